This is an optimization exercise on Yosys and OpenROAD, whose aim is small area, not a production implementation.
Where RTL was checked, it was by simulation tests only, not by an equivalence proof against the original.
The runs stand in the order in which they began. Some may have run side by side, so a run need not build on the results above it, and the first need not be the original design.
Not every run is shown, and edits may drop behaviour that the tests do not exercise.
Function not checked in runs 5, 6, 10, 13, 15 and 17: the RTL went through the layout flow alone.
Power is estimated from default activity; no workload was simulated.

--- design/flow/design.v ---
module alu #(
   parameter N_BITS = 32,
   parameter N_OPCODE = 6
)
(  input [N_BITS-1:0]   i_datoA,
   input [N_BITS-1:0]   i_datoB,
   input [N_OPCODE-1:0] i_opcode,
   output reg  [N_BITS-1:0] o_aluResult,
   output                   o_cero
);
   always @(*) begin
      case(i_opcode)
         6'b000000:  o_aluResult = i_datoA & i_datoB;
         6'b000001:   o_aluResult = i_datoA | i_datoB;
         6'b000010:  o_aluResult = i_datoA + i_datoB;
         6'b000011: o_aluResult = $unsigned(i_datoA) + $unsigned(i_datoB);
         6'b000100:  o_aluResult = ~(i_datoA | i_datoB);
         6'b000101:  begin
                o_aluResult = i_datoA ^ i_datoB; 
                end
         6'b000110:  o_aluResult = i_datoA << i_datoB;
         6'b000111:  o_aluResult = i_datoA >> i_datoB;
         6'b001000:  o_aluResult = i_datoA >>> i_datoB;
         6'b001001: o_aluResult = i_datoB << i_datoA;
         6'b001010: o_aluResult = i_datoB >> i_datoA;
         6'b001011: o_aluResult = i_datoB >>> i_datoA;
         6'b001100: o_aluResult = $unsigned(i_datoA) - $unsigned(i_datoB);
         6'b001101:  o_aluResult = i_datoA - i_datoB;
         6'b001110:  o_aluResult = i_datoA < i_datoB;
         6'b001111:  o_aluResult = i_datoB << 16;
         6'b010000:   o_aluResult = (i_datoA + i_datoB) & 32'h000000ff;
         6'b010001:   o_aluResult = (i_datoA + i_datoB) & 32'h0000ffff;
         6'b010010:  o_aluResult = ($unsigned(i_datoA) + $unsigned(i_datoB)) & 32'h000000ff;
         6'b010011:  o_aluResult = ($unsigned(i_datoA) + $unsigned(i_datoB)) & 32'h0000ffff;
         default: o_aluResult = {N_BITS{1'b0}}; 
      endcase
   end 
   assign o_cero = (o_aluResult == 0);
endmodule
`timescale 1ns / 1ps
module aluControl#(
      parameter N_OPCODE  = 6,
      parameter N_ALUOP = 2
)
(  input  [N_OPCODE-1:0]  i_funct,  
   input  [N_OPCODE-1:0]  i_op,     
   input  [N_ALUOP-1:0] i_aluOp,  
   output reg [N_OPCODE-1:0] o_opcodeAlu
);
   always@(*) begin
      case(i_aluOp)
      2'b00:  
      begin
         case(i_op)  
            6'b100000: o_opcodeAlu = 6'b010000;  
            6'b100001: o_opcodeAlu = 6'b010001;  
            6'b100011: o_opcodeAlu = 6'b010001;  
            6'b100100: o_opcodeAlu = 6'b010010;  
            6'b100101: o_opcodeAlu = 6'b010011;  
            6'b100111: o_opcodeAlu = 6'b000011;  
            6'b101000: o_opcodeAlu = 6'b0;  
            6'b101001: o_opcodeAlu = 6'b0;  
            6'b101011: o_opcodeAlu = 6'b0;  
            default: o_opcodeAlu = {N_OPCODE{1'b1}};   
         endcase
      end
      2'b01:  
      begin
         case(i_op)
            6'b000100,
            6'b000101: o_opcodeAlu = {N_OPCODE{1'b1}};  
            default: o_opcodeAlu = {N_OPCODE{1'b1}};
         endcase
      end
      2'b10:  
      begin
         case(i_funct)  
            6'b100100: o_opcodeAlu = 6'b000000;  
            6'b100101: o_opcodeAlu = 6'b000001;  
            6'b100001: o_opcodeAlu = 6'b000011;  
            6'b100111: o_opcodeAlu = 6'b000100;  
            6'b100110: o_opcodeAlu = 6'b000101;  
            6'b000000: o_opcodeAlu = 6'b000010;  
            6'b000011: o_opcodeAlu = 6'b001000;  
            6'b000100: o_opcodeAlu = 6'b001001;  
            6'b000110: o_opcodeAlu = 6'b001010;  
            6'b000111: o_opcodeAlu = 6'b001010;  
            6'b100011: o_opcodeAlu = 6'b001100;  
            6'b100010: o_opcodeAlu = 6'b001101;  
            6'b101010: o_opcodeAlu = 6'b001110;  
            6'b001000: o_opcodeAlu = {N_OPCODE{1'b1}};  
            6'b001001: o_opcodeAlu = {N_OPCODE{1'b1}};  
            default: o_opcodeAlu = {N_OPCODE{1'b1}};  
         endcase
      end
      2'b11:  
      begin
         case(i_op)  
            6'b001111: o_opcodeAlu = 6'b001111;  
            6'b001000: o_opcodeAlu = 6'b000010;  
            6'b001100: o_opcodeAlu = 6'b000000;  
            6'b001101: o_opcodeAlu = 6'b000001;  
            6'b001110: o_opcodeAlu = 6'b000101;  
            6'b001010: o_opcodeAlu = 6'b001110;  
            default: o_opcodeAlu = {N_OPCODE{1'b1}};  
         endcase
      end
      default: o_opcodeAlu = {N_OPCODE{1'b1}};  
      endcase
   end  
endmodule
`timescale 1ns / 1ps
module fowarding_unit #(
   parameter N_BITS_REG = 6
)
(   
   input  [N_BITS_REG-1:0] i_rt_id,
   input  [N_BITS_REG-1:0] i_rs_id,
   input  [N_BITS_REG-1:0] i_rd_EX_MEM,
   input  i_regWrite_EX_MEM,
   input  [N_BITS_REG-1:0] i_rd_MEM_WB, 
   input  i_regWrite_MEM_WB,
   output reg [1:0] o_forwardA,
   output reg [1:0] o_forwardB
);
   reg [2:0] temp1_EX;   
   reg [2:0] temp2_EX;   
   reg [3:0] temp1_MEM;  
   reg [3:0] temp2_MEM;  
   always @(*) begin 
      o_forwardA = 2'b00;
      o_forwardB = 2'b00;
      temp1_EX = {i_regWrite_EX_MEM, 
                     (i_rd_EX_MEM != 0), 
                     (i_rd_EX_MEM == i_rs_id)};
      temp2_EX = {i_regWrite_EX_MEM, 
                     (i_rd_EX_MEM != 0), 
                     (i_rd_EX_MEM == i_rt_id)};
      if(temp1_EX == 3'b111)
         o_forwardA = 2'b10;  
      if(temp2_EX == 3'b111)
         o_forwardB = 2'b10;  
      temp1_MEM = {i_regWrite_MEM_WB, 
                     (i_rd_MEM_WB != 0),
                  ~(i_regWrite_EX_MEM && (i_rd_EX_MEM != 0) && (i_rd_EX_MEM == i_rs_id)), 
                     (i_rd_MEM_WB == i_rs_id)};
      temp2_MEM = {i_regWrite_MEM_WB, 
                     (i_rd_MEM_WB != 0),
                  ~(i_regWrite_EX_MEM && (i_rd_EX_MEM != 0) && (i_rd_EX_MEM == i_rt_id)), 
                     (i_rd_MEM_WB == i_rt_id)};
      if(temp1_MEM == 4'b1111)
         o_forwardA = 2'b01;  
      if(temp2_MEM == 4'b1111)
         o_forwardB = 2'b01;  
   end 
endmodule
`timescale 1ns / 1ps
module IExecute #(
   parameter N_BITS = 32,
   parameter N_BITS_REG = 5,
   parameter N_OPCODE = 6
)
(  input i_clk, i_reset,
   input  i_exec_mode,
   input  i_step,
   input [1:0] i_aluOP,  
   input i_aluSrc,
   input [N_BITS-1:0] i_datoLeido1,  
   input [N_BITS-1:0] i_datoLeido2,
   input [N_BITS-1:0] i_datoExtSigno,
   input [N_BITS-1:0] i_instruccion,  
   input [N_BITS_REG-1:0] i_rt_id,  
   input [N_BITS_REG-1:0] i_rd_id,  
   input [N_BITS_REG-1:0] i_rt_OR_rd,  
   input [N_BITS_REG-1:0] i_rd_EX_MEM,  
   input [N_BITS_REG-1:0] i_rd_MEM_WB,  
   input [N_BITS_REG-1:0] i_rs_id,      
   input [N_BITS-1:0] i_wbData,
   input [N_BITS-1:0] i_memData,
   input i_memToReg,
   input i_regWrite_EX_MEM,
   input i_regWrite_MEM_WB,
   input [1:0] i_branch,
   input i_memWrite,
   input [1:0]i_memRead,
   input i_regWrite,
   input i_halt,
   output reg [N_BITS-1:0] o_instruccion,
   output reg  o_ceroSignal,
   output reg  [N_BITS-1:0] o_aluResult,
   output reg [N_BITS-1:0] o_datoLeido2,
   output reg [N_BITS_REG-1:0] o_rd_data,  
   output reg [N_BITS_REG-1:0] o_rt_OR_rd,
   output reg o_memToReg,
   output reg [1:0] o_branch,
   output reg o_memWrite,
   output reg o_memRead,
   output reg o_regWrite,
   output reg o_halt
);
   wire  [N_BITS-1:0] w_aluResult;
   wire  w_ceroSignal;
   wire [1:0] w_forwardA;
   wire [1:0] w_forwardB;
   reg [N_BITS-1:0] dato1ALU;  
   reg [N_BITS-1:0] dato2ALU;  
   reg [N_BITS-1:0] dato2_preALU;  
   wire [N_OPCODE-1:0] aluOpcode;  
   reg memToReg;
   reg regWrite_EX_MEM;
   reg regWrite_MEM_WB;
   reg branch;
   reg memWrite;
   reg memRead;
   always @(*)begin  
      case(w_forwardA)
         2'b00: dato1ALU = i_datoLeido1; 
         2'b01: dato1ALU = i_wbData;
         2'b10: dato1ALU = i_memData;
         default: dato1ALU = 32'h00000000;
      endcase
   end 
   always @(*)begin  
      case(w_forwardB)
         2'b00: dato2_preALU = i_datoLeido2; 
         2'b01: dato2_preALU = i_wbData;
         2'b10: dato2_preALU = i_memData;
         default: dato2_preALU = 32'h00000000;
      endcase
   end 
   always @(*)begin  
      case(i_aluSrc)
         1'b0: dato2ALU = dato2_preALU;
         1'b1: dato2ALU = i_datoExtSigno;
         default: dato2ALU = 32'h00000000;
      endcase
   end 
   always@(posedge i_clk) begin: EX_MEM
      if(i_reset) begin
         o_memToReg <= 1'b0;
         o_branch   <= 1'b0;
         o_memWrite <= 1'b0;
         o_memRead  <= 1'b0;
         o_aluResult <= 32'h00000000;
         o_ceroSignal <= 1'b0;
         o_datoLeido2 <= 32'h00000000;
         o_rd_data <= 6'b000000;
         o_rt_OR_rd <= 6'b000000;
         o_regWrite  <= 1'b0;
      end 
      else begin
         if((i_exec_mode == 1'b0 || (i_exec_mode && i_step)))
         begin
            o_instruccion <= i_instruccion;
            o_memToReg <= i_memToReg;
            o_branch   <= i_branch;
            o_memWrite <= i_memWrite;
            o_memRead  <= i_memRead;
            o_aluResult <= w_aluResult;
            o_ceroSignal <= w_ceroSignal;
            o_datoLeido2 <= dato2_preALU; 
            o_rd_data <= i_rd_id; 
            o_rt_OR_rd <= i_rt_OR_rd; 
            o_regWrite  <= i_regWrite;
            o_halt      <= i_halt;
         end
      end 
   end 
   aluControl
   u_aluBlock (
      .i_aluOp(i_aluOP),   
      .i_funct(i_instruccion[5:0]),  
      .i_op(i_instruccion[31:26]),  
      .o_opcodeAlu(aluOpcode)  
   );
   alu
   u_alu_1(
      .i_datoA(dato1ALU),
      .i_datoB(dato2ALU),
      .i_opcode(aluOpcode),
      .o_aluResult(w_aluResult),
      .o_cero(w_ceroSignal)
   );
   fowarding_unit
   u_corto (
      .i_rt_id(i_rt_id),
      .i_rs_id(i_rs_id),
      .i_rd_EX_MEM(i_rd_EX_MEM),
      .i_regWrite_EX_MEM(i_regWrite_EX_MEM),
      .i_rd_MEM_WB(i_rd_MEM_WB),
      .i_regWrite_MEM_WB(i_regWrite_MEM_WB),
      .o_forwardA(w_forwardA),
      .o_forwardB(w_forwardB)
   );
endmodule
--- design/flow/run.sh ---
#!/bin/bash
# synth_recipe.tcl (not shown) runs the flow's synth.tcl, then flattens the netlist and writes it again
# the make line also repeats each setting of config.mk as NAME=value (left out here)
make -C /OpenROAD-flow-scripts/flow DESIGN_CONFIG=/design/flow/config.mk WORK_HOME=/design/flow/orfs CLKGATE_MAP_FILE= SYNTH_SCRIPT=/design/flow/synth_recipe.tcl finish
--- design/flow/config.mk ---
export PLATFORM = sky130hd
export DESIGN_NAME = IExecute
export DESIGN_NICKNAME = IExecute
export VERILOG_FILES = /design/flow/design.v
export SDC_FILE = /design/flow/constraint.sdc
export NUM_CORES = 4
export LEC_CHECK = 0
export CAP_MARGIN = 20
export CORE_MARGIN = 2
export CORE_UTILIZATION = 40
export SLEW_MARGIN = 20
--- design/flow/constraint.sdc ---
create_clock -name core_clock -period 12.0 [get_ports {i_clk}]
set_input_delay 2.4000 -clock core_clock [delete_from_list [all_inputs] [get_ports {i_clk}]]
set_output_delay 2.4000 -clock core_clock [all_outputs]
set_load 0.01 [all_outputs]
==> results_dict.tcl, run 1 <==
set metrics [dict create \
    rsz0062_at_grt "false" \
    multi_input_area_um2 14300 \
    yosysTopAreaCellShare 0.0894 \
    slew_viol_final 0 \
    ys_ff_latch 114 \
    clock_path_buffers 2 \
    globalplace.congestion 1.15 \
    cts.sinks 114 \
    hold-path-endpoint "o_rt_OR_rd[1]$_SDFFE_PP0N_" \
    ios 353 \
    skew_ns 0 \
    insertion_delay_ns 0.45 \
    arrival_ns 10.46 \
    maxCapViolCount 0 \
    placedInstanceArea_um2 22300 \
    hpwlAfterDp_mm 86.9 \
    cts-buffers-inserted 17 \
    final_layout_size_suffix_gt1_frac 0.0781 \
    grt_pass1_vias 23010 \
    finalSetupViolCount 0 \
    synth_top_family_by_area "compound AO/OA/AOI/OAI gates" \
    drcViolationCount 0 \
    synth_area_leader_cell "dfxtp_1" \
    drt_iter0_drc 3967 \
    wire_per_inst_um 31.3 \
    synth.mux.area_fraction 0.0694 \
    cts_setup_buffers 0 \
    crit_fanout 17 \
    cp-end-kind "flop" \
    avgSynthCellArea_um2 6.96 \
    num_vias 24594 \
    die_w_um 217 \
    hold-path-cell-count 2 \
    yosysSeqAreaShare 0.144 \
    dr.pass1.iters 9 \
    ctsResizeCount 0 \
    grt_pass1_wl_mm 155 \
    p_leak_nw 8.37 \
    reg2regPathDepth 2 \
    antenna_left 0 \
    grt_max_degree 80 \
    synth_edf_count 33 \
    synthCells 2608 \
    cts_tree "done" \
    async_reset_ff_frac 0 \
    grt_util_all_layers 0.446 \
    synth_xor_area_frac 0.0130 \
    power.density_nw_per_um2 92.6 \
    r2r-start "o_aluResult[0]$_SDFFE_PP0N_" \
    r2r_end "o_aluResult[0]$_SDFFE_PP0N_" \
    syn_area_um2 18100 \
    synth-main-ff-cell "dfxtp_1" \
    path_clk_slew_ns 0.06 \
    initial_utilization 0.402 \
    core.rowCount 78 \
    synth_compound_area_frac 0.372 \
    final_cell_mix "349 x clkdlybuf4s50_1, 228 x nor2_1, 222 x nand2_1" \
    hold_start "o_rt_OR_rd[1]$_SDFFE_PP0N_" \
    vdd_ir_drop_max_mv 0.104 \
    synthSimpleGateAreaFrac 0.252 \
    nFillCells 4457 \
    max_freq_mhz 99.0 \
    status "timing/DRC/antenna clean" \
    via_per_inst 7.06 \
    hold_path.class "reg2reg" \
    antenna_found_initial 7 \
    path_class "in2reg" \
    root_buffer "clkbuf_16" \
    register_area_um2 2610 \
    nNetsFinal 3220 \
    hold_buffers 0 \
    h-tree-depth 4 \
    area_growth_pct 26.3 \
    die_area_um2 47100 \
    slew_headroom 0.138 \
    yosys_warnings 8 \
    die_h_um 217 \
    finalSetupTns_ns 0 \
    hold_viol_final 0 \
    grt-ovfl-total 0 \
    final_design_area_no_fill_um2 22900 \
    synth_cell_types 100 \
    wl_mm 109 \
    synthAdderAreaFrac 0.0781 \
    setup.worst_path.start_class "input port" \
    layout_min_cycle_time_ns 10.10 \
    crit_required_ns 12.36 \
    period_share 0.841 \
    core_um2 45100 \
    final_common_cell "clkdlybuf4s50_1" \
    rrSetupSlack_ns 11.28 \
    port_buffers 351 \
    worst_slew_pin_slew_ns 1.29 \
    synth_area_leaders "dfxtp_1 8.9%, ha_1 7.6%, mux2i_1 5.7%" \
]
## metal layers
layer	global-route usage	routed length (µm)	up-vias
li1	-	-	10604
met5	0	38	-
met3	0.125	14000	459
met4	0.334	9750	6
met1	0.540	39500	11449
met2	0.669	45800	2076
## kinds of logic (layout without fill, tap and decap cells)
group,after synthesis,after routing
AO/OA/AOI/OAI,977,977
buffers and inverters,313,587
other,0,3
flip-flops,114,114
XOR/XNOR,27,27
AND/OR/NAND/NOR,945,945
adder cells (fa/ha/maj),112,112
multiplexers,120,120
## final cells by class
| type | instances | share of cell area |
|---|---|---|
| Multi-Input combinational cell | 2181 | 0.625 |
| Antenna cell | 3 | 0.000328 |
| Clock inverter | 14 | 0.00524 |
| Sequential cell | 114 | 0.114 |
| Timing Repair Buffer | 451 | 0.186 |
| Inverter | 104 | 0.0170 |
| Tap cell | 600 | 0.0328 |
| Clock buffer | 18 | 0.0197 |
## worst max-delay path, stage by stage
cell	delay [ns]
clkdlybuf4s50_1	0.50
xor2_1	0.23
or4b_1	0.83
nor2_2	0.86
buf_4	0.32
mux2i_1	0.09
o21ai_0	0.68
ha_1	0.33
o21a_1	0.17
o21ai_0	0.10
or3_1	0.43
or3_1	0.47
a2111oi_0	0.63
buf_4	0.23
a31oi_1	0.17
o221ai_1	0.42
a41oi_1	0.24
nor4_1	0.58
nand4_1	0.17
nor4_1	0.24
nand3_1	0.13
o31ai_2	0.24
## how the worst max path moves through the flow
stage / from / endpoint / depth (start not counted)
2_1_floorplan: i_rd_MEM_WB[1] / o_ceroSignal$_SDFFE_PP0N_ / 24
3_3_place_gp: i_rd_MEM_WB[4] / o_ceroSignal$_SDFFE_PP0N_ / 22
3_5_place_dp: i_rd_MEM_WB[4] / o_ceroSignal$_SDFFE_PP0N_ / 22
4_1_cts: i_rd_MEM_WB[4] / o_ceroSignal$_SDFFE_PP0N_ / 22
5_1_grt: i_rd_MEM_WB[1] / o_ceroSignal$_SDFFE_PP0N_ / 21
6_report: i_rd_MEM_WB[4] / o_ceroSignal$_SDFFE_PP0N_ / 22
## power by group
part | switching [mW] | leakage [nW] | internal, mW | total, mW
sequential | 0.0151 | 0.987 | 0.430 | 0.445
clock | 0.211 | 0.273 | 0.281 | 0.492
combinational | 0.771 | 7.11 | 0.414 | 1.19
total | 0.997 | 8.37 | 1.12 | 2.12
## metrics by stage
step	std cells	hold WS (ns)	setup WS, ns	total power, mW	util
after global placement	3450	0.439	1.87	1.56	0.495
after CTS	3482	0.455	2.12	2.07	0.508
after floorplan	2608	0.476	3.69	1.08	-
final	3485	0.453	1.90	2.12	0.508
after global routing	3483	0.470	1.41	2.19	0.508
after detailed placement	3450	0.446	1.67	1.57	0.495
## synthesized netlist by cell type, types with 41 or more instances
cell      instances
buf_2            43
clkbuf_1        131
o21ai_0         162
o22ai_1          42
mux2i_1         103
nor3_1          176
dfxtp_1          81
a31oi_1          41
ha_1            110
a21oi_1         202
nand2_1         222
a211oi_1        131
a311oi_1         58
nand4_1          52
nor2_1          235
nand3_1          77
inv_1            98
## state kept, by name (all words and copies together) (netlist names)
name           flops
o_aluResult       32
o_datoLeido2      32
o_instruccion     32
o_rd_data          5
o_rt_OR_rd         5
o_branch           2
o_ceroSignal       1
o_halt             1
o_memRead          1
o_memToReg         1
o_memWrite         1
o_regWrite         1
==> run 2: changes to the inputs <==
==> design/flow/flow/run.sh (new file) <==
#!/bin/bash
cp standard.sh standard_sh_copy.log
export BUFFER_PORTS_ARGS="-buffer_cell sky130_fd_sc_hd__buf_1"
bash standard.sh > standard.log 2>&1
==> design/flow/standard.sh (new file) <==
#!/bin/bash
# synth_recipe.tcl (not shown) runs the flow's synth.tcl, then flattens the netlist and writes it again
# the make line also repeats each setting of config.mk as NAME=value (left out here)
make -C /OpenROAD-flow-scripts/flow DESIGN_CONFIG=/design/flow/config.mk WORK_HOME=/design/flow/orfs CLKGATE_MAP_FILE= SYNTH_SCRIPT=/design/flow/synth_recipe.tcl "${@:-finish}"
removed: design/flow/run.sh
==> run 2 against run 1 <==
Compared with the run above:
- register-to-register slack worse by 0.05 ns
- sequential cell count stayed put
- sequential share of layout area is 1.2 points higher
- maximum frequency is 3.6% higher
- largest cell class unchanged
- combinational power is 7% lower
==> results_dict.tcl, run 2 <==
set metrics [dict create \
    status "timing/DRC/antenna clean" \
    drcViolationCount 0 \
    layout_min_cycle_time_ns 9.74 \
    critPathSlowestCell "a311oi_1" \
    slew_headroom 0.142 \
    wire_per_inst_um 32.2 \
    swShare 0.488 \
    h-tree-depth 4 \
    clock_path_buffers 2 \
    cp_num_cells 22 \
    area_growth_pct 14.3 \
    num_vias 24965 \
    slew_viol_final 0 \
    path_class "in2reg" \
    die_h_um 217 \
    dp_cells 3451 \
    hpwlAfterDp_mm 90.0 \
    power.density_nw_per_um2 99.3 \
    switchingPower_mw 1.00 \
    synth_cell_types 100 \
    final_layout_size_suffix_gt1_frac 0.0780 \
    slowest_delay_ns 0.80 \
    antenna_found_initial 6 \
    maxCapViolCount 0 \
    hold_viol_final 0 \
    final_common_cell "buf_1" \
    r2r-start "o_aluResult[12]$_SDFFE_PP0N_" \
    reg_top3 "o_aluResult (32), o_datoLeido2 (32), o_instruccion (32)" \
    register_area_um2 2610 \
    yosys_warnings 8 \
    synth_area_leader_cell "dfxtp_1" \
    synth_area_leaders "dfxtp_1 8.9%, ha_1 7.6%, mux2i_1 5.7%" \
    die_area_um2 47100 \
    vdd_ir_drop_max_mv 0.104 \
    setup.worst_path.start_class "input port" \
    setup_slack_ns 2.26 \
    reg2regPathDepth 2 \
    core_um2 45100 \
    yosys-top-cells-count "235 x nor2_1, 222 x nand2_1, 202 x a21oi_1, 176 x nor3_1, 162 x o21ai_0" \
    finalSetupViolCount 0 \
    fin_cells 3487 \
    p_int_mw 1.05 \
    endpoint "o_ceroSignal$_SDFFE_PP0N_" \
    synthCells 2608 \
    cts-buffers-inserted 17 \
    globalplace.congestion 1.11 \
    hold_start "o_rd_data[1]$_SDFFE_PP0N_" \
    async_reset_ff_frac 0 \
    port_buffers 351 \
    yosysTopAreaCellShare 0.0894 \
    antenna_left 0 \
    worst-path-buf-inv 3 \
    nNetsFinal 3221 \
    via_per_inst 7.16 \
    multi_input_area_um2 14300 \
    yosysSeqAreaShare 0.144 \
    grt_pass1_vias 22615 \
    avgSynthCellArea_um2 6.96 \
    drt_iter0_drc 3792 \
    grt-ovfl-total 0 \
    nFillCells 4715 \
    wl_mm 112 \
    ctsResizeCount 0 \
    p_leak_nw 7.45 \
    period_share 0.812 \
    ys_ff_latch 114 \
    crit_fanout 28 \
    hold_buffers 0 \
    grt_util_all_layers 0.456 \
    cp-end-kind "flop" \
    crit_required_ns 12.37 \
    synth_most_common_cell "nor2_1" \
    path_cells "buf_1 > or4_4 > o211ai_4 > buf_4 > nor3_1 > a311oi_1 > nor2_1 > ha_1 > o21a_1 > o21ai_0 > or3_1 > or3_1 > a2111oi_0 > buf_4 > a31oi_1 > o221ai_1 > a41oi_1 > nor4_1 > nand4_1 > nor4_1 > nand3_1 > o31ai_2" \
    cts_tree "done" \
    finalSetupTns_ns 0 \
    syn_area_um2 18100 \
    path_clk_slew_ns 0.06 \
    grt_pass1_wl_mm 157 \
    skew_ns 0 \
    insertion_delay_ns 0.46 \
    rsz0062_at_grt "false" \
    worst_slew_pin_slew_ns 1.28 \
    final_cell_mix "349 x buf_1, 229 x nor2_1, 222 x nand2_1" \
    pwr-share-clk 0.245 \
    post-place-ws_ns 2.03 \
    initial_utilization 0.402 \
    p_comb_frac 0.539 \
    crit_path_start "i_rd_EX_MEM[4]" \
    r2r_end "o_aluResult[12]$_SDFFE_PP0N_" \
    synth_edf_count 33 \
    grt_max_degree 80 \
    cts_setup_buffers 0 \
    cts.sinks 114 \
    critPathTopFamily "simple AND/OR/NAND/NOR gates" \
    rrSetupSlack_ns 11.23 \
    arrival_ns 10.12 \
    root_buffer "clkbuf_16" \
    max_freq_mhz 103 \
    p_seq_frac 0.216 \
    ios 353 \
    die_w_um 217 \
    hold_path.class "reg2reg" \
    dr.pass1.iters 7 \
    core.rowCount 78 \
    synth-main-ff-cell "dfxtp_1" \
]
-- run 2: cell counts after synthesis --
No cell type changed its count.
-- run 2: cell families after synthesis --
kind of cell,count (synthesis),share of synthesized area
buffers and inverters,313,0.0711
multiplexers,120,0.0694
AO/OA/AOI/OAI,977,0.372
flip-flops,114,0.144
AND/OR/NAND/NOR,945,0.252
XOR/XNOR,27,0.0130
adder cells (fa/ha/maj),112,0.0781
-- run 2: layout make-up --
class                           instances  share of cell area
Timing Repair Buffer                  452               0.100
Tap cell                              600              0.0362
Clock buffer                           19              0.0219
Clock inverter                         13             0.00579
Inverter                              104              0.0188
Sequential cell                       114               0.126
Antenna cell                            4            0.000483
Multi-Input combinational cell       2181               0.691
-- run 2: worst register-to-register path: stages, from the launching register on --
cell and delay (ns):
dfxtp_1 0.34, nor2_1 0.05, a211oi_1 0.27
-- run 2: worst min path at each step --
stage,end,depth (start not counted)
5_1_grt,o_rd_data[4]$_SDFFE_PP0N_,2
2_1_floorplan,o_branch[0]$_SDFFE_PP0N_,2
3_3_place_gp,o_rd_data[3]$_SDFFE_PP0N_,2
6_report,o_rd_data[1]$_SDFFE_PP0N_,2
4_1_cts,o_rt_OR_rd[3]$_SDFFE_PP0N_,2
3_5_place_dp,o_rt_OR_rd[3]$_SDFFE_PP0N_,2
-- run 2: power groups by stage --
stage / Clock [mW] / Combinational (mW) / Sequential (mW)
6_report: 0.505 / 1.11 / 0.444
5_1_grt: 0.526 / 1.15 / 0.447
4_1_cts: 0.512 / 1.05 / 0.444
3_5_place_dp: 0 / 1.05 / 0.452
3_3_place_gp: 0 / 1.03 / 0.451
2_1_floorplan: 0 / 0.616 / 0.467
-- run 2: per-stage QoR --
stage	hold slack, ns	power [mW]	instance area (µm²)	utilization
after floorplan	0.476	1.08	18100	-
after global placement	0.437	1.48	20100	0.447
after detailed placement	0.445	1.50	20100	0.447
after CTS	0.452	2.01	20700	0.459
after global routing	0.467	2.12	20700	0.460
final	0.447	2.06	20700	0.460
-- run 2: metal layers --
metal | share of wire | global-route usage
met1 | 0.37 | 0.549
met3 | 0.12 | 0.123
met5 | 0.00025 | 0
met2 | 0.42 | 0.688
met4 | 0.091 | 0.351
==> run 3: changes to the inputs <==
==> design/flow/design.v (replaced) <==
`timescale 1ns / 1ps
module ex_aoi222 (input a1, a2, b1, b2, c1, c2, output y);
   assign y = ~((a1 & a2) | (b1 & b2) | (c1 & c2));
endmodule
module ex_aoi21 (input a1, a2, b1, output y);
   assign y = ~((a1 & a2) | b1);
endmodule
module ex_xor2 (input a, b, output y);
   assign y = a ^ b;
endmodule
module ex_xnor2 (input a, b, output y);
   assign y = ~(a ^ b);
endmodule
module ex_nor2 (input a, b, output y);
   assign y = ~(a | b);
endmodule
module ex_or2 (input a, b, output y);
   assign y = a | b;
endmodule
module ex_nand2 (input a, b, output y);
   assign y = ~(a & b);
endmodule
module ex_nand3 (input a, b, c, output y);
   assign y = ~(a & b & c);
endmodule
module ex_bsel (input nfb, ext, src, output nb);
   assign nb = ~(src ? ext : ~nfb);
endmodule
module ex_ldh (input d, ld, q, hold, output y);
   assign y = (d & ld) | (q & hold);
endmodule
module ex_nldh (input nd, q, hold, output y);
   assign y = ~(nd & ~(q & hold));
endmodule
module ex_shr (input [31:0] x, input [4:0] amt, output [31:0] y);
   assign y = x >> amt;
endmodule
module IExecute #(
   parameter N_BITS = 32,
   parameter N_BITS_REG = 5,
   parameter N_OPCODE = 6
)
(  input i_clk, i_reset,
   input  i_exec_mode,
   input  i_step,
   input [1:0] i_aluOP,
   input i_aluSrc,
   input [N_BITS-1:0] i_datoLeido1,
   input [N_BITS-1:0] i_datoLeido2,
   input [N_BITS-1:0] i_datoExtSigno,
   input [N_BITS-1:0] i_instruccion,
   input [N_BITS_REG-1:0] i_rt_id,
   input [N_BITS_REG-1:0] i_rd_id,
   input [N_BITS_REG-1:0] i_rt_OR_rd,
   input [N_BITS_REG-1:0] i_rd_EX_MEM,
   input [N_BITS_REG-1:0] i_rd_MEM_WB,
   input [N_BITS_REG-1:0] i_rs_id,
   input [N_BITS-1:0] i_wbData,
   input [N_BITS-1:0] i_memData,
   input i_memToReg,
   input i_regWrite_EX_MEM,
   input i_regWrite_MEM_WB,
   input [1:0] i_branch,
   input i_memWrite,
   input [1:0]i_memRead,
   input i_regWrite,
   input i_halt,
   output reg [N_BITS-1:0] o_instruccion,
   output reg  o_ceroSignal,
   output reg  [N_BITS-1:0] o_aluResult,
   output reg [N_BITS-1:0] o_datoLeido2,
   output reg [N_BITS_REG-1:0] o_rd_data,
   output reg [N_BITS_REG-1:0] o_rt_OR_rd,
   output reg o_memToReg,
   output reg [1:0] o_branch,
   output reg o_memWrite,
   output reg o_memRead,
   output reg o_regWrite,
   output reg o_halt
);
   genvar i;
   wire en   = ~i_exec_mode | i_step;
   wire ld   = en & ~i_reset;
   wire hold = ~en & ~i_reset;
   wire nld  = ~ld;
   wire exA = i_regWrite_EX_MEM & (|i_rd_EX_MEM) & (i_rd_EX_MEM == i_rs_id);
   wire wbA = i_regWrite_MEM_WB & (|i_rd_MEM_WB) & (i_rd_MEM_WB == i_rs_id) & ~exA;
   wire exB = i_regWrite_EX_MEM & (|i_rd_EX_MEM) & (i_rd_EX_MEM == i_rt_id);
   wire wbB = i_regWrite_MEM_WB & (|i_rd_MEM_WB) & (i_rd_MEM_WB == i_rt_id) & ~exB;
   wire rfA = ~exA & ~wbA;
   wire exBg = exB & ld;
   wire wbBg = wbB & ld;
   wire rfBg = ~exB & ~wbB & ld;
   wire [5:0] op = i_instruccion[31:26];
   wire [5:0] fn = i_instruccion[5:0];
   wire o00 = (i_aluOP == 2'b00);
   wire o10 = (i_aluOP == 2'b10);
   wire o11 = (i_aluOP == 2'b11);
   wire d_add8  = o00 & (op == 6'b100000 | op == 6'b100100);
   wire d_add16 = o00 & (op == 6'b100001 | op == 6'b100011 | op == 6'b100101);
   wire d_add   = (o00 & op == 6'b100111) | (o10 & (fn == 6'b100001 | fn == 6'b000000)) |
                  (o11 & op == 6'b001000);
   wire d_and   = (o00 & (op == 6'b101000 | op == 6'b101001 | op == 6'b101011)) |
                  (o10 & fn == 6'b100100) | (o11 & op == 6'b001100);
   wire d_or    = (o10 & fn == 6'b100101) | (o11 & op == 6'b001101);
   wire d_nor   = (o10 & fn == 6'b100111);
   wire d_xor   = (o10 & fn == 6'b100110) | (o11 & op == 6'b001110);
   wire d_srA   = (o10 & fn == 6'b000011);                         
   wire d_sl    = (o10 & fn == 6'b000100);                         
   wire d_srB   = (o10 & (fn == 6'b000110 | fn == 6'b000111));     
   wire d_sub   = (o10 & (fn == 6'b100011 | fn == 6'b100010));
   wire d_slt   = (o10 & fn == 6'b101010) | (o11 & op == 6'b001010);
   wire d_lui   = (o11 & op == 6'b001111);                         
   wire inv = d_sub | d_slt;
   wire [31:0] nA, nFB, nB, nBx;
   generate for (i = 0; i < 32; i = i + 1) begin : g_opnd
      ex_aoi222 u_a (.a1(exA), .a2(i_memData[i]), .b1(wbA), .b2(i_wbData[i]),
                     .c1(rfA), .c2(i_datoLeido1[i]), .y(nA[i]));
      ex_aoi222 u_b (.a1(exBg), .a2(i_memData[i]), .b1(wbBg), .b2(i_wbData[i]),
                     .c1(rfBg), .c2(i_datoLeido2[i]), .y(nFB[i]));
      ex_bsel   u_s (.nfb(nFB[i]), .ext(i_datoExtSigno[i]), .src(i_aluSrc), .nb(nB[i]));
      ex_xor2   u_x (.a(nB[i]), .b(inv), .y(nBx[i]));
   end endgenerate
   wire [32:0] cc;
   wire [31:0] s, p, g, nt;
   assign cc[0] = inv;
   generate for (i = 0; i < 32; i = i + 1) begin : g_add
      ex_xor2 u_p (.a(nA[i]), .b(nBx[i]), .y(p[i]));
      ex_nor2 u_g (.a(nA[i]), .b(nBx[i]), .y(g[i]));
      ex_nor2 u_t (.a(p[i]), .b(g[i]), .y(nt[i]));
      if (i % 2 == 0) begin : g_e
         ex_aoi21 u_c (.a1(p[i]), .a2(cc[i]), .b1(g[i]), .y(cc[i+1]));
         ex_xor2  u_s (.a(p[i]), .b(cc[i]), .y(s[i]));
      end else begin : g_o
         wire ng;
         ex_or2   u_n (.a(nA[i]), .b(nBx[i]), .y(ng));
         ex_aoi21 u_c (.a1(ng), .a2(cc[i]), .b1(nt[i]), .y(cc[i+1]));
         ex_xnor2 u_s (.a(p[i]), .b(cc[i]), .y(s[i]));
      end
   end endgenerate
   wire lt = ~cc[32];    
   wire [31:0] X, Y;
   wire selA = d_srA;
   wire selB = ~d_srA & d_srB;
   wire selR = ~d_srA & ~d_srB;
   generate for (i = 0; i < 32; i = i + 1) begin : g_shin
      ex_aoi222 u_x (.a1(selA), .a2(nA[i]), .b1(selB), .b2(nB[i]),
                     .c1(selR), .c2(nB[31-i]), .y(X[i]));
   end endgenerate
   wire [31:0] Av = ~nA;
   wire [31:0] Bv = ~nB;
   wire [4:0]  amt = d_srA ? Bv[4:0] : (d_lui ? 5'd16 : Av[4:0]);
   wire        big = d_srA ? (|Bv[31:5]) : (~d_lui & (|Av[31:5]));
   ex_shr u_shr (.x(X), .amt(amt), .y(Y));
   wire g_s8  = ld & (d_add8 | d_add16 | d_add | d_sub);
   wire g_s16 = ld & (d_add16 | d_add | d_sub);
   wire g_s32 = ld & (d_add | d_sub);
   wire g_t11 = ld & (d_and | d_or);
   wire g_t01 = ld & (d_or | d_xor);
   wire g_t00 = ld & d_nor;
   wire g_sr  = ld & (d_srA | d_srB) & ~big;
   wire g_sl  = ld & (d_sl & ~big | d_lui);
   wire g_lt  = ld & d_slt & lt;
   wire [31:0] rn;
   generate for (i = 0; i < 32; i = i + 1) begin : g_res
      wire ms = (i < 8) ? g_s8 : (i < 16) ? g_s16 : g_s32;
      wire m1, m2, hq;
      ex_aoi222 u_m1 (.a1(s[i]), .a2(ms), .b1(g[i]), .b2(g_t11), .c1(p[i]), .c2(g_t01), .y(m1));
      ex_aoi222 u_m2 (.a1(nt[i]), .a2(g_t00), .b1(Y[i]), .b2(g_sr), .c1(Y[31-i]), .c2(g_sl), .y(m2));
      if (i == 0) begin : g_b0
         wire hl;
         assign hl = ~((o_aluResult[0] & hold) | g_lt);
         ex_nand3 u_r (.a(m1), .b(m2), .c(hl), .y(rn[i]));
      end else begin : g_bn
         ex_nand2 u_h (.a(o_aluResult[i]), .b(hold), .y(hq));
         ex_nand3 u_r (.a(m1), .b(m2), .c(hq), .y(rn[i]));
      end
   end endgenerate
   wire [31:0] d2n, insn;
   wire [4:0] rdn, rtrdn;
   wire [1:0] brn;
   wire m2rn, mwn, mrn, rwn, hn;
   generate for (i = 0; i < 32; i = i + 1) begin : g_reg32
      ex_nldh u_d2 (.nd(nFB[i]), .q(o_datoLeido2[i]), .hold(hold), .y(d2n[i]));
      ex_ldh  u_in (.d(i_instruccion[i]), .ld(ld), .q(o_instruccion[i]), .hold(nld), .y(insn[i]));
   end endgenerate
   generate for (i = 0; i < 5; i = i + 1) begin : g_reg5
      ex_ldh u_rd (.d(i_rd_id[i]), .ld(ld), .q(o_rd_data[i]), .hold(hold), .y(rdn[i]));
      ex_ldh u_rr (.d(i_rt_OR_rd[i]), .ld(ld), .q(o_rt_OR_rd[i]), .hold(hold), .y(rtrdn[i]));
   end endgenerate
   generate for (i = 0; i < 2; i = i + 1) begin : g_reg2
      ex_ldh u_br (.d(i_branch[i]), .ld(ld), .q(o_branch[i]), .hold(hold), .y(brn[i]));
   end endgenerate
   ex_ldh u_m2r (.d(i_memToReg),  .ld(ld), .q(o_memToReg), .hold(hold), .y(m2rn));
   ex_ldh u_mw  (.d(i_memWrite),  .ld(ld), .q(o_memWrite), .hold(hold), .y(mwn));
   ex_ldh u_mr  (.d(i_memRead[0]), .ld(ld), .q(o_memRead), .hold(hold), .y(mrn));
   ex_ldh u_rw  (.d(i_regWrite),  .ld(ld), .q(o_regWrite), .hold(hold), .y(rwn));
   ex_ldh u_hl  (.d(i_halt),      .ld(ld), .q(o_halt),     .hold(nld),  .y(hn));
   wire zn = (ld & ~(|rn)) | (hold & o_ceroSignal);
   always @(posedge i_clk) begin
      o_aluResult   <= rn;
      o_ceroSignal  <= zn;
      o_datoLeido2  <= d2n;
      o_rd_data     <= rdn;
      o_rt_OR_rd    <= rtrdn;
      o_branch      <= brn;
      o_memToReg    <= m2rn;
      o_memWrite    <= mwn;
      o_memRead     <= mrn;
      o_regWrite    <= rwn;
      o_instruccion <= insn;
      o_halt        <= hn;
   end
endmodule
==> design/flow/flow/run.sh (replaced) <==
#!/bin/bash
# Layout flow: the standard flow (standard.sh) with two changes:
#  - synthesis is the standard flow's own script (synth_recipe.tcl), except that Yosys's
#    abc call uses an area-oriented mapping script (flow/abc_area.script);
#  - buffer_ports inserts buf_1 cells as the port buffers.
# Each tool's output is in the ORFS logs; make's output is in standard.log.
set -euo pipefail
HERE=$(pwd)
cat > "$HERE/my_synth.tcl" <<EOF
proc abc {args} {
  set i [lsearch -exact \$args -script]
  if {\$i >= 0} { lset args [expr {\$i+1}] $HERE/flow/abc_area.script }
  puts "abc with area script: \$args"
  yosys abc {*}\$args
}
source $HERE/synth_recipe.tcl
EOF
export BUFFER_PORTS_ARGS="-buffer_cell sky130_fd_sc_hd__buf_1"
bash standard.sh SYNTH_SCRIPT="$HERE/my_synth.tcl" finish > standard.log 2>&1
==> design/flow/flow/abc_area.script (new file) <==
strash; &get -n; &st; &dch; &nf -a; &put
--- a/design/flow/config.mk
+++ b/design/flow/config.mk
@@ -9,3 +9,5 @@
 export CORE_MARGIN = 2
 export CORE_UTILIZATION = 40
 export SLEW_MARGIN = 20
+export SYNTH_HIERARCHICAL = 1
+export SYNTH_MINIMUM_KEEP_SIZE = 0
==> run 3 against run 2 <==
Compared with the run above:
- still clean
- register-to-register slack got worse by 1.1 ns
- core utilization increased by 7.7 points
- sequential share of layout area increased by 6.8 points
- synthesized cell count decreased by 63%
- sequential cell count unchanged
- sequential power decreased by 5.0%
- worst setup slack got worse by 1.4 ns
- clock power increased by 4%
- critical endpoint is now o_ceroSignal$_DFF_P_
==> results_dict.tcl, run 3 <==
set metrics [dict create \
    status "timing/DRC/antenna clean" \
    root_buffer "clkbuf_16" \
    register_area_um2 2280 \
    finalSetupTns_ns 0 \
    nFillCells 2177 \
    synth_most_common_cell "a222oi_1" \
    maxCapViolCount 0 \
    reg_top3 "o_aluResult (32), o_datoLeido2 (32), o_instruccion (32)" \
    final_common_cell "buf_1" \
    max_freq_mhz 89.9 \
    via_per_inst 6.45 \
    insertion_delay_ns 0.43 \
    die_h_um 153 \
    ys_ff_latch 114 \
    drt_iter0_drc 1568 \
    hold_viol_final 0 \
    final_cell_mix "350 x buf_1, 160 x a222oi_1, 121 x nor2_1" \
    synth_cell_types 44 \
    antenna_left 0 \
    p_leak_nw 4.41 \
    post-place-ws_ns 0.0624 \
    synth_top_family_by_area "compound AO/OA/AOI/OAI gates" \
    num_vias 10876 \
    synthSimpleGateAreaFrac 0.162 \
    path_class "in2reg" \
    hold_start "o_ceroSignal$_DFF_P_" \
    yosys-top-cells-count "160 x a222oi_1, 125 x nor2_1, 114 x dfxtp_1, 86 x xor2_1, 76 x a21oi_1" \
    hold-path-cell-count 1 \
    grt_util_all_layers 0.310 \
    h-tree-depth 4 \
    setup.worst_path.start_class "input port" \
    nNetsFinal 1630 \
    yosysSeqAreaShare 0.255 \
    hpwlAfterDp_mm 29.4 \
    hold-path-endpoint "o_ceroSignal$_DFF_P_" \
    slowest_delay_ns 0.57 \
    synth_area_leaders "dfxtp_1 26%, a222oi_1 18%, mux4_2 8.6%" \
    utilization 0.536 \
    placedInstanceArea_um2 11100 \
    cts-buffers-inserted 17 \
    antenna_found_initial 2 \
    grt-ovfl-total 0 \
    worst_slew_pin_slew_ns 1.20 \
    clock_path_buffers 2 \
    core_um2 21900 \
    layout_min_cycle_time_ns 11.13 \
    hold_path.class "reg2reg" \
    rrSetupSlack_ns 10.18 \
    grt_pass1_wl_mm 57.7 \
    hold_buffers 0 \
    slew_viol_final 0 \
    path_clk_slew_ns 0.06 \
    die_area_um2 23600 \
    synth_xor_area_frac 0.114 \
    synth_area_leader_cell "dfxtp_1" \
    synthAdderAreaFrac 0 \
    die_w_um 153 \
    fin_cells 1685 \
    dr.pass1.iters 11 \
    grt_max_degree 52 \
    dp_cells 1648 \
    ios 353 \
    r2r-start "o_aluResult[12]$_DFF_P_" \
    drcViolationCount 0 \
    arrival_ns 11.50 \
    cp-end-kind "flop" \
    crit_top_cell "a21oi_1" \
    wl_mm 38.2 \
    yosysTopAreaCellShare 0.255 \
    yosys_warnings 7 \
    avgSynthCellArea_um2 9.21 \
    skew_ns 0.00815 \
    vdd_ir_drop_max_mv 0.0844 \
    power.density_nw_per_um2 119 \
    area_growth_pct 31.4 \
    r2r_end "o_ceroSignal$_DFF_P_" \
    critPathSlowestCell "or4_1" \
    port_buffers 351 \
    core.rowCount 54 \
    syn_area_um2 8940 \
    crit_required_ns 12.37 \
    final_layout_size_suffix_gt1_frac 0.107 \
    period_share 0.927 \
    crit_fanout 5 \
    globalplace.congestion 0.985 \
    synth_edf_count 0 \
    final_design_area_no_fill_um2 11700 \
    cts_tree "done" \
    wire_per_inst_um 22.7 \
    initial_utilization 0.408 \
    async_reset_ff_frac 0 \
    cts.sinks 114 \
    grt_pass1_vias 10433 \
    reg2regPathDepth 6 \
    setup_slack_ns 0.873 \
    synth_compound_area_frac 0.339 \
    synth-main-ff-cell "dfxtp_1" \
    multi_input_area_um2 6780 \
    finalSetupViolCount 0 \
    slew_headroom 0.202 \
    synthCells 970 \
    synth.mux.area_fraction 0.126 \
]
-- run 3: how the worst max path moves through the flow --
stage,startpoint,end,slack [ns],depth (start not counted)
floorplan,i_step,o_ceroSignal$_DFF_P_,0.39,48
global placement,i_rd_MEM_WB[1],o_ceroSignal$_DFF_P_,0.23,48
detailed placement,i_rd_MEM_WB[1],o_ceroSignal$_DFF_P_,0.06,48
CTS,i_rd_MEM_WB[1],o_ceroSignal$_DFF_P_,0.43,48
global route,i_rd_MEM_WB[1],o_ceroSignal$_DFF_P_,-0.06,48
finish,i_rd_MEM_WB[1],o_ceroSignal$_DFF_P_,0.87,48
-- run 3: modules after synthesis (local to each module, per instance), excerpt --
module     area (µm²)  copies in the design
ex_nldh          10.0                    32
ex_xnor2         8.76                    16
ex_aoi21         5.00                    32
ex_nor2          3.75                    64
ex_shr           1550                     1
ex_xor2          8.76                    80
IExecute         3130                     1
ex_nand3         5.00                    32
ex_aoi222        10.0                   160
ex_ldh           8.76                    49
-- run 3: through the flow --
stage	hold WS, ns	total power, mW
floorplan	0.497	0.709
global route	0.465	1.46
detailed placement	0.441	0.865
CTS	0.456	1.40
global placement	0.437	0.860
finish	0.452	1.40
-- run 3: logic make-up after synthesis --
| family | Yosys count |
|---|---|
| AOI/OAI and AO/OA | 359 |
| and+or+nand+nor | 302 |
| DFF | 114 |
| muxes | 68 |
| xor gates and xnor gates | 116 |
| buffers and inverters | 11 |
-- run 3: routing by layer --
layer / track usage / vias up / wire [µm] / part of all wire
li1: - / 4998 / - / -
met1: 0.371 / 5150 / 14700 / 0.39
met2: 0.538 / 619 / 18500 / 0.48
met3: 0.0476 / 107 / 2940 / 0.077
met4: 0.159 / 2 / 1980 / 0.052
met5: 0 / - / 12 / 0.00031
-- run 3: layout make-up --
type                    count  share of cell area
clock inverters            15              0.0139
multi-input cells         845               0.578
flip-flops and latches    114               0.194
well taps                 280              0.0298
diodes                      1            0.000213
inverters                  11             0.00362
clock buffers              17              0.0362
repair buffers            402               0.144
-- run 3: power breakdown --
part / switching (mW) / internal [mW]
clock network: 0.230 / 0.295
logic: 0.267 / 0.182
registers: 0.0147 / 0.407
-- run 3: critical path: cells and delay by family --
family,cells,cell delay [ns]
AO/OA/AOI/OAI,36,6.54
XOR/XNOR,3,0.47
buffers and inverters,1,0.21
AND/OR/NAND/NOR,8,1.85
-- run 3: timing repair --
item	in CTS	in global routing
gates resized for setup	0	13
hold endpoints to repair	0	0
buffers inserted	0	2
endpoints found under the setup margin	0	2
==> run 4: changes to the inputs <==
--- a/design/flow/design.v
+++ b/design/flow/design.v
@@ -29,11 +29,45 @@
 module ex_ldh (input d, ld, q, hold, output y);
    assign y = (d & ld) | (q & hold);
 endmodule
-module ex_nldh (input nd, q, hold, output y);
-   assign y = ~(nd & ~(q & hold));
-endmodule
-module ex_shr (input [31:0] x, input [4:0] amt, output [31:0] y);
-   assign y = x >> amt;
+module ex_aoi22 (input a1, a2, b1, b2, output y);
+   assign y = ~((a1 & a2) | (b1 & b2));
+endmodule
+module ex_ao22 (input a1, a2, b1, b2, output y);
+   assign y = (a1 & a2) | (b1 & b2);
+endmodule
+module ex_and2 (input a, b, output y);
+   assign y = a & b;
+endmodule
+module ex_shr (input [31:0] x, input [4:0] s, input [4:0] ns, output [31:0] y);
+   wire [31:0] y0, y1, y2, y3;
+   genvar i;
+   generate for (i = 0; i < 32; i = i + 1) begin : g
+      if (i + 1 < 32) begin : f0
+         ex_ao22 u (.a1(x[i]), .a2(ns[0]), .b1(x[i+1]), .b2(s[0]), .y(y0[i]));
+      end else begin : z0
+         ex_and2 u (.a(x[i]), .b(ns[0]), .y(y0[i]));
+      end
+      if (i + 2 < 32) begin : f1
+         ex_aoi22 u (.a1(y0[i]), .a2(ns[1]), .b1(y0[i+2]), .b2(s[1]), .y(y1[i]));
+      end else begin : z1
+         ex_nand2 u (.a(y0[i]), .b(ns[1]), .y(y1[i]));
+      end
+      if (i + 4 < 32) begin : f2
+         ex_aoi22 u (.a1(y1[i]), .a2(ns[2]), .b1(y1[i+4]), .b2(s[2]), .y(y2[i]));
+      end else begin : z2
+         ex_nor2 u (.a(y1[i]), .b(s[2]), .y(y2[i]));
+      end
+      if (i + 8 < 32) begin : f3
+         ex_aoi22 u (.a1(y2[i]), .a2(ns[3]), .b1(y2[i+8]), .b2(s[3]), .y(y3[i]));
+      end else begin : z3
+         ex_nand2 u (.a(y2[i]), .b(ns[3]), .y(y3[i]));
+      end
+      if (i + 16 < 32) begin : f4
+         ex_aoi22 u (.a1(y3[i]), .a2(ns[4]), .b1(y3[i+16]), .b2(s[4]), .y(y[i]));
+      end else begin : z4
+         ex_nor2 u (.a(y3[i]), .b(s[4]), .y(y[i]));
+      end
+   end endgenerate
 endmodule
 module IExecute #(
    parameter N_BITS = 32,
@@ -151,7 +185,7 @@
    wire [31:0] Bv = ~nB;
    wire [4:0]  amt = d_srA ? Bv[4:0] : (d_lui ? 5'd16 : Av[4:0]);
    wire        big = d_srA ? (|Bv[31:5]) : (~d_lui & (|Av[31:5]));
-   ex_shr u_shr (.x(X), .amt(amt), .y(Y));
+   ex_shr u_shr (.x(X), .s(amt), .ns(~amt), .y(Y));
    wire g_s8  = ld & (d_add8 | d_add16 | d_add | d_sub);
    wire g_s16 = ld & (d_add16 | d_add | d_sub);
    wire g_s32 = ld & (d_add | d_sub);
@@ -181,7 +215,9 @@
    wire [1:0] brn;
    wire m2rn, mwn, mrn, rwn, hn;
    generate for (i = 0; i < 32; i = i + 1) begin : g_reg32
-      ex_nldh u_d2 (.nd(nFB[i]), .q(o_datoLeido2[i]), .hold(hold), .y(d2n[i]));
+      wire hq;
+      ex_nand2 u_dh (.a(o_datoLeido2[i]), .b(hold), .y(hq));
+      ex_nand2 u_d2 (.a(nFB[i]), .b(hq), .y(d2n[i]));
       ex_ldh  u_in (.d(i_instruccion[i]), .ld(ld), .q(o_instruccion[i]), .hold(nld), .y(insn[i]));
    end endgenerate
    generate for (i = 0; i < 5; i = i + 1) begin : g_reg5
--- a/design/flow/flow/run.sh
+++ b/design/flow/flow/run.sh
@@ -2,7 +2,8 @@
 # Layout flow: the standard flow (standard.sh) with two changes:
 #  - synthesis is the standard flow's own script (synth_recipe.tcl), except that Yosys's
 #    abc call uses an area-oriented mapping script (flow/abc_area.script);
-#  - buffer_ports inserts buf_1 cells as the port buffers.
+#  - buffer_ports inserts buf_1 cells as the port buffers;
+#  - clock tree synthesis uses small clock buffers and no dummy loads.
 # Each tool's output is in the ORFS logs; make's output is in standard.log.
 set -euo pipefail
 HERE=$(pwd)
@@ -16,4 +17,6 @@
 source $HERE/synth_recipe.tcl
 EOF
 export BUFFER_PORTS_ARGS="-buffer_cell sky130_fd_sc_hd__buf_1"
+# CTS as ORFS runs it, with small clock buffers and no dummy balancing loads
+export CTS_ARGS="-sink_clustering_enable -repair_clock_nets -dont_use_dummy_load -buf_list {sky130_fd_sc_hd__clkbuf_2 sky130_fd_sc_hd__clkbuf_4 sky130_fd_sc_hd__clkbuf_8}"
 bash standard.sh SYNTH_SCRIPT="$HERE/my_synth.tcl" finish > standard.log 2>&1
--- a/design/flow/config.mk
+++ b/design/flow/config.mk
@@ -8,6 +8,7 @@
 export CAP_MARGIN = 20
 export CORE_MARGIN = 2
 export CORE_UTILIZATION = 40
+export GPL_TIMING_DRIVEN = 0
 export SLEW_MARGIN = 20
 export SYNTH_HIERARCHICAL = 1
 export SYNTH_MINIMUM_KEEP_SIZE = 0
==> run 4 against run 3 <==
Compared with the run above:
- still clean on timing, DRC and antenna
- sequential share of layout area grew 1.2 points
- register-to-register slack better by 0.14 ns
- maximum frequency decreased by 2.2%
- core utilization shrank 0.75 points
- clock power fell by 48%
- sequential power hardly changed
- global-route usage grew 1.4 points
- non-clock buffer count down 20
- largest cell class unchanged
==> results_dict.tcl, run 4 <==
set metrics [dict create \
    status "timing/DRC/antenna clean" \
    async_reset_ff_frac 0 \
    skew_ns 0.00863 \
    synth-main-ff-cell "dfxtp_1" \
    critPathTopFamily "compound AO/OA/AOI/OAI gates" \
    grt_max_degree 53 \
    dr.pass1.iters 15 \
    hpwlAfterDp_mm 29.6 \
    synth_edf_count 0 \
    slew_headroom 0.190 \
    drcViolationCount 0 \
    yosysSeqAreaShare 0.270 \
    reg_top3 "o_aluResult (32), o_datoLeido2 (32), o_instruccion (32)" \
    core.rowCount 53 \
    hold_viol_final 0 \
    antenna_found_initial 1 \
    hold-path-cell-count 2 \
    finalSetupViolCount 0 \
    die_w_um 149 \
    via_per_inst 6.57 \
    final_cell_mix "350 x buf_1, 160 x a222oi_1, 121 x nor2_1" \
    grt-ovfl-total 0 \
    setup.worst_path.start_class "input port" \
    synth_cell_types 37 \
    r2r-start "o_aluResult[13]$_DFF_P_" \
    swShare 0.384 \
    maxCapViolCount 0 \
    p_leak_nw 4.01 \
    grt_util_all_layers 0.324 \
    final_design_area_no_fill_um2 11000 \
    clock_path_buffers 2 \
    globalplace.congestion 0.973 \
    cts-buffers-inserted 17 \
    p_seq_frac 0.375 \
    crit_required_ns 12.35 \
    crit_top_cell "a21oi_2" \
    crit_fanout 25 \
    synth_most_common_cell "a222oi_1" \
    hold_path.class "reg2reg" \
    antenna_left 0 \
    drt_iter0_drc 1601 \
    avgSynthCellArea_um2 8.28 \
    area_growth_pct 30.9 \
    hold-path-endpoint "o_datoLeido2[7]$_DFF_P_" \
    synth_area_leader_cell "dfxtp_1" \
    insertion_delay_ns 0.44 \
    max_freq_mhz 87.9 \
    nNetsFinal 1660 \
    hold_start "o_datoLeido2[7]$_DFF_P_" \
    ys_ff_latch 114 \
    rrSetupSlack_ns 10.32 \
    fin_cells 1695 \
    yosys-top-cells-count "160 x a222oi_1, 126 x nor2_1, 114 x dfxtp_1, 114 x nand2_1, 98 x a22oi_1" \
    grt_pass1_vias 10049 \
    die_h_um 149 \
    power.density_nw_per_um2 102 \
    slowest_delay_ns 0.60 \
    period_share 0.948 \
    p_comb_frac 0.384 \
    switchingPower_uw 432 \
    reg2regPathDepth 5 \
    worst_slew_pin_slew_ns 1.21 \
    yosys_warnings 7 \
    path_class "in2reg" \
    worst-path-buf-inv 3 \
    initial_utilization 0.404 \
    grt_pass1_wl_mm 56.1 \
    synthCells 1019 \
    synth_area_leaders "dfxtp_1 27%, a222oi_1 19%, xor2_1 8.9%" \
    p_total_mw 1.12 \
    core_um2 20900 \
    placedInstanceArea_um2 10600 \
    cp-end-kind "flop" \
    num_vias 11137 \
    h-tree-depth 4 \
    wl_mm 38.3 \
    path_clk_slew_ns 0.06 \
    final_layout_size_suffix_gt1_frac 0.0684 \
    critPathSlowestCell "or4_1" \
    whs_ns 0.442 \
    yosysTopAreaCellShare 0.270 \
    cts_tree "done" \
    final_common_cell "buf_1" \
    cts.sinks 114 \
    die_area_um2 22300 \
    vdd_ir_drop_max_mv 0.0561 \
    pwr-share-clk 0.241 \
    ios 353 \
    root_buffer "clkbuf_8" \
    layout_min_cycle_time_ns 11.38 \
    p_int_uw 692 \
    r2r_end "o_ceroSignal$_DFF_P_" \
    syn_area_um2 8440 \
    port_buffers 351 \
    wire_per_inst_um 22.6 \
    arrival_ns 11.73 \
    slew_viol_final 0 \
    dp_cells 1665 \
    nFillCells 2161 \
]
-- run 4: changes by cell type in the layout (fill, tap and decap cells not counted), moves of 11 or more --
cell | before | now
a21bo_1 | 32 | 0
a21oi_1 | 64 | 49
a22o_1 | 49 | 80
a22oi_1 | 5 | 98
buf_4 | 48 | 12
clkbuf_16 | 17 | 0
clkbuf_8 | 0 | 17
mux2_1 | 16 | 1
mux2i_1 | 18 | 0
mux4_2 | 34 | 0
nand2_1 | 45 | 113
o21ai_0 | 12 | 1
-- run 4: final cells by class --
class	count	area (µm²)	share of cell area
multi-input combinational	897	6410	0.580
sequential	114	2280	0.207
timing repair buffer	382	1730	0.157
tap	275	344	0.0311
clock buffer	17	234	0.0212
inverter	9	46.3	0.00419
antenna	1	2.50	0.000227
-- run 4: per-stage QoR --
stage | util | setup slack [ns] | setup TNS, ns
finish | 0.529 | 0.623 | 0
global route | 0.529 | -0.0289 | -0.0289
CTS | 0.521 | 0.0412 | 0
detailed placement | 0.507 | -1.43 | -2.50
global placement | 0.484 | -3.60 | -36.04
floorplan | - | 0.00377 | 0
-- run 4: worst max path at each step --
stage	end	cells after the start	startpoint	slack, ns
after floorplan	o_ceroSignal$_DFF_P_	47	i_step	0.004
after global placement	o_ceroSignal$_DFF_P_	48	i_step	-3.60
after detailed placement	o_ceroSignal$_DFF_P_	48	i_step	-1.43
after CTS	o_ceroSignal$_DFF_P_	47	i_rd_MEM_WB[0]	0.04
after global routing	o_ceroSignal$_DFF_P_	47	i_rd_MEM_WB[0]	-0.03
final	o_ceroSignal$_DFF_P_	45	i_rd_MEM_WB[0]	0.62
-- run 4: tightest hold or removal path, stage by stage (launching register included) --
cell     delay (ns)
dfxtp_1        0.32
nand2_1        0.05
nand2_1        0.04
-- run 4: what timing repair did --
action	4_1_cts	5_1_grt
hold buffers	0	0
pin swaps	2	6
cloned	0	1
resized for setup	10	21
setup buffers	2	7
endpoints found under the setup margin	2	4
-- run 4: logic make-up (layout without fill, tap and decap cells) --
| kind of cell | Yosys count | in the layout | share of synthesized area |
|---|---|---|---|
| simple gates | 354 | 355 | 0.187 |
| mux | 1 | 1 | 0.00133 |
| xor+xnor | 116 | 116 | 0.120 |
| other cells | 0 | 1 | 0 |
| compound gates | 425 | 425 | 0.416 |
| flops | 114 | 114 | 0.270 |
| buf+inv | 9 | 408 | 0.00400 |
-- run 4: per-layer routing --
layer	up-vias	track usage	part of all wire
met5	-	0	0
met4	0	0.131	0.036
met3	72	0.0550	0.084
met2	654	0.559	0.48
met1	5291	0.400	0.40
li1	5120	-	-
-- run 4: power by group through the flow --
stage          clock (mW)  sequential, mW  combinational [mW]
2_1_floorplan           0           0.442               0.246
3_5_place_dp            0           0.429               0.408
5_1_grt             0.290           0.424               0.466
4_1_cts             0.275           0.421               0.412
3_3_place_gp            0           0.429               0.392
6_report            0.271           0.421               0.431
-- run 4: per-module statistics from Yosys (local to each module, per instance), a selection --
module / cell area, µm² / cells
ex_and2: 6.26 / 1
ex_aoi21: 5.00 / 1
ex_nor2: 3.75 / 1
IExecute: 3140 / 251
ex_aoi222: 10.0 / 1
ex_xor2: 8.76 / 1
ex_ao22: 8.76 / 1
ex_nand3: 5.00 / 1
ex_ldh: 8.76 / 1
ex_nand2: 3.75 / 1
ex_or2: 6.26 / 1
ex_xnor2: 8.76 / 1
ex_bsel: 8.76 / 2
ex_aoi22: 7.51 / 1
==> run 5: changes to the inputs <==
--- a/design/flow/design.v
+++ b/design/flow/design.v
@@ -14,8 +14,8 @@
 module ex_nor2 (input a, b, output y);
    assign y = ~(a | b);
 endmodule
-module ex_or2 (input a, b, output y);
-   assign y = a | b;
+module ex_inv (input a, output y);
+   assign y = ~a;
 endmodule
 module ex_nand2 (input a, b, output y);
    assign y = ~(a & b);
@@ -32,40 +32,32 @@
 module ex_aoi22 (input a1, a2, b1, b2, output y);
    assign y = ~((a1 & a2) | (b1 & b2));
 endmodule
-module ex_ao22 (input a1, a2, b1, b2, output y);
-   assign y = (a1 & a2) | (b1 & b2);
-endmodule
-module ex_and2 (input a, b, output y);
-   assign y = a & b;
-endmodule
-module ex_shr (input [31:0] x, input [4:0] s, input [4:0] ns, output [31:0] y);
-   wire [31:0] y0, y1, y2, y3;
+module ex_nand4 (input a, b, c, d, output y);
+   assign y = ~(a & b & c & d);
+endmodule
+module ex_shr (input [31:0] x, input [3:0] s, input [3:0] ns, output [31:0] z);
+   wire [31:0] y0, y1, y2;
    genvar i;
    generate for (i = 0; i < 32; i = i + 1) begin : g
       if (i + 1 < 32) begin : f0
-         ex_ao22 u (.a1(x[i]), .a2(ns[0]), .b1(x[i+1]), .b2(s[0]), .y(y0[i]));
+         ex_aoi22 u (.a1(x[i]), .a2(ns[0]), .b1(x[i+1]), .b2(s[0]), .y(y0[i]));
       end else begin : z0
-         ex_and2 u (.a(x[i]), .b(ns[0]), .y(y0[i]));
+         ex_nand2 u (.a(x[i]), .b(ns[0]), .y(y0[i]));
       end
       if (i + 2 < 32) begin : f1
          ex_aoi22 u (.a1(y0[i]), .a2(ns[1]), .b1(y0[i+2]), .b2(s[1]), .y(y1[i]));
       end else begin : z1
-         ex_nand2 u (.a(y0[i]), .b(ns[1]), .y(y1[i]));
+         ex_nor2 u (.a(y0[i]), .b(s[1]), .y(y1[i]));
       end
       if (i + 4 < 32) begin : f2
          ex_aoi22 u (.a1(y1[i]), .a2(ns[2]), .b1(y1[i+4]), .b2(s[2]), .y(y2[i]));
       end else begin : z2
-         ex_nor2 u (.a(y1[i]), .b(s[2]), .y(y2[i]));
+         ex_nand2 u (.a(y1[i]), .b(ns[2]), .y(y2[i]));
       end
       if (i + 8 < 32) begin : f3
-         ex_aoi22 u (.a1(y2[i]), .a2(ns[3]), .b1(y2[i+8]), .b2(s[3]), .y(y3[i]));
+         ex_aoi22 u (.a1(y2[i]), .a2(ns[3]), .b1(y2[i+8]), .b2(s[3]), .y(z[i]));
       end else begin : z3
-         ex_nand2 u (.a(y2[i]), .b(ns[3]), .y(y3[i]));
-      end
-      if (i + 16 < 32) begin : f4
-         ex_aoi22 u (.a1(y3[i]), .a2(ns[4]), .b1(y3[i+16]), .b2(s[4]), .y(y[i]));
-      end else begin : z4
-         ex_nor2 u (.a(y3[i]), .b(s[4]), .y(y[i]));
+         ex_nor2 u (.a(y2[i]), .b(s[3]), .y(z[i]));
       end
    end endgenerate
 endmodule
@@ -167,13 +159,13 @@
          ex_xor2  u_s (.a(p[i]), .b(cc[i]), .y(s[i]));
       end else begin : g_o
          wire ng;
-         ex_or2   u_n (.a(nA[i]), .b(nBx[i]), .y(ng));
+         ex_inv   u_n (.a(g[i]), .y(ng));
          ex_aoi21 u_c (.a1(ng), .a2(cc[i]), .b1(nt[i]), .y(cc[i+1]));
          ex_xnor2 u_s (.a(p[i]), .b(cc[i]), .y(s[i]));
       end
    end endgenerate
    wire lt = ~cc[32];    
-   wire [31:0] X, Y;
+   wire [31:0] X, Z;    
    wire selA = d_srA;
    wire selB = ~d_srA & d_srB;
    wire selR = ~d_srA & ~d_srB;
@@ -185,7 +177,7 @@
    wire [31:0] Bv = ~nB;
    wire [4:0]  amt = d_srA ? Bv[4:0] : (d_lui ? 5'd16 : Av[4:0]);
    wire        big = d_srA ? (|Bv[31:5]) : (~d_lui & (|Av[31:5]));
-   ex_shr u_shr (.x(X), .s(amt), .ns(~amt), .y(Y));
+   ex_shr u_shr (.x(X), .s(amt[3:0]), .ns(~amt[3:0]), .z(Z));
    wire g_s8  = ld & (d_add8 | d_add16 | d_add | d_sub);
    wire g_s16 = ld & (d_add16 | d_add | d_sub);
    wire g_s32 = ld & (d_add | d_sub);
@@ -194,20 +186,27 @@
    wire g_t00 = ld & d_nor;
    wire g_sr  = ld & (d_srA | d_srB) & ~big;
    wire g_sl  = ld & (d_sl & ~big | d_lui);
-   wire g_lt  = ld & d_slt & lt;
+   wire g_srL = g_sr & ~amt[4];
+   wire g_srH = g_sr & amt[4];
+   wire g_slL = g_sl & ~amt[4];
+   wire g_slH = g_sl & amt[4];
+   wire nlt   = ~(ld & d_slt & lt);
    wire [31:0] rn;
    generate for (i = 0; i < 32; i = i + 1) begin : g_res
       wire ms = (i < 8) ? g_s8 : (i < 16) ? g_s16 : g_s32;
-      wire m1, m2, hq;
+      wire m1, m2, m3;
       ex_aoi222 u_m1 (.a1(s[i]), .a2(ms), .b1(g[i]), .b2(g_t11), .c1(p[i]), .c2(g_t01), .y(m1));
-      ex_aoi222 u_m2 (.a1(nt[i]), .a2(g_t00), .b1(Y[i]), .b2(g_sr), .c1(Y[31-i]), .c2(g_sl), .y(m2));
+      if (i < 16) begin : g_lo
+         ex_aoi222 u_m2 (.a1(nt[i]), .a2(g_t00), .b1(Z[i]), .b2(g_srL), .c1(Z[i+16]), .c2(g_srH), .y(m2));
+         ex_aoi22  u_m3 (.a1(Z[31-i]), .a2(g_slL), .b1(o_aluResult[i]), .b2(hold), .y(m3));
+      end else begin : g_hi
+         ex_aoi222 u_m2 (.a1(nt[i]), .a2(g_t00), .b1(Z[i]), .b2(g_srL), .c1(Z[31-i]), .c2(g_slL), .y(m2));
+         ex_aoi22  u_m3 (.a1(Z[47-i]), .a2(g_slH), .b1(o_aluResult[i]), .b2(hold), .y(m3));
+      end
       if (i == 0) begin : g_b0
-         wire hl;
-         assign hl = ~((o_aluResult[0] & hold) | g_lt);
-         ex_nand3 u_r (.a(m1), .b(m2), .c(hl), .y(rn[i]));
+         ex_nand4 u_r (.a(m1), .b(m2), .c(m3), .d(nlt), .y(rn[i]));
       end else begin : g_bn
-         ex_nand2 u_h (.a(o_aluResult[i]), .b(hold), .y(hq));
-         ex_nand3 u_r (.a(m1), .b(m2), .c(hq), .y(rn[i]));
+         ex_nand3 u_r (.a(m1), .b(m2), .c(m3), .y(rn[i]));
       end
    end endgenerate
    wire [31:0] d2n, insn;
--- a/design/flow/flow/run.sh
+++ b/design/flow/flow/run.sh
@@ -18,5 +18,5 @@
 EOF
 export BUFFER_PORTS_ARGS="-buffer_cell sky130_fd_sc_hd__buf_1"
 # CTS as ORFS runs it, with small clock buffers and no dummy balancing loads
-export CTS_ARGS="-sink_clustering_enable -repair_clock_nets -dont_use_dummy_load -buf_list {sky130_fd_sc_hd__clkbuf_2 sky130_fd_sc_hd__clkbuf_4 sky130_fd_sc_hd__clkbuf_8}"
+export CTS_ARGS="-sink_clustering_enable -repair_clock_nets -dont_use_dummy_load -buf_list {sky130_fd_sc_hd__clkbuf_4 sky130_fd_sc_hd__clkbuf_8}"
 bash standard.sh SYNTH_SCRIPT="$HERE/my_synth.tcl" finish > standard.log 2>&1
--- a/design/flow/config.mk
+++ b/design/flow/config.mk
@@ -7,8 +7,8 @@
 export LEC_CHECK = 0
 export CAP_MARGIN = 20
 export CORE_MARGIN = 2
-export CORE_UTILIZATION = 40
-export GPL_TIMING_DRIVEN = 0
+export CORE_UTILIZATION = 60
+export PLACE_DENSITY = 0.75
 export SLEW_MARGIN = 20
 export SYNTH_HIERARCHICAL = 1
 export SYNTH_MINIMUM_KEEP_SIZE = 0
==> run 5 against run 4 <==
Compared with the run above:
- worst setup slack improved by 0.11 ns
- clock power is 5% lower
- hold slack barely moved
- synthesized area is 0.93% lower
- non-clock buffer count rose by 11
- combinational power is 3% lower
==> results_dict.tcl, run 5 <==
set metrics [dict create \
    syn_area_um2 8360 \
    wl_met1_mm 13.4 \
    endpoint "o_ceroSignal$_DFF_P_" \
    die_area_um2 14900 \
    wl_mm 36.1 \
    crit_path_start "i_rd_MEM_WB[3]" \
    core_um2 13700 \
    synth_most_common_cell "a222oi_1" \
    period_share 0.939 \
    hpwlAfterDp_mm 27.6 \
    async_reset_ff_frac 0 \
    antenna_left 0 \
    path_class "in2reg" \
    maxCapViolCount 0 \
    r2r_end "o_ceroSignal$_DFF_P_" \
    antenna_found_initial 1 \
    met3_length_mm 5.28 \
    arrival_ns 11.64 \
    port_buffers 351 \
    reg2regPathDepth 6 \
    worst_slew_pin_slew_ns 1.15 \
    dr.pass1.iters 14 \
    cp-end-kind "flop" \
    synth_area_leaders "dfxtp_1 27%, a222oi_1 19%, a22oi_1 13%" \
    pwr-share-clk 0.235 \
    crit_required_ns 12.37 \
    root_buffer "clkbuf_8" \
    yosys_warnings 7 \
    vdd_ir_drop_max_mv 0.0980 \
    area_growth_pct 26.5 \
    p_comb_frac 0.380 \
    yosys-top-cells-count "160 x a222oi_1, 146 x a22oi_1, 123 x nor2_1, 114 x dfxtp_1, 87 x xor2_1" \
    grt-ovfl-total 0 \
    core.rowCount 43 \
    p_seq_frac 0.385 \
    die_h_um 122 \
    max_freq_mhz 88.7 \
    whs_ns 0.442 \
    drcViolationCount 0 \
    status "timing/DRC/antenna clean" \
    switchingPower_uw 418 \
    grt_pass1_wl_mm 52.7 \
    hold_path.class "reg2reg" \
    crit_fanout 6 \
    rrSetupSlack_ns 10.33 \
    initial_utilization 0.609 \
    ios 353 \
    finalSetupViolCount 0 \
    power.density_nw_per_um2 104 \
    clock_path_buffers 2 \
    via_per_inst 7.23 \
    critPathSlowestCell "or4_4" \
    grt_util_all_layers 0.452 \
    hold_buffers 0 \
    yosysSeqAreaShare 0.273 \
    nNetsFinal 1649 \
    crit_top_cell "a21oi_2" \
    synth_cell_types 35 \
    num_vias 11492 \
    final_common_cell "buf_1" \
    ys_ff_latch 114 \
    synthCells 998 \
    hold_viol_final 0 \
    p_int_uw 681 \
    r2r-start "o_aluResult[13]$_DFF_P_" \
    skew_ns 0.0197 \
    insertion_delay_ns 0.45 \
    grt_pass1_vias 10040 \
    synth-main-ff-cell "dfxtp_1" \
    avgSynthCellArea_um2 8.38 \
    final_layout_size_suffix_gt1_frac 0.0646 \
    cts.sinks 114 \
    setup.worst_path.start_class "input port" \
    wire_per_inst_um 22.7 \
    globalplace.congestion 1.08 \
    path_clk_slew_ns 0.05 \
    grt_max_degree 82 \
    wl_met2_mm 15.4 \
    finalSetupTns_ns 0 \
    slew_viol_final 0 \
    h-tree-depth 4 \
    reg_top3 "o_aluResult (32), o_datoLeido2 (32), o_instruccion (32)" \
    slowest_delay_ns 0.62 \
    final_cell_mix "350 x buf_1, 160 x a222oi_1, 146 x a22oi_1" \
    yosysTopAreaCellShare 0.273 \
    slew_headroom 0.234 \
    top_layer_used "met4" \
    nFillCells 1041 \
    layout_min_cycle_time_ns 11.27 \
    die_w_um 122 \
    synth_area_leader_cell "dfxtp_1" \
    swShare 0.380 \
    drt_iter0_drc 2861 \
    synth_edf_count 0 \
    cts-buffers-inserted 17 \
    cts_tree "done" \
    p_leak_nw 3.86 \
]
==> run 5: changes by cell type in the layout (fill, tap and decap cells not counted), sizes merged, moves of 3 or more <==
cell | previous run | this run
buf | 381 | 392
clkinv | 9 | 22
nor2 | 126 | 123
nand2 | 114 | 76
a22oi | 98 | 146
nand2b | 3 | 7
a22o | 80 | 49
o22ai | 4 | 0
o22a | 0 | 4
or2 | 16 | 1
==> run 5: area by class of cell <==
| cell class | count | area (µm²) | share of cell area |
|---|---|---|---|
| antenna | 1 | 2.50 | 0.000237 |
| clock buffer | 17 | 234 | 0.0221 |
| inverter | 22 | 83.8 | 0.00793 |
| multi-input combinational | 862 | 6120 | 0.578 |
| sequential | 114 | 2280 | 0.216 |
| tap | 180 | 225 | 0.0213 |
| timing repair buffer | 393 | 1630 | 0.154 |
==> run 5: worst max-delay path, delay by kind of cell <==
kind	cells	cell delay (ns)
compound gates	36	6.33
xor+xnor	3	0.67
buf+inv	2	0.35
simple gates	8	1.88
==> run 5: modules after synthesis, one instance, submodules excluded, excerpt <==
module	cell area [µm²]	cells	copies in the design
ex_inv	3.75	1	16
ex_nand3	5.00	1	31
ex_aoi22	7.51	1	145
ex_aoi222	10.0	1	160
ex_xor2	8.76	1	80
ex_nand4	6.26	1	1
ex_bsel	8.76	2	32
ex_xnor2	8.76	1	16
ex_nand2	3.75	1	69
ex_nor2	3.75	1	74
ex_ldh	8.76	1	49
ex_aoi21	5.00	1	32
IExecute	3200	261	1
==> run 5: kinds of logic (layout without fill, tap and decap cells) <==
kind of cell              Yosys count  after routing  synth area share
other                               0              1                 0
and+or+nand+nor                   307            307             0.167
DFF                               114            114             0.273
xor gates and xnor gates          116            116             0.122
AOI/OAI and AO/OA                 439            439             0.428
buffers and inverters              22            432           0.00988
==> run 5: worst min-delay path by stage <==
stage	start	to	slack [ns]	depth (start not counted)
2_1_floorplan	o_datoLeido2[0]$_DFF_P_	o_datoLeido2[0]$_DFF_P_	0.47	2
3_3_place_gp	o_datoLeido2[13]$_DFF_P_	o_datoLeido2[13]$_DFF_P_	0.43	2
3_5_place_dp	o_datoLeido2[5]$_DFF_P_	o_datoLeido2[5]$_DFF_P_	0.43	2
4_1_cts	o_datoLeido2[8]$_DFF_P_	o_datoLeido2[8]$_DFF_P_	0.45	2
5_1_grt	o_datoLeido2[6]$_DFF_P_	o_datoLeido2[6]$_DFF_P_	0.46	2
6_report	o_datoLeido2[5]$_DFF_P_	o_datoLeido2[5]$_DFF_P_	0.44	2
==> run 5: per-layer routing <==
layer / up-vias / track usage
li1: 5081 / -
met1: 5187 / 0.587
met2: 1066 / 0.683
met3: 158 / 0.125
met4: 0 / 0.234
met5: - / 0
==> run 5: power groups by stage <==
| stage | registers (mW) | logic, mW | clock network, mW |
|---|---|---|---|
| after global placement | 0.429 | 0.384 | 0 |
| final | 0.423 | 0.418 | 0.258 |
| after detailed placement | 0.430 | 0.392 | 0 |
| after CTS | 0.423 | 0.394 | 0.257 |
| after floorplan | 0.443 | 0.236 | 0 |
| after global routing | 0.426 | 0.447 | 0.278 |
==> run 5: what timing repair did <==
item                       4_1_cts  5_1_grt
setup buffers                    0        1
gates resized for setup          0       19
setup endpoints to repair        0        3
==> run 5: stage by stage <==
step / worst slack, ns / area, µm² / power [mW] / cells / util
floorplan: 0.487 / 8370 / 0.679 / 998 / -
global placement: 0.0916 / 10300 / 0.812 / 1570 / 0.747
detailed placement: -0.265 / 10300 / 0.822 / 1570 / 0.747
CTS: 0.132 / 10500 / 1.07 / 1587 / 0.765
global route: -0.0427 / 10600 / 1.15 / 1589 / 0.771
finish: 0.732 / 10600 / 1.10 / 1589 / 0.771
==> run 6: changes to the inputs <==
--- a/design/flow/config.mk
+++ b/design/flow/config.mk
@@ -7,8 +7,7 @@
 export LEC_CHECK = 0
 export CAP_MARGIN = 20
 export CORE_MARGIN = 2
-export CORE_UTILIZATION = 60
-export PLACE_DENSITY = 0.75
+export CORE_UTILIZATION = 45
 export SLEW_MARGIN = 20
 export SYNTH_HIERARCHICAL = 1
 export SYNTH_MINIMUM_KEEP_SIZE = 0
==> run 6 against run 5 <==
Compared with the run above:
- still clean on timing, DRC and antenna
- total power is 1.0% higher
- critical path depth is 1 lower
- wire length is 4.2% higher
- sequential cell count stayed put
- register-to-register slack worse by 0.11 ns
- final cell count is 4.5% higher
- clock power is 2% higher
- core utilization is 18 points lower
- count of clock-buffer cells in the layout stayed put
- sequential power hardly changed
- combinational power is 2% higher
==> results_dict.tcl, run 6 <==
set metrics [dict create \
    status "timing/DRC/antenna clean" \
    final_common_cell "buf_1" \
    finalSetupViolCount 0 \
    ios 353 \
    drcViolationCount 0 \
    critPathSlowestCell "or4_4" \
    crit_required_ns 12.37 \
    avgSynthCellArea_um2 8.38 \
    skew_ns 0.0112 \
    nNetsFinal 1666 \
    clock_path_buffers 2 \
    path_class "in2reg" \
    insertion_delay_ns 0.43 \
    utilization 0.595 \
    hold_path.class "reg2reg" \
    slew_headroom 0.195 \
    slowest_delay_ns 0.62 \
    arrival_ns 11.51 \
    core.rowCount 49 \
    hold_buffers 0 \
    synth_cell_types 35 \
    area_growth_pct 28.6 \
    via_per_inst 6.66 \
    h-tree-depth 4 \
    rsz0062_at_grt "false" \
    layout_min_cycle_time_ns 11.14 \
    yosys-top-cells-count "160 x a222oi_1, 146 x a22oi_1, 123 x nor2_1, 114 x dfxtp_1, 87 x xor2_1" \
    nFillCells 1847 \
    reg_top3 "o_aluResult (32), o_datoLeido2 (32), o_instruccion (32)" \
    wl_mm 37.6 \
    synth_edf_count 0 \
    synthCells 998 \
    wire_per_inst_um 22.6 \
    root_buffer "clkbuf_8" \
    yosys_warnings 7 \
    synth_area_leaders "dfxtp_1 27%, a222oi_1 19%, a22oi_1 13%" \
    crit_top_cell "a21oi_1" \
    initial_utilization 0.462 \
    final_cell_mix "350 x buf_1, 160 x a222oi_1, 146 x a22oi_1" \
    synth-main-ff-cell "dfxtp_1" \
    grt_pass1_wl_mm 55.8 \
    die_h_um 140 \
    globalplace.congestion 0.951 \
    synth_area_leader_cell "dfxtp_1" \
    port_buffers 351 \
    p_leak_nw 3.94 \
    die_area_um2 19700 \
    path_clk_slew_ns 0.05 \
    grt-ovfl-total 0 \
    maxCapViolCount 0 \
    grt_pass1_vias 9898 \
    yosysSeqAreaShare 0.273 \
    final_layout_size_suffix_gt1_frac 0.0709 \
    hold_viol_final 0 \
    syn_area_um2 8360 \
    cts_tree "done" \
    vdd_ir_drop_max_mv 0.0819 \
    core_um2 18100 \
    dr.pass1.iters 10 \
    cp-end-kind "flop" \
    num_vias 11063 \
    cts-buffers-inserted 17 \
    die_w_um 140 \
    worst_slew_pin_slew_ns 1.21 \
    drt_iter0_drc 2235 \
    ys_ff_latch 114 \
    whs_ns 0.443 \
    antenna_left 0 \
    crit_fanout 3 \
    period_share 0.928 \
    synth_most_common_cell "a222oi_1" \
    max_freq_mhz 89.8 \
    async_reset_ff_frac 0 \
    cts.sinks 114 \
    setup.worst_path.start_class "input port" \
    grt_util_all_layers 0.360 \
    antenna_found_initial 4 \
    hpwlAfterDp_mm 29.0 \
    grt_max_degree 82 \
    yosysTopAreaCellShare 0.273 \
    power.density_nw_per_um2 103 \
    slew_viol_final 0 \
]
## run 6: per-module statistics from Yosys (local to each module, per instance), excerpt
module,flip-flops and latches,times used
ex_nor2,0,74
ex_xor2,0,80
ex_nand2,0,69
ex_aoi22,0,145
ex_nand3,0,31
IExecute,114,1
ex_xnor2,0,16
ex_bsel,0,32
## run 6: cell type report
class                           count  area (µm²)  share of cell area
Antenna cell                        7        17.5             0.00163
Tap cell                          229         287              0.0266
Timing Repair Buffer              410        1760               0.164
Inverter                           22        83.8             0.00780
Clock buffer                       17         234              0.0218
Multi-Input combinational cell    862        6090               0.566
Sequential cell                   114        2280               0.212
## run 6: per-stage QoR
stage	std cells	worst slack [ns]	TNS, ns	power, mW	cell area [µm²]
after global routing	1658	0.000147	0	1.16	10700
after global placement	1637	0.194	0	0.833	10400
after floorplan	998	0.487	0	0.679	8370
final	1661	0.861	0	1.11	10800
after CTS	1654	0.391	0	1.10	10700
after detailed placement	1637	-0.0178	-0.0178	0.837	10400
## run 6: kinds of logic after synthesis
group / Yosys count / share of synthesized area
compound gates: 439 / 0.428
simple gates: 307 / 0.167
xor+xnor: 116 / 0.122
flops: 114 / 0.273
buf+inv: 22 / 0.00988
## run 6: repair_timing
item / CTS / global route
setup buffers: 0 / 0
setup endpoints to repair: 0 / 1
resized for setup: 0 / 13
## run 6: final timing paths
| path | cells after the start | start | to | slack, ns |
|---|---|---|---|---|
| max reg2reg | 6 | o_aluResult[17]$_DFF_P_ | o_ceroSignal$_DFF_P_ | 10.22 |
| max | 48 | i_rd_EX_MEM[1] | o_ceroSignal$_DFF_P_ | 0.86 |
| min reg2reg | 2 | o_datoLeido2[15]$_DFF_P_ | o_datoLeido2[15]$_DFF_P_ | 0.44 |
| min | 2 | o_datoLeido2[15]$_DFF_P_ | o_datoLeido2[15]$_DFF_P_ | 0.44 |
## run 6: critical path, delay by kind of cell
kind / cells / cell delay [ns]
compound gates: 36 / 6.46
simple gates: 8 / 1.96
xor+xnor: 3 / 0.48
buf+inv: 1 / 0.16
## run 6: report_power, final
group          leakage (nW)  switching, mW  internal [mW]
sequential            0.943         0.0149          0.407
clock                 0.122          0.139          0.124
combinational          2.88          0.269          0.157
total                  3.94          0.422          0.688
## run 6: metal layers
metal	GRT usage	share of wire	up-vias
li1	-	-	5114
met1	0.496	0.42	5119
met2	0.535	0.43	746
met3	0.0848	0.11	84
met4	0.162	0.038	0
met5	0	0	-
==> run 7: changes to the inputs <==
--- a/design/flow/design.v
+++ b/design/flow/design.v
@@ -31,6 +31,9 @@
 endmodule
 module ex_aoi22 (input a1, a2, b1, b2, output y);
    assign y = ~((a1 & a2) | (b1 & b2));
+endmodule
+module ex_nor4 (input a, b, c, d, output y);
+   assign y = ~(a | b | c | d);
 endmodule
 module ex_nand4 (input a, b, c, d, output y);
    assign y = ~(a & b & c & d);
@@ -231,7 +234,15 @@
    ex_ldh u_mr  (.d(i_memRead[0]), .ld(ld), .q(o_memRead), .hold(hold), .y(mrn));
    ex_ldh u_rw  (.d(i_regWrite),  .ld(ld), .q(o_regWrite), .hold(hold), .y(rwn));
    ex_ldh u_hl  (.d(i_halt),      .ld(ld), .q(o_halt),     .hold(nld),  .y(hn));
-   wire zn = (ld & ~(|rn)) | (hold & o_ceroSignal);
+   wire z_lo = ld & ~(|rn[23:0]);
+   wire z_a, z_b, z_c, z_n, z_h;
+   ex_nor4  u_za (.a(rn[24]), .b(rn[25]), .c(rn[26]), .d(rn[27]), .y(z_a));
+   ex_nor2  u_zb (.a(rn[28]), .b(rn[29]), .y(z_b));
+   ex_nor2  u_zc (.a(rn[30]), .b(rn[31]), .y(z_c));
+   ex_nand4 u_zn (.a(z_lo), .b(z_a), .c(z_b), .d(z_c), .y(z_n));
+   ex_nand2 u_zh (.a(o_ceroSignal), .b(hold), .y(z_h));
+   wire zn;
+   ex_nand2 u_zo (.a(z_n), .b(z_h), .y(zn));
    always @(posedge i_clk) begin
       o_aluResult   <= rn;
       o_ceroSignal  <= zn;
--- a/design/flow/flow/run.sh
+++ b/design/flow/flow/run.sh
@@ -3,7 +3,8 @@
 #  - synthesis is the standard flow's own script (synth_recipe.tcl), except that Yosys's
 #    abc call uses an area-oriented mapping script (flow/abc_area.script);
 #  - buffer_ports inserts buf_1 cells as the port buffers;
-#  - clock tree synthesis uses small clock buffers and no dummy loads.
+#  - clock tree synthesis uses small clock buffers and no dummy loads;
+#  - timing-driven placement does not keep the buffers of its trial repairs.
 # Each tool's output is in the ORFS logs; make's output is in standard.log.
 set -euo pipefail
 HERE=$(pwd)
@@ -17,6 +18,8 @@
 source $HERE/synth_recipe.tcl
 EOF
 export BUFFER_PORTS_ARGS="-buffer_cell sky130_fd_sc_hd__buf_1"
+# timing-driven global placement, without keeping its resizer's buffers
+export GPL_KEEP_OVERFLOW=0
 # CTS as ORFS runs it, with small clock buffers and no dummy balancing loads
 export CTS_ARGS="-sink_clustering_enable -repair_clock_nets -dont_use_dummy_load -buf_list {sky130_fd_sc_hd__clkbuf_4 sky130_fd_sc_hd__clkbuf_8}"
 bash standard.sh SYNTH_SCRIPT="$HERE/my_synth.tcl" finish > standard.log 2>&1
==> run 7 against run 6 <==
Compared with the run above:
- synthesized cell count rose by 0.50%
- hold slack got worse by 0.0026 ns
- final cell count fell by 2.4%
- wire length grew 0.84%
- total power decreased by 0.64%
- register-to-register slack got worse by 0.19 ns
- clock power barely moved
==> results_dict.tcl, run 7 <==
set metrics [dict create \
    path_clk_slew_ns 0.06 \
    post-place-ws_ns -1.26 \
    setup_slack_ns 0.548 \
    core.rowCount 49 \
    grt_max_degree 56 \
    clock_path_buffers 2 \
    ys_ff_latch 114 \
    grt_pass1_wl_mm 56.8 \
    globalplace.congestion 0.974 \
    grt_util_all_layers 0.365 \
    final_layout_size_suffix_gt1_frac 0.0575 \
    die_h_um 141 \
    crit_top_cell "a21oi_1" \
    slowest_delay_ns 0.62 \
    yosysTopAreaCellShare 0.272 \
    multi_input_area_um2 6240 \
    synth_cell_types 34 \
    switchingPower_uw 426 \
    grt_pass1_vias 10173 \
    pwr-share-clk 0.238 \
    hold_buffers 0 \
    finalSetupTns_ns 0 \
    synth_area_leaders "dfxtp_1 27%, a222oi_1 19%, a22oi_1 13%" \
    wire_per_inst_um 23.4 \
    met3_usage 0.0807 \
    dp_cells 1597 \
    path_class "in2reg" \
    cts-buffers-inserted 17 \
    yosys-top-cells-count "160 x a222oi_1, 145 x a22oi_1, 125 x nor2_1, 114 x dfxtp_1, 87 x xor2_1" \
    final_common_cell "buf_1" \
    antenna_found_initial 0 \
    initial_utilization 0.462 \
    fin_cells 1621 \
    max_freq_mhz 87.3 \
    p_leak_nw 3.81 \
    cts_tree "done" \
    hpwlAfterDp_mm 28.2 \
    area_growth_pct 27.7 \
    nFillCells 1781 \
    period_share 0.954 \
    yosys_warnings 7 \
    whs_ns 0.441 \
    nNetsFinal 1633 \
    arrival_ns 11.83 \
    crit_fanout 14 \
    syn_area_um2 8380 \
    worst_slew_pin_slew_ns 1.20 \
    yosysSeqAreaShare 0.272 \
    ios 353 \
    grt-ovfl-total 0 \
    die_area_um2 19700 \
    finalSetupViolCount 0 \
    p_int_uw 678 \
    port_buffers 351 \
    final_design_area_no_fill_um2 10700 \
    diodes 0 \
    cts.sinks 114 \
    hold_viol_final 0 \
    drt_iter0_drc 2064 \
    p_seq_frac 0.382 \
    synth-main-ff-cell "dfxtp_1" \
    skew_ns 0.0166 \
    met2_usage 0.588 \
    vdd_ir_drop_max_mv 0.0893 \
    grt-busiest-layer "met2" \
    slew_headroom 0.197 \
    p_total_mw 1.10 \
    utilization 0.590 \
    use_met1 0.467 \
    slew_viol_final 0 \
    maxCapViolCount 0 \
    synth_edf_count 0 \
    reg_top3 "o_aluResult (32), o_datoLeido2 (32), o_instruccion (32)" \
    setup.worst_path.start_class "input port" \
    final_cell_mix "350 x buf_1, 160 x a222oi_1, 145 x a22oi_1" \
    h-tree-depth 4 \
    swShare 0.386 \
    p_comb_frac 0.380 \
    power.density_nw_per_um2 103 \
    num_vias 11184 \
    wl_mm 37.9 \
    layout_min_cycle_time_ns 11.45 \
    die_w_um 141 \
    hold_path.class "reg2reg" \
    async_reset_ff_frac 0 \
    register_area_um2 2280 \
    avgSynthCellArea_um2 8.36 \
    drcViolationCount 0 \
    root_buffer "clkbuf_8" \
    antenna_left 0 \
    critPathSlowestCell "or4_4" \
    cp-end-kind "flop" \
    insertion_delay_ns 0.45 \
    synth_most_common_cell "a222oi_1" \
    via_per_inst 6.90 \
    synthCells 1003 \
    synth_area_leader_cell "dfxtp_1" \
    status "timing/DRC/antenna clean" \
    placedInstanceArea_um2 10300 \
    crit_required_ns 12.37 \
    dr.pass1.iters 15 \
    core_um2 18100 \
]
-- run 7: cell types whose count changed after synthesis, moves of 2 or more --
cell      previous run  this run
nor4b_1              1         4
nand2b_1             7         9
nand3b_1             0         2
nor2_1             123       125
nor3b_1              2         0
or4b_1               2         0
-- run 7: cell families (layout without fill, tap and decap cells) --
family | after synthesis | count (layout) | share of synthesized area
DFF | 114 | 114 | 0.272
xor gates and xnor gates | 116 | 116 | 0.121
buffers and inverters | 22 | 408 | 0.00985
AOI/OAI and AO/OA | 438 | 438 | 0.426
and+or+nand+nor | 313 | 316 | 0.171
-- run 7: area by class of cell --
class,instances,area share
Multi-Input combinational cell,870,0.583
Sequential cell,114,0.213
Timing Repair Buffer,369,0.147
Tap cell,229,0.0268
Clock buffer,17,0.0219
Inverter,22,0.00842
-- run 7: power by group through the flow --
stage               Sequential (mW)  Combinational [mW]  Clock (mW)
finish                        0.422               0.419       0.262
detailed placement            0.429               0.393           0
global route                  0.425               0.450       0.283
CTS                           0.422               0.399       0.268
global placement              0.429               0.384           0
floorplan                     0.442               0.236           0
-- run 7: per-layer routing --
metal	vias up	wire, µm
li1	5059	-
met1	5239	14700
met2	771	17200
met3	115	4040
met4	0	1900
met5	-	0
-- run 7: path summary, 6_finish.rpt --
check	start	endpoint	slack [ns]	cells past startpoint
min	o_datoLeido2[23]$_DFF_P_	o_datoLeido2[23]$_DFF_P_	0.44	2
min reg2reg	o_datoLeido2[23]$_DFF_P_	o_datoLeido2[23]$_DFF_P_	0.44	2
max	i_rd_EX_MEM[3]	o_ceroSignal$_DFF_P_	0.55	49
max reg2reg	o_aluResult[20]$_DFF_P_	o_ceroSignal$_DFF_P_	10.03	7
-- run 7: critical path, delay by kind of cell --
family	cells	cell delay [ns]
buffers and inverters	2	0.36
AND/OR/NAND/NOR	13	2.55
XOR/XNOR	2	0.55
AO/OA/AOI/OAI	32	5.93
-- run 7: modules after synthesis, one instance, submodules excluded, excerpt --
| module | cells | copies in the design | area (µm²) |
|---|---|---|---|
| IExecute | 260 | 1 | 3200 |
| ex_nand4 | 1 | 2 | 6.26 |
| ex_xor2 | 1 | 80 | 8.76 |
| ex_nor2 | 1 | 76 | 3.75 |
| ex_nand3 | 1 | 31 | 5.00 |
| ex_inv | 1 | 16 | 3.75 |
| ex_aoi21 | 1 | 32 | 5.00 |
| ex_bsel | 2 | 32 | 8.76 |
| ex_xnor2 | 1 | 16 | 8.76 |
| ex_nand2 | 1 | 71 | 3.75 |
| ex_aoi222 | 1 | 160 | 10.0 |
-- run 7: timing repair --
action                                  4_1_cts  5_1_grt
pin swaps                                     2        3
setup buffers                                 2        2
gates resized for setup                       8       18
endpoints found under the setup margin        4        4
gates cloned                                  2        1
==> run 8: changes to the inputs <==
--- a/design/flow/flow/run.sh
+++ b/design/flow/flow/run.sh
@@ -21,5 +21,5 @@
 # timing-driven global placement, without keeping its resizer's buffers
 export GPL_KEEP_OVERFLOW=0
 # CTS as ORFS runs it, with small clock buffers and no dummy balancing loads
-export CTS_ARGS="-sink_clustering_enable -repair_clock_nets -dont_use_dummy_load -buf_list {sky130_fd_sc_hd__clkbuf_4 sky130_fd_sc_hd__clkbuf_8}"
+export CTS_ARGS="-sink_clustering_enable -sink_clustering_size 30 -sink_clustering_max_diameter 100 -repair_clock_nets -dont_use_dummy_load -buf_list {sky130_fd_sc_hd__clkbuf_8}"
 bash standard.sh SYNTH_SCRIPT="$HERE/my_synth.tcl" finish > standard.log 2>&1
==> run 8 against run 7 <==
Compared with the run above:
- still clean on timing, DRC and antenna
- synthesized area did not move
- register-to-register slack barely moved
- clock power barely moved
- wire length did not move
- critical path type unchanged
- highest routed layer unchanged
==> results_dict.tcl, run 8 <==
set metrics [dict create \
    yosysTopAreaCellShare 0.272 \
    rrSetupSlack_ns 10.03 \
    max_freq_mhz 87.3 \
    synth_area_leader_cell "dfxtp_1" \
    hold-path-endpoint "o_datoLeido2[23]$_DFF_P_" \
    hpwlAfterDp_mm 28.2 \
    placedInstanceArea_um2 10300 \
    layout_min_cycle_time_ns 11.45 \
    yosysSeqAreaShare 0.272 \
    whs_ns 0.441 \
    worst_slew_pin_slew_ns 1.20 \
    switchingPower_uw 426 \
    path_clk_slew_ns 0.06 \
    root_buffer "clkbuf_8" \
    grt_max_degree 56 \
    met2_usage 0.588 \
    cts_tree "done" \
    slew_headroom 0.197 \
    slowest_delay_ns 0.62 \
    ios 353 \
    ys_ff_latch 114 \
    p_leak_nw 3.81 \
    crit_required_ns 12.37 \
    hold_buffers 0 \
    vdd_ir_drop_max_mv 0.0893 \
    initial_utilization 0.462 \
    final_layout_size_suffix_gt1_frac 0.0575 \
    status "timing/DRC/antenna clean" \
    slew_viol_final 0 \
    diodes 0 \
    h-tree-depth 4 \
    path_class "in2reg" \
    synth_area_leaders "dfxtp_1 27%, a222oi_1 19%, a22oi_1 13%" \
    syn_area_um2 8380 \
    hold-path-cell-count 2 \
    pwr-share-clk 0.238 \
    power.density_nw_per_um2 103 \
    crit_top_cell "a21oi_1" \
    antenna_left 0 \
    globalplace.congestion 0.974 \
    worst-path-buf-inv 2 \
    setup.worst_path.start_class "input port" \
    grt_pass1_vias 10173 \
    num_vias 11184 \
    async_reset_ff_frac 0 \
    antenna_found_initial 0 \
    final_common_cell "buf_1" \
    dr.pass1.iters 15 \
    die_w_um 141 \
    met3_usage 0.0807 \
    critPathSlowestCell "or4_4" \
    avgSynthCellArea_um2 8.36 \
    critPathTopFamily "compound AO/OA/AOI/OAI gates" \
    port_buffers 351 \
    r2r-start "o_aluResult[20]$_DFF_P_" \
    clock_path_buffers 2 \
    core.rowCount 49 \
    cts.sinks 114 \
    swShare 0.386 \
    cp-end-kind "flop" \
    p_comb_frac 0.380 \
    synth_edf_count 0 \
    insertion_delay_ns 0.45 \
    use_met1 0.467 \
    r2r_end "o_ceroSignal$_DFF_P_" \
    final_design_area_no_fill_um2 10700 \
    reg_top3 "o_aluResult (32), o_datoLeido2 (32), o_instruccion (32)" \
    grt-busiest-layer "met2" \
    drt_iter0_drc 2064 \
    final_cell_mix "350 x buf_1, 160 x a222oi_1, 145 x a22oi_1" \
    p_total_mw 1.10 \
    hold_start "o_datoLeido2[23]$_DFF_P_" \
    nNetsFinal 1633 \
    nFillCells 1781 \
    arrival_ns 11.83 \
    skew_ns 0.0166 \
    die_h_um 141 \
    grt-ovfl-total 0 \
    period_share 0.954 \
    die_area_um2 19700 \
    core_um2 18100 \
    hold_path.class "reg2reg" \
    synth_cell_types 34 \
    grt_util_all_layers 0.365 \
    synthCells 1003 \
    p_seq_frac 0.382 \
    p_int_uw 678 \
    drcViolationCount 0 \
    yosys_warnings 7 \
    hold_viol_final 0 \
    cts-buffers-inserted 17 \
    area_growth_pct 27.7 \
    synth-main-ff-cell "dfxtp_1" \
    grt_pass1_wl_mm 56.8 \
    wire_per_inst_um 23.4 \
    synth_most_common_cell "a222oi_1" \
    yosys-top-cells-count "160 x a222oi_1, 145 x a22oi_1, 125 x nor2_1, 114 x dfxtp_1, 87 x xor2_1" \
    crit_fanout 14 \
    via_per_inst 6.90 \
    maxCapViolCount 0 \
    wl_mm 37.9 \
    finalSetupViolCount 0 \
    reg2regPathDepth 7 \
]
-- run 8: logic make-up after synthesis --
group / after synthesis / synth area share
simple gates: 313 / 0.171
compound gates: 438 / 0.426
buf+inv: 22 / 0.00985
xor+xnor: 116 / 0.121
flops: 114 / 0.272
-- run 8: worst reg2reg max path: stages (launching register included) --
cell and delay, ns:
dfxtp_1 0.33, a22oi_1 0.15, nand3_1 0.17, nor4_1 0.77
nand2_1 0.11, nor3_1 0.16, nand4_1 0.11, nand2_1 0.11
-- run 8: stage by stage --
stage / utilization / std cells / TNS, ns / setup WS, ns
after floorplan: - / 1003 / 0 / 0.0675
after global placement: 0.551 / 1583 / -20.62 / -3.00
after detailed placement: 0.569 / 1597 / -3.36 / -1.26
after CTS: 0.585 / 1618 / 0 / 0.00775
after global routing: 0.590 / 1621 / -0.0428 / -0.0428
final: 0.590 / 1621 / 0 / 0.548
-- run 8: metal layers --
layer	part of all wire	vias up
met1	0.39	5239
met4	0.050	0
met2	0.45	771
met5	0	-
li1	-	5059
met3	0.11	115
-- run 8: Yosys stat by module, one instance, submodules excluded, excerpt --
module / area (µm²) / cells
ex_inv: 3.75 / 1
ex_aoi222: 10.0 / 1
ex_xnor2: 8.76 / 1
ex_aoi21: 5.00 / 1
ex_nor2: 3.75 / 1
ex_aoi22: 7.51 / 1
ex_nand2: 3.75 / 1
ex_nor4: 6.26 / 1
ex_nand3: 5.00 / 1
IExecute: 3200 / 260
ex_nand4: 6.26 / 1
-- run 8: cell type report --
cell class	instances	area, µm²	area share
Clock buffer	17	234	0.0219
Inverter	22	90.1	0.00842
Multi-Input combinational cell	870	6240	0.583
Sequential cell	114	2280	0.213
Tap cell	229	287	0.0268
Timing Repair Buffer	369	1570	0.147
-- run 8: worst max path at each step --
stage,depth (start not counted),end,start,slack [ns]
after floorplan,48,o_ceroSignal$_DFF_P_,i_step,0.07
after global placement,49,o_ceroSignal$_DFF_P_,i_step,-3.00
after detailed placement,49,o_ceroSignal$_DFF_P_,i_step,-1.26
after CTS,49,o_ceroSignal$_DFF_P_,i_rd_EX_MEM[2],0.008
after global routing,49,o_ceroSignal$_DFF_P_,i_rd_MEM_WB[2],-0.04
final,49,o_ceroSignal$_DFF_P_,i_rd_EX_MEM[3],0.55
-- run 8: power groups by stage --
| stage | Clock, mW | Combinational, mW | Sequential, mW |
|---|---|---|---|
| 2_1_floorplan | 0 | 0.236 | 0.442 |
| 3_3_place_gp | 0 | 0.384 | 0.429 |
| 3_5_place_dp | 0 | 0.393 | 0.429 |
| 4_1_cts | 0.268 | 0.399 | 0.422 |
| 5_1_grt | 0.283 | 0.450 | 0.425 |
| 6_report | 0.262 | 0.419 | 0.422 |
-- run 8: repair_timing --
action / in CTS / in global routing
cloned: 2 / 1
pin swaps: 2 / 3
gates resized for setup: 8 / 18
buffers inserted: 2 / 2
setup endpoints to repair: 4 / 4
==> run 9: changes to the inputs <==
--- a/design/flow/flow/run.sh
+++ b/design/flow/flow/run.sh
@@ -21,5 +21,5 @@
 # timing-driven global placement, without keeping its resizer's buffers
 export GPL_KEEP_OVERFLOW=0
 # CTS as ORFS runs it, with small clock buffers and no dummy balancing loads
-export CTS_ARGS="-sink_clustering_enable -sink_clustering_size 30 -sink_clustering_max_diameter 100 -repair_clock_nets -dont_use_dummy_load -buf_list {sky130_fd_sc_hd__clkbuf_8}"
+export CTS_ARGS="-repair_clock_nets -dont_use_dummy_load -buf_list {sky130_fd_sc_hd__clkbuf_4 sky130_fd_sc_hd__clkbuf_8}"
 bash standard.sh SYNTH_SCRIPT="$HERE/my_synth.tcl" finish > standard.log 2>&1
==> run 9 against run 8 <==
Compared with the run above:
- still clean on timing, DRC and antenna
- core utilization unchanged
- synthesized area did not move
- critical path depth did not move
- sequential cell count unchanged
- maximum frequency is the same
- sequential power barely moved
- worst setup slack stayed put
- total power unchanged
- critical path type unchanged
- critical endpoint unchanged
- largest power group unchanged
- highest routed layer unchanged
==> results_dict.tcl, run 9 <==
set metrics [dict create \
    syn_area_um2 8380 \
    core.rowCount 49 \
    final_layout_size_suffix_gt1_frac 0.0575 \
    cp-end-kind "flop" \
    die_w_um 141 \
    hpwlAfterDp_mm 28.2 \
    yosys_warnings 7 \
    initial_utilization 0.462 \
    wl_mm 37.9 \
    setup.worst_path.start_class "input port" \
    via_per_inst 6.90 \
    synth-main-ff-cell "dfxtp_1" \
    root_buffer "clkbuf_8" \
    hold_buffers 0 \
    globalplace.congestion 0.974 \
    area_growth_pct 27.7 \
    async_reset_ff_frac 0 \
    h-tree-depth 4 \
    ios 353 \
    ys_ff_latch 114 \
    nFillCells 1781 \
    reg_top3 "o_aluResult (32), o_datoLeido2 (32), o_instruccion (32)" \
    swShare 0.386 \
    synthCells 1003 \
    die_h_um 141 \
    crit_fanout 14 \
    synthSimpleGateAreaFrac 0.171 \
    core_um2 18100 \
    synth_compound_area_frac 0.426 \
    yosysSeqAreaShare 0.272 \
    finalSetupTns_ns 0 \
    p_comb_frac 0.380 \
    cts-buffers-inserted 17 \
    hold-path-cell-count 2 \
    final_design_area_no_fill_um2 10700 \
    p_leak_nw 3.81 \
    status "timing/DRC/antenna clean" \
    avgSynthCellArea_um2 8.36 \
    max_freq_mhz 87.3 \
    reg2regPathDepth 7 \
    critPathSlowestCell "or4_4" \
    synth_most_common_cell "a222oi_1" \
    crit_required_ns 12.37 \
    skew_ns 0.0166 \
    synth_area_leaders "dfxtp_1 27%, a222oi_1 19%, a22oi_1 13%" \
    vdd_ir_drop_max_mv 0.0893 \
    synth_cell_types 34 \
    power.density_nw_per_um2 103 \
    worst-path-buf-inv 2 \
    clock_path_buffers 2 \
    wire_per_inst_um 23.4 \
    synth_area_leader_cell "dfxtp_1" \
    critPathTopFamily "compound AO/OA/AOI/OAI gates" \
    diodes 0 \
    path_clk_slew_ns 0.06 \
    synth_top_family_by_area "compound AO/OA/AOI/OAI gates" \
    hold_viol_final 0 \
    insertion_delay_ns 0.45 \
    cp_num_cells 49 \
    synthAdderAreaFrac 0 \
    final_common_cell "buf_1" \
    placedInstanceArea_um2 10300 \
    utilization 0.590 \
    finalSetupViolCount 0 \
    path_class "in2reg" \
    layout_min_cycle_time_ns 11.45 \
    yosysTopAreaCellShare 0.272 \
    switchingPower_uw 426 \
    die_area_um2 19700 \
    slowest_delay_ns 0.62 \
    synth.mux.area_fraction 0 \
    period_share 0.954 \
    grt_pass1_vias 10173 \
    worst_slew_pin_slew_ns 1.20 \
    num_vias 11184 \
    hold_path.class "reg2reg" \
    drt_iter0_drc 2064 \
    antenna_found_initial 0 \
    nNetsFinal 1633 \
    grt_util_all_layers 0.365 \
    port_buffers 351 \
    synth_edf_count 0 \
    grt_pass1_wl_mm 56.8 \
    slew_viol_final 0 \
    crit_top_cell "a21oi_1" \
    p_int_uw 678 \
    grt-ovfl-total 0 \
    dr.pass1.iters 15 \
    grt_max_degree 56 \
    synth_xor_area_frac 0.121 \
    arrival_ns 11.83 \
    drcViolationCount 0 \
    p_seq_frac 0.382 \
    slew_headroom 0.197 \
    cts.sinks 114 \
    final_cell_mix "350 x buf_1, 160 x a222oi_1, 145 x a22oi_1" \
    antenna_left 0 \
    yosys-top-cells-count "160 x a222oi_1, 145 x a22oi_1, 125 x nor2_1, 114 x dfxtp_1, 87 x xor2_1" \
    cts_tree "done" \
    pwr-share-clk 0.238 \
    maxCapViolCount 0 \
]
run 9: cell counts in the layout (fill, tap and decap cells not counted):
Identical to the previous run, type by type.
run 9: area by class of cell:
class / instances / area (µm²) / area share
Multi-Input combinational cell: 870 / 6240 / 0.583
Clock buffer: 17 / 234 / 0.0219
Sequential cell: 114 / 2280 / 0.213
Timing Repair Buffer: 369 / 1570 / 0.147
Inverter: 22 / 90.1 / 0.00842
Tap cell: 229 / 287 / 0.0268
run 9: metal layers:
metal  wire (µm)  up-vias  GRT usage
li1            -     5059          -
met1       14700     5239      0.467
met2       17200      771      0.588
met3        4040      115     0.0807
met4        1900        0      0.169
met5           0        -          0
run 9: power by group through the flow:
stage	Clock, mW	Combinational, mW	Sequential [mW]
global route	0.283	0.450	0.425
floorplan	0	0.236	0.442
detailed placement	0	0.393	0.429
finish	0.262	0.419	0.422
CTS	0.268	0.399	0.422
global placement	0	0.384	0.429
run 9: Yosys stat by module (local to each module, per instance), excerpt:
module | flops+latches | cells inside | copies in the design | cell area, µm²
ex_inv | 0 | 1 | 16 | 3.75
ex_bsel | 0 | 2 | 32 | 8.76
ex_nand2 | 0 | 1 | 71 | 3.75
ex_ldh | 0 | 1 | 49 | 8.76
ex_aoi222 | 0 | 1 | 160 | 10.0
ex_aoi21 | 0 | 1 | 32 | 5.00
ex_xor2 | 0 | 1 | 80 | 8.76
IExecute | 114 | 260 | 1 | 3200
ex_nor2 | 0 | 1 | 76 | 3.75
ex_nor4 | 0 | 1 | 1 | 6.26
ex_xnor2 | 0 | 1 | 16 | 8.76
ex_nand3 | 0 | 1 | 31 | 5.00
run 9: metrics by stage:
| step | worst slack, ns | total power, mW | hold slack (ns) | instances |
|---|---|---|---|---|
| finish | 0.548 | 1.10 | 0.441 | 1621 |
| global route | -0.0428 | 1.16 | 0.458 | 1621 |
| CTS | 0.00775 | 1.09 | 0.443 | 1618 |
| detailed placement | -1.26 | 0.822 | 0.430 | 1597 |
| global placement | -3.00 | 0.814 | 0.427 | 1583 |
| floorplan | 0.0675 | 0.678 | 0.472 | 1003 |
run 9: what timing repair did:
action / CTS / global route
pin swaps: 2 / 3
gates cloned: 2 / 1
setup buffers: 2 / 2
setup endpoints to repair: 4 / 4
resized for setup: 8 / 18
run 9: worst paths after layout:
path                       startpoint                       end  slack, ns
max                    i_rd_EX_MEM[3]      o_ceroSignal$_DFF_P_       0.55
min          o_datoLeido2[23]$_DFF_P_  o_datoLeido2[23]$_DFF_P_       0.44
max reg2reg   o_aluResult[20]$_DFF_P_      o_ceroSignal$_DFF_P_      10.03
min reg2reg  o_datoLeido2[23]$_DFF_P_  o_datoLeido2[23]$_DFF_P_       0.44
run 9: logic make-up (layout without fill, tap and decap cells):
group / after synthesis / in the layout
AO/OA/AOI/OAI: 438 / 438
flip-flops: 114 / 114
AND/OR/NAND/NOR: 313 / 316
XOR/XNOR: 116 / 116
buffers and inverters: 22 / 408
run 9: tightest hold or removal path, stage by stage, from the launching register on:
cell and delay, ns:
dfxtp_1 0.32, nand2_1 0.05, nand2_1 0.04
==> run 10: changes to the inputs <==
--- a/design/flow/design.v
+++ b/design/flow/design.v
@@ -31,6 +31,28 @@
 endmodule
 module ex_aoi22 (input a1, a2, b1, b2, output y);
    assign y = ~((a1 & a2) | (b1 & b2));
+endmodule
+module ex_nor3 (input a, b, c, output y);
+   assign y = ~(a | b | c);
+endmodule
+module ex_fwd (input [4:0] rem, input [4:0] rmw, input [4:0] r, input vem, vmw, ng,
+               output ex, wb, rf);
+   wire [4:0] e, w;
+   wire e1, e2, w1, w2, exr, wbr;
+   genvar k;
+   generate for (k = 0; k < 5; k = k + 1) begin : g
+      ex_xnor2 u_e (.a(rem[k]), .b(r[k]), .y(e[k]));
+      ex_xnor2 u_w (.a(rmw[k]), .b(r[k]), .y(w[k]));
+   end endgenerate
+   ex_nand3 u_e1 (.a(e[0]), .b(e[1]), .c(e[2]), .y(e1));
+   ex_nand3 u_e2 (.a(e[3]), .b(e[4]), .c(vem), .y(e2));
+   ex_nand3 u_w1 (.a(w[0]), .b(w[1]), .c(w[2]), .y(w1));
+   ex_nand3 u_w2 (.a(w[3]), .b(w[4]), .c(vmw), .y(w2));
+   ex_nor2  u_x  (.a(e1), .b(e2), .y(exr));
+   ex_nor2  u_w  (.a(w1), .b(w2), .y(wbr));
+   ex_nor3  u_ox (.a(e1), .b(e2), .c(ng), .y(ex));
+   ex_nor4  u_ow (.a(w1), .b(w2), .c(exr), .d(ng), .y(wb));
+   ex_nor3  u_of (.a(wbr), .b(exr), .c(ng), .y(rf));
 endmodule
 module ex_nor4 (input a, b, c, d, output y);
    assign y = ~(a | b | c | d);
@@ -112,14 +134,13 @@
    wire ld   = en & ~i_reset;
    wire hold = ~en & ~i_reset;
    wire nld  = ~ld;
-   wire exA = i_regWrite_EX_MEM & (|i_rd_EX_MEM) & (i_rd_EX_MEM == i_rs_id);
-   wire wbA = i_regWrite_MEM_WB & (|i_rd_MEM_WB) & (i_rd_MEM_WB == i_rs_id) & ~exA;
-   wire exB = i_regWrite_EX_MEM & (|i_rd_EX_MEM) & (i_rd_EX_MEM == i_rt_id);
-   wire wbB = i_regWrite_MEM_WB & (|i_rd_MEM_WB) & (i_rd_MEM_WB == i_rt_id) & ~exB;
-   wire rfA = ~exA & ~wbA;
-   wire exBg = exB & ld;
-   wire wbBg = wbB & ld;
-   wire rfBg = ~exB & ~wbB & ld;
+   wire vEM = i_regWrite_EX_MEM & (|i_rd_EX_MEM);
+   wire vMW = i_regWrite_MEM_WB & (|i_rd_MEM_WB);
+   wire exA, wbA, rfA, exBg, wbBg, rfBg;
+   ex_fwd u_fa (.rem(i_rd_EX_MEM), .rmw(i_rd_MEM_WB), .r(i_rs_id), .vem(vEM), .vmw(vMW),
+                .ng(1'b0), .ex(exA), .wb(wbA), .rf(rfA));
+   ex_fwd u_fb (.rem(i_rd_EX_MEM), .rmw(i_rd_MEM_WB), .r(i_rt_id), .vem(vEM), .vmw(vMW),
+                .ng(nld), .ex(exBg), .wb(wbBg), .rf(rfBg));
    wire [5:0] op = i_instruccion[31:26];
    wire [5:0] fn = i_instruccion[5:0];
    wire o00 = (i_aluOP == 2'b00);
--- a/design/flow/flow/run.sh
+++ b/design/flow/flow/run.sh
@@ -21,5 +21,5 @@
 # timing-driven global placement, without keeping its resizer's buffers
 export GPL_KEEP_OVERFLOW=0
 # CTS as ORFS runs it, with small clock buffers and no dummy balancing loads
-export CTS_ARGS="-repair_clock_nets -dont_use_dummy_load -buf_list {sky130_fd_sc_hd__clkbuf_4 sky130_fd_sc_hd__clkbuf_8}"
+export CTS_ARGS="-sink_clustering_enable -repair_clock_nets -dont_use_dummy_load -buf_list {sky130_fd_sc_hd__clkbuf_4 sky130_fd_sc_hd__clkbuf_8}"
 bash standard.sh SYNTH_SCRIPT="$HERE/my_synth.tcl" finish > standard.log 2>&1
--- a/design/flow/config.mk
+++ b/design/flow/config.mk
@@ -5,9 +5,9 @@
 export SDC_FILE = /design/flow/constraint.sdc
 export NUM_CORES = 4
 export LEC_CHECK = 0
-export CAP_MARGIN = 20
+export CAP_MARGIN = 10
 export CORE_MARGIN = 2
 export CORE_UTILIZATION = 45
-export SLEW_MARGIN = 20
+export SLEW_MARGIN = 10
 export SYNTH_HIERARCHICAL = 1
 export SYNTH_MINIMUM_KEEP_SIZE = 0
==> run 10 against run 9 <==
Compared with the run above:
- critical endpoint unchanged
- design area grew 1.0%
- highest routed layer unchanged
- critical path type unchanged
- maximum frequency grew 0.77%
- clock power grew 2%
- still clean on timing, DRC and antenna
- hold slack lost 0.0014 ns
- final cell count grew 0.43%
==> results_dict.tcl, run 10 <==
set metrics [dict create \
    fin_cells 1628 \
    synth_area_leaders "dfxtp_1 27%, a222oi_1 19%, a22oi_1 13%" \
    grt_max_degree 54 \
    hold-path-cell-count 2 \
    via_per_inst 6.89 \
    area_growth_pct 28.8 \
    synthCells 1004 \
    arrival_ns 11.70 \
    cts.sinks 114 \
    core.rowCount 49 \
    syn_area_um2 8400 \
    ys_ff_latch 114 \
    cts-buffers-inserted 17 \
    synth_cell_types 38 \
    status "timing/DRC/antenna clean" \
    core_um2 18100 \
    final_cell_mix "350 x buf_1, 160 x a222oi_1, 146 x a22oi_1" \
    final_layout_size_suffix_gt1_frac 0.0543 \
    synth_most_common_cell "a222oi_1" \
    die_h_um 141 \
    register_area_um2 2280 \
    multi_input_area_um2 6220 \
    crit_top_cell "a21oi_1" \
    h-tree-depth 4 \
    yosys-top-cells-count "160 x a222oi_1, 146 x a22oi_1, 121 x nor2_1, 114 x dfxtp_1, 80 x xor2_1" \
    setup.worst_path.start_class "input port" \
    final_design_area_no_fill_um2 10800 \
    grt-ovfl-total 0 \
    yosysTopAreaCellShare 0.272 \
    antenna_left 0 \
    avgSynthCellArea_um2 8.36 \
    clock_path_buffers 2 \
    finalSetupTns_ns 0 \
    diodes 0 \
    cts_tree "done" \
    critPathSlowestCell "or4_1" \
    async_reset_ff_frac 0 \
    hold_buffers 0 \
    final_common_cell "buf_1" \
    globalplace.congestion 0.997 \
    initial_utilization 0.463 \
    die_area_um2 19800 \
    drt_iter0_drc 2130 \
    num_vias 11219 \
    yosys_warnings 7 \
    die_w_um 141 \
    synth_edf_count 0 \
    slowest_delay_ns 0.54 \
    grt_pass1_wl_mm 57.2 \
    port_buffers 351 \
    synth-main-ff-cell "dfxtp_1" \
    maxCapViolCount 0 \
    slew_viol_final 0 \
    antenna_found_initial 0 \
    max_freq_mhz 88.0 \
    path_clk_slew_ns 0.06 \
    worst_slew_pin_slew_ns 1.38 \
    synth_area_leader_cell "dfxtp_1" \
    root_buffer "clkbuf_8" \
    ios 353 \
    cp-end-kind "flop" \
    rsz0062_at_grt "false" \
    post-place-ws_ns -0.777 \
    crit_fanout 8 \
    reg_top3 "o_aluResult (32), o_datoLeido2 (32), o_instruccion (32)" \
    hold_path.class "reg2reg" \
    nFillCells 1749 \
    grt_util_all_layers 0.367 \
    slew_headroom 0.0772 \
    vdd_ir_drop_max_mv 0.0706 \
    grt_pass1_vias 10333 \
    finalSetupViolCount 0 \
    crit_required_ns 12.34 \
    period_share 0.947 \
    wl_mm 38.0 \
    power.density_nw_per_um2 100 \
    path_class "in2reg" \
    p_total_mw 1.09 \
    dp_cells 1604 \
    setup_slack_ns 0.636 \
    p_leak_nw 3.82 \
    dr.pass1.iters 15 \
    insertion_delay_ns 0.44 \
    skew_ns 0.00885 \
    nNetsFinal 1640 \
    reg2regPathDepth 7 \
    layout_min_cycle_time_ns 11.36 \
    wire_per_inst_um 23.3 \
    hold_viol_final 0 \
    placedInstanceArea_um2 10500 \
    yosysSeqAreaShare 0.272 \
    drcViolationCount 0 \
    hpwlAfterDp_mm 29.0 \
]
run 10: worst max-delay path: cells and delay by family:
kind / cells / cell delay (ns)
AO/OA/AOI/OAI: 35 / 6.97
AND/OR/NAND/NOR: 11 / 1.82
XOR/XNOR: 2 / 0.36
buffers and inverters: 1 / 0.13
run 10: power by group:
| part | switching, mW | total, mW | internal (mW) |
|---|---|---|---|
| Combinational | 0.258 | 0.398 | 0.140 |
| Clock | 0.143 | 0.267 | 0.124 |
| Sequential | 0.0149 | 0.422 | 0.407 |
| Total | 0.416 | 1.09 | 0.671 |
run 10: repair_timing:
action,CTS,global route
setup endpoints to repair,1,4
pin swaps,3,2
gates resized for setup,2,14
buffers inserted,5,2
gates cloned,0,0
endpoints found under the hold margin,0,0
run 10: final cells by class:
| type | instances | area share |
|---|---|---|
| sequential | 114 | 0.211 |
| timing repair buffer | 376 | 0.157 |
| tap | 229 | 0.0265 |
| clock buffer | 17 | 0.0216 |
| inverter | 23 | 0.00810 |
| multi-input combinational | 869 | 0.576 |
run 10: final timing paths:
check                            from                  endpoint  slack (ns)
max                    i_rd_EX_MEM[1]      o_ceroSignal$_DFF_P_        0.64
min          o_datoLeido2[18]$_DFF_P_  o_datoLeido2[18]$_DFF_P_        0.44
max reg2reg    o_aluResult[8]$_DFF_P_      o_ceroSignal$_DFF_P_       10.01
min reg2reg  o_datoLeido2[18]$_DFF_P_  o_datoLeido2[18]$_DFF_P_        0.44
run 10: metrics by stage:
stage / hold slack (ns) / util
final: 0.439 / 0.596
after global routing: 0.464 / 0.596
after CTS: 0.441 / 0.591
after floorplan: 0.472 / -
after detailed placement: 0.430 / 0.576
after global placement: 0.428 / 0.553
run 10: logic make-up (layout without fill, tap and decap cells):
family / count (synthesis) / count (layout) / synth area share
and+or+nand+nor: 308 / 308 / 0.167
other: 1 / 3 / 0.000447
DFF: 114 / 114 / 0.272
xor gates and xnor gates: 116 / 116 / 0.121
buffers and inverters: 23 / 416 / 0.0103
AOI/OAI and AO/OA: 442 / 442 / 0.429
run 10: routing by layer:
layer,global-route usage,vias up,share of wire
met5,0,-,0
met4,0.177,0,0.051
met3,0.0693,124,0.096
met2,0.594,793,0.46
met1,0.472,5237,0.39
li1,-,5065,-
run 10: per-module statistics from Yosys (local to each module, per instance), a selection:
| module | cell area, µm² | cells inside | flip-flops and latches | times used |
|---|---|---|---|---|
| ex_nor2 | 3.75 | 1 | 0 | 80 |
| ex_ldh | 8.76 | 1 | 0 | 49 |
| IExecute | 2950 | 223 | 114 | 1 |
| ex_bsel | 8.76 | 2 | 0 | 32 |
| ex_nand4 | 6.26 | 1 | 0 | 2 |
| ex_aoi22 | 7.51 | 1 | 0 | 145 |
| ex_nor4 | 6.26 | 1 | 0 | 3 |
| ex_nor3 | 5.00 | 1 | 0 | 4 |
| ex_nand3 | 5.00 | 1 | 0 | 39 |
| ex_aoi21 | 5.00 | 1 | 0 | 32 |
| ex_nand2 | 3.75 | 1 | 0 | 71 |
| ex_xnor2 | 8.76 | 1 | 0 | 36 |
| ex_aoi222 | 10.0 | 1 | 0 | 160 |
| ex_inv | 3.75 | 1 | 0 | 16 |
==> run 11: changes to the inputs <==
--- a/design/flow/design.v
+++ b/design/flow/design.v
@@ -31,28 +31,6 @@
 endmodule
 module ex_aoi22 (input a1, a2, b1, b2, output y);
    assign y = ~((a1 & a2) | (b1 & b2));
-endmodule
-module ex_nor3 (input a, b, c, output y);
-   assign y = ~(a | b | c);
-endmodule
-module ex_fwd (input [4:0] rem, input [4:0] rmw, input [4:0] r, input vem, vmw, ng,
-               output ex, wb, rf);
-   wire [4:0] e, w;
-   wire e1, e2, w1, w2, exr, wbr;
-   genvar k;
-   generate for (k = 0; k < 5; k = k + 1) begin : g
-      ex_xnor2 u_e (.a(rem[k]), .b(r[k]), .y(e[k]));
-      ex_xnor2 u_w (.a(rmw[k]), .b(r[k]), .y(w[k]));
-   end endgenerate
-   ex_nand3 u_e1 (.a(e[0]), .b(e[1]), .c(e[2]), .y(e1));
-   ex_nand3 u_e2 (.a(e[3]), .b(e[4]), .c(vem), .y(e2));
-   ex_nand3 u_w1 (.a(w[0]), .b(w[1]), .c(w[2]), .y(w1));
-   ex_nand3 u_w2 (.a(w[3]), .b(w[4]), .c(vmw), .y(w2));
-   ex_nor2  u_x  (.a(e1), .b(e2), .y(exr));
-   ex_nor2  u_w  (.a(w1), .b(w2), .y(wbr));
-   ex_nor3  u_ox (.a(e1), .b(e2), .c(ng), .y(ex));
-   ex_nor4  u_ow (.a(w1), .b(w2), .c(exr), .d(ng), .y(wb));
-   ex_nor3  u_of (.a(wbr), .b(exr), .c(ng), .y(rf));
 endmodule
 module ex_nor4 (input a, b, c, d, output y);
    assign y = ~(a | b | c | d);
@@ -134,13 +112,14 @@
    wire ld   = en & ~i_reset;
    wire hold = ~en & ~i_reset;
    wire nld  = ~ld;
-   wire vEM = i_regWrite_EX_MEM & (|i_rd_EX_MEM);
-   wire vMW = i_regWrite_MEM_WB & (|i_rd_MEM_WB);
-   wire exA, wbA, rfA, exBg, wbBg, rfBg;
-   ex_fwd u_fa (.rem(i_rd_EX_MEM), .rmw(i_rd_MEM_WB), .r(i_rs_id), .vem(vEM), .vmw(vMW),
-                .ng(1'b0), .ex(exA), .wb(wbA), .rf(rfA));
-   ex_fwd u_fb (.rem(i_rd_EX_MEM), .rmw(i_rd_MEM_WB), .r(i_rt_id), .vem(vEM), .vmw(vMW),
-                .ng(nld), .ex(exBg), .wb(wbBg), .rf(rfBg));
+   wire exA = i_regWrite_EX_MEM & (|i_rd_EX_MEM) & (i_rd_EX_MEM == i_rs_id);
+   wire wbA = i_regWrite_MEM_WB & (|i_rd_MEM_WB) & (i_rd_MEM_WB == i_rs_id) & ~exA;
+   wire exB = i_regWrite_EX_MEM & (|i_rd_EX_MEM) & (i_rd_EX_MEM == i_rt_id);
+   wire wbB = i_regWrite_MEM_WB & (|i_rd_MEM_WB) & (i_rd_MEM_WB == i_rt_id) & ~exB;
+   wire rfA = ~exA & ~wbA;
+   wire exBg = exB & ld;
+   wire wbBg = wbB & ld;
+   wire rfBg = ~exB & ~wbB & ld;
    wire [5:0] op = i_instruccion[31:26];
    wire [5:0] fn = i_instruccion[5:0];
    wire o00 = (i_aluOP == 2'b00);
==> run 11 against run 10 <==
Compared with the run above:
- still clean on timing, DRC and antenna
- synthesized area down 0.13%
- design area shrank 1.6%
- global-route usage decreased by 0.55 points
- combinational power grew 4%
- total power grew 1.8%
- count of clock-buffer cells in the layout unchanged
- sequential cell count did not move
- sequential power hardly changed
- critical path type unchanged
==> results_dict.tcl, run 11 <==
set metrics [dict create \
    status "timing/DRC/antenna clean" \
    hold_start "o_datoLeido2[27]$_DFF_P_" \
    grt-busiest-layer "met2" \
    die_area_um2 19700 \
    critPathTopFamily "compound AO/OA/AOI/OAI gates" \
    final_common_cell "buf_1" \
    period_share 0.953 \
    wl_mm 37.6 \
    hold-path-endpoint "o_datoLeido2[27]$_DFF_P_" \
    hold_path.class "reg2reg" \
    core.rowCount 49 \
    async_reset_ff_frac 0 \
    cp-end-kind "flop" \
    diodes 0 \
    crit_fanout 11 \
    syn_area_um2 8380 \
    yosysSeqAreaShare 0.272 \
    yosys_warnings 7 \
    slowest_delay_ns 0.56 \
    whs_ns 0.441 \
    arrival_ns 11.77 \
    antenna_left 0 \
    worst-path-buf-inv 1 \
    synth-main-ff-cell "dfxtp_1" \
    area_growth_pct 26.8 \
    cts_tree "done" \
    avgSynthCellArea_um2 8.36 \
    p_total_mw 1.11 \
    port_buffers 351 \
    clock_path_buffers 2 \
    setup_slack_ns 0.561 \
    grt_max_degree 55 \
    drcViolationCount 0 \
    skew_ns 0.0221 \
    wire_per_inst_um 23.3 \
    die_w_um 141 \
    maxCapViolCount 0 \
    finalSetupTns_ns 0 \
    crit_path_start "i_rd_EX_MEM[0]" \
    final_layout_size_suffix_gt1_frac 0.0526 \
    use_met1 0.456 \
    placedInstanceArea_um2 10300 \
    synth_cell_types 34 \
    synth_area_leader_cell "dfxtp_1" \
    grt_pass1_vias 10118 \
    grt-ovfl-total 0 \
    finalSetupViolCount 0 \
    max_freq_mhz 87.4 \
    synthCells 1003 \
    dp_cells 1595 \
    die_h_um 141 \
    insertion_delay_ns 0.46 \
    cts-buffers-inserted 17 \
    p_leak_nw 3.79 \
    path_clk_slew_ns 0.06 \
    hold_viol_final 0 \
    antenna_found_initial 0 \
    ys_ff_latch 114 \
    met3_usage 0.0889 \
    h-tree-depth 4 \
    reg2regPathDepth 7 \
    fin_cells 1617 \
    dr.pass1.iters 14 \
    crit_top_cell "a21oi_1" \
    grt_pass1_wl_mm 56.2 \
    ios 353 \
    worst_slew_pin_slew_ns 1.27 \
    post-place-ws_ns -1.32 \
    layout_min_cycle_time_ns 11.44 \
    rsz0062_at_grt "false" \
    final_cell_mix "350 x buf_1, 160 x a222oi_1, 145 x a22oi_1" \
    synth_edf_count 0 \
    synth_area_leaders "dfxtp_1 27%, a222oi_1 19%, a22oi_1 13%" \
    synth_most_common_cell "a222oi_1" \
    met2_usage 0.583 \
    yosysTopAreaCellShare 0.272 \
    utilization 0.586 \
    via_per_inst 6.85 \
    hpwlAfterDp_mm 28.2 \
    hold-path-cell-count 2 \
    num_vias 11072 \
    globalplace.congestion 0.974 \
    r2r-start "o_aluResult[11]$_DFF_P_" \
    final_design_area_no_fill_um2 10600 \
    power.density_nw_per_um2 104 \
    slew_headroom 0.156 \
    drt_iter0_drc 2045 \
    reg_top3 "o_aluResult (32), o_datoLeido2 (32), o_instruccion (32)" \
    yosys-top-cells-count "160 x a222oi_1, 145 x a22oi_1, 125 x nor2_1, 114 x dfxtp_1, 87 x xor2_1" \
    r2r_end "o_ceroSignal$_DFF_P_" \
    initial_utilization 0.462 \
    vdd_ir_drop_max_mv 0.0720 \
    crit_required_ns 12.33 \
    slew_viol_final 0 \
    rrSetupSlack_ns 10.00 \
    core_um2 18100 \
    path_class "in2reg" \
    critPathSlowestCell "or4_1" \
    root_buffer "clkbuf_8" \
    cts.sinks 114 \
    grt_util_all_layers 0.361 \
    setup.worst_path.start_class "input port" \
    nNetsFinal 1629 \
]
[run 11: changes by cell type after synthesis, sizes merged, moves of 2 or more]
cell and delta:
nand2 +2, nand2b +4, nand3 -3, nand4 +2, nor2 +4, nor2b -2, nor3 -2, nor4 -4
o21a -2, or4 +4, xnor2 -7, xor2 +7
[run 11: kinds of logic (layout without fill, tap and decap cells)]
| kind of cell | after synthesis | in the layout | share of synthesized area |
|---|---|---|---|
| XOR/XNOR | 116 | 116 | 0.121 |
| AND/OR/NAND/NOR | 313 | 315 | 0.171 |
| AO/OA/AOI/OAI | 438 | 438 | 0.426 |
| flip-flops | 114 | 114 | 0.272 |
| buffers and inverters | 22 | 405 | 0.00985 |
[run 11: worst max path at each step]
stage | cells after the start | to | slack, ns
6_report | 49 | o_ceroSignal$_DFF_P_ | 0.56
5_1_grt | 47 | o_ceroSignal$_DFF_P_ | 0.03
4_1_cts | 49 | o_ceroSignal$_DFF_P_ | 0.05
3_5_place_dp | 49 | o_ceroSignal$_DFF_P_ | -1.32
3_3_place_gp | 49 | o_ceroSignal$_DFF_P_ | -3.00
2_1_floorplan | 48 | o_ceroSignal$_DFF_P_ | 0.07
[run 11: per-module statistics from Yosys (local to each module, per instance), excerpt]
module	cell area (µm²)	cells
ex_xor2	8.76	1
IExecute	3200	260
ex_nand3	5.00	1
ex_nor2	3.75	1
ex_bsel	8.76	2
ex_inv	3.75	1
ex_aoi22	7.51	1
ex_nand4	6.26	1
[run 11: power by group]
| group | internal [mW] | switching, mW |
|---|---|---|
| combinational | 0.145 | 0.270 |
| sequential | 0.407 | 0.0149 |
| clock | 0.124 | 0.144 |
| total | 0.677 | 0.429 |
[run 11: cell type report]
type | instances | area (µm²)
clock buffer | 17 | 234
multi-input combinational | 869 | 6210
tap | 229 | 287
inverter | 22 | 90.1
sequential | 114 | 2280
fill | 1822 | 7510
timing repair buffer | 366 | 1540
[run 11: worst register-to-register path: stages (launching register included)]
cell and delay [ns]:
dfxtp_1 0.32, a22oi_1 0.18, nand3_1 0.15, nor4_1 0.67, nand4_1 0.19, nor3_1 0.21
nand4_1 0.11, nand2_1 0.11
[run 11: what timing repair did]
item                       CTS  global route
setup buffers                2             1
hold buffers                 0             0
pin swaps                    1             2
gates resized for setup      7            18
setup endpoints to repair    4             4
cloned                       1             1
[run 11: routing by layer]
metal  share of wire  routed length (µm)  vias to the layer above
met5               0                   0                        -
met4           0.047                1780                        0
met3            0.11                4030                      124
met2            0.45               17100                      758
met1            0.39               14700                     5139
li1                -                   -                     5051
==> run 12: changes to the inputs <==
--- a/design/flow/design.v
+++ b/design/flow/design.v
@@ -169,25 +169,25 @@
    end endgenerate
    wire lt = ~cc[32];    
    wire [31:0] X, Z;    
-   wire selA = d_srA;
-   wire selB = ~d_srA & d_srB;
-   wire selR = ~d_srA & ~d_srB;
+   wire d_log = d_and | d_or;
+   wire selA = d_srA | d_log;
+   wire selB = ~d_srA & (d_srB | d_log);
+   wire selR = ~d_srA & ~d_srB & ~d_log;
    generate for (i = 0; i < 32; i = i + 1) begin : g_shin
       ex_aoi222 u_x (.a1(selA), .a2(nA[i]), .b1(selB), .b2(nB[i]),
                      .c1(selR), .c2(nB[31-i]), .y(X[i]));
    end endgenerate
    wire [31:0] Av = ~nA;
    wire [31:0] Bv = ~nB;
-   wire [4:0]  amt = d_srA ? Bv[4:0] : (d_lui ? 5'd16 : Av[4:0]);
-   wire        big = d_srA ? (|Bv[31:5]) : (~d_lui & (|Av[31:5]));
+   wire [4:0]  amt = d_srA ? Bv[4:0] : d_lui ? 5'd16 : d_log ? 5'd0 : Av[4:0];
+   wire        big = d_srA ? (|Bv[31:5]) : (~d_lui & ~d_log & (|Av[31:5]));
    ex_shr u_shr (.x(X), .s(amt[3:0]), .ns(~amt[3:0]), .z(Z));
    wire g_s8  = ld & (d_add8 | d_add16 | d_add | d_sub);
    wire g_s16 = ld & (d_add16 | d_add | d_sub);
    wire g_s32 = ld & (d_add | d_sub);
-   wire g_t11 = ld & (d_and | d_or);
    wire g_t01 = ld & (d_or | d_xor);
    wire g_t00 = ld & d_nor;
-   wire g_sr  = ld & (d_srA | d_srB) & ~big;
+   wire g_sr  = ld & (d_srA | d_srB | d_log) & ~big;
    wire g_sl  = ld & (d_sl & ~big | d_lui);
    wire g_srL = g_sr & ~amt[4];
    wire g_srH = g_sr & amt[4];
@@ -198,14 +198,13 @@
    generate for (i = 0; i < 32; i = i + 1) begin : g_res
       wire ms = (i < 8) ? g_s8 : (i < 16) ? g_s16 : g_s32;
       wire m1, m2, m3;
-      ex_aoi222 u_m1 (.a1(s[i]), .a2(ms), .b1(g[i]), .b2(g_t11), .c1(p[i]), .c2(g_t01), .y(m1));
+      ex_aoi222 u_m1 (.a1(s[i]), .a2(ms), .b1(p[i]), .b2(g_t01), .c1(nt[i]), .c2(g_t00), .y(m1));
       if (i < 16) begin : g_lo
-         ex_aoi222 u_m2 (.a1(nt[i]), .a2(g_t00), .b1(Z[i]), .b2(g_srL), .c1(Z[i+16]), .c2(g_srH), .y(m2));
-         ex_aoi22  u_m3 (.a1(Z[31-i]), .a2(g_slL), .b1(o_aluResult[i]), .b2(hold), .y(m3));
+         ex_aoi222 u_m2 (.a1(Z[i]), .a2(g_srL), .b1(Z[i+16]), .b2(g_srH), .c1(Z[31-i]), .c2(g_slL), .y(m2));
       end else begin : g_hi
-         ex_aoi222 u_m2 (.a1(nt[i]), .a2(g_t00), .b1(Z[i]), .b2(g_srL), .c1(Z[31-i]), .c2(g_slL), .y(m2));
-         ex_aoi22  u_m3 (.a1(Z[47-i]), .a2(g_slH), .b1(o_aluResult[i]), .b2(hold), .y(m3));
-      end
+         ex_aoi222 u_m2 (.a1(Z[i]), .a2(g_srL), .b1(Z[31-i]), .b2(g_slL), .c1(Z[47-i]), .c2(g_slH), .y(m2));
+      end
+      ex_nand2 u_h (.a(o_aluResult[i]), .b(hold), .y(m3));
       if (i == 0) begin : g_b0
          ex_nand4 u_r (.a(m1), .b(m2), .c(m3), .d(nlt), .y(rn[i]));
       end else begin : g_bn
==> run 12 against run 11 <==
Compared with the run above:
- highest routed layer unchanged
- wire length decreased by 6.4%
- synthesized cell count down 0.20%
- first-iteration DRC count fell by 18%
- global-route usage is 2.3 points lower
- final cell count grew 0.37%
- largest cell class unchanged
==> results_dict.tcl, run 12 <==
set metrics [dict create \
    status "timing/DRC/antenna clean" \
    yosys-top-cells-count "160 x a222oi_1, 119 x nor2_1, 116 x nand2_1, 115 x a22oi_1, 114 x dfxtp_1" \
    final_layout_size_suffix_gt1_frac 0.0588 \
    whs_ns 0.442 \
    nFillCells 1780 \
    avgSynthCellArea_um2 8.25 \
    rsz0062_at_grt "false" \
    core.rowCount 49 \
    finalSetupTns_ns 0 \
    antenna_left 0 \
    met3_usage 0.0661 \
    slowest_delay_ns 1.21 \
    die_h_um 139 \
    port_buffers 351 \
    final_common_cell "buf_1" \
    reg_top3 "o_aluResult (32), o_datoLeido2 (32), o_instruccion (32)" \
    finalSetupViolCount 0 \
    synth_most_common_cell "a222oi_1" \
    worst_slew_pin_slew_ns 1.38 \
    synth_edf_count 0 \
    synth_area_leaders "dfxtp_1 28%, a222oi_1 19%, a22oi_1 10%" \
    core_um2 18000 \
    async_reset_ff_frac 0 \
    synthCells 1001 \
    dr.pass1.iters 13 \
    area_growth_pct 28.9 \
    cts_tree "done" \
    p_leak_nw 3.87 \
    grt-busiest-layer "met2" \
    h-tree-depth 4 \
    grt-ovfl-total 0 \
    hold_viol_final 0 \
    path_class "in2reg" \
    ios 353 \
    crit_required_ns 12.39 \
    globalplace.congestion 0.959 \
    antenna_found_initial 0 \
    maxCapViolCount 0 \
    crit_top_cell "a21oi_1" \
    via_per_inst 6.65 \
    yosys_warnings 7 \
    insertion_delay_ns 0.44 \
    met2_usage 0.570 \
    layout_min_cycle_time_ns 11.15 \
    root_buffer "clkbuf_8" \
    cts.sinks 114 \
    period_share 0.929 \
    synth_area_leader_cell "dfxtp_1" \
    die_area_um2 19400 \
    cts-buffers-inserted 17 \
    drcViolationCount 0 \
    diodes 0 \
    arrival_ns 11.54 \
    hpwlAfterDp_mm 26.7 \
    synth_cell_types 35 \
    slew_headroom 0.0817 \
    slew_viol_final 0 \
    grt_max_degree 54 \
    initial_utilization 0.460 \
    setup.worst_path.start_class "input port" \
    hold_buffers 0 \
    wl_mm 35.2 \
    die_w_um 139 \
    grt_pass1_vias 9778 \
    grt_pass1_wl_mm 52.4 \
    p_total_mw 1.10 \
    drt_iter0_drc 1670 \
    use_met1 0.416 \
    power.density_nw_per_um2 103 \
    critPathSlowestCell "a222oi_1" \
    wire_per_inst_um 21.7 \
    cp-end-kind "flop" \
    skew_ns 0.0260 \
    yosysTopAreaCellShare 0.276 \
    path_clk_slew_ns 0.07 \
    ys_ff_latch 114 \
    final_cell_mix "350 x buf_1, 160 x a222oi_1, 116 x nand2_1" \
    hold_path.class "reg2reg" \
    syn_area_um2 8260 \
    crit_fanout 32 \
    yosysSeqAreaShare 0.276 \
    num_vias 10788 \
    clock_path_buffers 2 \
    nNetsFinal 1635 \
    synth-main-ff-cell "dfxtp_1" \
    vdd_ir_drop_max_mv 0.0773 \
    grt_util_all_layers 0.339 \
    max_freq_mhz 89.7 \
]
## run 12: logic make-up after synthesis
| family | after synthesis | share of synthesized area |
|---|---|---|
| buffers and inverters | 17 | 0.00773 |
| AOI/OAI and AO/OA | 412 | 0.408 |
| and+or+nand+nor | 342 | 0.185 |
| DFF | 114 | 0.276 |
| xor gates and xnor gates | 116 | 0.123 |
## run 12: modules after synthesis, one instance, submodules excluded, excerpt
module | cells | copies in the design
IExecute | 258 | 1
ex_bsel | 2 | 32
ex_aoi222 | 1 | 160
ex_nand4 | 1 | 2
ex_ldh | 1 | 49
ex_xnor2 | 1 | 16
ex_nor2 | 1 | 76
ex_nand2 | 1 | 103
ex_aoi21 | 1 | 32
ex_aoi22 | 1 | 113
ex_nor4 | 1 | 1
## run 12: final cells by class
type                    count  area (µm²)  share of cell area
flip-flops and latches    114        2280               0.215
multi-input cells         874        6160               0.579
well taps                 229         287              0.0269
repair buffers            372        1600               0.151
clock buffers              17         234              0.0220
inverters                  17        76.3             0.00717
## run 12: worst max-delay path, delay by kind of cell
kind	cells	cell delay, ns
xor+xnor	3	0.54
compound gates	30	6.57
simple gates	8	1.81
buf+inv	1	0.21
## run 12: through the flow
| stage | setup WS [ns] | cell area [µm²] | std cells | util |
|---|---|---|---|---|
| after floorplan | 0.255 | 8270 | 1001 | - |
| final | 0.854 | 10600 | 1623 | 0.592 |
| after global placement | -2.39 | 9870 | 1581 | 0.549 |
| after CTS | 0.129 | 10500 | 1618 | 0.586 |
| after global routing | 0.0202 | 10600 | 1623 | 0.592 |
| after detailed placement | -2.03 | 10200 | 1597 | 0.569 |
## run 12: where the power goes
group / total, mW / internal, mW / switching [mW]
Clock: 0.261 / 0.124 / 0.137
Sequential: 0.422 / 0.407 / 0.0147
Combinational: 0.417 / 0.154 / 0.263
## run 12: final timing paths
path                                 start                       end  slack, ns  cells past startpoint
hold / removal    o_datoLeido2[22]$_DFF_P_  o_datoLeido2[22]$_DFF_P_       0.44                      2
setup / recovery            i_rd_EX_MEM[2]      o_ceroSignal$_DFF_P_       0.85                     42
setup reg to reg   o_aluResult[13]$_DFF_P_      o_ceroSignal$_DFF_P_      10.29                      7
hold reg to reg   o_datoLeido2[22]$_DFF_P_  o_datoLeido2[22]$_DFF_P_       0.44                      2
## run 12: metal layers
layer / wire length, µm / part of all wire / up-vias
li1: - / - / 5020
met1: 13900 / 0.39 / 5056
met2: 16700 / 0.47 / 632
met3: 3190 / 0.091 / 80
met4: 1490 / 0.042 / 0
met5: 0 / 0 / -
## run 12: repair_timing
action	4_1_cts	5_1_grt
endpoints found under the setup margin	10	6
gates cloned	2	2
gates resized for setup	9	19
buffers inserted	2	3
pin swaps	1	6
==> run 13: changes to the inputs <==
--- a/design/flow/design.v
+++ b/design/flow/design.v
@@ -34,6 +34,15 @@
 endmodule
 module ex_nor4 (input a, b, c, d, output y);
    assign y = ~(a | b | c | d);
+endmodule
+module ex_ao21 (input a1, a2, b1, output y);
+   assign y = (a1 & a2) | b1;
+endmodule
+module ex_oai21 (input a1, a2, b1, output y);
+   assign y = ~((a1 | a2) & b1);
+endmodule
+module ex_and2 (input a, b, output y);
+   assign y = a & b;
 endmodule
 module ex_nand4 (input a, b, c, d, output y);
    assign y = ~(a & b & c & d);
@@ -150,24 +159,35 @@
       ex_bsel   u_s (.nfb(nFB[i]), .ext(i_datoExtSigno[i]), .src(i_aluSrc), .nb(nB[i]));
       ex_xor2   u_x (.a(nB[i]), .b(inv), .y(nBx[i]));
    end endgenerate
-   wire [32:0] cc;
+   wire [16:0] C;
    wire [31:0] s, p, g, nt;
-   assign cc[0] = inv;
+   assign C[0] = inv;
    generate for (i = 0; i < 32; i = i + 1) begin : g_add
       ex_xor2 u_p (.a(nA[i]), .b(nBx[i]), .y(p[i]));
       ex_nor2 u_g (.a(nA[i]), .b(nBx[i]), .y(g[i]));
       ex_nor2 u_t (.a(p[i]), .b(g[i]), .y(nt[i]));
-      if (i % 2 == 0) begin : g_e
-         ex_aoi21 u_c (.a1(p[i]), .a2(cc[i]), .b1(g[i]), .y(cc[i+1]));
-         ex_xor2  u_s (.a(p[i]), .b(cc[i]), .y(s[i]));
-      end else begin : g_o
-         wire ng;
-         ex_inv   u_n (.a(g[i]), .y(ng));
-         ex_aoi21 u_c (.a1(ng), .a2(cc[i]), .b1(nt[i]), .y(cc[i+1]));
-         ex_xnor2 u_s (.a(p[i]), .b(cc[i]), .y(s[i]));
-      end
-   end endgenerate
-   wire lt = ~cc[32];    
+   end endgenerate
+   generate for (i = 0; i < 32; i = i + 2) begin : g_pair
+      if ((i / 2) % 2 == 0) begin : g_t
+         wire ncj, G, P;
+         ex_aoi21 u_cj (.a1(p[i]), .a2(C[i/2]), .b1(g[i]), .y(ncj));
+         ex_xor2  u_si (.a(p[i]), .b(C[i/2]), .y(s[i]));
+         ex_xnor2 u_sj (.a(p[i+1]), .b(ncj), .y(s[i+1]));
+         ex_ao21  u_G  (.a1(p[i+1]), .a2(g[i]), .b1(g[i+1]), .y(G));
+         ex_and2  u_P  (.a(p[i]), .b(p[i+1]), .y(P));
+         ex_aoi21 u_c  (.a1(P), .a2(C[i/2]), .b1(G), .y(C[i/2+1]));
+      end else begin : g_n
+         wire ng, cj, nG, nP;
+         ex_inv   u_ng (.a(g[i]), .y(ng));
+         ex_aoi21 u_cj (.a1(ng), .a2(C[i/2]), .b1(nt[i]), .y(cj));
+         ex_xnor2 u_si (.a(p[i]), .b(C[i/2]), .y(s[i]));
+         ex_xor2  u_sj (.a(p[i+1]), .b(cj), .y(s[i+1]));
+         ex_aoi21 u_G  (.a1(p[i+1]), .a2(g[i]), .b1(g[i+1]), .y(nG));
+         ex_nand2 u_P  (.a(p[i]), .b(p[i+1]), .y(nP));
+         ex_oai21 u_c  (.a1(nP), .a2(C[i/2]), .b1(nG), .y(C[i/2+1]));
+      end
+   end endgenerate
+   wire lt = ~C[16];    
    wire [31:0] X, Z;    
    wire d_log = d_and | d_or;
    wire selA = d_srA | d_log;
==> run 13 against run 12 <==
Compared with the run above:
- critical path type unchanged
- design area about the same
- first-iteration DRC count up 13%
- total power increased by 0.81%
- maximum frequency grew 0.85%
- global-route usage up 0.15 points
- clock power is 2% higher
- sequential share of layout area about the same
- combinational power grew 1%
- clock skew is 0.0065 ns lower
- via count rose by 1.2%
- register-to-register slack hardly changed
- sequential power about the same
- still clean
==> results_dict.tcl, run 13 <==
set metrics [dict create \
    status "timing/DRC/antenna clean" \
    crit_required_ns 12.39 \
    skew_ns 0.0195 \
    yosys-top-cells-count "160 x a222oi_1, 124 x nand2_1, 119 x nor2_1, 115 x a22oi_1, 114 x dfxtp_1" \
    vdd_ir_drop_max_mv 0.0806 \
    p_leak_nw 3.92 \
    ios 353 \
    core_um2 18100 \
    final_cell_mix "350 x buf_1, 160 x a222oi_1, 124 x nand2_1" \
    drt_iter0_drc 1889 \
    synthCells 1025 \
    die_w_um 141 \
    rrSetupSlack_ns 10.29 \
    placedInstanceArea_um2 10400 \
    initial_utilization 0.463 \
    cts.sinks 114 \
    hold_path.class "reg2reg" \
    cp-end-kind "flop" \
    maxCapViolCount 0 \
    nFillCells 1835 \
    arrival_ns 11.44 \
    yosysTopAreaCellShare 0.271 \
    final_layout_size_suffix_gt1_frac 0.0418 \
    synth_cell_types 35 \
    yosys_warnings 7 \
    critPathTopFamily "compound AO/OA/AOI/OAI gates" \
    setup.worst_path.start_class "input port" \
    ys_ff_latch 114 \
    slew_viol_final 0 \
    yosysSeqAreaShare 0.271 \
    core.rowCount 49 \
    worst-path-buf-inv 1 \
    drcViolationCount 0 \
    port_buffers 351 \
    cts_tree "done" \
    diodes 0 \
    antenna_left 0 \
    nNetsFinal 1652 \
    grt_pass1_vias 10021 \
    dr.pass1.iters 14 \
    max_freq_mhz 90.5 \
    synth-main-ff-cell "dfxtp_1" \
    path_class "in2reg" \
    h-tree-depth 4 \
    grt_util_all_layers 0.340 \
    clock_path_buffers 2 \
    via_per_inst 6.66 \
    slowest_delay_ns 0.65 \
    wire_per_inst_um 21.6 \
    hold_buffers 0 \
    cts_setup_buffers 0 \
    grt-ovfl-total 0 \
    setup_slack_ns 0.948 \
    crit_top_cell "a21oi_1" \
    register_area_um2 2280 \
    critPathSlowestCell "or4_1" \
    layout_min_cycle_time_ns 11.05 \
    syn_area_um2 8410 \
    antenna_found_initial 0 \
    grt_pass1_wl_mm 53.7 \
    synth_area_leaders "dfxtp_1 27%, a222oi_1 19%, a22oi_1 10%" \
    worst_slew_pin_slew_ns 1.09 \
    path_clk_slew_ns 0.08 \
    die_area_um2 19800 \
    finalSetupViolCount 0 \
    slew_headroom 0.271 \
    die_h_um 141 \
    hpwlAfterDp_mm 27.0 \
    globalplace.congestion 0.954 \
    final_design_area_no_fill_um2 10600 \
    power.density_nw_per_um2 104 \
    post-place-ws_ns -0.739 \
    num_vias 10916 \
    avgSynthCellArea_um2 8.20 \
    root_buffer "clkbuf_8" \
    synth_most_common_cell "a222oi_1" \
    wl_mm 35.4 \
    grt_max_degree 54 \
    insertion_delay_ns 0.44 \
    rsz0062_at_grt "false" \
    hold_viol_final 0 \
    cts-buffers-inserted 17 \
    final_common_cell "buf_1" \
    async_reset_ff_frac 0 \
    multi_input_area_um2 6220 \
    reg_top3 "o_aluResult (32), o_datoLeido2 (32), o_instruccion (32)" \
    area_growth_pct 26.6 \
    period_share 0.921 \
    crit_fanout 32 \
    synth_edf_count 0 \
    synth_area_leader_cell "dfxtp_1" \
]
[run 13: worst reg2reg max path, stage by stage, from the launching register on]
cell and delay [ns]:
dfxtp_1 0.32, nand2_1 0.07, nand3_1 0.09, nor4_1 0.60
nand4_1 0.16, nor3_1 0.21, nand4_1 0.11, nand2_1 0.10
[run 13: power by group]
group	internal, mW	total [mW]	switching [mW]
clock	0.124	0.266	0.142
combinational	0.155	0.421	0.266
sequential	0.407	0.422	0.0150
[run 13: through the flow]
| step | utilization | hold slack, ns | setup TNS [ns] | power (mW) | instances |
|---|---|---|---|---|---|
| 6_report | 0.587 | 0.443 | 0 | 1.11 | 1640 |
| 5_1_grt | 0.587 | 0.464 | 0 | 1.18 | 1640 |
| 4_1_cts | 0.586 | 0.444 | 0 | 1.10 | 1639 |
| 3_5_place_dp | 0.572 | 0.431 | -0.866 | 0.838 | 1622 |
| 3_3_place_gp | 0.552 | 0.427 | -55.56 | 0.824 | 1605 |
| 2_1_floorplan | - | 0.472 | 0 | 0.699 | 1025 |
[run 13: path summary, 6_finish.rpt]
kind | startpoint | end | depth (start not counted)
max | i_rd_MEM_WB[2] | o_ceroSignal$_DFF_P_ | 34
min | o_datoLeido2[27]$_DFF_P_ | o_datoLeido2[27]$_DFF_P_ | 2
max reg2reg | o_aluResult[13]$_DFF_P_ | o_ceroSignal$_DFF_P_ | 7
min reg2reg | o_datoLeido2[27]$_DFF_P_ | o_datoLeido2[27]$_DFF_P_ | 2
[run 13: cell families (layout without fill, tap and decap cells)]
family	Yosys count	in the layout	share of synthesized area
compound gates	428	428	0.413
flops	114	114	0.271
simple gates	358	359	0.191
xor+xnor	116	116	0.121
buf+inv	9	394	0.00402
[run 13: repair_timing]
item / in CTS / in global routing
gates cloned: 0 / 1
endpoints found under the setup margin: 1 / 1
resized for setup: 2 / 6
pin swaps: 0 / 1
[run 13: cell type report]
class                           instances  share of cell area
Multi-Input combinational cell        903               0.585
Sequential cell                       114               0.214
Timing Repair Buffer                  368               0.149
Tap cell                              229              0.0269
Clock buffer                           17              0.0220
Inverter                                9             0.00364
[run 13: routing by layer]
metal / vias up / global-route usage / part of all wire
met5: - / 0 / 0
met4: 0 / 0.156 / 0.044
met3: 83 / 0.0710 / 0.089
met2: 650 / 0.574 / 0.47
met1: 5082 / 0.418 / 0.39
li1: 5101 / - / -
[run 13: modules after synthesis (local to each module, per instance), a selection]
module | cell area [µm²] | times used
ex_aoi22 | 7.51 | 113
ex_aoi21 | 5.00 | 32
ex_xor2 | 8.76 | 80
ex_oai21 | 5.00 | 8
ex_xnor2 | 8.76 | 16
ex_ldh | 8.76 | 49
ex_nand3 | 5.00 | 31
IExecute | 3190 | 1
ex_ao21 | 7.51 | 8
ex_bsel | 8.76 | 32
==> run 14: changes to the inputs <==
==> design/flow/design.v: back to that of run 12 <==
==> design/flow/flow/run.sh (replaced) <==
#!/bin/bash
# Layout flow: the standard flow (standard.sh) with two changes:
#  - synthesis is the standard flow's own script (synth_recipe.tcl), except that Yosys's
#    abc call uses an area-oriented mapping script (flow/abc_area.script);
#  - buffer_ports inserts buf_1 cells as the port buffers;
#  - clock tree synthesis uses small clock buffers and no dummy loads.
# Each tool's output is in the ORFS logs; make's output is in standard.log.
set -euo pipefail
HERE=$(pwd)
cat > "$HERE/my_synth.tcl" <<EOF
proc abc {args} {
  set i [lsearch -exact \$args -script]
  if {\$i >= 0} { lset args [expr {\$i+1}] $HERE/flow/abc_area.script }
  puts "abc with area script: \$args"
  yosys abc {*}\$args
}
source $HERE/synth_recipe.tcl
EOF
export BUFFER_PORTS_ARGS="-buffer_cell sky130_fd_sc_hd__buf_1"
# CTS as ORFS runs it, with small clock buffers and no dummy balancing loads
export CTS_ARGS="-sink_clustering_enable -repair_clock_nets -dont_use_dummy_load -buf_list {sky130_fd_sc_hd__clkbuf_4 sky130_fd_sc_hd__clkbuf_8}"
bash standard.sh SYNTH_SCRIPT="$HERE/my_synth.tcl" finish > standard.log 2>&1
==> run 14 against run 13 <==
Compared with the run above:
- clock skew decreased by 0.00073 ns
- sequential share of layout area up 0.31 points
- via count fell by 0.73%
- critical path type unchanged
- largest power group unchanged
==> results_dict.tcl, run 14 <==
set metrics [dict create \
    final_layout_size_suffix_gt1_frac 0.0563 \
    yosys-top-cells-count "160 x a222oi_1, 119 x nor2_1, 116 x nand2_1, 115 x a22oi_1, 114 x dfxtp_1" \
    antenna_left 0 \
    die_h_um 139 \
    p_int_uw 684 \
    reg_top3 "o_aluResult (32), o_datoLeido2 (32), o_instruccion (32)" \
    synth_cell_types 35 \
    finalSetupViolCount 0 \
    rrSetupSlack_ns 10.29 \
    maxCapViolCount 0 \
    max_freq_mhz 89.9 \
    layout_min_cycle_time_ns 11.12 \
    drt_iter0_drc 1986 \
    yosys_warnings 7 \
    p_leak_nw 3.85 \
    cts-buffers-inserted 17 \
    initial_utilization 0.460 \
    hold_path.class "reg2reg" \
    hpwlAfterDp_mm 26.6 \
    avgSynthCellArea_um2 8.25 \
    crit_fanout 5 \
    nNetsFinal 1643 \
    slew_viol_final 0 \
    worst_slew_pin_slew_ns 1.25 \
    yosysTopAreaCellShare 0.276 \
    arrival_ns 11.46 \
    core.rowCount 49 \
    drcViolationCount 0 \
    p_comb_frac 0.377 \
    via_per_inst 6.64 \
    hold_viol_final 0 \
    synthCells 1001 \
    diodes 0 \
    root_buffer "clkbuf_8" \
    cp-end-kind "flop" \
    synth-main-ff-cell "dfxtp_1" \
    grt_max_degree 82 \
    yosysSeqAreaShare 0.276 \
    cts.sinks 114 \
    rsz0062_at_grt "false" \
    period_share 0.927 \
    final_common_cell "buf_1" \
    vdd_ir_drop_max_mv 0.0724 \
    status "timing/DRC/antenna clean" \
    grt_pass1_vias 9948 \
    antenna_found_initial 0 \
    h-tree-depth 4 \
    die_w_um 139 \
    final_cell_mix "350 x buf_1, 160 x a222oi_1, 116 x nand2_1" \
    skew_ns 0.0187 \
    critPathSlowestCell "or4_1" \
    clock_path_buffers 2 \
    slew_headroom 0.165 \
    power.density_nw_per_um2 104 \
    switchingPower_uw 407 \
    grt_pass1_wl_mm 53.2 \
    cts_setup_buffers 0 \
    reg2regPathDepth 7 \
    post-place-ws_ns 0.0720 \
    num_vias 10836 \
    grt_util_all_layers 0.340 \
    crit_required_ns 12.34 \
    core_um2 18000 \
    slowest_delay_ns 0.59 \
    grt-ovfl-total 0 \
    dr.pass1.iters 14 \
    synth_edf_count 0 \
    globalplace.congestion 0.968 \
    setup_slack_ns 0.876 \
    pwr-share-clk 0.236 \
    synth_most_common_cell "a222oi_1" \
    syn_area_um2 8260 \
    cts_tree "done" \
    die_area_um2 19400 \
    insertion_delay_ns 0.44 \
    finalSetupTns_ns 0 \
    hold-path-cell-count 2 \
    crit_top_cell "a21oi_1" \
    port_buffers 351 \
    p_seq_frac 0.387 \
    synth_area_leader_cell "dfxtp_1" \
    ios 353 \
    path_class "in2reg" \
    wl_mm 34.6 \
    synth_area_leaders "dfxtp_1 28%, a222oi_1 19%, a22oi_1 10%" \
    swShare 0.373 \
    setup.worst_path.start_class "input port" \
    path_clk_slew_ns 0.07 \
    area_growth_pct 27.1 \
    ys_ff_latch 114 \
    wire_per_inst_um 21.2 \
    async_reset_ff_frac 0 \
]
run 14: cell types whose count changed after synthesis:
cell	previous run	this run
a21o_1	9	1
and2_0	9	1
clkinv_1	9	17
nand2_1	124	116
o21ai_0	12	4
run 14: kinds of logic after synthesis:
| group | Yosys count | synth area share |
|---|---|---|
| simple gates | 342 | 0.185 |
| buf+inv | 17 | 0.00773 |
| xor+xnor | 116 | 0.123 |
| compound gates | 412 | 0.408 |
| flops | 114 | 0.276 |
run 14: worst max-delay path: cells and delay by family:
family,cells,cell delay (ns)
and+or+nand+nor,12,2.25
xor gates and xnor gates,2,0.37
AOI/OAI and AO/OA,34,6.28
buffers and inverters,1,0.17
run 14: path summary, 6_finish.rpt:
path | start | endpoint
setup / recovery | i_rd_MEM_WB[1] | o_ceroSignal$_DFF_P_
hold / removal | o_datoLeido2[24]$_DFF_P_ | o_datoLeido2[24]$_DFF_P_
setup reg to reg | o_aluResult[12]$_DFF_P_ | o_ceroSignal$_DFF_P_
hold reg to reg | o_datoLeido2[24]$_DFF_P_ | o_datoLeido2[24]$_DFF_P_
run 14: final cells by class:
class	instances	area (µm²)
clock buffer	17	234
sequential	114	2280
tap	229	287
fill	1794	7470
timing repair buffer	384	1570
multi-input combinational	870	6050
inverter	17	65.1
run 14: per-module statistics from Yosys (local to each module, per instance), a selection:
module | cells | area (µm²) | flip-flops and latches
ex_nand2 | 1 | 3.75 | 0
ex_nor4 | 1 | 6.26 | 0
ex_nand3 | 1 | 5.00 | 0
ex_nor2 | 1 | 3.75 | 0
ex_ldh | 1 | 8.76 | 0
ex_aoi22 | 1 | 7.51 | 0
ex_nand4 | 1 | 6.26 | 0
ex_aoi21 | 1 | 5.00 | 0
ex_xor2 | 1 | 8.76 | 0
ex_inv | 1 | 3.75 | 0
IExecute | 258 | 3190 | 114
ex_xnor2 | 1 | 8.76 | 0
ex_bsel | 2 | 8.76 | 0
run 14: per-stage QoR:
step / std cells / utilization / power (mW) / hold WS, ns / instance area [µm²]
3_5_place_dp: 1613 / 0.568 / 0.827 / 0.432 / 10200
4_1_cts: 1630 / 0.581 / 1.09 / 0.445 / 10400
2_1_floorplan: 1001 / - / 0.689 / 0.472 / 8270
3_3_place_gp: 1613 / 0.568 / 0.820 / 0.428 / 10200
6_report: 1631 / 0.584 / 1.09 / 0.442 / 10500
5_1_grt: 1631 / 0.584 / 1.16 / 0.458 / 10500
run 14: timing repair:
item	4_1_cts	5_1_grt
hold buffers	0	0
gates resized for setup	0	13
endpoints found under the setup margin	0	1
endpoints found under the hold margin	0	0
run 14: layer usage:
metal / vias to the layer above / track usage / routed length [µm]
met5: - / 0 / 0
met4: 0 / 0.184 / 1700
met3: 95 / 0.0685 / 2940
met2: 655 / 0.570 / 16500
met1: 5055 / 0.409 / 13500
li1: 5031 / - / -
run 14: power groups by stage:
stage | sequential (mW) | combinational (mW) | clock, mW
finish | 0.422 | 0.411 | 0.258
detailed placement | 0.429 | 0.398 | 0
floorplan | 0.442 | 0.246 | 0
global placement | 0.429 | 0.391 | 0
CTS | 0.422 | 0.399 | 0.264
global route | 0.425 | 0.448 | 0.282
==> run 15: changes to the inputs <==
==> design/flow/design.v: back to that of run 13 <==
--- a/design/flow/flow/run.sh
+++ b/design/flow/flow/run.sh
@@ -3,7 +3,8 @@
 #  - synthesis is the standard flow's own script (synth_recipe.tcl), except that Yosys's
 #    abc call uses an area-oriented mapping script (flow/abc_area.script);
 #  - buffer_ports inserts buf_1 cells as the port buffers;
-#  - clock tree synthesis uses small clock buffers and no dummy loads.
+#  - clock tree synthesis uses small clock buffers and no dummy loads;
+#  - timing-driven placement does not keep the buffers of its trial repairs.
 # Each tool's output is in the ORFS logs; make's output is in standard.log.
 set -euo pipefail
 HERE=$(pwd)
@@ -17,6 +18,8 @@
 source $HERE/synth_recipe.tcl
 EOF
 export BUFFER_PORTS_ARGS="-buffer_cell sky130_fd_sc_hd__buf_1"
+# timing-driven global placement, without keeping its resizer's buffers
+export GPL_KEEP_OVERFLOW=0
 # CTS as ORFS runs it, with small clock buffers and no dummy balancing loads
 export CTS_ARGS="-sink_clustering_enable -repair_clock_nets -dont_use_dummy_load -buf_list {sky130_fd_sc_hd__clkbuf_4 sky130_fd_sc_hd__clkbuf_8}"
 bash standard.sh SYNTH_SCRIPT="$HERE/my_synth.tcl" finish > standard.log 2>&1
--- a/design/flow/config.mk
+++ b/design/flow/config.mk
@@ -7,7 +7,8 @@
 export LEC_CHECK = 0
 export CAP_MARGIN = 10
 export CORE_MARGIN = 2
-export CORE_UTILIZATION = 45
+export CORE_UTILIZATION = 50
+export PLACE_DENSITY = 0.7
 export SLEW_MARGIN = 10
 export SYNTH_HIERARCHICAL = 1
 export SYNTH_MINIMUM_KEEP_SIZE = 0
==> run 15 against run 14 <==
Compared with the run above:
- synthesized cell count increased by 2.4%
- highest routed layer unchanged
- synthesized area grew 1.8%
- non-clock buffer count is 16 lower
- global-route usage is 3.3 points higher
- sequential cell count unchanged
==> results_dict.tcl, run 15 <==
set metrics [dict create \
    status "timing/DRC/antenna clean" \
    wl_met2_mm 16.1 \
    hpwlAfterDp_mm 26.3 \
    synth_edf_count 0 \
    root_buffer "clkbuf_8" \
    area_growth_pct 26.1 \
    nNetsFinal 1652 \
    crit_top_cell "a21oi_1" \
    insertion_delay_ns 0.44 \
    drt_iter0_drc 1883 \
    yosysSeqAreaShare 0.271 \
    synth_xor_area_frac 0.121 \
    synth_compound_area_frac 0.413 \
    path_class "in2reg" \
    drcViolationCount 0 \
    reg_top3 "o_aluResult (32), o_datoLeido2 (32), o_instruccion (32)" \
    via_per_inst 6.77 \
    path_clk_slew_ns 0.07 \
    antenna_left 0 \
    synthSimpleGateAreaFrac 0.191 \
    slew_viol_final 0 \
    post-place-ws_ns -0.395 \
    final_design_area_no_fill_um2 10600 \
    async_reset_ff_frac 0 \
    rrSetupSlack_ns 10.24 \
    grt-ovfl-total 0 \
    power.density_nw_per_um2 105 \
    crit_fanout 32 \
    period_share 0.930 \
    rsz0062_at_grt "false" \
    cp-end-kind "flop" \
    cts-buffers-inserted 17 \
    initial_utilization 0.509 \
    yosysTopAreaCellShare 0.271 \
    worst-path-buf-inv 1 \
    synth_top_family_by_area "compound AO/OA/AOI/OAI gates" \
    clock_path_buffers 2 \
    grt_pass1_wl_mm 53.1 \
    setup_slack_ns 0.840 \
    yosys-top-cells-count "160 x a222oi_1, 124 x nand2_1, 119 x nor2_1, 115 x a22oi_1, 114 x dfxtp_1" \
    multi_input_area_um2 6210 \
    met3_length_mm 3.50 \
    dr.pass1.iters 15 \
    wire_per_inst_um 21.4 \
    antenna_found_initial 0 \
    synthAdderAreaFrac 0 \
    r2r-start "o_aluResult[15]$_DFF_P_" \
    nFillCells 1572 \
    synth_most_common_cell "a222oi_1" \
    die_h_um 134 \
    hold_path.class "reg2reg" \
    critPathSlowestCell "or4_1" \
    grt_max_degree 54 \
    wl_met1_mm 13.3 \
    num_vias 11047 \
    p_leak_nw 3.92 \
    synth_cell_types 35 \
    hold-path-cell-count 2 \
    register_area_um2 2280 \
    synth_area_leaders "dfxtp_1 27%, a222oi_1 19%, a22oi_1 10%" \
    synthCells 1025 \
    hold_buffers 0 \
    grt_util_all_layers 0.373 \
    slowest_delay_ns 0.66 \
    worst_slew_pin_slew_ns 1.25 \
    core.rowCount 47 \
    reg2regPathDepth 7 \
    skew_ns 0.0141 \
    setup.worst_path.start_class "input port" \
    cts.sinks 114 \
    finalSetupViolCount 0 \
    p_total_mw 1.11 \
    core_um2 16500 \
    max_freq_mhz 89.6 \
    vdd_ir_drop_max_mv 0.0882 \
    top_layer_used "met4" \
    ys_ff_latch 114 \
    yosys_warnings 7 \
    layout_min_cycle_time_ns 11.16 \
    diodes 0 \
    arrival_ns 11.55 \
    placedInstanceArea_um2 10400 \
    syn_area_um2 8410 \
    synth.mux.area_fraction 0 \
    final_cell_mix "350 x buf_1, 160 x a222oi_1, 124 x nand2_1" \
    globalplace.congestion 0.994 \
    wl_mm 34.9 \
    h-tree-depth 4 \
    die_area_um2 17900 \
    cts_tree "done" \
    synth-main-ff-cell "dfxtp_1" \
    hold_start "o_datoLeido2[14]$_DFF_P_" \
    ios 353 \
    critPathTopFamily "compound AO/OA/AOI/OAI gates" \
    slew_headroom 0.164 \
    synth_area_leader_cell "dfxtp_1" \
    hold-path-endpoint "o_datoLeido2[14]$_DFF_P_" \
    hold_viol_final 0 \
    r2r_end "o_ceroSignal$_DFF_P_" \
    crit_required_ns 12.39 \
    final_layout_size_suffix_gt1_frac 0.0390 \
    maxCapViolCount 0 \
    final_common_cell "buf_1" \
    port_buffers 351 \
    grt_pass1_vias 10249 \
    die_w_um 134 \
    avgSynthCellArea_um2 8.20 \
]
==> run 15: tightest hold or removal path: cells and delay by family, from the launching register on <==
family	cells	cell delay, ns
flip-flops	1	0.32
AND/OR/NAND/NOR	2	0.09
==> run 15: what timing repair did <==
item                       in CTS  in global routing
gates resized for setup         0                  4
setup buffers                   0                  0
setup endpoints to repair       0                  5
==> run 15: final cells by class <==
cell class              instances  share of cell area
inverters                       9             0.00342
multi-input cells             903               0.586
well taps                     220              0.0260
flip-flops and latches        114               0.215
clock buffers                  17              0.0221
repair buffers                368               0.148
==> run 15: power breakdown <==
group	switching, mW	internal [mW]	total, mW
combinational	0.266	0.154	0.421
clock	0.144	0.124	0.268
sequential	0.0152	0.407	0.422
total	0.425	0.686	1.11
==> run 15: kinds of logic after synthesis <==
| kind of cell | after synthesis |
|---|---|
| buf+inv | 9 |
| simple gates | 358 |
| flops | 114 |
| xor+xnor | 116 |
| compound gates | 428 |
==> run 15: worst max path at each step <==
| stage | startpoint | endpoint | slack [ns] | cells past startpoint |
|---|---|---|---|---|
| floorplan | i_aluOP[0] | o_ceroSignal$_DFF_P_ | 0.02 | 28 |
| global placement | i_rd_EX_MEM[3] | o_ceroSignal$_DFF_P_ | -3.68 | 31 |
| detailed placement | i_step | o_ceroSignal$_DFF_P_ | -0.40 | 34 |
| CTS | i_step | o_ceroSignal$_DFF_P_ | 0.04 | 34 |
| global route | i_rd_MEM_WB[3] | o_ceroSignal$_DFF_P_ | 0.05 | 34 |
| finish | i_rd_MEM_WB[3] | o_ceroSignal$_DFF_P_ | 0.84 | 34 |
==> run 15: per-layer routing <==
layer	up-vias	GRT usage
met3	105	0.0845
met2	714	0.615
li1	5094	-
met5	-	0
met4	0	0.218
met1	5134	0.446
==> run 15: stage by stage <==
stage,util,TNS [ns],hold WS (ns),cells
2_1_floorplan,-,0,0.472,1025
3_3_place_gp,0.605,-54.13,0.427,1596
3_5_place_dp,0.627,-0.395,0.432,1613
4_1_cts,0.641,0,0.446,1630
5_1_grt,0.642,0,0.466,1631
6_report,0.642,0,0.442,1631
==> run 15: per-module statistics from Yosys, one instance, submodules excluded, a selection <==
module,area (µm²),flip-flops and latches
ex_ao21,7.51,0
ex_nand3,5.00,0
ex_inv,3.75,0
ex_oai21,5.00,0
ex_and2,6.26,0
ex_nand4,6.26,0
ex_nor2,3.75,0
ex_aoi21,5.00,0
ex_xor2,8.76,0
ex_bsel,8.76,0
ex_xnor2,8.76,0
ex_ldh,8.76,0
ex_nand2,3.75,0
==> run 16: changes to the inputs <==
==> design/flow/design.v: back to that of run 12 <==
==> design/flow/flow/run.sh (replaced) <==
#!/bin/bash
# Layout flow: the standard flow (standard.sh) with these changes:
#  - synthesis is the standard flow's own script (synth_recipe.tcl), except that Yosys's
#    abc call uses an area-oriented mapping script (flow/abc_area.script);
#  - buffer_ports inserts buf_1 cells as the port buffers;
#  - clock tree synthesis uses small clock buffers and no dummy loads.
# Each tool's output is in the ORFS logs; make's output is in standard.log.
set -euo pipefail
HERE=$(pwd)
cat > "$HERE/my_synth.tcl" <<EOF
proc abc {args} {
  set i [lsearch -exact \$args -script]
  if {\$i >= 0} { lset args [expr {\$i+1}] $HERE/flow/abc_area.script }
  puts "abc with area script: \$args"
  yosys abc {*}\$args
}
source $HERE/synth_recipe.tcl
EOF
export BUFFER_PORTS_ARGS="-buffer_cell sky130_fd_sc_hd__buf_1"
# CTS as ORFS runs it, with small clock buffers and no dummy balancing loads
export CTS_ARGS="-sink_clustering_enable -repair_clock_nets -dont_use_dummy_load -buf_list {sky130_fd_sc_hd__clkbuf_4 sky130_fd_sc_hd__clkbuf_8}"
bash standard.sh SYNTH_SCRIPT="$HERE/my_synth.tcl" finish > standard.log 2>&1
--- a/design/flow/config.mk
+++ b/design/flow/config.mk
@@ -7,8 +7,7 @@
 export LEC_CHECK = 0
 export CAP_MARGIN = 10
 export CORE_MARGIN = 2
-export CORE_UTILIZATION = 50
-export PLACE_DENSITY = 0.7
+export CORE_UTILIZATION = 45
 export SLEW_MARGIN = 10
 export SYNTH_HIERARCHICAL = 1
 export SYNTH_MINIMUM_KEEP_SIZE = 0
==> run 16 against run 15 <==
Compared with the run above:
- still clean on timing, DRC and antenna
- wire length shrank 0.74%
- non-clock buffer count rose by 16
- combinational power shrank 2%
- synthesized cell count down 2.3%
- sequential power about the same
- synthesized area shrank 1.8%
- clock power down 4%
- critical path depth grew 15
- design area shrank 1.0%
- count of clock-buffer cells in the layout stayed put
- core utilization shrank 5.8 points
- critical path type unchanged
- critical endpoint unchanged
==> results_dict.tcl, run 16 <==
set metrics [dict create \
    core.rowCount 49 \
    fin_cells 1631 \
    grt_pass1_vias 9948 \
    synth-main-ff-cell "dfxtp_1" \
    hpwlAfterDp_mm 26.6 \
    synth_area_leaders "dfxtp_1 28%, a222oi_1 19%, a22oi_1 10%" \
    p_leak_nw 3.85 \
    die_w_um 139 \
    cts_tree "done" \
    drcViolationCount 0 \
    final_layout_size_suffix_gt1_frac 0.0563 \
    insertion_delay_ns 0.44 \
    die_area_um2 19400 \
    power.density_nw_per_um2 104 \
    path_clk_slew_ns 0.07 \
    synth_edf_count 0 \
    crit_fanout 5 \
    slew_headroom 0.165 \
    wire_per_inst_um 21.2 \
    max_freq_mhz 89.9 \
    cts.sinks 114 \
    synth_most_common_cell "a222oi_1" \
    hold_path.class "reg2reg" \
    rsz0062_at_grt "false" \
    setup.worst_path.start_class "input port" \
    switchingPower_uw 407 \
    globalplace.congestion 0.968 \
    dp_cells 1613 \
    ios 353 \
    clock_path_buffers 2 \
    grt_max_degree 82 \
    layout_min_cycle_time_ns 11.12 \
    synthCells 1001 \
    syn_area_um2 8260 \
    initial_utilization 0.460 \
    slew_viol_final 0 \
    yosysTopAreaCellShare 0.276 \
    wl_mm 34.6 \
    root_buffer "clkbuf_8" \
    skew_ns 0.0187 \
    status "timing/DRC/antenna clean" \
    crit_required_ns 12.34 \
    grt-ovfl-total 0 \
    critPathSlowestCell "or4_1" \
    hold_viol_final 0 \
    p_int_uw 684 \
    arrival_ns 11.46 \
    slowest_delay_ns 0.59 \
    die_h_um 139 \
    p_comb_frac 0.377 \
    period_share 0.927 \
    cts-buffers-inserted 17 \
    ys_ff_latch 114 \
    finalSetupTns_ns 0 \
    p_seq_frac 0.387 \
    antenna_left 0 \
    yosys-top-cells-count "160 x a222oi_1, 119 x nor2_1, 116 x nand2_1, 115 x a22oi_1, 114 x dfxtp_1" \
    swShare 0.373 \
    drt_iter0_drc 1986 \
    finalSetupViolCount 0 \
    synth_cell_types 35 \
    area_growth_pct 27.1 \
    path_class "in2reg" \
    cp-end-kind "flop" \
    grt_pass1_wl_mm 53.2 \
    h-tree-depth 4 \
    vdd_ir_drop_max_mv 0.0724 \
    nNetsFinal 1643 \
    dr.pass1.iters 14 \
    whs_ns 0.442 \
    yosysSeqAreaShare 0.276 \
    antenna_found_initial 0 \
    final_cell_mix "350 x buf_1, 160 x a222oi_1, 116 x nand2_1" \
    num_vias 10836 \
    synth_area_leader_cell "dfxtp_1" \
    pwr-share-clk 0.236 \
    avgSynthCellArea_um2 8.25 \
    reg_top3 "o_aluResult (32), o_datoLeido2 (32), o_instruccion (32)" \
    yosys_warnings 7 \
    grt_util_all_layers 0.340 \
    maxCapViolCount 0 \
    crit_top_cell "a21oi_1" \
    async_reset_ff_frac 0 \
    worst_slew_pin_slew_ns 1.25 \
    port_buffers 351 \
    diodes 0 \
    via_per_inst 6.64 \
    final_common_cell "buf_1" \
    core_um2 18000 \
]
## run 16: changes by cell type after synthesis, sizes merged
cell    previous run  this run
nand2            124       116
clkinv             9        17
and2               9         1
o21ai             12         4
a21o               9         1
## run 16: cells by family after synthesis
logic type	after synthesis	synth area share
simple gates	342	0.185
flops	114	0.276
buf+inv	17	0.00773
xor+xnor	116	0.123
compound gates	412	0.408
## run 16: final timing paths
kind | startpoint | to | slack [ns] | depth (start not counted)
worst max-delay path | i_rd_MEM_WB[1] | o_ceroSignal$_DFF_P_ | 0.88 | 49
worst min-delay path | o_datoLeido2[24]$_DFF_P_ | o_datoLeido2[24]$_DFF_P_ | 0.44 | 2
worst max register to register | o_aluResult[12]$_DFF_P_ | o_ceroSignal$_DFF_P_ | 10.29 | 7
worst min register to register | o_datoLeido2[24]$_DFF_P_ | o_datoLeido2[24]$_DFF_P_ | 0.44 | 2
## run 16: per-layer routing
layer  track usage  up-vias  part of all wire
met5             0        -                 0
met4         0.184        0             0.049
met3        0.0685       95             0.085
met2         0.570      655              0.48
met1         0.409     5055              0.39
li1              -     5031                 -
## run 16: what timing repair did
| action | CTS | global route |
|---|---|---|
| endpoints found under the setup margin | 0 | 1 |
| endpoints found under the hold margin | 0 | 0 |
| resized for setup | 0 | 13 |
| buffers inserted | 0 | 0 |
| hold buffers | 0 | 0 |
## run 16: per-module statistics from Yosys (local to each module, per instance), a selection
module     copies in the design  cell area (µm²)  flops+latches
ex_aoi22                    113             7.51              0
ex_aoi222                   160             10.0              0
ex_nor2                      76             3.75              0
ex_aoi21                     32             5.00              0
ex_nand3                     31             5.00              0
ex_bsel                      32             8.76              0
ex_xnor2                     16             8.76              0
ex_xor2                      80             8.76              0
ex_nand4                      2             6.26              0
ex_nand2                    103             3.75              0
ex_ldh                       49             8.76              0
IExecute                      1             3190            114
ex_nor4                       1             6.26              0
ex_inv                       16             3.75              0
## run 16: area by class of cell
| cell class | instances | area, µm² |
|---|---|---|
| well taps | 229 | 287 |
| repair buffers | 384 | 1570 |
| fillers | 1794 | 7470 |
| multi-input cells | 870 | 6050 |
| clock buffers | 17 | 234 |
| inverters | 17 | 65.1 |
| flip-flops and latches | 114 | 2280 |
## run 16: critical path, delay by kind of cell
| kind | cells | cell delay [ns] |
|---|---|---|
| simple gates | 12 | 2.25 |
| xor+xnor | 2 | 0.37 |
| compound gates | 34 | 6.28 |
| buf+inv | 1 | 0.17 |
## run 16: metrics by stage
step           total power [mW]  area [µm²]   util  worst slack (ns)
3_5_place_dp              0.827       10200  0.568            0.0720
2_1_floorplan             0.689        8270      -             0.255
4_1_cts                    1.09       10400  0.581             0.486
6_report                   1.09       10500  0.584             0.876
3_3_place_gp              0.820       10200  0.568             0.255
5_1_grt                    1.16       10500  0.584            0.0372
## run 16: power groups by stage
stage	Sequential, mW	Clock (mW)	Combinational [mW]
3_5_place_dp	0.429	0	0.398
2_1_floorplan	0.442	0	0.246
6_report	0.422	0.258	0.411
3_3_place_gp	0.429	0	0.391
4_1_cts	0.422	0.264	0.399
5_1_grt	0.425	0.282	0.448
==> run 17: changes to the inputs <==
==> design/flow/design.v: back to that of run 13 <==
==> run 17 against run 16 <==
Compared with the run above:
- maximum frequency grew 0.34%
- core utilization shrank 0.22 points
- final cell count grew 1.2%
- die area grew 1.8%
- first-iteration DRC count shrank 1.9%
- synthesized cell count grew 2.4%
- design area grew 0.64%
- via count grew 0.85%
- clock power grew 2%
==> results_dict.tcl, run 17 <==
set metrics [dict create \
    via_per_inst 6.62 \
    synth_area_leader_cell "dfxtp_1" \
    die_h_um 141 \
    crit_required_ns 12.38 \
    hold_path.class "reg2reg" \
    cp-end-kind "flop" \
    synth_xor_area_frac 0.121 \
    hpwlAfterDp_mm 27.1 \
    drt_iter0_drc 1948 \
    yosysTopAreaCellShare 0.271 \
    synth.mux.area_fraction 0 \
    maxCapViolCount 0 \
    synthAdderAreaFrac 0 \
    grt_pass1_wl_mm 53.8 \
    grt_util_all_layers 0.341 \
    slowest_delay_ns 0.52 \
    ios 353 \
    yosysSeqAreaShare 0.271 \
    insertion_delay_ns 0.43 \
    arrival_ns 11.47 \
    power.density_nw_per_um2 105 \
    synth_edf_count 0 \
    synthCells 1025 \
    path_class "in2reg" \
    clock_path_buffers 2 \
    ys_ff_latch 114 \
    yosys_warnings 7 \
    finalSetupTns_ns 0 \
    grt-ovfl-total 0 \
    p_leak_nw 3.92 \
    path_clk_slew_ns 0.07 \
    dr.pass1.iters 17 \
    grt_pass1_vias 10164 \
    yosys-top-cells-count "160 x a222oi_1, 124 x nand2_1, 119 x nor2_1, 115 x a22oi_1, 114 x dfxtp_1" \
    status "timing/DRC/antenna clean" \
    final_layout_size_suffix_gt1_frac 0.0436 \
    core.rowCount 49 \
    finalSetupViolCount 0 \
    synth_compound_area_frac 0.413 \
    p_total_mw 1.11 \
    async_reset_ff_frac 0 \
    final_common_cell "buf_1" \
    synth_most_common_cell "a222oi_1" \
    max_freq_mhz 90.2 \
    worst-path-buf-inv 2 \
    die_w_um 141 \
    cts_setup_buffers 0 \
    core_um2 18100 \
    top_layer_used "met4" \
    hold_buffers 0 \
    globalplace.congestion 0.923 \
    crit_top_cell "a21oi_1" \
    layout_min_cycle_time_ns 11.09 \
    synth-main-ff-cell "dfxtp_1" \
    cts-buffers-inserted 17 \
    slew_headroom 0.239 \
    die_area_um2 19800 \
    final_cell_mix "350 x buf_1, 160 x a222oi_1, 124 x nand2_1" \
    skew_ns 0.0197 \
    vdd_ir_drop_max_mv 0.0660 \
    cts_tree "done" \
    critPathTopFamily "compound AO/OA/AOI/OAI gates" \
    area_growth_pct 25.6 \
    wire_per_inst_um 21.4 \
    antenna_found_initial 0 \
    synth_top_family_by_area "compound AO/OA/AOI/OAI gates" \
    wl_met1_mm 13.7 \
    num_vias 10928 \
    synth_area_leaders "dfxtp_1 27%, a222oi_1 19%, a22oi_1 10%" \
    initial_utilization 0.463 \
    utilization 0.582 \
    root_buffer "clkbuf_8" \
    cts.sinks 114 \
    port_buffers 351 \
    wl_mm 35.4 \
    antenna_left 0 \
    diodes 0 \
    grt_max_degree 82 \
    syn_area_um2 8410 \
    crit_fanout 6 \
    nNetsFinal 1662 \
    worst_slew_pin_slew_ns 1.14 \
    period_share 0.924 \
    slew_viol_final 0 \
    h-tree-depth 4 \
    synth_cell_types 35 \
    synthSimpleGateAreaFrac 0.191 \
    wl_met2_mm 17.3 \
    hold_viol_final 0 \
    reg_top3 "o_aluResult (32), o_datoLeido2 (32), o_instruccion (32)" \
    avgSynthCellArea_um2 8.20 \
    drcViolationCount 0 \
    rsz0062_at_grt "false" \
    critPathSlowestCell "or4_1" \
    met3_length_mm 3.05 \
    setup.worst_path.start_class "input port" \
]
## run 17: logic make-up (layout without fill, tap and decap cells)
kind of cell | count (synthesis) | count (layout)
compound gates | 428 | 428
flops | 114 | 114
buf+inv | 9 | 405
simple gates | 358 | 358
xor+xnor | 116 | 116
## run 17: tightest hold or removal path: stages, from the launching register on
cell     delay [ns]
dfxtp_1        0.32
nand2_1        0.05
nand2_1        0.04
## run 17: metal layers
layer,up-vias,track usage
li1,5115,-
met1,5122,0.410
met2,620,0.603
met3,71,0.0581
met4,0,0.145
met5,-,0
## run 17: cell type report
type,instances,area (µm²)
flip-flops and latches,114,2280
clock buffers,17,234
fillers,1851,7590
well taps,229,287
multi-input cells,902,6180
repair buffers,379,1540
inverters,9,33.8
## run 17: worst paths after layout
path	startpoint	endpoint	slack [ns]	cells past startpoint
setup / recovery	i_rd_EX_MEM[0]	o_ceroSignal$_DFF_P_	0.91	36
hold reg to reg	o_datoLeido2[6]$_DFF_P_	o_datoLeido2[6]$_DFF_P_	0.44	2
hold / removal	o_datoLeido2[6]$_DFF_P_	o_datoLeido2[6]$_DFF_P_	0.44	2
setup reg to reg	o_aluResult[12]$_DFF_P_	o_ceroSignal$_DFF_P_	10.25	7
## run 17: metrics by stage
stage / cell area (µm²) / instances / setup WS (ns) / hold slack, ns
floorplan: 8410 / 1025 / 0.0173 / 0.472
global placement: 10300 / 1631 / 0.472 / 0.428
detailed placement: 10300 / 1631 / 0.336 / 0.430
CTS: 10500 / 1648 / 0.744 / 0.444
global route: 10600 / 1650 / 0.0000622 / 0.460
finish: 10600 / 1650 / 0.914 / 0.441
## run 17: Yosys stat by module (local to each module, per instance), a selection
module | cell area (µm²) | copies in the design | cells inside | flip-flops and latches
IExecute | 3190 | 1 | 258 | 114
ex_aoi222 | 10.0 | 160 | 1 | 0
ex_ldh | 8.76 | 49 | 1 | 0
ex_xor2 | 8.76 | 80 | 1 | 0
ex_xnor2 | 8.76 | 16 | 1 | 0
ex_bsel | 8.76 | 32 | 2 | 0
ex_ao21 | 7.51 | 8 | 1 | 0
ex_nor4 | 6.26 | 1 | 1 | 0
ex_and2 | 6.26 | 8 | 1 | 0
ex_nand4 | 6.26 | 2 | 1 | 0
ex_nand3 | 5.00 | 31 | 1 | 0
ex_aoi21 | 5.00 | 32 | 1 | 0
ex_nor2 | 3.75 | 76 | 1 | 0
## run 17: report_power, final
part | switching (mW) | internal (mW)
clock | 0.140 | 0.124
sequential | 0.0153 | 0.407
combinational | 0.265 | 0.155
total | 0.420 | 0.686
## run 17: what timing repair did
item,CTS,global route
gates resized for setup,0,1
setup endpoints to repair,0,1
hold endpoints to repair,0,0
==> run 18: changes to the inputs <==
==> design/flow/design.v: back to that of run 12 <==
--- a/design/flow/config.mk
+++ b/design/flow/config.mk
@@ -7,7 +7,8 @@
 export LEC_CHECK = 0
 export CAP_MARGIN = 10
 export CORE_MARGIN = 2
-export CORE_UTILIZATION = 45
+export CORE_UTILIZATION = 50
+export PLACE_DENSITY = 0.7
 export SLEW_MARGIN = 10
 export SYNTH_HIERARCHICAL = 1
 export SYNTH_MINIMUM_KEEP_SIZE = 0
==> run 18 against run 17 <==
Compared with the run above:
- worst setup slack got worse by 0.091 ns
- combinational power decreased by 3%
- still clean on timing, DRC and antenna
- final cell count decreased by 1.9%
- count of clock-buffer cells in the layout unchanged
- synthesized cell count fell by 2.3%
- clock power about the same
- highest routed layer unchanged
- non-clock buffer count rose by 4
- register-to-register slack about the same
- largest cell class unchanged
==> results_dict.tcl, run 18 <==
set metrics [dict create \
    hpwlAfterDp_mm 25.6 \
    yosysTopAreaCellShare 0.276 \
    rsz0062_at_grt "false" \
    core_um2 16000 \
    grt-ovfl-total 0 \
    hold-path-cell-count 2 \
    nFillCells 1550 \
    nNetsFinal 1642 \
    vdd_ir_drop_max_mv 0.0801 \
    num_vias 10863 \
    synth_edf_count 0 \
    area_growth_pct 26.9 \
    layout_min_cycle_time_ns 11.18 \
    wire_per_inst_um 20.7 \
    grt_pass1_wl_mm 51.2 \
    h-tree-depth 4 \
    antenna_found_initial 1 \
    port_buffers 351 \
    die_area_um2 17600 \
    yosys-top-cells-count "160 x a222oi_1, 119 x nor2_1, 116 x nand2_1, 115 x a22oi_1, 114 x dfxtp_1" \
    yosys_warnings 7 \
    crit_fanout 3 \
    ios 353 \
    grt_util_all_layers 0.361 \
    drcViolationCount 0 \
    status "timing/DRC/antenna clean" \
    placedInstanceArea_um2 10200 \
    cts-buffers-inserted 17 \
    path_clk_slew_ns 0.07 \
    hold_viol_final 0 \
    reg_top3 "o_aluResult (32), o_datoLeido2 (32), o_instruccion (32)" \
    synth_area_leader_cell "dfxtp_1" \
    synth_cell_types 35 \
    dr.pass1.iters 12 \
    slowest_delay_ns 0.58 \
    maxCapViolCount 0 \
    finalSetupViolCount 0 \
    insertion_delay_ns 0.44 \
    final_layout_size_suffix_gt1_frac 0.0564 \
    post-place-ws_ns -0.178 \
    avgSynthCellArea_um2 8.25 \
    grt_max_degree 66 \
    path_class "in2reg" \
    arrival_ns 11.51 \
    max_freq_mhz 89.5 \
    power.density_nw_per_um2 104 \
    die_h_um 133 \
    syn_area_um2 8260 \
    cp-end-kind "flop" \
    whs_ns 0.440 \
    cts_tree "done" \
    final_cell_mix "350 x buf_1, 160 x a222oi_1, 116 x nand2_1" \
    yosysSeqAreaShare 0.276 \
    setup.worst_path.start_class "input port" \
    async_reset_ff_frac 0 \
    initial_utilization 0.516 \
    setup_slack_ns 0.823 \
    slew_headroom 0.215 \
    core.rowCount 46 \
    globalplace.congestion 0.947 \
    fin_cells 1618 \
    p_leak_nw 3.85 \
    slew_viol_final 0 \
    grt_pass1_vias 10075 \
    root_buffer "clkbuf_8" \
    reg2regPathDepth 7 \
    synth-main-ff-cell "dfxtp_1" \
    crit_top_cell "a21oi_1" \
    worst_slew_pin_slew_ns 1.18 \
    ys_ff_latch 114 \
    dp_cells 1598 \
    final_design_area_no_fill_um2 10500 \
    antenna_left 0 \
    synth_area_leaders "dfxtp_1 28%, a222oi_1 19%, a22oi_1 10%" \
    die_w_um 133 \
    clock_path_buffers 2 \
    rrSetupSlack_ns 10.26 \
    synth_most_common_cell "a222oi_1" \
    wl_mm 33.5 \
    crit_required_ns 12.34 \
    final_common_cell "buf_1" \
    drt_iter0_drc 1916 \
    critPathSlowestCell "or4_1" \
    hold_path.class "reg2reg" \
    period_share 0.931 \
    skew_ns 0.0156 \
    cts.sinks 114 \
    via_per_inst 6.71 \
    synthCells 1001 \
]
run 18: changes by cell type in the layout (fill, tap and decap cells not counted), moves of 7 or more:
cell / delta
and2_0: -8
a21oi_2: +12
clkinv_1: +7
nand2_1: -8
a21oi_1: -11
a21o_1: -8
o21ai_0: -7
run 18: final timing paths:
check / startpoint / to
setup / recovery: i_rd_MEM_WB[3] / o_ceroSignal$_DFF_P_
hold reg to reg: o_datoLeido2[6]$_DFF_P_ / o_datoLeido2[6]$_DFF_P_
hold / removal: o_datoLeido2[6]$_DFF_P_ / o_datoLeido2[6]$_DFF_P_
setup reg to reg: o_aluResult[13]$_DFF_P_ / o_ceroSignal$_DFF_P_
run 18: modules after synthesis, one instance, submodules excluded, excerpt:
module,flops+latches,cell area (µm²),copies in the design
ex_xnor2,0,8.76,16
ex_aoi21,0,5.00,32
ex_bsel,0,8.76,32
ex_nor2,0,3.75,76
ex_nand3,0,5.00,31
ex_inv,0,3.75,16
ex_aoi22,0,7.51,113
ex_nand2,0,3.75,103
ex_xor2,0,8.76,80
ex_aoi222,0,10.0,160
ex_ldh,0,8.76,49
ex_nor4,0,6.26,1
run 18: kinds of logic (layout without fill, tap and decap cells):
| family | after synthesis | in the layout | share of synthesized area |
|---|---|---|---|
| compound gates | 412 | 412 | 0.408 |
| xor+xnor | 116 | 116 | 0.123 |
| buf+inv | 17 | 417 | 0.00773 |
| flops | 114 | 114 | 0.276 |
| other cells | 0 | 1 | 0 |
| simple gates | 342 | 342 | 0.185 |
run 18: per-stage QoR:
stage | power (mW) | utilization | setup TNS [ns]
floorplan | 0.689 | - | 0
detailed placement | 0.822 | 0.635 | -0.178
CTS | 1.08 | 0.650 | 0
global route | 1.15 | 0.655 | 0
finish | 1.09 | 0.655 | 0
global placement | 0.815 | 0.635 | 0
run 18: where the power goes:
part	total, mW	switching (mW)	internal, mW	leakage (nW)
logic	0.409	0.257	0.152	2.78
registers	0.423	0.0155	0.407	0.942
clock network	0.262	0.138	0.124	0.122
run 18: repair_timing:
item,4_1_cts,5_1_grt
hold buffers,0,0
buffers inserted,0,1
resized for setup,0,13
setup endpoints to repair,0,2
run 18: area by class of cell:
| class | count | area [µm²] | area share |
|---|---|---|---|
| diodes | 1 | 2.50 | 0.000239 |
| clock buffers | 17 | 234 | 0.0223 |
| inverters | 17 | 65.1 | 0.00621 |
| multi-input cells | 870 | 6060 | 0.578 |
| flip-flops and latches | 114 | 2280 | 0.218 |
| well taps | 216 | 270 | 0.0258 |
| repair buffers | 383 | 1560 | 0.149 |
run 18: worst max-delay path: cells and delay by family:
family                    cells  cell delay [ns]
AOI/OAI and AO/OA            35             6.52
buffers and inverters         1             0.17
xor gates and xnor gates      2             0.37
and+or+nand+nor              11             2.03
run 18: metal layers:
layer	GRT usage	vias to the layer above	wire [µm]
met2	0.622	694	16000
met1	0.424	5039	12700
met4	0.198	0	1750
li1	-	5024	-
met5	0	-	0
met3	0.0644	106	3020
==> run 19: changes to the inputs <==
==> design/flow/flow/abc_area.script (replaced) <==
strash; &get -n; &st; &dch; &nf -a; &put; &get -n; &st; &dch; &nf -a; &put
--- a/design/flow/config.mk
+++ b/design/flow/config.mk
@@ -7,8 +7,7 @@
 export LEC_CHECK = 0
 export CAP_MARGIN = 10
 export CORE_MARGIN = 2
-export CORE_UTILIZATION = 50
-export PLACE_DENSITY = 0.7
+export CORE_UTILIZATION = 45
 export SLEW_MARGIN = 10
 export SYNTH_HIERARCHICAL = 1
 export SYNTH_MINIMUM_KEEP_SIZE = 0
==> run 19 against run 18 <==
Compared with the run above:
- hold slack barely moved
- largest power group unchanged
- sequential cell count did not move
- critical path type unchanged
- clock power barely moved
- still clean on timing, DRC and antenna
==> results_dict.tcl, run 19 <==
set metrics [dict create \
    p_seq_frac 0.388 \
    drt_iter0_drc 1759 \
    finalSetupViolCount 0 \
    core_um2 17900 \
    hold_start "o_datoLeido2[6]$_DFF_P_" \
    num_vias 10480 \
    grt_max_degree 57 \
    die_w_um 139 \
    yosys_warnings 7 \
    switchingPower_uw 407 \
    hold-path-endpoint "o_datoLeido2[6]$_DFF_P_" \
    crit_top_cell "a21oi_1" \
    h-tree-depth 4 \
    core.rowCount 49 \
    diodes 0 \
    nNetsFinal 1640 \
    layout_min_cycle_time_ns 11.04 \
    ys_ff_latch 114 \
    finalSetupTns_ns 0 \
    globalplace.congestion 0.936 \
    grt_pass1_vias 9685 \
    p_total_mw 1.09 \
    wire_per_inst_um 20.4 \
    rrSetupSlack_ns 10.34 \
    antenna_left 0 \
    max_freq_mhz 90.6 \
    hold_viol_final 0 \
    final_layout_size_suffix_gt1_frac 0.0565 \
    synth_cell_types 32 \
    grt_pass1_wl_mm 51.4 \
    grt-ovfl-total 0 \
    area_growth_pct 26.9 \
    grt_util_all_layers 0.329 \
    r2r-start "o_aluResult[12]$_DFF_P_" \
    p_comb_frac 0.370 \
    die_area_um2 19300 \
    wl_met1_mm 13.3 \
    arrival_ns 11.44 \
    hold_buffers 0 \
    setup_slack_ns 0.957 \
    dr.pass1.iters 15 \
    port_buffers 351 \
    pwr-share-clk 0.242 \
    cp-end-kind "flop" \
    hold-path-cell-count 2 \
    synth_edf_count 0 \
    async_reset_ff_frac 0 \
    drcViolationCount 0 \
    path_class "in2reg" \
    path_clk_slew_ns 0.08 \
    p_leak_nw 3.83 \
    setup.worst_path.start_class "input port" \
    cts-buffers-inserted 17 \
    hold_path.class "reg2reg" \
    hpwlAfterDp_mm 25.7 \
    worst-path-buf-inv 2 \
    clock_path_buffers 2 \
    critPathSlowestCell "or4_1" \
    synth-main-ff-cell "dfxtp_1" \
    antenna_found_initial 0 \
    cts_setup_buffers 0 \
    reg_top3 "o_aluResult (32), o_datoLeido2 (32), o_instruccion (32)" \
    synth_most_common_cell "a222oi_1" \
    root_buffer "clkbuf_8" \
    vdd_ir_drop_max_mv 0.0833 \
    met3_length_mm 2.47 \
    synth_area_leader_cell "dfxtp_1" \
    critPathTopFamily "compound AO/OA/AOI/OAI gates" \
    cts_tree "done" \
    slew_viol_final 0 \
    final_common_cell "buf_1" \
    worst_slew_pin_slew_ns 1.25 \
    ios 353 \
    yosysTopAreaCellShare 0.278 \
    post-place-ws_ns -0.0375 \
    die_h_um 139 \
    top_layer_used "met4" \
    swShare 0.374 \
    p_int_uw 682 \
    wl_met2_mm 15.8 \
    crit_fanout 29 \
    power.density_nw_per_um2 105 \
    avgSynthCellArea_um2 8.23 \
    reg2regPathDepth 7 \
    slowest_delay_ns 0.51 \
    crit_required_ns 12.40 \
    cts.sinks 114 \
    r2r_end "o_ceroSignal$_DFF_P_" \
    period_share 0.920 \
    maxCapViolCount 0 \
    final_cell_mix "350 x buf_1, 160 x a222oi_1, 119 x nor2_1" \
    slew_headroom 0.165 \
    yosysSeqAreaShare 0.278 \
    whs_ns 0.441 \
    via_per_inst 6.44 \
    initial_utilization 0.459 \
    yosys-top-cells-count "160 x a222oi_1, 124 x nor2_1, 115 x a22oi_1, 115 x nand2_1, 114 x dfxtp_1" \
    dp_cells 1611 \
    synthCells 998 \
    status "timing/DRC/antenna clean" \
    cp_num_cells 48 \
    synth_area_leaders "dfxtp_1 28%, a222oi_1 20%, a22oi_1 11%" \
    skew_ns 0.0219 \
    syn_area_um2 8210 \
    wl_mm 33.2 \
    fin_cells 1628 \
    insertion_delay_ns 0.45 \
]
==> run 19: changes by cell type after synthesis, sizes merged, moves of 3 or more <==
cell / delta
nor3: -5
clkinv: +6
o22a: -4
or4: -3
nor2: +5
and3: -3
nand4: +3
==> run 19: worst register-to-register path, stage by stage, from the launching register on <==
cell and delay, ns:
dfxtp_1 0.33, nand2_1 0.07, nand3_1 0.10, nor4_1 0.54, nand4_1 0.19, nor3_1 0.21
nand4_1 0.10, nand2_1 0.08
==> run 19: cells by family (layout without fill, tap and decap cells) <==
family | count (synthesis) | after routing | synth area share
DFF | 114 | 114 | 0.278
xor gates and xnor gates | 116 | 116 | 0.124
buffers and inverters | 23 | 424 | 0.0105
AOI/OAI and AO/OA | 411 | 411 | 0.410
and+or+nand+nor | 334 | 334 | 0.178
==> run 19: how the worst max path moves through the flow <==
stage	start	end	slack, ns
after CTS	i_rd_EX_MEM[0]	o_ceroSignal$_DFF_P_	0.41
after detailed placement	i_rd_MEM_WB[0]	o_ceroSignal$_DFF_P_	-0.04
after global placement	i_rd_MEM_WB[0]	o_ceroSignal$_DFF_P_	0.17
after floorplan	i_step	o_ceroSignal$_DFF_P_	0.13
after global routing	i_rd_EX_MEM[0]	o_ceroSignal$_DFF_P_	-0.01
final	i_rd_EX_MEM[1]	o_ceroSignal$_DFF_P_	0.96
==> run 19: per-module statistics from Yosys (local to each module, per instance), excerpt <==
module	copies in the design	cell area, µm²	flops+latches	cells inside
IExecute	1	3140	114	255
ex_aoi21	32	5.00	0	1
ex_aoi22	113	7.51	0	1
ex_aoi222	160	10.0	0	1
ex_bsel	32	8.76	0	2
ex_inv	16	3.75	0	1
ex_ldh	49	8.76	0	1
ex_nand2	103	3.75	0	1
ex_nand3	31	5.00	0	1
ex_nand4	2	6.26	0	1
ex_nor2	76	3.75	0	1
ex_nor4	1	6.26	0	1
ex_xnor2	16	8.76	0	1
ex_xor2	80	8.76	0	1
==> run 19: timing repair <==
| action | in CTS | in global routing |
|---|---|---|
| setup endpoints to repair | 0 | 2 |
| resized for setup | 0 | 10 |
| hold endpoints to repair | 0 | 0 |
==> run 19: area by class of cell <==
type | count | area [µm²]
repair buffers | 384 | 1570
inverters | 23 | 87.6
flip-flops and latches | 114 | 2280
clock buffers | 17 | 234
fillers | 1859 | 7480
well taps | 229 | 287
multi-input cells | 861 | 5960
==> run 19: power groups by stage <==
stage               registers, mW  clock network (mW)  logic [mW]
finish                      0.423               0.264       0.404
global route                0.425               0.287       0.443
CTS                         0.422               0.270       0.395
detailed placement          0.429                   0       0.393
global placement            0.430                   0       0.387
floorplan                   0.443                   0       0.246
==> run 19: metrics by stage <==
stage | utilization | cell area (µm²)
final | 0.582 | 10400
after detailed placement | 0.567 | 10100
after global routing | 0.582 | 10400
after global placement | 0.567 | 10100
after CTS | 0.580 | 10400
after floorplan | - | 8220
==> run 19: metal layers <==
metal  vias up  track usage
met5         -            0
met3        76       0.0628
met1      4846        0.401
li1       5001            -
met4         0        0.169
met2       557        0.555

## re-timing with driven ports
No port has a modelled driver above. Below, the same layouts with a new extraction and two added sets of constraints. Step 1 (the two cells are an assumption about what drives the block):
set clk [get_ports {i_clk}]
set_driving_cell -lib_cell sky130_fd_sc_hd__clkbuf_16 $clk
set_driving_cell -lib_cell sky130_fd_sc_hd__buf_2 [delete_from_list [all_inputs] $clk]
Step 2 times the ports against the registers' clock, not the clock port: input delays grow and output delays shrink by t, the midpoint of the rising clock arrivals with the driver on. Slacks: ideal ports / drivers / drivers and shift; pairs: ideal ports / drivers.
run | shift t [ns] | setup slack, ns | worst setup path after step 2 | latest minus earliest clock arrival (ns)
run 1 | 0.515 | 1.903 / 1.945 / 1.430 | input to register | 0.022 / 0.022
run 2 | 0.518 | 2.255 / 2.292 / 1.773 | input to register | 0.021 / 0.021
run 3 | 0.476 | 0.873 / 0.899 / 0.423 | input to register | 0.014 / 0.015
run 4 | 0.483 | 0.623 / 0.630 / 0.147 | input to register | 0.036 / 0.036
run 5 | 0.477 | 0.732 / 0.747 / 0.270 | input to register | 0.025 / 0.025
run 6 | 0.473 | 0.861 / 0.874 / 0.401 | input to register | 0.020 / 0.019
run 7 | 0.470 | 0.548 / 0.566 / 0.096 | input to register | 0.036 / 0.036
run 8 | 0.470 | 0.548 / 0.566 / 0.096 | input to register | 0.036 / 0.036
run 9 | 0.470 | 0.548 / 0.566 / 0.096 | input to register | 0.036 / 0.036
run 10 | 0.478 | 0.636 / 0.655 / 0.177 | input to register | 0.046 / 0.047
run 11 | 0.484 | 0.561 / 0.581 / 0.097 | input to register | 0.032 / 0.032
run 12 | 0.482 | 0.854 / 0.861 / 0.379 | input to register | 0.044 / 0.044
run 13 | 0.475 | 0.948 / 0.952 / 0.477 | input to register | 0.034 / 0.034
run 14 | 0.473 | 0.876 / 0.889 / 0.416 | input to register | 0.041 / 0.041
run 15 | 0.479 | 0.840 / 0.826 / 0.347 | input to register | 0.037 / 0.036
run 16 | 0.473 | 0.876 / 0.889 / 0.416 | input to register | 0.041 / 0.041
run 17 | 0.471 | 0.914 / 0.933 / 0.463 | input to register | 0.036 / 0.037
run 18 | 0.474 | 0.823 / 0.837 / 0.364 | input to register | 0.033 / 0.033
run 19 | 0.479 | 0.957 / 0.978 / 0.499 | input to register | 0.030 / 0.030
After both steps every run listed still meets setup and hold. For run 15, which loses most, drivers alone change the setup slack by -0.014 ns; drivers and shift together by -0.493 ns.
